This is an optimization exercise on Yosys and OpenROAD, whose aim is small area, a short achievable clock period and few clock cycles, not a production implementation.
Function was checked by simulation only, so behaviour that the tests miss may differ from the original.
Runs are listed by start time; runs that overlapped did not see each other's results, and the first one shown may already differ from the original design.
Some runs may be left out. An edit can pass the tests and still lose a function that they never use.
Power is estimated from default activity; no workload was simulated.

## flow/design.v

```verilog
module fib (
        ap_clk,
        ap_rst,
        ap_start,
        ap_done,
        ap_idle,
        ap_ready,
        n,
        ap_return
);
input   ap_clk;
input   ap_rst;
input   ap_start;
output   ap_done;
output   ap_idle;
output   ap_ready;
input  [31:0] n;
output  [63:0] ap_return;
reg busy;         
reg done_r;       
reg init;         
reg [5:0] ph;     
reg cy;           
reg bw;           
reg nz;           
reg [63:0] a;     
reg [63:0] b;     
reg [31:0] r;     
wire in_tab = (n[31:7] == 25'd0);
wire [63:0] rom;
fib_rom u_rom (
    .x0(n[6]), .x1(n[5]), .x2(n[4]), .x3(n[3]), .x4(n[2]), .x5(n[1]), .x6(n[0]),
    .z00(rom[0]),
    .z01(rom[1]),
    .z02(rom[2]),
    .z03(rom[3]),
    .z04(rom[4]),
    .z05(rom[5]),
    .z06(rom[6]),
    .z07(rom[7]),
    .z08(rom[8]),
    .z09(rom[9]),
    .z10(rom[10]),
    .z11(rom[11]),
    .z12(rom[12]),
    .z13(rom[13]),
    .z14(rom[14]),
    .z15(rom[15]),
    .z16(rom[16]),
    .z17(rom[17]),
    .z18(rom[18]),
    .z19(rom[19]),
    .z20(rom[20]),
    .z21(rom[21]),
    .z22(rom[22]),
    .z23(rom[23]),
    .z24(rom[24]),
    .z25(rom[25]),
    .z26(rom[26]),
    .z27(rom[27]),
    .z28(rom[28]),
    .z29(rom[29]),
    .z30(rom[30]),
    .z31(rom[31]),
    .z32(rom[32]),
    .z33(rom[33]),
    .z34(rom[34]),
    .z35(rom[35]),
    .z36(rom[36]),
    .z37(rom[37]),
    .z38(rom[38]),
    .z39(rom[39]),
    .z40(rom[40]),
    .z41(rom[41]),
    .z42(rom[42]),
    .z43(rom[43]),
    .z44(rom[44]),
    .z45(rom[45]),
    .z46(rom[46]),
    .z47(rom[47]),
    .z48(rom[48]),
    .z49(rom[49]),
    .z50(rom[50]),
    .z51(rom[51]),
    .z52(rom[52]),
    .z53(rom[53]),
    .z54(rom[54]),
    .z55(rom[55]),
    .z56(rom[56]),
    .z57(rom[57]),
    .z58(rom[58]),
    .z59(rom[59]),
    .z60(rom[60]),
    .z61(rom[61]),
    .z62(rom[62]),
    .z63(rom[63])
);
wire ph0  = (ph == 6'd0);
wire ph63 = (ph == 6'd63);
wire a0 = a[0];
wire b0 = b[0];
wire cin = ph0 ? 1'b0 : cy;
wire s = a0 ^ b0 ^ cin;
wire a_in = init ? 1'b0 : b0;
wire b_in = init ? ph0 : s;
wire r0 = r[0];
wire bin = ph0 ? 1'b1 : bw;
wire dec = ph[5] ? r0 : (r0 ^ bin);
wire r_in = init ? n[ph[4:0]] : dec;
wire nz_n = ph[5] ? nz : ((~ph0 & nz) | dec);
wire last = ph63 & (init ? n[31] : ~nz);
always @(posedge ap_clk) begin
    a <= busy ? {a_in, a[63:1]} : rom;
    b <= {b_in, b[63:1]};
    r <= {r_in, r[31:1]};
    cy <= (a0 & b0) | (cin & (a0 ^ b0));
    bw <= ~r0 & bin;
    nz <= nz_n;
    ph <= busy ? ph + 6'd1 : 6'd0;
    init <= busy ? (init & ~ph63) : 1'b1;
end
always @(posedge ap_clk) begin
    if (ap_rst) begin
        busy <= 1'b0;
        done_r <= 1'b0;
    end else if (~busy) begin
        busy <= ap_start;
        done_r <= ap_start & in_tab;
    end else if (done_r) begin
        busy <= 1'b0;
        done_r <= 1'b0;
    end else begin
        done_r <= last;
    end
end
assign ap_done = done_r;
assign ap_ready = done_r;
assign ap_idle = ~ap_start & ~busy;
assign ap_return = a;
endmodule
module fib_rom ( 
    x0, x1, x2, x3, x4, x5, x6,
    z00, z01, z02, z03, z04, z05, z06, z07, z08, z09, z10, z11, z12, z13,
    z14, z15, z16, z17, z18, z19, z20, z21, z22, z23, z24, z25, z26, z27,
    z28, z29, z30, z31, z32, z33, z34, z35, z36, z37, z38, z39, z40, z41,
    z42, z43, z44, z45, z46, z47, z48, z49, z50, z51, z52, z53, z54, z55,
    z56, z57, z58, z59, z60, z61, z62, z63  );
  input  x0, x1, x2, x3, x4, x5, x6;
  output z00, z01, z02, z03, z04, z05, z06, z07, z08, z09, z10, z11, z12, z13,
    z14, z15, z16, z17, z18, z19, z20, z21, z22, z23, z24, z25, z26, z27,
    z28, z29, z30, z31, z32, z33, z34, z35, z36, z37, z38, z39, z40, z41,
    z42, z43, z44, z45, z46, z47, z48, z49, z50, z51, z52, z53, z54, z55,
    z56, z57, z58, z59, z60, z61, z62, z63;
  wire new_n72, new_n73, new_n74, new_n75, new_n76, new_n77, new_n78,
    new_n79, new_n80, new_n81, new_n82, new_n83, new_n84, new_n85, new_n86,
    new_n87, new_n88, new_n89, new_n90, new_n91, new_n92, new_n93, new_n94,
    new_n95, new_n96, new_n97, new_n98, new_n99, new_n100, new_n101,
    new_n102, new_n103, new_n104, new_n105, new_n106, new_n107, new_n108,
    new_n109, new_n110, new_n111, new_n112, new_n113, new_n114, new_n116,
    new_n117, new_n118, new_n119, new_n120, new_n121, new_n122, new_n123,
    new_n124, new_n125, new_n126, new_n127, new_n128, new_n129, new_n130,
    new_n131, new_n132, new_n133, new_n134, new_n135, new_n136, new_n137,
    new_n138, new_n139, new_n140, new_n141, new_n142, new_n143, new_n144,
    new_n145, new_n147, new_n148, new_n149, new_n150, new_n151, new_n152,
    new_n153, new_n154, new_n155, new_n156, new_n157, new_n158, new_n159,
    new_n160, new_n161, new_n162, new_n163, new_n164, new_n165, new_n166,
    new_n167, new_n168, new_n169, new_n170, new_n171, new_n173, new_n174,
    new_n175, new_n176, new_n177, new_n178, new_n179, new_n180, new_n181,
    new_n182, new_n183, new_n184, new_n185, new_n186, new_n187, new_n188,
    new_n189, new_n190, new_n191, new_n192, new_n193, new_n194, new_n195,
    new_n197, new_n198, new_n199, new_n200, new_n201, new_n202, new_n203,
    new_n204, new_n205, new_n206, new_n207, new_n208, new_n209, new_n210,
    new_n211, new_n212, new_n213, new_n214, new_n215, new_n216, new_n217,
    new_n218, new_n219, new_n220, new_n221, new_n222, new_n224, new_n225,
    new_n226, new_n227, new_n228, new_n229, new_n230, new_n231, new_n232,
    new_n233, new_n234, new_n235, new_n236, new_n237, new_n238, new_n239,
    new_n240, new_n241, new_n242, new_n243, new_n244, new_n245, new_n246,
    new_n247, new_n248, new_n249, new_n250, new_n251, new_n252, new_n253,
    new_n254, new_n255, new_n256, new_n257, new_n258, new_n259, new_n260,
    new_n261, new_n262, new_n263, new_n265, new_n266, new_n267, new_n268,
    new_n269, new_n270, new_n271, new_n272, new_n273, new_n274, new_n275,
    new_n276, new_n277, new_n278, new_n279, new_n280, new_n281, new_n282,
    new_n283, new_n284, new_n285, new_n286, new_n287, new_n288, new_n289,
    new_n290, new_n291, new_n292, new_n293, new_n294, new_n295, new_n296,
    new_n297, new_n298, new_n299, new_n300, new_n301, new_n302, new_n303,
    new_n304, new_n305, new_n306, new_n307, new_n308, new_n309, new_n310,
    new_n311, new_n312, new_n313, new_n314, new_n315, new_n317, new_n318,
    new_n319, new_n320, new_n321, new_n322, new_n323, new_n324, new_n325,
    new_n326, new_n327, new_n328, new_n329, new_n330, new_n331, new_n332,
    new_n333, new_n334, new_n335, new_n336, new_n337, new_n338, new_n339,
    new_n340, new_n341, new_n342, new_n343, new_n344, new_n345, new_n346,
    new_n347, new_n348, new_n349, new_n350, new_n351, new_n352, new_n354,
    new_n355, new_n356, new_n357, new_n358, new_n359, new_n360, new_n361,
    new_n362, new_n363, new_n364, new_n365, new_n366, new_n367, new_n368,
    new_n369, new_n370, new_n371, new_n372, new_n373, new_n374, new_n375,
    new_n376, new_n377, new_n378, new_n379, new_n380, new_n381, new_n382,
    new_n383, new_n384, new_n385, new_n386, new_n387, new_n388, new_n389,
    new_n390, new_n391, new_n392, new_n393, new_n394, new_n395, new_n397,
    new_n398, new_n399, new_n400, new_n401, new_n402, new_n403, new_n404,
    new_n405, new_n406, new_n407, new_n408, new_n409, new_n410, new_n411,
    new_n412, new_n413, new_n414, new_n415, new_n416, new_n417, new_n418,
    new_n419, new_n420, new_n421, new_n422, new_n423, new_n424, new_n425,
    new_n426, new_n427, new_n428, new_n429, new_n430, new_n431, new_n432,
    new_n433, new_n434, new_n435, new_n437, new_n438, new_n439, new_n440,
    new_n441, new_n442, new_n443, new_n444, new_n445, new_n446, new_n447,
    new_n448, new_n449, new_n450, new_n451, new_n452, new_n453, new_n454,
    new_n455, new_n456, new_n457, new_n458, new_n459, new_n460, new_n461,
    new_n462, new_n463, new_n464, new_n465, new_n466, new_n468, new_n469,
    new_n470, new_n471, new_n472, new_n473, new_n474, new_n475, new_n476,
    new_n477, new_n478, new_n479, new_n480, new_n481, new_n482, new_n483,
    new_n484, new_n485, new_n486, new_n487, new_n488, new_n489, new_n490,
    new_n491, new_n492, new_n493, new_n494, new_n496, new_n497, new_n498,
    new_n499, new_n500, new_n501, new_n502, new_n503, new_n504, new_n505,
    new_n506, new_n507, new_n508, new_n509, new_n510, new_n511, new_n512,
    new_n513, new_n514, new_n515, new_n516, new_n517, new_n518, new_n519,
    new_n520, new_n521, new_n522, new_n523, new_n524, new_n525, new_n526,
    new_n527, new_n528, new_n530, new_n531, new_n532, new_n533, new_n534,
    new_n535, new_n536, new_n537, new_n538, new_n539, new_n540, new_n541,
    new_n542, new_n543, new_n544, new_n545, new_n546, new_n547, new_n548,
    new_n549, new_n550, new_n551, new_n552, new_n553, new_n554, new_n555,
    new_n557, new_n558, new_n559, new_n560, new_n561, new_n562, new_n563,
    new_n564, new_n565, new_n566, new_n567, new_n568, new_n569, new_n570,
    new_n571, new_n572, new_n573, new_n574, new_n575, new_n576, new_n577,
    new_n578, new_n579, new_n580, new_n581, new_n582, new_n583, new_n585,
    new_n586, new_n587, new_n588, new_n589, new_n590, new_n591, new_n592,
    new_n593, new_n594, new_n595, new_n596, new_n597, new_n598, new_n599,
    new_n600, new_n601, new_n602, new_n603, new_n604, new_n605, new_n606,
    new_n607, new_n608, new_n609, new_n611, new_n612, new_n613, new_n614,
    new_n615, new_n616, new_n617, new_n618, new_n619, new_n620, new_n621,
    new_n622, new_n623, new_n624, new_n625, new_n626, new_n627, new_n628,
    new_n629, new_n630, new_n631, new_n632, new_n633, new_n634, new_n635,
    new_n636, new_n638, new_n639, new_n640, new_n641, new_n642, new_n643,
    new_n644, new_n645, new_n646, new_n647, new_n648, new_n649, new_n650,
    new_n651, new_n652, new_n653, new_n654, new_n655, new_n656, new_n657,
    new_n658, new_n659, new_n661, new_n662, new_n663, new_n664, new_n665,
    new_n666, new_n667, new_n668, new_n669, new_n670, new_n671, new_n672,
    new_n673, new_n674, new_n675, new_n676, new_n677, new_n678, new_n679,
    new_n680, new_n681, new_n682, new_n683, new_n685, new_n686, new_n687,
    new_n688, new_n689, new_n690, new_n691, new_n692, new_n693, new_n694,
    new_n695, new_n696, new_n697, new_n698, new_n699, new_n700, new_n701,
    new_n702, new_n703, new_n704, new_n705, new_n706, new_n708, new_n709,
    new_n710, new_n711, new_n712, new_n713, new_n714, new_n715, new_n716,
    new_n717, new_n718, new_n719, new_n720, new_n721, new_n722, new_n723,
    new_n724, new_n725, new_n726, new_n727, new_n728, new_n729, new_n731,
    new_n732, new_n733, new_n734, new_n735, new_n736, new_n737, new_n738,
    new_n739, new_n740, new_n741, new_n742, new_n743, new_n744, new_n745,
    new_n746, new_n747, new_n748, new_n749, new_n750, new_n751, new_n752,
    new_n753, new_n755, new_n756, new_n757, new_n758, new_n759, new_n760,
    new_n761, new_n762, new_n763, new_n764, new_n765, new_n766, new_n767,
    new_n768, new_n769, new_n770, new_n771, new_n773, new_n774, new_n775,
    new_n776, new_n777, new_n778, new_n779, new_n780, new_n781, new_n782,
    new_n783, new_n784, new_n785, new_n786, new_n787, new_n788, new_n789,
    new_n790, new_n791, new_n792, new_n793, new_n794, new_n795, new_n796,
    new_n798, new_n799, new_n800, new_n801, new_n802, new_n803, new_n804,
    new_n805, new_n806, new_n807, new_n808, new_n809, new_n810, new_n811,
    new_n812, new_n813, new_n814, new_n815, new_n816, new_n818, new_n819,
    new_n820, new_n821, new_n822, new_n823, new_n824, new_n825, new_n826,
    new_n827, new_n828, new_n829, new_n830, new_n831, new_n832, new_n833,
    new_n834, new_n835, new_n836, new_n837, new_n839, new_n840, new_n841,
    new_n842, new_n843, new_n844, new_n845, new_n846, new_n847, new_n848,
    new_n849, new_n850, new_n851, new_n852, new_n853, new_n854, new_n855,
    new_n856, new_n858, new_n859, new_n860, new_n861, new_n862, new_n863,
    new_n864, new_n865, new_n866, new_n867, new_n868, new_n869, new_n870,
    new_n871, new_n872, new_n873, new_n874, new_n875, new_n877, new_n878,
    new_n879, new_n880, new_n881, new_n882, new_n883, new_n884, new_n885,
    new_n886, new_n887, new_n888, new_n889, new_n890, new_n891, new_n892,
    new_n893, new_n894, new_n896, new_n897, new_n898, new_n899, new_n900,
    new_n901, new_n902, new_n903, new_n904, new_n905, new_n906, new_n907,
    new_n908, new_n909, new_n910, new_n911, new_n912, new_n913, new_n915,
    new_n916, new_n917, new_n918, new_n919, new_n920, new_n921, new_n922,
    new_n923, new_n924, new_n925, new_n926, new_n927, new_n928, new_n929,
    new_n930, new_n931, new_n932, new_n933, new_n934, new_n935, new_n937,
    new_n938, new_n939, new_n940, new_n941, new_n942, new_n943, new_n944,
    new_n945, new_n946, new_n947, new_n948, new_n949, new_n950, new_n951,
    new_n952, new_n954, new_n955, new_n956, new_n957, new_n958, new_n959,
    new_n960, new_n961, new_n962, new_n963, new_n964, new_n965, new_n966,
    new_n968, new_n969, new_n970, new_n971, new_n972, new_n973, new_n974,
    new_n975, new_n976, new_n977, new_n978, new_n979, new_n980, new_n981,
    new_n983, new_n984, new_n985, new_n986, new_n987, new_n988, new_n989,
    new_n990, new_n991, new_n992, new_n993, new_n994, new_n995, new_n997,
    new_n998, new_n999, new_n1000, new_n1001, new_n1002, new_n1003,
    new_n1004, new_n1005, new_n1006, new_n1007, new_n1008, new_n1009,
    new_n1010, new_n1011, new_n1012, new_n1013, new_n1014, new_n1016,
    new_n1017, new_n1018, new_n1019, new_n1020, new_n1021, new_n1022,
    new_n1023, new_n1024, new_n1025, new_n1026, new_n1027, new_n1028,
    new_n1029, new_n1030, new_n1031, new_n1033, new_n1034, new_n1035,
    new_n1036, new_n1037, new_n1038, new_n1039, new_n1040, new_n1041,
    new_n1042, new_n1043, new_n1044, new_n1045, new_n1046, new_n1047,
    new_n1048, new_n1050, new_n1051, new_n1052, new_n1053, new_n1054,
    new_n1055, new_n1056, new_n1057, new_n1058, new_n1059, new_n1060,
    new_n1061, new_n1063, new_n1064, new_n1065, new_n1066, new_n1067,
    new_n1068, new_n1069, new_n1070, new_n1071, new_n1072, new_n1073,
    new_n1074, new_n1075, new_n1076, new_n1077, new_n1078, new_n1079,
    new_n1080, new_n1082, new_n1083, new_n1084, new_n1085, new_n1086,
    new_n1087, new_n1088, new_n1089, new_n1090, new_n1091, new_n1092,
    new_n1093, new_n1094, new_n1096, new_n1097, new_n1098, new_n1099,
    new_n1100, new_n1101, new_n1102, new_n1103, new_n1104, new_n1105,
    new_n1106, new_n1107, new_n1108, new_n1109, new_n1110, new_n1111,
    new_n1113, new_n1114, new_n1115, new_n1116, new_n1117, new_n1118,
    new_n1119, new_n1120, new_n1121, new_n1122, new_n1123, new_n1125,
    new_n1126, new_n1127, new_n1128, new_n1129, new_n1130, new_n1131,
    new_n1132, new_n1133, new_n1135, new_n1136, new_n1137, new_n1138,
    new_n1139, new_n1140, new_n1141, new_n1142, new_n1143, new_n1144,
    new_n1146, new_n1147, new_n1148, new_n1149, new_n1150, new_n1151,
    new_n1152, new_n1153, new_n1154, new_n1155, new_n1156, new_n1158,
    new_n1159, new_n1160, new_n1161, new_n1162, new_n1163, new_n1164,
    new_n1165, new_n1166, new_n1167, new_n1169, new_n1170, new_n1171,
    new_n1172, new_n1173, new_n1174, new_n1175, new_n1176, new_n1177,
    new_n1178, new_n1179, new_n1181, new_n1182, new_n1183, new_n1184,
    new_n1185, new_n1186, new_n1187, new_n1188, new_n1189, new_n1190,
    new_n1191, new_n1192, new_n1193, new_n1194, new_n1196, new_n1197,
    new_n1198, new_n1199, new_n1200, new_n1201, new_n1202, new_n1203,
    new_n1205, new_n1206, new_n1207, new_n1208, new_n1209, new_n1210,
    new_n1211, new_n1212, new_n1213, new_n1214, new_n1215, new_n1217,
    new_n1218, new_n1219, new_n1220, new_n1221, new_n1222, new_n1223,
    new_n1224, new_n1225, new_n1226, new_n1227, new_n1228, new_n1229,
    new_n1231, new_n1232, new_n1233, new_n1234, new_n1235, new_n1236,
    new_n1237, new_n1238, new_n1239, new_n1240, new_n1242, new_n1243,
    new_n1244, new_n1245, new_n1246, new_n1247, new_n1248, new_n1249,
    new_n1251, new_n1252, new_n1253, new_n1254, new_n1255, new_n1256,
    new_n1257, new_n1258, new_n1259, new_n1260, new_n1262, new_n1263,
    new_n1264, new_n1265, new_n1266, new_n1267, new_n1268, new_n1269,
    new_n1270, new_n1272, new_n1273, new_n1274, new_n1275, new_n1276,
    new_n1277, new_n1278, new_n1279, new_n1280, new_n1282, new_n1283,
    new_n1284, new_n1285, new_n1286, new_n1287, new_n1288, new_n1289,
    new_n1291, new_n1292, new_n1293, new_n1294, new_n1295, new_n1296,
    new_n1298, new_n1299, new_n1300, new_n1301, new_n1302, new_n1303,
    new_n1305, new_n1306, new_n1307, new_n1308, new_n1309, new_n1310,
    new_n1311, new_n1313, new_n1314, new_n1315, new_n1316, new_n1317,
    new_n1318, new_n1319, new_n1321, new_n1322, new_n1323, new_n1324,
    new_n1325, new_n1326, new_n1327, new_n1329, new_n1330, new_n1331,
    new_n1332, new_n1333, new_n1334, new_n1335;
  assign new_n72 = x4 & ~x6;
  assign new_n73 = ~x4 & x6;
  assign new_n74 = ~new_n72 & ~new_n73;
  assign new_n75 = ~x3 & ~new_n74;
  assign new_n76 = x5 & ~x6;
  assign new_n77 = ~x5 & x6;
  assign new_n78 = ~new_n76 & ~new_n77;
  assign new_n79 = ~x3 & ~new_n78;
  assign new_n80 = x5 & new_n72;
  assign new_n81 = ~x4 & ~new_n77;
  assign new_n82 = ~new_n76 & new_n81;
  assign new_n83 = x3 & new_n82;
  assign new_n84 = ~new_n80 & ~new_n83;
  assign new_n85 = ~new_n79 & new_n84;
  assign new_n86 = ~new_n75 & ~new_n85;
  assign new_n87 = x2 & new_n86;
  assign new_n88 = ~x5 & ~x6;
  assign new_n89 = ~x4 & ~x5;
  assign new_n90 = ~new_n80 & ~new_n89;
  assign new_n91 = ~new_n88 & ~new_n90;
  assign new_n92 = x3 & x4;
  assign new_n93 = ~x3 & ~x4;
  assign new_n94 = ~x3 & ~x5;
  assign new_n95 = ~new_n93 & ~new_n94;
  assign new_n96 = ~new_n92 & new_n95;
  assign new_n97 = new_n91 & new_n96;
  assign new_n98 = new_n78 & new_n93;
  assign new_n99 = new_n78 & new_n92;
  assign new_n100 = ~new_n98 & ~new_n99;
  assign new_n101 = ~new_n97 & new_n100;
  assign new_n102 = x2 & new_n101;
  assign new_n103 = ~new_n86 & ~new_n102;
  assign new_n104 = ~new_n87 & ~new_n103;
  assign new_n105 = ~x2 & ~new_n101;
  assign new_n106 = ~new_n87 & ~new_n105;
  assign new_n107 = ~x0 & x1;
  assign new_n108 = new_n106 & new_n107;
  assign new_n109 = ~new_n104 & new_n108;
  assign new_n110 = x0 & ~x1;
  assign new_n111 = ~new_n107 & ~new_n110;
  assign new_n112 = ~new_n106 & new_n111;
  assign new_n113 = new_n104 & new_n110;
  assign new_n114 = ~new_n112 & ~new_n113;
  assign z00 = ~new_n109 & new_n114;
  assign new_n116 = x4 & ~x5;
  assign new_n117 = ~x6 & ~new_n116;
  assign new_n118 = ~x4 & x5;
  assign new_n119 = new_n117 & ~new_n118;
  assign new_n120 = x6 & new_n116;
  assign new_n121 = ~x3 & ~new_n120;
  assign new_n122 = ~new_n119 & new_n121;
  assign new_n123 = x5 & x6;
  assign new_n124 = ~x4 & new_n123;
  assign new_n125 = ~x5 & new_n72;
  assign new_n126 = ~new_n124 & ~new_n125;
  assign new_n127 = x3 & new_n126;
  assign new_n128 = ~new_n122 & ~new_n127;
  assign new_n129 = x2 & new_n128;
  assign new_n130 = x3 & ~new_n116;
  assign new_n131 = x5 & new_n74;
  assign new_n132 = ~new_n77 & ~new_n131;
  assign new_n133 = new_n130 & ~new_n132;
  assign new_n134 = new_n75 & new_n78;
  assign new_n135 = ~new_n133 & ~new_n134;
  assign new_n136 = x2 & new_n135;
  assign new_n137 = ~new_n128 & ~new_n136;
  assign new_n138 = ~new_n129 & ~new_n137;
  assign new_n139 = ~x2 & ~new_n135;
  assign new_n140 = ~new_n129 & ~new_n139;
  assign new_n141 = new_n107 & new_n140;
  assign new_n142 = ~new_n138 & new_n141;
  assign new_n143 = new_n111 & ~new_n140;
  assign new_n144 = new_n110 & new_n138;
  assign new_n145 = ~new_n143 & ~new_n144;
  assign z01 = new_n142 | ~new_n145;
  assign new_n147 = x6 & new_n92;
  assign new_n148 = ~new_n75 & ~new_n147;
  assign new_n149 = x2 & ~new_n148;
  assign new_n150 = ~x4 & ~x6;
  assign new_n151 = x3 & ~new_n150;
  assign new_n152 = x4 & x6;
  assign new_n153 = ~x3 & ~new_n152;
  assign new_n154 = ~x2 & ~new_n153;
  assign new_n155 = ~new_n151 & new_n154;
  assign new_n156 = ~new_n149 & ~new_n155;
  assign new_n157 = x3 & ~new_n72;
  assign new_n158 = ~new_n73 & new_n157;
  assign new_n159 = ~x2 & ~new_n158;
  assign new_n160 = x2 & ~new_n93;
  assign new_n161 = ~new_n159 & ~new_n160;
  assign new_n162 = new_n156 & new_n161;
  assign new_n163 = ~x2 & x3;
  assign new_n164 = ~new_n74 & ~new_n163;
  assign new_n165 = ~new_n149 & new_n164;
  assign new_n166 = ~new_n162 & ~new_n165;
  assign new_n167 = new_n107 & new_n156;
  assign new_n168 = new_n166 & new_n167;
  assign new_n169 = new_n111 & ~new_n156;
  assign new_n170 = new_n110 & ~new_n166;
  assign new_n171 = ~new_n169 & ~new_n170;
  assign z02 = new_n168 | ~new_n171;
  assign new_n173 = ~new_n123 & new_n153;
  assign new_n174 = x3 & x5;
  assign new_n175 = x4 & new_n174;
  assign new_n176 = ~new_n173 & ~new_n175;
  assign new_n177 = x2 & ~new_n176;
  assign new_n178 = x3 & ~x5;
  assign new_n179 = ~new_n158 & ~new_n178;
  assign new_n180 = x3 & ~new_n152;
  assign new_n181 = ~x5 & ~new_n180;
  assign new_n182 = ~new_n179 & ~new_n181;
  assign new_n183 = ~x2 & new_n95;
  assign new_n184 = ~new_n182 & new_n183;
  assign new_n185 = ~new_n177 & ~new_n184;
  assign new_n186 = ~new_n110 & new_n185;
  assign new_n187 = new_n95 & ~new_n182;
  assign new_n188 = x2 & ~new_n187;
  assign new_n189 = new_n176 & ~new_n188;
  assign new_n190 = ~new_n176 & new_n188;
  assign new_n191 = ~new_n189 & ~new_n190;
  assign new_n192 = ~new_n111 & ~new_n191;
  assign new_n193 = ~new_n186 & ~new_n192;
  assign new_n194 = new_n107 & new_n185;
  assign new_n195 = ~new_n191 & new_n194;
  assign z03 = new_n193 | new_n195;
  assign new_n197 = x3 & ~new_n118;
  assign new_n198 = x6 & new_n197;
  assign new_n199 = x3 & ~new_n198;
  assign new_n200 = ~x2 & ~new_n199;
  assign new_n201 = ~x3 & new_n116;
  assign new_n202 = new_n84 & ~new_n201;
  assign new_n203 = x2 & ~new_n202;
  assign new_n204 = ~new_n200 & ~new_n203;
  assign new_n205 = x1 & ~new_n204;
  assign new_n206 = ~x2 & new_n202;
  assign new_n207 = x3 & ~x6;
  assign new_n208 = ~new_n94 & ~new_n207;
  assign new_n209 = ~new_n89 & ~new_n208;
  assign new_n210 = x2 & new_n209;
  assign new_n211 = ~x1 & ~new_n210;
  assign new_n212 = ~new_n206 & new_n211;
  assign new_n213 = x0 & ~new_n212;
  assign new_n214 = ~new_n205 & new_n213;
  assign new_n215 = ~x1 & ~new_n204;
  assign new_n216 = x1 & x2;
  assign new_n217 = ~new_n199 & new_n216;
  assign new_n218 = x1 & ~x2;
  assign new_n219 = ~new_n209 & new_n218;
  assign new_n220 = ~x0 & ~new_n219;
  assign new_n221 = ~new_n217 & new_n220;
  assign new_n222 = ~new_n215 & new_n221;
  assign z04 = new_n214 | new_n222;
  assign new_n224 = ~x3 & ~new_n132;
  assign new_n225 = ~new_n201 & ~new_n224;
  assign new_n226 = ~new_n76 & new_n130;
  assign new_n227 = x2 & ~new_n226;
  assign new_n228 = new_n225 & new_n227;
  assign new_n229 = x3 & new_n73;
  assign new_n230 = ~new_n72 & new_n174;
  assign new_n231 = ~new_n229 & ~new_n230;
  assign new_n232 = ~x3 & ~new_n73;
  assign new_n233 = ~new_n89 & new_n232;
  assign new_n234 = ~x2 & ~new_n233;
  assign new_n235 = ~new_n79 & new_n234;
  assign new_n236 = new_n231 & new_n235;
  assign new_n237 = ~new_n228 & ~new_n236;
  assign new_n238 = new_n107 & ~new_n237;
  assign new_n239 = ~new_n92 & ~new_n207;
  assign new_n240 = ~new_n88 & ~new_n239;
  assign new_n241 = ~new_n116 & ~new_n118;
  assign new_n242 = new_n151 & new_n241;
  assign new_n243 = ~x2 & ~new_n242;
  assign new_n244 = ~new_n240 & new_n243;
  assign new_n245 = x6 & new_n130;
  assign new_n246 = ~x4 & new_n77;
  assign new_n247 = ~new_n95 & ~new_n246;
  assign new_n248 = ~new_n72 & new_n247;
  assign new_n249 = ~new_n245 & ~new_n248;
  assign new_n250 = x2 & ~new_n249;
  assign new_n251 = ~new_n244 & ~new_n250;
  assign new_n252 = new_n111 & ~new_n251;
  assign new_n253 = ~new_n118 & new_n130;
  assign new_n254 = ~x2 & ~new_n253;
  assign new_n255 = ~new_n98 & new_n254;
  assign new_n256 = ~x3 & new_n78;
  assign new_n257 = x2 & ~new_n256;
  assign new_n258 = new_n94 & ~new_n152;
  assign new_n259 = new_n257 & ~new_n258;
  assign new_n260 = ~new_n207 & new_n259;
  assign new_n261 = ~new_n255 & ~new_n260;
  assign new_n262 = new_n110 & ~new_n261;
  assign new_n263 = ~new_n252 & ~new_n262;
  assign z05 = ~new_n238 & new_n263;
  assign new_n265 = new_n74 & new_n130;
  assign new_n266 = ~x2 & ~new_n265;
  assign new_n267 = new_n225 & new_n266;
  assign new_n268 = ~new_n77 & ~new_n118;
  assign new_n269 = x3 & ~new_n268;
  assign new_n270 = x2 & ~new_n79;
  assign new_n271 = x4 & x5;
  assign new_n272 = ~x6 & ~new_n271;
  assign new_n273 = x2 & new_n272;
  assign new_n274 = ~new_n270 & ~new_n273;
  assign new_n275 = ~new_n269 & ~new_n274;
  assign new_n276 = ~new_n267 & ~new_n275;
  assign new_n277 = x1 & ~new_n276;
  assign new_n278 = ~x3 & new_n90;
  assign new_n279 = x3 & new_n78;
  assign new_n280 = ~new_n77 & new_n92;
  assign new_n281 = ~new_n279 & ~new_n280;
  assign new_n282 = ~x1 & ~x2;
  assign new_n283 = new_n281 & new_n282;
  assign new_n284 = ~new_n278 & new_n283;
  assign new_n285 = ~x5 & ~new_n152;
  assign new_n286 = ~x3 & ~new_n150;
  assign new_n287 = ~new_n285 & new_n286;
  assign new_n288 = ~x3 & ~new_n287;
  assign new_n289 = ~x1 & x2;
  assign new_n290 = new_n231 & new_n289;
  assign new_n291 = ~new_n288 & new_n290;
  assign new_n292 = x0 & ~new_n291;
  assign new_n293 = ~new_n284 & new_n292;
  assign new_n294 = ~new_n277 & new_n293;
  assign new_n295 = ~new_n120 & new_n197;
  assign new_n296 = ~x3 & ~new_n268;
  assign new_n297 = ~new_n295 & ~new_n296;
  assign new_n298 = ~x2 & ~new_n297;
  assign new_n299 = ~x3 & x6;
  assign new_n300 = ~new_n116 & new_n299;
  assign new_n301 = x2 & ~new_n300;
  assign new_n302 = ~new_n269 & new_n301;
  assign new_n303 = x1 & ~new_n302;
  assign new_n304 = ~new_n298 & new_n303;
  assign new_n305 = x3 & ~new_n285;
  assign new_n306 = ~new_n150 & new_n305;
  assign new_n307 = new_n282 & ~new_n306;
  assign new_n308 = ~x1 & ~new_n256;
  assign new_n309 = x2 & ~new_n201;
  assign new_n310 = new_n78 & new_n151;
  assign new_n311 = new_n309 & ~new_n310;
  assign new_n312 = new_n308 & new_n311;
  assign new_n313 = ~x0 & ~new_n312;
  assign new_n314 = ~new_n307 & new_n313;
  assign new_n315 = ~new_n304 & new_n314;
  assign z06 = new_n294 | new_n315;
  assign new_n317 = new_n116 & new_n163;
  assign new_n318 = ~x3 & ~new_n118;
  assign new_n319 = new_n74 & new_n318;
  assign new_n320 = ~new_n147 & ~new_n319;
  assign new_n321 = x2 & ~new_n320;
  assign new_n322 = ~new_n317 & ~new_n321;
  assign new_n323 = ~x1 & ~new_n322;
  assign new_n324 = ~new_n147 & ~new_n279;
  assign new_n325 = ~x2 & ~new_n122;
  assign new_n326 = new_n324 & new_n325;
  assign new_n327 = x3 & new_n76;
  assign new_n328 = new_n78 & new_n286;
  assign new_n329 = ~new_n327 & ~new_n328;
  assign new_n330 = x2 & ~new_n295;
  assign new_n331 = new_n329 & new_n330;
  assign new_n332 = x1 & ~new_n331;
  assign new_n333 = ~new_n326 & new_n332;
  assign new_n334 = ~new_n323 & ~new_n333;
  assign new_n335 = ~x0 & ~new_n334;
  assign new_n336 = ~x3 & ~new_n131;
  assign new_n337 = ~new_n246 & new_n336;
  assign new_n338 = ~new_n295 & ~new_n337;
  assign new_n339 = x2 & ~new_n338;
  assign new_n340 = ~x2 & ~new_n197;
  assign new_n341 = ~new_n95 & ~new_n123;
  assign new_n342 = ~new_n89 & new_n341;
  assign new_n343 = new_n340 & ~new_n342;
  assign new_n344 = ~x1 & ~new_n343;
  assign new_n345 = ~new_n339 & new_n344;
  assign new_n346 = ~new_n151 & ~new_n300;
  assign new_n347 = new_n218 & ~new_n346;
  assign new_n348 = new_n216 & ~new_n299;
  assign new_n349 = ~new_n117 & new_n348;
  assign new_n350 = x0 & ~new_n349;
  assign new_n351 = ~new_n347 & new_n350;
  assign new_n352 = ~new_n345 & new_n351;
  assign z07 = new_n335 | new_n352;
  assign new_n354 = x2 & ~new_n279;
  assign new_n355 = ~x3 & new_n131;
  assign new_n356 = ~new_n258 & ~new_n355;
  assign new_n357 = ~new_n147 & new_n356;
  assign new_n358 = new_n354 & new_n357;
  assign new_n359 = x3 & ~new_n91;
  assign new_n360 = ~x4 & new_n299;
  assign new_n361 = ~x2 & ~new_n360;
  assign new_n362 = ~new_n359 & new_n361;
  assign new_n363 = ~new_n358 & ~new_n362;
  assign new_n364 = new_n110 & ~new_n363;
  assign new_n365 = x3 & new_n289;
  assign new_n366 = new_n207 & new_n271;
  assign new_n367 = ~x1 & ~new_n366;
  assign new_n368 = ~new_n365 & ~new_n367;
  assign new_n369 = ~x6 & new_n89;
  assign new_n370 = new_n95 & ~new_n240;
  assign new_n371 = ~new_n369 & ~new_n370;
  assign new_n372 = x2 & ~new_n371;
  assign new_n373 = ~new_n368 & ~new_n372;
  assign new_n374 = ~x6 & ~new_n241;
  assign new_n375 = ~new_n246 & ~new_n374;
  assign new_n376 = ~x3 & new_n375;
  assign new_n377 = ~x4 & new_n207;
  assign new_n378 = x2 & ~new_n377;
  assign new_n379 = ~new_n279 & new_n378;
  assign new_n380 = ~new_n376 & new_n379;
  assign new_n381 = ~x3 & ~new_n285;
  assign new_n382 = new_n266 & ~new_n381;
  assign new_n383 = x1 & ~new_n382;
  assign new_n384 = ~new_n380 & new_n383;
  assign new_n385 = ~new_n373 & ~new_n384;
  assign new_n386 = ~x0 & ~new_n385;
  assign new_n387 = x0 & x1;
  assign new_n388 = x2 & ~new_n178;
  assign new_n389 = ~new_n376 & new_n388;
  assign new_n390 = ~x2 & ~new_n328;
  assign new_n391 = ~new_n147 & ~new_n178;
  assign new_n392 = new_n390 & new_n391;
  assign new_n393 = ~new_n389 & ~new_n392;
  assign new_n394 = new_n387 & ~new_n393;
  assign new_n395 = ~new_n386 & ~new_n394;
  assign z08 = ~new_n364 & new_n395;
  assign new_n397 = new_n123 & new_n163;
  assign new_n398 = x4 & new_n397;
  assign new_n399 = ~x1 & ~new_n398;
  assign new_n400 = ~x3 & x5;
  assign new_n401 = ~new_n74 & new_n400;
  assign new_n402 = new_n388 & ~new_n401;
  assign new_n403 = new_n399 & ~new_n402;
  assign new_n404 = ~new_n89 & new_n153;
  assign new_n405 = x2 & ~new_n404;
  assign new_n406 = ~new_n88 & ~new_n179;
  assign new_n407 = new_n405 & ~new_n406;
  assign new_n408 = ~x5 & new_n74;
  assign new_n409 = x3 & ~new_n408;
  assign new_n410 = ~new_n77 & new_n153;
  assign new_n411 = ~x2 & ~new_n410;
  assign new_n412 = ~new_n409 & new_n411;
  assign new_n413 = x1 & ~new_n412;
  assign new_n414 = ~new_n407 & new_n413;
  assign new_n415 = ~new_n403 & ~new_n414;
  assign new_n416 = ~x0 & ~new_n415;
  assign new_n417 = ~x3 & ~new_n408;
  assign new_n418 = ~new_n271 & new_n417;
  assign new_n419 = ~new_n123 & new_n418;
  assign new_n420 = new_n243 & ~new_n419;
  assign new_n421 = ~new_n74 & new_n253;
  assign new_n422 = new_n405 & ~new_n421;
  assign new_n423 = ~new_n420 & ~new_n422;
  assign new_n424 = new_n387 & ~new_n423;
  assign new_n425 = x5 & new_n150;
  assign new_n426 = new_n130 & ~new_n425;
  assign new_n427 = ~new_n278 & ~new_n426;
  assign new_n428 = ~x2 & ~new_n427;
  assign new_n429 = ~x3 & ~new_n125;
  assign new_n430 = ~new_n425 & new_n429;
  assign new_n431 = x2 & ~new_n265;
  assign new_n432 = ~new_n430 & new_n431;
  assign new_n433 = new_n110 & ~new_n432;
  assign new_n434 = ~new_n428 & new_n433;
  assign new_n435 = ~new_n424 & ~new_n434;
  assign z09 = ~new_n416 & new_n435;
  assign new_n437 = ~x2 & ~new_n310;
  assign new_n438 = ~new_n77 & new_n336;
  assign new_n439 = new_n437 & ~new_n438;
  assign new_n440 = ~new_n73 & new_n94;
  assign new_n441 = new_n378 & ~new_n440;
  assign new_n442 = ~x1 & ~new_n441;
  assign new_n443 = ~new_n439 & new_n442;
  assign new_n444 = ~new_n93 & ~new_n299;
  assign new_n445 = ~new_n426 & new_n444;
  assign new_n446 = new_n216 & ~new_n445;
  assign new_n447 = ~new_n89 & ~new_n179;
  assign new_n448 = ~x3 & new_n272;
  assign new_n449 = new_n218 & ~new_n448;
  assign new_n450 = ~new_n447 & new_n449;
  assign new_n451 = ~new_n446 & ~new_n450;
  assign new_n452 = ~new_n443 & new_n451;
  assign new_n453 = x0 & ~new_n452;
  assign new_n454 = ~new_n92 & ~new_n327;
  assign new_n455 = new_n289 & new_n454;
  assign new_n456 = ~new_n247 & new_n455;
  assign new_n457 = ~x0 & ~new_n456;
  assign new_n458 = x3 & ~new_n124;
  assign new_n459 = new_n444 & ~new_n458;
  assign new_n460 = new_n218 & ~new_n459;
  assign new_n461 = ~new_n116 & new_n216;
  assign new_n462 = ~new_n150 & new_n318;
  assign new_n463 = ~new_n230 & ~new_n462;
  assign new_n464 = new_n461 & ~new_n463;
  assign new_n465 = ~new_n460 & ~new_n464;
  assign new_n466 = new_n457 & new_n465;
  assign z10 = ~new_n453 & ~new_n466;
  assign new_n468 = x3 & new_n90;
  assign new_n469 = ~new_n233 & ~new_n468;
  assign new_n470 = new_n309 & ~new_n469;
  assign new_n471 = ~new_n89 & ~new_n131;
  assign new_n472 = ~x3 & new_n471;
  assign new_n473 = new_n254 & ~new_n472;
  assign new_n474 = x1 & ~new_n473;
  assign new_n475 = ~new_n470 & new_n474;
  assign new_n476 = new_n73 & new_n400;
  assign new_n477 = ~new_n182 & ~new_n476;
  assign new_n478 = new_n289 & ~new_n477;
  assign new_n479 = ~new_n147 & new_n282;
  assign new_n480 = ~new_n173 & new_n479;
  assign new_n481 = x0 & ~new_n480;
  assign new_n482 = ~new_n478 & new_n481;
  assign new_n483 = ~new_n475 & new_n482;
  assign new_n484 = new_n78 & ~new_n93;
  assign new_n485 = x2 & ~new_n484;
  assign new_n486 = new_n173 & ~new_n369;
  assign new_n487 = ~x2 & ~new_n280;
  assign new_n488 = ~new_n486 & new_n487;
  assign new_n489 = ~new_n485 & ~new_n488;
  assign new_n490 = x1 & ~new_n489;
  assign new_n491 = new_n90 & ~new_n360;
  assign new_n492 = new_n289 & new_n491;
  assign new_n493 = ~x0 & ~new_n492;
  assign new_n494 = ~new_n490 & new_n493;
  assign z11 = ~new_n483 & ~new_n494;
  assign new_n496 = ~x3 & new_n72;
  assign new_n497 = ~x2 & ~new_n201;
  assign new_n498 = ~new_n496 & new_n497;
  assign new_n499 = new_n78 & new_n130;
  assign new_n500 = new_n498 & ~new_n499;
  assign new_n501 = ~new_n79 & ~new_n130;
  assign new_n502 = x2 & new_n501;
  assign new_n503 = x0 & ~new_n502;
  assign new_n504 = ~new_n500 & new_n503;
  assign new_n505 = ~x3 & new_n126;
  assign new_n506 = x2 & ~new_n505;
  assign new_n507 = x6 & new_n253;
  assign new_n508 = ~x0 & ~new_n507;
  assign new_n509 = new_n506 & new_n508;
  assign new_n510 = ~new_n504 & ~new_n509;
  assign new_n511 = ~x1 & ~new_n510;
  assign new_n512 = x2 & ~new_n426;
  assign new_n513 = ~new_n417 & new_n512;
  assign new_n514 = x3 & ~new_n246;
  assign new_n515 = ~x2 & ~new_n514;
  assign new_n516 = ~new_n425 & new_n515;
  assign new_n517 = ~new_n513 & ~new_n516;
  assign new_n518 = new_n387 & ~new_n517;
  assign new_n519 = ~new_n118 & new_n158;
  assign new_n520 = x2 & ~new_n519;
  assign new_n521 = ~new_n336 & new_n520;
  assign new_n522 = new_n82 & ~new_n400;
  assign new_n523 = ~new_n120 & ~new_n496;
  assign new_n524 = ~new_n522 & new_n523;
  assign new_n525 = ~x2 & ~new_n524;
  assign new_n526 = ~new_n521 & ~new_n525;
  assign new_n527 = new_n107 & ~new_n526;
  assign new_n528 = ~new_n518 & ~new_n527;
  assign z12 = new_n511 | ~new_n528;
  assign new_n530 = ~x2 & ~new_n286;
  assign new_n531 = new_n281 & new_n530;
  assign new_n532 = ~new_n271 & new_n381;
  assign new_n533 = x2 & ~new_n310;
  assign new_n534 = ~new_n532 & new_n533;
  assign new_n535 = ~new_n531 & ~new_n534;
  assign new_n536 = x1 & ~new_n535;
  assign new_n537 = new_n318 & ~new_n408;
  assign new_n538 = ~x2 & new_n239;
  assign new_n539 = ~new_n537 & new_n538;
  assign new_n540 = ~new_n181 & ~new_n327;
  assign new_n541 = x2 & ~new_n540;
  assign new_n542 = ~x1 & ~new_n541;
  assign new_n543 = ~new_n539 & new_n542;
  assign new_n544 = ~new_n536 & ~new_n543;
  assign new_n545 = x0 & ~new_n544;
  assign new_n546 = ~new_n153 & new_n289;
  assign new_n547 = ~new_n447 & new_n546;
  assign new_n548 = ~new_n125 & ~new_n239;
  assign new_n549 = ~new_n417 & ~new_n548;
  assign new_n550 = new_n216 & ~new_n549;
  assign new_n551 = ~new_n92 & ~new_n119;
  assign new_n552 = new_n218 & ~new_n551;
  assign new_n553 = ~x0 & ~new_n552;
  assign new_n554 = ~new_n550 & new_n553;
  assign new_n555 = ~new_n547 & new_n554;
  assign z13 = ~new_n545 & ~new_n555;
  assign new_n557 = x3 & ~new_n374;
  assign new_n558 = ~new_n246 & new_n557;
  assign new_n559 = ~new_n93 & ~new_n558;
  assign new_n560 = x2 & ~new_n559;
  assign new_n561 = x3 & ~new_n117;
  assign new_n562 = ~new_n152 & new_n400;
  assign new_n563 = ~x2 & ~new_n562;
  assign new_n564 = ~new_n561 & new_n563;
  assign new_n565 = x1 & ~new_n564;
  assign new_n566 = ~new_n560 & new_n565;
  assign new_n567 = new_n180 & ~new_n369;
  assign new_n568 = ~new_n233 & ~new_n567;
  assign new_n569 = ~x6 & new_n530;
  assign new_n570 = ~x1 & ~new_n569;
  assign new_n571 = ~new_n568 & new_n570;
  assign new_n572 = x0 & ~new_n571;
  assign new_n573 = ~new_n566 & new_n572;
  assign new_n574 = ~new_n90 & new_n207;
  assign new_n575 = ~x2 & ~new_n574;
  assign new_n576 = ~new_n75 & new_n575;
  assign new_n577 = new_n431 & ~new_n476;
  assign new_n578 = x1 & ~new_n577;
  assign new_n579 = ~new_n576 & new_n578;
  assign new_n580 = new_n95 & new_n289;
  assign new_n581 = ~new_n253 & new_n580;
  assign new_n582 = ~x0 & ~new_n581;
  assign new_n583 = ~new_n579 & new_n582;
  assign z14 = ~new_n573 & ~new_n583;
  assign new_n585 = x4 & ~new_n77;
  assign new_n586 = ~x3 & ~new_n585;
  assign new_n587 = new_n216 & ~new_n586;
  assign new_n588 = ~new_n182 & new_n587;
  assign new_n589 = new_n289 & new_n514;
  assign new_n590 = x4 & new_n208;
  assign new_n591 = ~new_n150 & new_n218;
  assign new_n592 = ~new_n590 & new_n591;
  assign new_n593 = ~new_n589 & ~new_n592;
  assign new_n594 = ~new_n588 & new_n593;
  assign new_n595 = ~x0 & ~new_n594;
  assign new_n596 = ~new_n77 & new_n197;
  assign new_n597 = new_n235 & ~new_n596;
  assign new_n598 = ~new_n152 & new_n197;
  assign new_n599 = x2 & ~new_n296;
  assign new_n600 = ~new_n598 & new_n599;
  assign new_n601 = new_n110 & ~new_n600;
  assign new_n602 = ~new_n597 & new_n601;
  assign new_n603 = ~new_n88 & new_n130;
  assign new_n604 = new_n259 & ~new_n603;
  assign new_n605 = ~x2 & ~new_n174;
  assign new_n606 = ~new_n496 & new_n605;
  assign new_n607 = new_n387 & ~new_n606;
  assign new_n608 = ~new_n604 & new_n607;
  assign new_n609 = ~new_n602 & ~new_n608;
  assign z15 = new_n595 | ~new_n609;
  assign new_n611 = new_n281 & new_n365;
  assign new_n612 = new_n357 & new_n575;
  assign new_n613 = x2 & ~new_n81;
  assign new_n614 = ~new_n207 & new_n613;
  assign new_n615 = x1 & ~new_n614;
  assign new_n616 = ~new_n612 & new_n615;
  assign new_n617 = ~new_n611 & ~new_n616;
  assign new_n618 = ~x0 & ~new_n617;
  assign new_n619 = ~new_n123 & new_n429;
  assign new_n620 = new_n340 & ~new_n619;
  assign new_n621 = x3 & new_n88;
  assign new_n622 = x2 & ~new_n621;
  assign new_n623 = ~new_n118 & new_n622;
  assign new_n624 = ~x1 & ~new_n623;
  assign new_n625 = ~new_n620 & new_n624;
  assign new_n626 = ~x3 & ~new_n77;
  assign new_n627 = ~new_n72 & new_n626;
  assign new_n628 = ~new_n73 & new_n627;
  assign new_n629 = ~new_n458 & ~new_n628;
  assign new_n630 = new_n216 & ~new_n629;
  assign new_n631 = x3 & ~new_n78;
  assign new_n632 = new_n218 & ~new_n631;
  assign new_n633 = ~new_n627 & new_n632;
  assign new_n634 = x0 & ~new_n633;
  assign new_n635 = ~new_n630 & new_n634;
  assign new_n636 = ~new_n625 & new_n635;
  assign z16 = new_n618 | new_n636;
  assign new_n638 = ~new_n174 & ~new_n233;
  assign new_n639 = ~x2 & ~new_n638;
  assign new_n640 = new_n429 & new_n471;
  assign new_n641 = ~new_n279 & ~new_n640;
  assign new_n642 = x2 & ~new_n641;
  assign new_n643 = ~new_n639 & ~new_n642;
  assign new_n644 = new_n387 & ~new_n643;
  assign new_n645 = new_n159 & ~new_n430;
  assign new_n646 = ~new_n242 & new_n257;
  assign new_n647 = ~new_n645 & ~new_n646;
  assign new_n648 = x1 & ~new_n647;
  assign new_n649 = x6 & ~new_n241;
  assign new_n650 = new_n365 & new_n649;
  assign new_n651 = ~x0 & ~new_n650;
  assign new_n652 = ~new_n648 & new_n651;
  assign new_n653 = ~new_n279 & ~new_n355;
  assign new_n654 = ~x2 & new_n653;
  assign new_n655 = ~new_n174 & new_n585;
  assign new_n656 = x2 & ~new_n655;
  assign new_n657 = ~x1 & ~new_n656;
  assign new_n658 = ~new_n654 & new_n657;
  assign new_n659 = ~new_n652 & ~new_n658;
  assign z17 = ~new_n644 & new_n659;
  assign new_n661 = ~new_n306 & new_n563;
  assign new_n662 = ~new_n81 & ~new_n174;
  assign new_n663 = x2 & ~new_n662;
  assign new_n664 = ~x1 & ~new_n663;
  assign new_n665 = ~new_n661 & new_n664;
  assign new_n666 = new_n218 & ~new_n296;
  assign new_n667 = ~new_n359 & new_n666;
  assign new_n668 = new_n151 & ~new_n152;
  assign new_n669 = new_n461 & ~new_n668;
  assign new_n670 = ~new_n667 & ~new_n669;
  assign new_n671 = ~new_n665 & new_n670;
  assign new_n672 = x0 & ~new_n671;
  assign new_n673 = x2 & new_n92;
  assign new_n674 = ~x1 & ~new_n673;
  assign new_n675 = ~x0 & ~new_n674;
  assign new_n676 = x2 & ~new_n400;
  assign new_n677 = new_n281 & new_n676;
  assign new_n678 = ~new_n73 & new_n130;
  assign new_n679 = ~x2 & ~new_n440;
  assign new_n680 = ~new_n678 & new_n679;
  assign new_n681 = x1 & ~new_n680;
  assign new_n682 = ~new_n677 & new_n681;
  assign new_n683 = new_n675 & ~new_n682;
  assign z18 = new_n672 | new_n683;
  assign new_n685 = new_n153 & new_n241;
  assign new_n686 = ~new_n88 & new_n685;
  assign new_n687 = x2 & new_n454;
  assign new_n688 = ~new_n686 & new_n687;
  assign new_n689 = ~x3 & ~new_n116;
  assign new_n690 = ~new_n76 & new_n689;
  assign new_n691 = ~x2 & ~new_n690;
  assign new_n692 = ~new_n133 & new_n691;
  assign new_n693 = ~new_n688 & ~new_n692;
  assign new_n694 = ~x1 & ~new_n693;
  assign new_n695 = new_n216 & new_n391;
  assign new_n696 = ~new_n537 & new_n695;
  assign new_n697 = ~new_n125 & ~new_n318;
  assign new_n698 = new_n218 & ~new_n697;
  assign new_n699 = x0 & ~new_n698;
  assign new_n700 = ~new_n696 & new_n699;
  assign new_n701 = ~new_n694 & new_n700;
  assign new_n702 = ~x2 & ~new_n477;
  assign new_n703 = new_n270 & ~new_n561;
  assign new_n704 = ~new_n702 & ~new_n703;
  assign new_n705 = ~x0 & ~new_n367;
  assign new_n706 = ~new_n704 & new_n705;
  assign z19 = new_n701 | new_n706;
  assign new_n708 = ~new_n78 & new_n689;
  assign new_n709 = new_n227 & ~new_n708;
  assign new_n710 = ~x3 & ~new_n91;
  assign new_n711 = ~new_n558 & ~new_n710;
  assign new_n712 = ~x2 & ~new_n711;
  assign new_n713 = ~new_n709 & ~new_n712;
  assign new_n714 = x0 & ~new_n713;
  assign new_n715 = ~new_n306 & new_n676;
  assign new_n716 = ~x2 & new_n501;
  assign new_n717 = ~x0 & ~new_n716;
  assign new_n718 = ~new_n715 & new_n717;
  assign new_n719 = ~new_n714 & ~new_n718;
  assign new_n720 = x1 & ~new_n719;
  assign new_n721 = new_n123 & new_n675;
  assign new_n722 = ~new_n404 & ~new_n440;
  assign new_n723 = ~new_n596 & new_n722;
  assign new_n724 = x2 & ~new_n723;
  assign new_n725 = new_n361 & new_n391;
  assign new_n726 = x0 & ~new_n725;
  assign new_n727 = ~new_n724 & new_n726;
  assign new_n728 = ~new_n721 & ~new_n727;
  assign new_n729 = ~x1 & ~new_n728;
  assign z20 = new_n720 | new_n729;
  assign new_n731 = x5 & new_n152;
  assign new_n732 = ~new_n596 & ~new_n731;
  assign new_n733 = x2 & ~new_n628;
  assign new_n734 = new_n732 & new_n733;
  assign new_n735 = ~new_n118 & new_n157;
  assign new_n736 = ~x2 & ~new_n735;
  assign new_n737 = ~new_n342 & new_n736;
  assign new_n738 = x1 & ~new_n737;
  assign new_n739 = ~new_n734 & new_n738;
  assign new_n740 = ~new_n229 & ~new_n491;
  assign new_n741 = ~new_n78 & new_n92;
  assign new_n742 = x2 & ~new_n741;
  assign new_n743 = ~new_n740 & new_n742;
  assign new_n744 = ~x2 & ~new_n232;
  assign new_n745 = ~new_n226 & new_n744;
  assign new_n746 = ~x1 & ~new_n745;
  assign new_n747 = ~new_n743 & new_n746;
  assign new_n748 = x0 & ~new_n747;
  assign new_n749 = ~new_n739 & new_n748;
  assign new_n750 = ~new_n133 & new_n270;
  assign new_n751 = ~x2 & new_n540;
  assign new_n752 = new_n107 & ~new_n751;
  assign new_n753 = ~new_n750 & new_n752;
  assign z21 = new_n749 | new_n753;
  assign new_n755 = ~new_n305 & new_n506;
  assign new_n756 = new_n390 & ~new_n468;
  assign new_n757 = ~new_n755 & ~new_n756;
  assign new_n758 = ~x1 & ~new_n757;
  assign new_n759 = ~new_n99 & new_n231;
  assign new_n760 = new_n356 & new_n759;
  assign new_n761 = new_n216 & ~new_n760;
  assign new_n762 = ~new_n758 & ~new_n761;
  assign new_n763 = x0 & ~new_n762;
  assign new_n764 = ~x2 & ~new_n567;
  assign new_n765 = ~new_n233 & new_n764;
  assign new_n766 = ~new_n287 & new_n378;
  assign new_n767 = new_n107 & ~new_n766;
  assign new_n768 = ~new_n765 & new_n767;
  assign new_n769 = ~new_n242 & new_n387;
  assign new_n770 = new_n744 & new_n769;
  assign new_n771 = ~new_n768 & ~new_n770;
  assign z22 = new_n763 | ~new_n771;
  assign new_n773 = new_n309 & ~new_n668;
  assign new_n774 = ~x2 & ~new_n447;
  assign new_n775 = ~new_n685 & new_n774;
  assign new_n776 = ~new_n773 & ~new_n775;
  assign new_n777 = x1 & ~new_n776;
  assign new_n778 = ~x3 & new_n246;
  assign new_n779 = ~new_n241 & ~new_n299;
  assign new_n780 = ~new_n207 & new_n282;
  assign new_n781 = ~new_n779 & new_n780;
  assign new_n782 = ~new_n778 & new_n781;
  assign new_n783 = x2 & ~new_n242;
  assign new_n784 = ~x1 & ~new_n375;
  assign new_n785 = new_n783 & new_n784;
  assign new_n786 = ~new_n782 & ~new_n785;
  assign new_n787 = ~new_n777 & new_n786;
  assign new_n788 = x0 & ~new_n787;
  assign new_n789 = new_n391 & ~new_n430;
  assign new_n790 = new_n216 & ~new_n789;
  assign new_n791 = ~new_n77 & new_n130;
  assign new_n792 = ~new_n118 & new_n791;
  assign new_n793 = new_n218 & ~new_n619;
  assign new_n794 = ~new_n792 & new_n793;
  assign new_n795 = ~new_n790 & ~new_n794;
  assign new_n796 = ~x0 & ~new_n795;
  assign z23 = new_n788 | new_n796;
  assign new_n798 = new_n154 & ~new_n369;
  assign new_n799 = ~x6 & ~new_n96;
  assign new_n800 = x2 & ~new_n799;
  assign new_n801 = ~new_n798 & ~new_n800;
  assign new_n802 = new_n107 & ~new_n801;
  assign new_n803 = x3 & ~new_n272;
  assign new_n804 = new_n405 & ~new_n803;
  assign new_n805 = ~new_n472 & new_n515;
  assign new_n806 = ~new_n804 & ~new_n805;
  assign new_n807 = ~x1 & ~new_n806;
  assign new_n808 = ~new_n152 & new_n201;
  assign new_n809 = ~x2 & ~new_n808;
  assign new_n810 = ~new_n245 & new_n809;
  assign new_n811 = x2 & ~new_n98;
  assign new_n812 = ~new_n678 & new_n811;
  assign new_n813 = x1 & ~new_n812;
  assign new_n814 = ~new_n810 & new_n813;
  assign new_n815 = ~new_n807 & ~new_n814;
  assign new_n816 = x0 & ~new_n815;
  assign z24 = new_n802 | new_n816;
  assign new_n818 = ~new_n120 & new_n151;
  assign new_n819 = new_n183 & ~new_n818;
  assign new_n820 = ~new_n229 & new_n388;
  assign new_n821 = ~new_n472 & new_n820;
  assign new_n822 = ~new_n819 & ~new_n821;
  assign new_n823 = new_n107 & ~new_n822;
  assign new_n824 = ~new_n99 & ~new_n318;
  assign new_n825 = new_n282 & ~new_n286;
  assign new_n826 = new_n824 & new_n825;
  assign new_n827 = new_n444 & ~new_n735;
  assign new_n828 = new_n289 & ~new_n827;
  assign new_n829 = new_n216 & ~new_n232;
  assign new_n830 = ~new_n408 & new_n829;
  assign new_n831 = new_n94 & ~new_n150;
  assign new_n832 = new_n218 & new_n239;
  assign new_n833 = ~new_n831 & new_n832;
  assign new_n834 = ~new_n830 & ~new_n833;
  assign new_n835 = ~new_n828 & new_n834;
  assign new_n836 = ~new_n826 & new_n835;
  assign new_n837 = x0 & ~new_n836;
  assign z25 = new_n823 | new_n837;
  assign new_n839 = ~new_n121 & new_n391;
  assign new_n840 = new_n216 & ~new_n839;
  assign new_n841 = ~x6 & new_n130;
  assign new_n842 = new_n218 & new_n841;
  assign new_n843 = ~x0 & ~new_n842;
  assign new_n844 = ~new_n840 & new_n843;
  assign new_n845 = ~x2 & ~new_n357;
  assign new_n846 = new_n153 & ~new_n271;
  assign new_n847 = new_n783 & ~new_n846;
  assign new_n848 = ~x1 & ~new_n847;
  assign new_n849 = ~new_n845 & new_n848;
  assign new_n850 = new_n73 & new_n388;
  assign new_n851 = ~x2 & ~new_n269;
  assign new_n852 = ~new_n586 & new_n851;
  assign new_n853 = ~new_n850 & ~new_n852;
  assign new_n854 = x1 & ~new_n853;
  assign new_n855 = x0 & ~new_n854;
  assign new_n856 = ~new_n849 & new_n855;
  assign z26 = ~new_n844 & ~new_n856;
  assign new_n858 = x2 & ~new_n514;
  assign new_n859 = ~new_n119 & new_n341;
  assign new_n860 = new_n858 & ~new_n859;
  assign new_n861 = ~x3 & ~new_n82;
  assign new_n862 = ~new_n499 & ~new_n861;
  assign new_n863 = new_n498 & ~new_n862;
  assign new_n864 = ~new_n860 & ~new_n863;
  assign new_n865 = ~x1 & ~new_n864;
  assign new_n866 = ~new_n462 & new_n759;
  assign new_n867 = ~x2 & ~new_n866;
  assign new_n868 = ~new_n90 & new_n622;
  assign new_n869 = x1 & ~new_n868;
  assign new_n870 = ~new_n867 & new_n869;
  assign new_n871 = ~new_n865 & ~new_n870;
  assign new_n872 = x0 & ~new_n871;
  assign new_n873 = new_n160 & ~new_n709;
  assign new_n874 = new_n107 & ~new_n764;
  assign new_n875 = ~new_n873 & new_n874;
  assign z27 = new_n872 | new_n875;
  assign new_n877 = ~new_n224 & new_n512;
  assign new_n878 = ~new_n73 & new_n226;
  assign new_n879 = ~x2 & ~new_n79;
  assign new_n880 = ~new_n878 & new_n879;
  assign new_n881 = x1 & ~new_n880;
  assign new_n882 = ~new_n877 & new_n881;
  assign new_n883 = ~new_n596 & ~new_n640;
  assign new_n884 = new_n282 & ~new_n883;
  assign new_n885 = ~x1 & ~new_n685;
  assign new_n886 = new_n858 & new_n885;
  assign new_n887 = x0 & ~new_n886;
  assign new_n888 = ~new_n884 & new_n887;
  assign new_n889 = ~new_n882 & new_n888;
  assign new_n890 = x2 & ~new_n468;
  assign new_n891 = ~new_n859 & new_n890;
  assign new_n892 = ~new_n397 & ~new_n891;
  assign new_n893 = x1 & ~new_n892;
  assign new_n894 = ~x0 & ~new_n893;
  assign z28 = ~new_n889 & ~new_n894;
  assign new_n896 = ~new_n447 & new_n722;
  assign new_n897 = new_n289 & ~new_n896;
  assign new_n898 = ~new_n73 & ~new_n418;
  assign new_n899 = new_n216 & ~new_n898;
  assign new_n900 = ~new_n178 & ~new_n731;
  assign new_n901 = ~new_n150 & new_n900;
  assign new_n902 = new_n218 & ~new_n901;
  assign new_n903 = ~x3 & new_n374;
  assign new_n904 = ~x1 & new_n340;
  assign new_n905 = ~new_n903 & new_n904;
  assign new_n906 = ~new_n902 & ~new_n905;
  assign new_n907 = ~new_n899 & new_n906;
  assign new_n908 = ~new_n897 & new_n907;
  assign new_n909 = x0 & ~new_n908;
  assign new_n910 = ~new_n426 & ~new_n685;
  assign new_n911 = x2 & ~new_n910;
  assign new_n912 = new_n107 & ~new_n487;
  assign new_n913 = ~new_n911 & new_n912;
  assign z29 = new_n909 | new_n913;
  assign new_n915 = ~new_n224 & ~new_n310;
  assign new_n916 = new_n216 & ~new_n915;
  assign new_n917 = new_n218 & new_n741;
  assign new_n918 = ~new_n916 & ~new_n917;
  assign new_n919 = ~x0 & ~new_n918;
  assign new_n920 = ~x1 & new_n679;
  assign new_n921 = ~new_n359 & new_n920;
  assign new_n922 = new_n74 & new_n94;
  assign new_n923 = ~x2 & ~new_n226;
  assign new_n924 = ~new_n922 & new_n923;
  assign new_n925 = x2 & new_n239;
  assign new_n926 = ~new_n341 & new_n925;
  assign new_n927 = x1 & ~new_n926;
  assign new_n928 = ~new_n924 & new_n927;
  assign new_n929 = x3 & new_n125;
  assign new_n930 = ~new_n124 & new_n289;
  assign new_n931 = ~new_n685 & new_n930;
  assign new_n932 = ~new_n929 & new_n931;
  assign new_n933 = x0 & ~new_n932;
  assign new_n934 = ~new_n928 & new_n933;
  assign new_n935 = ~new_n921 & new_n934;
  assign z30 = new_n919 | new_n935;
  assign new_n937 = new_n506 & ~new_n791;
  assign new_n938 = ~x2 & ~new_n532;
  assign new_n939 = ~new_n406 & new_n938;
  assign new_n940 = ~new_n937 & ~new_n939;
  assign new_n941 = ~x1 & ~new_n940;
  assign new_n942 = ~x3 & ~new_n119;
  assign new_n943 = new_n437 & ~new_n942;
  assign new_n944 = new_n270 & ~new_n468;
  assign new_n945 = ~new_n943 & ~new_n944;
  assign new_n946 = x1 & ~new_n945;
  assign new_n947 = x0 & ~new_n946;
  assign new_n948 = ~new_n941 & new_n947;
  assign new_n949 = ~new_n418 & ~new_n791;
  assign new_n950 = ~x2 & ~new_n731;
  assign new_n951 = new_n107 & ~new_n950;
  assign new_n952 = ~new_n949 & new_n951;
  assign z31 = new_n948 | new_n952;
  assign new_n954 = ~new_n406 & new_n733;
  assign new_n955 = ~x2 & ~new_n258;
  assign new_n956 = ~new_n791 & new_n955;
  assign new_n957 = x1 & ~new_n956;
  assign new_n958 = ~new_n954 & new_n957;
  assign new_n959 = ~new_n419 & new_n455;
  assign new_n960 = ~new_n230 & new_n497;
  assign new_n961 = new_n308 & new_n960;
  assign new_n962 = ~new_n959 & ~new_n961;
  assign new_n963 = ~new_n958 & new_n962;
  assign new_n964 = x0 & ~new_n963;
  assign new_n965 = new_n107 & ~new_n381;
  assign new_n966 = new_n354 & new_n965;
  assign z32 = new_n964 | new_n966;
  assign new_n968 = ~x0 & new_n216;
  assign new_n969 = ~new_n306 & ~new_n903;
  assign new_n970 = new_n968 & ~new_n969;
  assign new_n971 = ~new_n337 & ~new_n359;
  assign new_n972 = ~new_n273 & ~new_n971;
  assign new_n973 = x1 & ~new_n972;
  assign new_n974 = ~x3 & ~new_n471;
  assign new_n975 = new_n890 & ~new_n974;
  assign new_n976 = ~x2 & ~new_n279;
  assign new_n977 = ~new_n628 & new_n976;
  assign new_n978 = ~new_n975 & ~new_n977;
  assign new_n979 = ~x1 & ~new_n978;
  assign new_n980 = x0 & ~new_n979;
  assign new_n981 = ~new_n973 & new_n980;
  assign z33 = new_n970 | new_n981;
  assign new_n983 = ~new_n88 & ~new_n299;
  assign new_n984 = new_n613 & ~new_n983;
  assign new_n985 = ~new_n661 & ~new_n984;
  assign new_n986 = new_n110 & ~new_n985;
  assign new_n987 = ~new_n472 & ~new_n557;
  assign new_n988 = new_n968 & ~new_n987;
  assign new_n989 = ~new_n125 & new_n530;
  assign new_n990 = new_n92 & ~new_n123;
  assign new_n991 = x2 & ~new_n990;
  assign new_n992 = ~new_n410 & new_n991;
  assign new_n993 = new_n387 & ~new_n992;
  assign new_n994 = ~new_n989 & new_n993;
  assign new_n995 = ~new_n988 & ~new_n994;
  assign z34 = new_n986 | ~new_n995;
  assign new_n997 = ~new_n558 & new_n950;
  assign new_n998 = ~new_n94 & new_n997;
  assign new_n999 = new_n197 & ~new_n408;
  assign new_n1000 = new_n78 & new_n153;
  assign new_n1001 = x2 & ~new_n1000;
  assign new_n1002 = ~new_n999 & new_n1001;
  assign new_n1003 = x1 & ~new_n1002;
  assign new_n1004 = ~new_n998 & new_n1003;
  assign new_n1005 = x2 & ~new_n690;
  assign new_n1006 = ~new_n558 & new_n1005;
  assign new_n1007 = ~x2 & ~new_n247;
  assign new_n1008 = ~new_n557 & new_n1007;
  assign new_n1009 = ~x1 & ~new_n1008;
  assign new_n1010 = ~new_n1006 & new_n1009;
  assign new_n1011 = x0 & ~new_n1010;
  assign new_n1012 = ~new_n1004 & new_n1011;
  assign new_n1013 = ~new_n121 & new_n968;
  assign new_n1014 = ~new_n735 & new_n1013;
  assign z35 = new_n1012 | new_n1014;
  assign new_n1016 = ~new_n328 & ~new_n603;
  assign new_n1017 = x2 & ~new_n1016;
  assign new_n1018 = ~new_n400 & ~new_n803;
  assign new_n1019 = new_n744 & new_n1018;
  assign new_n1020 = ~x1 & ~new_n1019;
  assign new_n1021 = ~new_n1017 & new_n1020;
  assign new_n1022 = ~x5 & ~new_n72;
  assign new_n1023 = ~new_n239 & ~new_n1022;
  assign new_n1024 = ~new_n288 & ~new_n1023;
  assign new_n1025 = new_n216 & ~new_n1024;
  assign new_n1026 = ~new_n803 & ~new_n1000;
  assign new_n1027 = new_n218 & ~new_n1026;
  assign new_n1028 = x0 & ~new_n1027;
  assign new_n1029 = ~new_n1025 & new_n1028;
  assign new_n1030 = ~new_n1021 & new_n1029;
  assign new_n1031 = new_n107 & new_n873;
  assign z36 = new_n1030 | new_n1031;
  assign new_n1033 = ~new_n732 & new_n968;
  assign new_n1034 = ~x2 & ~new_n1018;
  assign new_n1035 = ~new_n92 & ~new_n621;
  assign new_n1036 = new_n309 & new_n1035;
  assign new_n1037 = x1 & ~new_n1036;
  assign new_n1038 = ~new_n1034 & new_n1037;
  assign new_n1039 = x3 & new_n471;
  assign new_n1040 = ~new_n425 & new_n626;
  assign new_n1041 = ~x2 & ~new_n1040;
  assign new_n1042 = ~new_n1039 & new_n1041;
  assign new_n1043 = ~new_n131 & ~new_n197;
  assign new_n1044 = x2 & ~new_n1043;
  assign new_n1045 = ~x1 & ~new_n1044;
  assign new_n1046 = ~new_n1042 & new_n1045;
  assign new_n1047 = ~new_n1038 & ~new_n1046;
  assign new_n1048 = x0 & ~new_n1047;
  assign z37 = new_n1033 | new_n1048;
  assign new_n1050 = new_n561 & new_n968;
  assign new_n1051 = ~x1 & ~new_n642;
  assign new_n1052 = ~new_n98 & new_n216;
  assign new_n1053 = ~new_n295 & new_n1052;
  assign new_n1054 = ~new_n586 & ~new_n603;
  assign new_n1055 = ~x2 & ~new_n1054;
  assign new_n1056 = ~new_n1053 & ~new_n1055;
  assign new_n1057 = ~new_n1051 & new_n1056;
  assign new_n1058 = ~new_n118 & new_n282;
  assign new_n1059 = ~new_n841 & new_n1058;
  assign new_n1060 = x0 & ~new_n1059;
  assign new_n1061 = ~new_n1057 & new_n1060;
  assign z38 = new_n1050 | new_n1061;
  assign new_n1063 = new_n174 & new_n968;
  assign new_n1064 = ~new_n76 & new_n93;
  assign new_n1065 = ~new_n242 & ~new_n1064;
  assign new_n1066 = ~new_n240 & new_n1065;
  assign new_n1067 = ~x2 & ~new_n1066;
  assign new_n1068 = ~new_n410 & new_n520;
  assign new_n1069 = ~new_n1067 & ~new_n1068;
  assign new_n1070 = ~x1 & ~new_n1069;
  assign new_n1071 = ~new_n79 & ~new_n621;
  assign new_n1072 = x4 & ~new_n1071;
  assign new_n1073 = ~new_n245 & ~new_n1072;
  assign new_n1074 = ~x2 & ~new_n1073;
  assign new_n1075 = x2 & ~new_n92;
  assign new_n1076 = ~new_n328 & new_n1075;
  assign new_n1077 = x1 & ~new_n1076;
  assign new_n1078 = ~new_n1074 & new_n1077;
  assign new_n1079 = ~new_n1070 & ~new_n1078;
  assign new_n1080 = x0 & ~new_n1079;
  assign z39 = new_n1063 | new_n1080;
  assign new_n1082 = new_n121 & ~new_n131;
  assign new_n1083 = ~new_n174 & ~new_n1082;
  assign new_n1084 = ~x2 & ~new_n1083;
  assign new_n1085 = ~new_n653 & new_n1075;
  assign new_n1086 = new_n387 & ~new_n1085;
  assign new_n1087 = ~new_n1084 & new_n1086;
  assign new_n1088 = ~new_n174 & new_n390;
  assign new_n1089 = x2 & ~new_n496;
  assign new_n1090 = ~new_n792 & new_n1089;
  assign new_n1091 = ~new_n1088 & ~new_n1090;
  assign new_n1092 = new_n110 & ~new_n1091;
  assign new_n1093 = new_n280 & new_n968;
  assign new_n1094 = ~new_n1092 & ~new_n1093;
  assign z40 = new_n1087 | ~new_n1094;
  assign new_n1096 = new_n741 & new_n968;
  assign new_n1097 = new_n179 & ~new_n627;
  assign new_n1098 = x2 & ~new_n1097;
  assign new_n1099 = ~x2 & ~new_n831;
  assign new_n1100 = new_n454 & new_n1099;
  assign new_n1101 = ~x1 & ~new_n1100;
  assign new_n1102 = ~new_n1098 & new_n1101;
  assign new_n1103 = ~new_n94 & ~new_n496;
  assign new_n1104 = new_n976 & new_n1103;
  assign new_n1105 = x1 & ~new_n1104;
  assign new_n1106 = ~new_n1102 & ~new_n1105;
  assign new_n1107 = ~new_n152 & new_n253;
  assign new_n1108 = new_n216 & ~new_n922;
  assign new_n1109 = ~new_n1107 & new_n1108;
  assign new_n1110 = x0 & ~new_n1109;
  assign new_n1111 = ~new_n1106 & new_n1110;
  assign z41 = new_n1096 | new_n1111;
  assign new_n1113 = x6 & new_n1093;
  assign new_n1114 = ~new_n468 & ~new_n710;
  assign new_n1115 = new_n282 & ~new_n1114;
  assign new_n1116 = ~new_n118 & new_n121;
  assign new_n1117 = new_n512 & ~new_n1116;
  assign new_n1118 = x1 & ~new_n639;
  assign new_n1119 = ~new_n1117 & new_n1118;
  assign new_n1120 = new_n289 & ~new_n1065;
  assign new_n1121 = x0 & ~new_n1120;
  assign new_n1122 = ~new_n1119 & new_n1121;
  assign new_n1123 = ~new_n1115 & new_n1122;
  assign z42 = new_n1113 | new_n1123;
  assign new_n1125 = ~new_n296 & new_n858;
  assign new_n1126 = ~x2 & ~new_n429;
  assign new_n1127 = ~new_n507 & new_n1126;
  assign new_n1128 = ~new_n1125 & ~new_n1127;
  assign new_n1129 = ~x1 & ~new_n1128;
  assign new_n1130 = ~new_n93 & ~new_n596;
  assign new_n1131 = new_n216 & ~new_n1130;
  assign new_n1132 = x0 & ~new_n1131;
  assign new_n1133 = ~new_n667 & new_n1132;
  assign z43 = ~new_n1129 & new_n1133;
  assign new_n1135 = x2 & ~new_n824;
  assign new_n1136 = ~new_n336 & new_n515;
  assign new_n1137 = ~new_n1135 & ~new_n1136;
  assign new_n1138 = ~x1 & ~new_n1137;
  assign new_n1139 = new_n259 & new_n759;
  assign new_n1140 = ~x2 & ~new_n426;
  assign new_n1141 = ~new_n122 & new_n1140;
  assign new_n1142 = x1 & ~new_n1141;
  assign new_n1143 = ~new_n1139 & new_n1142;
  assign new_n1144 = ~new_n1138 & ~new_n1143;
  assign z44 = x0 & ~new_n1144;
  assign new_n1146 = ~new_n640 & new_n774;
  assign new_n1147 = ~new_n147 & new_n257;
  assign new_n1148 = ~x1 & ~new_n1147;
  assign new_n1149 = ~new_n1146 & new_n1148;
  assign new_n1150 = ~new_n287 & ~new_n305;
  assign new_n1151 = x2 & ~new_n1150;
  assign new_n1152 = ~new_n562 & ~new_n596;
  assign new_n1153 = new_n1099 & new_n1152;
  assign new_n1154 = x1 & ~new_n1153;
  assign new_n1155 = ~new_n1151 & new_n1154;
  assign new_n1156 = ~new_n1149 & ~new_n1155;
  assign z45 = x0 & ~new_n1156;
  assign new_n1158 = ~x1 & ~new_n94;
  assign new_n1159 = ~new_n240 & new_n1158;
  assign new_n1160 = ~new_n282 & ~new_n1159;
  assign new_n1161 = ~new_n253 & new_n497;
  assign new_n1162 = ~new_n1160 & ~new_n1161;
  assign new_n1163 = ~new_n201 & new_n217;
  assign new_n1164 = new_n218 & ~new_n562;
  assign new_n1165 = ~new_n649 & new_n1164;
  assign new_n1166 = ~new_n1163 & ~new_n1165;
  assign new_n1167 = ~new_n1162 & new_n1166;
  assign z46 = x0 & ~new_n1167;
  assign new_n1169 = ~new_n94 & new_n444;
  assign new_n1170 = new_n783 & new_n1169;
  assign new_n1171 = ~x2 & ~new_n689;
  assign new_n1172 = ~new_n1023 & new_n1171;
  assign new_n1173 = x1 & ~new_n1172;
  assign new_n1174 = ~new_n1170 & new_n1173;
  assign new_n1175 = new_n308 & new_n431;
  assign new_n1176 = ~new_n99 & new_n282;
  assign new_n1177 = new_n1169 & new_n1176;
  assign new_n1178 = ~new_n1175 & ~new_n1177;
  assign new_n1179 = ~new_n1174 & new_n1178;
  assign z47 = x0 & ~new_n1179;
  assign new_n1181 = ~x1 & new_n997;
  assign new_n1182 = ~new_n80 & ~new_n1022;
  assign new_n1183 = x3 & ~new_n1182;
  assign new_n1184 = new_n218 & ~new_n537;
  assign new_n1185 = ~new_n1183 & new_n1184;
  assign new_n1186 = new_n216 & ~new_n631;
  assign new_n1187 = ~x4 & ~new_n626;
  assign new_n1188 = ~new_n808 & ~new_n1187;
  assign new_n1189 = new_n1186 & new_n1188;
  assign new_n1190 = ~new_n151 & new_n289;
  assign new_n1191 = ~new_n628 & new_n1190;
  assign new_n1192 = x0 & ~new_n1191;
  assign new_n1193 = ~new_n1189 & new_n1192;
  assign new_n1194 = ~new_n1185 & new_n1193;
  assign z48 = ~new_n1181 & new_n1194;
  assign new_n1196 = ~new_n708 & new_n1140;
  assign new_n1197 = new_n309 & ~new_n791;
  assign new_n1198 = x1 & ~new_n1197;
  assign new_n1199 = ~new_n1196 & new_n1198;
  assign new_n1200 = new_n378 & ~new_n562;
  assign new_n1201 = ~x1 & ~new_n803;
  assign new_n1202 = ~new_n1200 & new_n1201;
  assign new_n1203 = x0 & ~new_n1202;
  assign z49 = ~new_n1199 & new_n1203;
  assign new_n1205 = ~new_n247 & ~new_n409;
  assign new_n1206 = new_n289 & ~new_n1205;
  assign new_n1207 = new_n218 & ~new_n310;
  assign new_n1208 = ~new_n319 & new_n1207;
  assign new_n1209 = ~new_n79 & ~new_n585;
  assign new_n1210 = new_n216 & ~new_n1209;
  assign new_n1211 = ~new_n89 & new_n180;
  assign new_n1212 = new_n282 & ~new_n1211;
  assign new_n1213 = x0 & ~new_n1212;
  assign new_n1214 = ~new_n1210 & new_n1213;
  assign new_n1215 = ~new_n1208 & new_n1214;
  assign z50 = ~new_n1206 & new_n1215;
  assign new_n1217 = ~new_n152 & new_n430;
  assign new_n1218 = new_n330 & ~new_n1217;
  assign new_n1219 = new_n72 & new_n163;
  assign new_n1220 = ~x1 & ~new_n1219;
  assign new_n1221 = ~new_n1218 & new_n1220;
  assign new_n1222 = ~new_n242 & ~new_n685;
  assign new_n1223 = ~new_n1023 & new_n1222;
  assign new_n1224 = new_n216 & ~new_n1223;
  assign new_n1225 = x1 & ~new_n360;
  assign new_n1226 = ~new_n791 & new_n1225;
  assign new_n1227 = new_n809 & new_n1226;
  assign new_n1228 = x0 & ~new_n1227;
  assign new_n1229 = ~new_n1224 & new_n1228;
  assign z51 = ~new_n1221 & new_n1229;
  assign new_n1231 = ~new_n123 & new_n130;
  assign new_n1232 = new_n216 & ~new_n1231;
  assign new_n1233 = ~new_n224 & new_n1232;
  assign new_n1234 = new_n301 & new_n324;
  assign new_n1235 = ~new_n366 & new_n479;
  assign new_n1236 = ~new_n289 & ~new_n1235;
  assign new_n1237 = ~new_n1234 & ~new_n1236;
  assign new_n1238 = ~new_n288 & new_n632;
  assign new_n1239 = x0 & ~new_n1238;
  assign new_n1240 = ~new_n1237 & new_n1239;
  assign z52 = ~new_n1233 & new_n1240;
  assign new_n1242 = new_n520 & ~new_n619;
  assign new_n1243 = new_n399 & ~new_n1242;
  assign new_n1244 = new_n497 & ~new_n519;
  assign new_n1245 = x2 & ~new_n147;
  assign new_n1246 = ~new_n173 & new_n1245;
  assign new_n1247 = x1 & ~new_n1246;
  assign new_n1248 = ~new_n1244 & new_n1247;
  assign new_n1249 = x0 & ~new_n1248;
  assign z53 = ~new_n1243 & new_n1249;
  assign new_n1251 = ~new_n77 & new_n689;
  assign new_n1252 = ~x1 & ~new_n1251;
  assign new_n1253 = ~new_n1184 & ~new_n1252;
  assign new_n1254 = ~new_n548 & ~new_n1253;
  assign new_n1255 = ~new_n271 & new_n626;
  assign new_n1256 = ~new_n81 & new_n180;
  assign new_n1257 = new_n216 & ~new_n1256;
  assign new_n1258 = ~new_n1255 & new_n1257;
  assign new_n1259 = x0 & ~new_n282;
  assign new_n1260 = ~new_n1258 & new_n1259;
  assign z54 = ~new_n1254 & new_n1260;
  assign new_n1262 = ~new_n72 & new_n130;
  assign new_n1263 = new_n722 & ~new_n1262;
  assign new_n1264 = new_n216 & ~new_n1263;
  assign new_n1265 = new_n308 & new_n520;
  assign new_n1266 = ~new_n76 & new_n586;
  assign new_n1267 = ~new_n174 & new_n218;
  assign new_n1268 = ~new_n1266 & new_n1267;
  assign new_n1269 = ~new_n1265 & ~new_n1268;
  assign new_n1270 = ~new_n1264 & new_n1269;
  assign z55 = x0 & ~new_n1270;
  assign new_n1272 = ~new_n271 & new_n299;
  assign new_n1273 = new_n487 & ~new_n1272;
  assign new_n1274 = ~new_n229 & ~new_n1040;
  assign new_n1275 = new_n354 & new_n1274;
  assign new_n1276 = ~new_n1273 & ~new_n1275;
  assign new_n1277 = new_n387 & ~new_n1276;
  assign new_n1278 = ~new_n287 & ~new_n548;
  assign new_n1279 = x0 & new_n289;
  assign new_n1280 = ~new_n1278 & new_n1279;
  assign z56 = new_n1277 | new_n1280;
  assign new_n1282 = ~new_n201 & ~new_n265;
  assign new_n1283 = x2 & ~new_n1282;
  assign new_n1284 = ~x1 & ~new_n1283;
  assign new_n1285 = new_n329 & new_n497;
  assign new_n1286 = new_n216 & ~new_n318;
  assign new_n1287 = ~new_n567 & new_n1286;
  assign new_n1288 = x0 & ~new_n1287;
  assign new_n1289 = ~new_n1285 & new_n1288;
  assign z57 = ~new_n1284 & new_n1289;
  assign new_n1291 = ~new_n233 & ~new_n548;
  assign new_n1292 = new_n216 & ~new_n1291;
  assign new_n1293 = ~new_n831 & new_n1267;
  assign new_n1294 = new_n346 & new_n580;
  assign new_n1295 = ~new_n1293 & ~new_n1294;
  assign new_n1296 = ~new_n1292 & new_n1295;
  assign z58 = x0 & ~new_n1296;
  assign new_n1298 = new_n289 & ~new_n900;
  assign new_n1299 = new_n976 & ~new_n1064;
  assign new_n1300 = ~new_n232 & new_n388;
  assign new_n1301 = x1 & ~new_n1300;
  assign new_n1302 = ~new_n1299 & new_n1301;
  assign new_n1303 = ~new_n1298 & ~new_n1302;
  assign z59 = x0 & ~new_n1303;
  assign new_n1305 = new_n242 & new_n289;
  assign new_n1306 = ~new_n306 & ~new_n685;
  assign new_n1307 = ~x2 & ~new_n1306;
  assign new_n1308 = ~new_n296 & new_n354;
  assign new_n1309 = x1 & ~new_n1308;
  assign new_n1310 = ~new_n1307 & new_n1309;
  assign new_n1311 = ~new_n1305 & ~new_n1310;
  assign z60 = x0 & ~new_n1311;
  assign new_n1313 = new_n289 & new_n447;
  assign new_n1314 = ~x6 & new_n689;
  assign new_n1315 = new_n520 & ~new_n1314;
  assign new_n1316 = ~new_n198 & new_n809;
  assign new_n1317 = x1 & ~new_n1316;
  assign new_n1318 = ~new_n1315 & new_n1317;
  assign new_n1319 = ~new_n1313 & ~new_n1318;
  assign z61 = x0 & ~new_n1319;
  assign new_n1321 = new_n216 & ~new_n598;
  assign new_n1322 = ~new_n288 & new_n1321;
  assign new_n1323 = ~new_n126 & new_n365;
  assign new_n1324 = ~new_n242 & ~new_n1251;
  assign new_n1325 = new_n218 & ~new_n1324;
  assign new_n1326 = ~new_n1323 & ~new_n1325;
  assign new_n1327 = ~new_n1322 & new_n1326;
  assign z62 = x0 & ~new_n1327;
  assign new_n1329 = ~new_n99 & new_n234;
  assign new_n1330 = x2 & ~new_n1262;
  assign new_n1331 = ~new_n337 & new_n1330;
  assign new_n1332 = ~new_n1329 & ~new_n1331;
  assign new_n1333 = x1 & ~new_n1332;
  assign new_n1334 = new_n152 & new_n365;
  assign new_n1335 = ~new_n1333 & ~new_n1334;
  assign z63 = x0 & ~new_n1335;
endmodule
```

## flow/run.sh

```bash
#!/bin/bash
# synth_recipe.tcl (not shown) runs the flow's synth.tcl, then flattens the netlist and writes it again
# the make line also repeats each setting of config.mk as NAME=value (left out here)
make -C /OpenROAD-flow-scripts/flow DESIGN_CONFIG=/design/flow/config.mk WORK_HOME=/design/flow/orfs CLKGATE_MAP_FILE= SYNTH_SCRIPT=/design/flow/synth_recipe.tcl finish
```

## flow/config.mk

```make
export PLATFORM = sky130hd
export DESIGN_NAME = fib
export DESIGN_NICKNAME = fib
export VERILOG_FILES = /design/flow/design.v
export SDC_FILE = /design/flow/constraint.sdc
export NUM_CORES = 4
export LEC_CHECK = 0
export ABC_AREA = 1
export CAP_MARGIN = 20
export CORE_MARGIN = 2
export CORE_UTILIZATION = 30
export PLACE_DENSITY = 0.35
export SLEW_MARGIN = 20
export SYNTH_MEMORY_MAX_BITS = 16384
```

## flow/constraint.sdc

```tcl
create_clock -name core_clock -period 4.5 [get_ports {ap_clk}]
set_input_delay 0.9000 -clock core_clock [delete_from_list [all_inputs] [get_ports {ap_clk}]]
set_output_delay 0.9000 -clock core_clock [all_outputs]
set_load 0.01 [all_outputs]
```

==> impl_metrics.py, run 1 <==
metrics = {
    "global_route": {
        "met3_usage_pct": 14.4,
        "track_usage_pct": 42.7,
        "antenna_found_initial": 6,
        "busiest_layer": "met2",
        "use_met2_pct": 61.7,
        "gr-usage-met1_pct": 52.9,
        "grt_max_degree": 45,
        "grt_pass1_vias": 12100,
        "overflow": 0,
        "grt_pass1_wl_um": 96400,
    },
    "logic_synthesis": {
        "ys_ff_latch": 172,
        "synth_edf_count": 1,
        "yosys.area_share.xor_xnor_pct": 0,
        "synthArstFlopShare_pct": 0,
        "ys.flop_type": "dfxtp_1",
        "synth_top_family_by_area": "simple AND/OR/NAND/NOR gates",
        "yosysWarnings": 1,
        "synthMuxAreaShare_pct": 0,
        "syn_inst": 1448,
        "synth.distinct_cells": 40,
        "synth_nets": 1508,
        "synthSimpleGateAreaFrac_pct": 33.4,
        "synth-seq-area-share_pct": 36.5,
        "synth_compound_area_share_pct": 18.2,
        "synth_adder_area_share_pct": 3.38,
        "synth_area_mm2": 0.00947,
        "post_synth.cell_area_avg_um2": 6.54,
    },
    "worst_setup_path": {
        "worst-path-stages": 14,
        "slowest_delay_ns": 0.55,
        "r2r_slack_ns": 1.77,
        "startpoint_type": "primary input",
        "critPathMaxFanout": 15,
        "cp_common_cell": "nand2_1",
        "crit_arrival_ns": 3.85,
        "slowest_stage": "ha_1",
        "endpoint_kind": "register",
        "crit_required_ns": 4.85,
        "cp-startpoint": "n[2]",
        "worstSetupPathType": "primary input to register",
        "worstRegToRegCells": 10,
        "rr_startpoint": "ph[1]",
        "crit_family": "simple AND/OR/NAND/NOR gates",
        "crit_chain": "clkdlybuf4s50_1, buf_4, ha_1, inv_1, nand2_1, nand2_1, nand2_1, o21ai_0, nand2_1, nand2_1, nand3_1, nand2_1, nand2_1, nand2_1",
        "critPathBufInv": 3,
    },
    "clock_tree": {
        "clock_sinks": 172,
        "cts_buffer_depth": 2,
        "cts_resized": 0,
        "root_buffer": "clkbuf_16",
        "tritoncts": "built",
        "cts_buffers": 17,
        "postCtsSetupBuffers": 0,
        "htreeDepth": 4,
        "cts_hold_buffers": 0,
        "clock_latency_ns": 0.46,
        "cts.clk_slew.worst_paths_ns": 0.08,
    },
    "timing": {
        "finalMaxSlewViolations": 0,
        "tightest_slew_ns": 1.13,
        "fmax_mhz": 285,
        "hold_viol_final": 0,
        "layout_worst_path_cycle_share_pct": 77.9,
        "fin_crit_ns": 3.50,
        "finalSetupTns_ns": 0,
        "finalSetupViolCount": 0,
        "skew_ns": 0.0216,
        "rsz0062_at_grt": "no",
        "relSlewSlack_pct": 23.9,
    },
    "worst_hold_path": {
        "min_path_type": "register to register",
        "hold_depth": 0,
        "worstHoldStart": "r[7]",
    },
    "floorplanning": {
        "io_pins": 102,
        "fp.dieW_um": 182,
        "dieArea_mm2": 0.0330,
        "core_area_mm2": 0.0313,
        "start_util_pct": 30.2,
        "row_count": 65,
        "die_h_um": 182,
    },
    "final_layout": {
        "num-fill-cells": 3427,
        "final_nets": 1691,
        "final_util_pct": 39.3,
        "layout_common_cells": "nand2_1 (384), dfxtp_1 (170), nand3_1 (164), nor2_1 (144), buf_4 (132)",
        "instances_no_fill": 2050,
        "final_common_cell": "nand2_1",
        "syn_to_final_growth_pct": 29.9,
        "layout-drive-gt1-share_pct": 12.4,
    },
    "place": {
        "dp.cells": 2014,
        "hpwl_um": 55300,
        "placement.io_buffers": 101,
        "gp_congestion": 1.11,
    },
    "detailed_routing": {
        "drc": 0,
        "drt-initial-drc-count": 1957,
        "drt-total-wl_um": 70700,
        "ant_nets": 0,
        "vias": 12400,
        "vias_per_cell": 6.07,
        "dr.pass1.iters": 6,
        "drt-wirelength-per-cell_um": 34.5,
    },
    "pwr": {
        "peakVddDrop_v": 0.000351,
        "p_leak_nw": 5.69,
        "p_total_mw": 4.86,
        "power_density_mw_per_mm2": 395,
    },
    "job": {
        "drv_cap": 0,
    },
    "outcome": {
        "status": "no timing/DRC/antenna violations",
    },
}
-- power by group --
part	switching [mW]	internal (mW)
sequential	0.118	1.72
clock	0.757	0.820
combinational	0.968	0.470
total	1.84	3.01
-- layer usage --
metal	vias to the layer above	wire length (um)
li1	5207	-
met3	282	8900
met1	5863	27100
met5	-	0
met2	1095	28800
met4	0	5900
-- cell usage after synthesis (all sizes together) (10+ instances only) --
cell type	n	area, um^2
clkbuf	30	113
nand4	11	68.8
o211ai	22	165
nand3	164	821
nor2	156	623
a31oi	21	131
dfxtp	171	3420
nand2	392	1490
buf	41	230
o21ai	136	681
o22ai	10	62.6
ha	24	300
a21oi	89	445
inv	119	447
-- registers in the layout, indices dropped and copies added, names as in the netlist --
signal	count
a	64
b	64
busy	1
bw	1
cy	1
done_r	1
init	1
nz	1
ph	6
r	32
-- cell type report --
| cell class | instances | area (um^2) | area share [%] |
|---|---|---|---|
| timing repair buffer | 235 | 2030 | 16.5 |
| tap | 402 | 503 | 4.09 |
| inverter | 122 | 458 | 3.72 |
| sequential | 172 | 3450 | 28.1 |
| clock inverter | 14 | 191 | 1.56 |
| multi-input combinational | 1083 | 5220 | 42.4 |
| antenna | 4 | 10.0 | 0.0814 |
| clock buffer | 18 | 439 | 3.57 |
-- path summary, 6_finish.rpt --
check / endpoint
worst max register to register: r[31]
worst min register to register: r[6]
worst min-delay path: r[6]
worst max-delay path: a[19]
-- stage by stage --
stage | hold slack (ns) | area (um^2) | worst slack (ns)
floorplan | 0.310 | 9470 | 1.96
global placement | 0.310 | 11700 | 0.530
detailed placement | 0.312 | 11700 | 0.629
CTS | 0.317 | 12300 | 1.11
global route | 0.329 | 12300 | 0.929
finish | 0.315 | 12300 | 0.996
-- kinds of logic after synthesis --
kind of cell / count (synthesis)
AOI/OAI and AO/OA: 308
adders and majority gates: 25
and+or+nand+nor: 750
DFF: 172
buffers and inverters: 193
Testbench counts, summed over its fixed seeds: cycles 1,024.
==> run 2, diff against run 1 <==
==> flow/flow/run.sh (new file) <==
#!/bin/bash
# The standard layout, with plain buffers (rather than delay cells) on the ports, and sizing free
# to change a cell's footprint so those buffers and the logic can be resized for timing.
set -euo pipefail
bash standard.sh \
  "BUFFER_PORTS_ARGS=-buffer_cell sky130_fd_sc_hd__buf_2" \
  MATCH_CELL_FOOTPRINT=0 \
  finish > standard_flow.log 2>&1
==> flow/standard.sh (new file) <==
#!/bin/bash
# synth_recipe.tcl (not shown) runs the flow's synth.tcl, then flattens the netlist and writes it again
# the make line also repeats each setting of config.mk as NAME=value (left out here)
make -C /OpenROAD-flow-scripts/flow DESIGN_CONFIG=/design/flow/config.mk WORK_HOME=/design/flow/orfs CLKGATE_MAP_FILE= SYNTH_SCRIPT=/design/flow/synth_recipe.tcl "${@:-finish}"
removed: flow/run.sh
==> run 2 against run 1 <==
Register-to-register slack lost 0.06 ns. Setup slack lost 0.049 ns. Still clean. Clock-buffer cell count is the same. Largest cell class unchanged. Wire length shrank 5.4%. Sequential cell count is the same. Synthesized area is the same. Total power shrank 5.4%. Critical path type unchanged. Combinational power shrank 12%.
==> impl_metrics.py, run 2 <==
metrics = {
    "detailed_routing": {
        "drc": 0,
        "drt-initial-drc-count": 1890,
        "drt-total-wl_um": 66800,
        "vias_per_cell": 6.13,
        "ant_nets": 0,
        "vias": 12300,
        "dr.pass1.iters": 6,
        "drt-wirelength-per-cell_um": 33.4,
    },
    "final_layout": {
        "syn_to_final_growth_pct": 20.4,
        "layout-drive-gt1-share_pct": 15.7,
        "fin_area_mm2": 0.0114,
        "regArea_mm2": 0.00345,
        "layout_common_cells": "nand2_1 (384), dfxtp_1 (170), nand3_1 (164), nor2_1 (144), o21ai_0 (130)",
        "num-fill-cells": 3464,
        "multi_input_area_mm2": 0.00522,
        "reg_top3": "a: 64 flops, b: 64 flops, r: 32 flops",
        "final_nets": 1641,
        "final_util_pct": 36.4,
        "final_common_cell": "nand2_1",
    },
    "timing": {
        "layout_worst_path_cycle_share_pct": 78.9,
        "rsz0062_at_grt": "no",
        "tightest_slew_ns": 0.954,
        "fin_crit_ns": 3.55,
        "finalSetupTns_ns": 0,
        "finalMaxSlewViolations": 0,
        "fmax_mhz": 281,
        "relSlewSlack_pct": 36.2,
        "finalSetupViolCount": 0,
        "skew_ns": 0.0121,
        "hold_viol_final": 0,
    },
    "worst_setup_path": {
        "critPathMaxFanout": 10,
        "worstRegToRegCells": 10,
        "reg2reg_to": "r[31]",
        "startpoint_type": "primary input",
        "cp-startpoint": "n[2]",
        "crit_arrival_ns": 3.88,
        "r2r_slack_ns": 1.71,
        "endpoint_kind": "register",
        "crit_required_ns": 4.83,
        "rr_startpoint": "ph[1]",
        "crit_path_end": "a[53]",
        "worstSetupPathType": "primary input to register",
    },
    "logic_synthesis": {
        "synth_common_cells": "nand2_1 (384), dfxtp_1 (171), nand3_1 (164)",
        "post_synth.cell_area_avg_um2": 6.54,
        "synthArstFlopShare_pct": 0,
        "ys_ff_latch": 172,
        "yosysTopAreaCellShare_pct": 36.2,
        "synth_top_area_cell": "dfxtp_1",
        "synth_compound_area_share_pct": 18.2,
        "synth_adder_area_share_pct": 3.38,
        "synth_nets": 1508,
        "synth_area_mm2": 0.00947,
        "synth-seq-area-share_pct": 36.5,
        "synth.distinct_cells": 40,
        "ys_top_cells_by_area": "dfxtp_1 (36%), nand2_1 (15%), nand3_1 (8.7%), o21ai_0 (6.9%), nor2_1 (5.7%)",
        "syn_inst": 1448,
        "yosysMostFrequentCell": "nand2_1",
        "synth_top_family_by_area": "simple AND/OR/NAND/NOR gates",
        "synthMuxAreaShare_pct": 0,
        "ys.flop_type": "dfxtp_1",
        "yosys.area_share.xor_xnor_pct": 0,
        "synth_edf_count": 1,
        "yosysWarnings": 1,
        "synthSimpleGateAreaFrac_pct": 33.4,
    },
    "place": {
        "place_area_mm2": 0.0108,
        "placement.io_buffers": 101,
        "hpwl_um": 51600,
        "gp_congestion": 1.11,
    },
    "global_route": {
        "track_usage_pct": 40.2,
        "grt_max_degree": 57,
        "grt_pass1_vias": 11700,
        "overflow": 0,
        "antenna_found_initial": 4,
        "grt_pass1_wl_um": 91400,
    },
    "clock_tree": {
        "htreeDepth": 4,
        "cts_buffer_depth": 2,
        "clock_latency_ns": 0.46,
        "postCtsSetupBuffers": 0,
        "root_buffer": "clkbuf_16",
        "cts_hold_buffers": 0,
        "tritoncts": "built",
        "cts.clk_slew.worst_paths_ns": 0.07,
        "clock_sinks": 172,
        "cts_resized": 0,
        "cts_buffers": 17,
    },
    "pwr": {
        "p_leak_nw": 5.48,
        "power_density_mw_per_mm2": 403,
        "peakVddDrop_v": 0.000313,
    },
    "floorplanning": {
        "row_count": 65,
        "die_h_um": 182,
        "core_area_mm2": 0.0313,
        "fp.dieW_um": 182,
        "dieArea_mm2": 0.0330,
        "start_util_pct": 30.2,
        "io_pins": 102,
    },
    "worst_hold_path": {
        "hold_depth": 0,
        "min_path_type": "register to register",
    },
    "job": {
        "drv_cap": 0,
    },
    "outcome": {
        "status": "no timing/DRC/antenna violations",
    },
}
[run 2: cell count changes in the layout (fill, tap and decap cells not counted), sizes merged]
| cell | before | now |
|---|---|---|
| diode | 4 | 3 |
| buf | 137 | 185 |
| bufinv | 1 | 0 |
| clkdlybuf4s50 | 98 | 0 |
| clkinv | 9 | 10 |
[run 2: report_power, final]
group	internal (mW)	leakage (nW)	switching, mW	total [mW]
registers	1.72	1.44	0.105	1.83
clock network	0.751	0.289	0.744	1.49
logic	0.336	3.75	0.934	1.27
[run 2: cell type report]
class | count | share of cell area [%]
Timing Repair Buffer | 185 | 10.2
Clock inverter | 14 | 1.49
Sequential cell | 172 | 30.3
Multi-Input combinational cell | 1083 | 45.8
Tap cell | 402 | 4.41
Inverter | 122 | 4.02
Antenna cell | 3 | 0.0659
Clock buffer | 18 | 3.76
[run 2: logic make-up after synthesis]
group | Yosys count
simple gates | 750
compound gates | 308
buf+inv | 193
flops | 172
fa+ha+maj | 25
[run 2: per-stage QoR]
stage | instances | setup WS (ns) | power, mW | hold WS (ns)
2_1_floorplan | 1448 | 1.96 | 2.41 | 0.310
3_3_place_gp | 1964 | 0.520 | 3.09 | 0.310
3_5_place_dp | 1964 | 0.703 | 3.05 | 0.312
4_1_cts | 1996 | 1.18 | 4.56 | 0.324
5_1_grt | 1996 | 0.919 | 4.72 | 0.331
6_report | 1999 | 0.947 | 4.59 | 0.326
[run 2: metal layers]
| metal | wire (um) | track usage, % | up-vias |
|---|---|---|---|
| li1 | - | - | 5097 |
| met2 | 26700 | 57.3 | 1027 |
| met5 | 16 | 0 | - |
| met4 | 5130 | 26.3 | 2 |
| met3 | 8800 | 13.6 | 274 |
| met1 | 26200 | 51.5 | 5855 |
[run 2: worst min-delay path by stage]
stage / from / endpoint
3_3_place_gp: b[10] / b[9]
6_report: r[2] / r[1]
4_1_cts: b[45] / b[44]
2_1_floorplan: b[1] / b[0]
3_5_place_dp: r[11] / r[10]
5_1_grt: b[45] / b[44]
[run 2: critical path, stage by stage]
cell,delay [ns]
buf_2,0.10
inv_1,0.20
buf_4,0.28
ha_1,0.23
inv_1,0.22
nand2_2,0.31
nor2_1,0.55
nand2_1,0.35
nand2_1,0.24
nor2_1,0.13
o211ai_1,0.25
nand2_1,0.09
==> run 3, diff against run 2 <==
==> flow/run.sh (new file) <==
#!/bin/bash
# synth_recipe.tcl (not shown) runs the flow's synth.tcl, then flattens the netlist and writes it again
# the make line also repeats each setting of config.mk as NAME=value (left out here)
make -C /OpenROAD-flow-scripts/flow DESIGN_CONFIG=/design/flow/config.mk WORK_HOME=/design/flow/orfs CLKGATE_MAP_FILE= SYNTH_SCRIPT=/design/flow/synth_recipe.tcl finish
==> flow/config.mk (replaced) <==
export PLATFORM = sky130hd
export DESIGN_NAME = fib
export DESIGN_NICKNAME = fib
export VERILOG_FILES = /design/flow/design.v
export SDC_FILE = /design/flow/constraint.sdc
export NUM_CORES = 4
export LEC_CHECK = 0
export CAP_MARGIN = 20
export CELL_PAD_IN_SITES_DETAIL_PLACEMENT = 1
export CELL_PAD_IN_SITES_GLOBAL_PLACEMENT = 2
export CORE_MARGIN = 2
export CORE_UTILIZATION = 30
export PLACE_DENSITY = 0.35
export SETUP_SLACK_MARGIN = 2.2
export SLEW_MARGIN = 20
removed: flow/flow/run.sh
removed: flow/standard.sh
==> run 3 against run 2 <==
Sequential cell count unchanged. Register-to-register slack better by 0.64 ns. Largest cell class unchanged. Sequential share of layout area down 8.3 points. Non-clock buffer count up 131. Die area up 8.3%. Design area up 39%. Final cell count down 3.2%. First-iteration DRC count up 22%. Maximum frequency up 42%. Synthesized cell count down 12%. Combinational power up 43%. Clock-buffer cell count down 1.
==> impl_metrics.py, run 3 <==
metrics = {
    "outcome": {
        "status": "no timing/DRC/antenna violations",
    },
    "final_layout": {
        "layout_common_cells": "dfxtp_1 (154), buf_4 (153), nand2_1 (99), nor2_1 (76), o21ai_0 (68)",
        "layout-drive-gt1-share_pct": 36.2,
        "multi_input_area_mm2": 0.00764,
        "reg_top3": "a: 64 flops, b: 64 flops, r: 32 flops",
        "final_common_cell": "dfxtp_1",
        "num-fill-cells": 3733,
        "final_nets": 1532,
        "syn_to_final_growth_pct": 53.7,
        "regArea_mm2": 0.00348,
    },
    "detailed_routing": {
        "drt-total-wl_um": 78000,
        "vias": 13500,
        "ant_nets": 0,
        "drc": 0,
        "vias_per_cell": 6.95,
        "dr.pass1.iters": 6,
        "drt-initial-drc-count": 2305,
        "drt-wirelength-per-cell_um": 40.3,
    },
    "global_route": {
        "antenna_found_initial": 5,
        "gr-usage-met1_pct": 52.7,
        "grt_max_degree": 54,
        "track_usage_pct": 42.7,
        "busiest_layer": "met2",
        "grt_pass1_vias": 13000,
        "use_met2_pct": 60.8,
        "grt_pass1_wl_um": 106000,
        "met3_usage_pct": 15.7,
        "overflow": 0,
    },
    "place": {
        "pre_cts_slack_ns": 0.339,
        "hpwl_um": 52000,
        "placement.io_buffers": 101,
        "gp_congestion": 1.04,
    },
    "logic_synthesis": {
        "ys_ff_latch": 172,
        "post_synth.cell_area_avg_um2": 8.08,
        "synth-seq-area-share_pct": 33.6,
        "synth_area_mm2": 0.0103,
        "synth_nets": 1332,
        "yosysTopAreaCellShare_pct": 33.3,
        "synth_edf_count": 1,
        "synth_common_cells": "dfxtp_1 (171), nand2_1 (111), o21ai_0 (97)",
        "ys.flop_type": "dfxtp_1",
        "ys_top_cells_by_area": "dfxtp_1 (33%), o21ai_0 (4.7%), nand2_1 (4.1%), nor2_1 (3.5%), a21oi_1 (3.3%)",
        "synth.distinct_cells": 85,
        "syn_inst": 1272,
        "synth_top_area_cell": "dfxtp_1",
        "yosysWarnings": 1,
        "yosysMostFrequentCell": "dfxtp_1",
        "synthArstFlopShare_pct": 0,
    },
    "timing": {
        "finalSetupTns_ns": 0,
        "relSlewSlack_pct": 34.0,
        "skew_ns": 0.0228,
        "finalSetupViolCount": 0,
        "fin_crit_ns": 2.50,
        "fmax_mhz": 400,
        "tightest_slew_ns": 0.985,
        "rsz0062_at_grt": "yes",
        "finalMaxSlewViolations": 0,
        "hold_viol_final": 0,
        "layout_worst_path_cycle_share_pct": 55.6,
        "setup_slack_ns": 2.00,
    },
    "worst_hold_path": {
        "min_path_type": "register to register",
        "worstHoldStart": "b[24]",
    },
    "floorplanning": {
        "row_count": 67,
        "die_h_um": 189,
        "fp.dieW_um": 189,
        "io_pins": 102,
        "start_util_pct": 30.6,
        "core_area_mm2": 0.0336,
        "dieArea_mm2": 0.0357,
    },
    "worst_setup_path": {
        "startpoint_type": "primary input",
        "worstSetupPathType": "primary input to register",
        "rr_startpoint": "ph[0]",
        "endpoint_kind": "register",
        "cp-startpoint": "n[1]",
        "crit_arrival_ns": 2.82,
        "crit_required_ns": 4.82,
        "critPathMaxFanout": 8,
    },
    "pwr": {
        "p_leak_nw": 6.21,
        "peakVddDrop_v": 0.000296,
        "power_density_mw_per_mm2": 335,
    },
    "clock_tree": {
        "cts_hold_buffers": 0,
        "clock_sinks": 172,
        "cts_buffer_depth": 2,
        "root_buffer": "clkbuf_16",
        "clock_latency_ns": 0.50,
        "htreeDepth": 4,
        "cts.clk_slew.worst_paths_ns": 0.08,
        "tritoncts": "built",
        "cts_buffers": 17,
    },
    "job": {
        "drv_cap": 0,
    },
}
[run 3: worst max-delay path: stages]
cell	delay, ns
buf_12	0.09
clkinvlp_4	0.14
buf_12	0.18
ha_4	0.37
buf_12	0.16
nand2_4	0.07
o21a_4	0.26
o211ai_1	0.39
a41oi_2	0.25
[run 3: kinds of logic after synthesis]
group | after synthesis | synth area share [%]
buffers and inverters | 161 | 7.39
xor gates and xnor gates | 4 | 0.341
muxes | 16 | 2.91
and+or+nand+nor | 433 | 20.8
AOI/OAI and AO/OA | 461 | 31.8
adders and majority gates | 25 | 3.12
DFF | 172 | 33.6
[run 3: metrics by stage]
step                      utilization [%]  power [mW]  instance area [um^2]  cells  hold slack (ns)
after floorplan                         -        2.48                 10600   1272            0.310
after global placement               35.8        3.23                 12000   1773            0.310
after CTS                            43.9        5.09                 14700   1890            0.331
after global routing                 47.0        5.41                 15800   1933            0.335
after detailed placement             35.9        3.21                 12100   1773            0.313
final                                47.0        5.29                 15800   1936            0.328
[run 3: area by class of cell]
type | instances | share of cell area (%)
diodes | 3 | 0.0475
clock buffers | 17 | 2.69
clock inverters | 15 | 1.39
inverters | 26 | 0.927
multi-input cells | 939 | 48.4
flip-flops and latches | 172 | 22.0
well taps | 448 | 3.55
repair buffers | 316 | 20.9
[run 3: metal layers]
layer | vias to the layer above | part of all wire [%] | wire, um
li1 | 5236 | - | -
met1 | 6575 | 38 | 29400
met2 | 1243 | 41 | 31700
met3 | 398 | 13 | 9990
met4 | 2 | 8.8 | 6880
met5 | - | 0.017 | 13
[run 3: worst paths after layout]
kind                            endpoint  slack (ns)  cells after the start
worst min-delay path               b[23]        0.33                      0
worst max register to register     r[31]        2.35                     11
worst max-delay path               a[15]        2.00                      9
worst min register to register     b[23]        0.33                      0
[run 3: what timing repair did]
item,CTS,global route
setup buffers,81,41
gates resized for setup,355,153
pin swaps,65,80
gates cloned,4,2
setup endpoints to repair,104,82
[run 3: power by group]
part	switching [mW]	total [mW]	internal, mW
clock	0.825	1.64	0.817
combinational	1.11	1.82	0.708
sequential	0.117	1.83	1.72
==> run 4, diff against run 3 <==
==> flow/config.mk (replaced) <==
export PLATFORM = sky130hd
export DESIGN_NAME = fib
export DESIGN_NICKNAME = fib
export VERILOG_FILES = /design/flow/design.v
export SDC_FILE = /design/flow/constraint.sdc
export NUM_CORES = 4
export LEC_CHECK = 0
export CAP_MARGIN = 20
export CORE_MARGIN = 2
export CORE_UTILIZATION = 30
export PLACE_DENSITY = 0.35
export SETUP_SLACK_MARGIN = 1.5
export SLEW_MARGIN = 20
==> run 4 against run 3 <==
Highest routed layer unchanged. Maximum frequency is 20% lower. Design area is 20% lower. Largest cell class unchanged. Critical path depth is 1 lower. Register-to-register slack worse by 0.55 ns.
==> impl_metrics.py, run 4 <==
metrics = {
    "outcome": {
        "status": "no timing/DRC/antenna violations",
    },
    "worst_setup_path": {
        "endpoint_kind": "register",
        "critPathBufInv": 2,
        "crit_family": "compound AO/OA/AOI/OAI gates",
        "crit_arrival_ns": 3.48,
        "worst-path-stages": 8,
        "cp-startpoint": "n[2]",
        "slowest_delay_ns": 0.81,
        "slowest_stage": "a2111oi_2",
        "critPathMaxFanout": 22,
        "worstSetupPathType": "primary input to register",
        "crit_required_ns": 4.84,
        "rr_startpoint": "busy",
        "worstRegToRegCells": 5,
        "crit_chain": "buf_2, buf_4, ha_1, a21oi_1, a2111oi_2, a31oi_1, nor2_1, o311ai_1",
        "startpoint_type": "primary input",
    },
    "logic_synthesis": {
        "ys_top_cells_by_area": "dfxtp_1 (33%), o21ai_0 (4.7%), nand2_1 (4.1%), nor2_1 (3.5%), a21oi_1 (3.3%)",
        "yosysWarnings": 1,
        "synth_top_area_cell": "dfxtp_1",
        "ys_ff_latch": 172,
        "synthArstFlopShare_pct": 0,
        "yosysMostFrequentCell": "dfxtp_1",
        "post_synth.cell_area_avg_um2": 8.08,
        "synth_area_mm2": 0.0103,
        "synth_common_cells": "dfxtp_1 (171), nand2_1 (111), o21ai_0 (97)",
        "ys.flop_type": "dfxtp_1",
        "synth.distinct_cells": 85,
        "synth_nets": 1332,
        "synth_edf_count": 1,
        "syn_inst": 1272,
        "synth-seq-area-share_pct": 33.6,
        "yosysTopAreaCellShare_pct": 33.3,
    },
    "floorplanning": {
        "core_area_mm2": 0.0336,
        "io_pins": 102,
        "row_count": 67,
        "start_util_pct": 30.6,
        "die_h_um": 189,
        "dieArea_mm2": 0.0357,
        "fp.dieW_um": 189,
    },
    "final_layout": {
        "reg_top3": "a: 64 flops, b: 64 flops, r: 32 flops",
        "layout_common_cells": "dfxtp_1 (170), nand2_1 (110), o21ai_0 (96), clkdlybuf4s50_1 (95), nor2_1 (91)",
        "instances_no_fill": 1812,
        "num-fill-cells": 3552,
        "syn_to_final_growth_pct": 23.3,
        "final_nets": 1408,
        "layout-drive-gt1-share_pct": 13.8,
        "final_common_cell": "dfxtp_1",
    },
    "clock_tree": {
        "tritoncts": "built",
        "root_buffer": "clkbuf_16",
        "clock_latency_ns": 0.48,
        "cts_buffer_depth": 2,
        "htreeDepth": 4,
        "cts_buffers": 17,
        "clock_sinks": 172,
        "cts.clk_slew.worst_paths_ns": 0.09,
    },
    "worst_hold_path": {
        "hold_depth": 0,
        "worstHoldStart": "b[37]",
        "min_path_type": "register to register",
    },
    "detailed_routing": {
        "vias_per_cell": 6.78,
        "dr.pass1.iters": 6,
        "vias": 12300,
        "drc": 0,
        "drt-wirelength-per-cell_um": 37.8,
        "drt-total-wl_um": 68400,
        "drt-initial-drc-count": 2243,
        "ant_nets": 0,
    },
    "place": {
        "pre_cts_slack_ns": 0.626,
        "gp_congestion": 1.06,
        "dp.cells": 1776,
        "hpwl_um": 48900,
        "placement.io_buffers": 101,
    },
    "timing": {
        "layout_worst_path_cycle_share_pct": 69.9,
        "setup_slack_ns": 1.36,
        "hold_viol_final": 0,
        "relSlewSlack_pct": 15.9,
        "skew_ns": 0.0225,
        "rsz0062_at_grt": "yes",
        "finalSetupTns_ns": 0,
        "fmax_mhz": 318,
        "tightest_slew_ns": 1.26,
        "fin_crit_ns": 3.14,
        "finalSetupViolCount": 0,
        "finalMaxSlewViolations": 0,
    },
    "global_route": {
        "grt_pass1_wl_um": 94200,
        "overflow": 0,
        "antenna_found_initial": 7,
        "grt_max_degree": 102,
        "track_usage_pct": 37.7,
        "grt_pass1_vias": 11800,
    },
    "job": {
        "drv_cap": 0,
    },
    "pwr": {
        "p_total_mw": 4.80,
        "p_leak_nw": 4.65,
        "clkPwrFrac_pct": 32.9,
        "power_density_mw_per_mm2": 378,
        "power_switching_mw": 1.82,
        "p_int_mw": 2.97,
        "pwr-share-seq_pct": 37.9,
        "comb_power_share_pct": 29.2,
        "peakVddDrop_v": 0.000281,
        "switching_share_pct": 38.0,
    },
}
run 4: what timing repair did:
| action | CTS | global route |
|---|---|---|
| hold buffers | 0 | 0 |
| buffers inserted | 0 | 1 |
| hold endpoints to repair | 0 | 0 |
| setup endpoints to repair | 27 | 31 |
| pin swaps | 0 | 2 |
| resized for setup | 13 | 17 |
run 4: worst reg2reg max path, cell delays in order, from the launching register on:
cell and delay [ns]:
dfxtp_4 0.37, buf_4 0.29, nor2_1 1.09, o311ai_0 0.51, o22ai_1 0.24, a21oi_1 0.07
run 4: stage by stage:
| step | hold slack, ns | area [um^2] | utilization (%) |
|---|---|---|---|
| 4_1_cts | 0.315 | 12600 | 37.5 |
| 3_3_place_gp | 0.310 | 11900 | 35.5 |
| 3_5_place_dp | 0.312 | 11900 | 35.5 |
| 5_1_grt | 0.328 | 12700 | 37.7 |
| 2_1_floorplan | 0.310 | 10300 | - |
| 6_report | 0.314 | 12700 | 37.7 |
run 4: logic make-up (layout without fill, tap and decap cells):
kind of cell | Yosys count | count (layout) | share of synthesized area (%)
and+or+nand+nor | 433 | 433 | 20.8
AOI/OAI and AO/OA | 461 | 461 | 31.8
other | 0 | 3 | 0
adders and majority gates | 25 | 25 | 3.12
xor gates and xnor gates | 4 | 4 | 0.341
DFF | 172 | 172 | 33.6
buffers and inverters | 161 | 250 | 7.39
muxes | 16 | 16 | 2.91
run 4: metal layers:
metal	track usage [%]	vias up	wire length, um
met2	55.0	1076	28000
met3	10.7	278	7890
li1	-	4968	-
met1	48.4	5947	27100
met5	0	-	57
met4	24.7	8	5410
run 4: final timing paths:
| check | slack, ns | end |
|---|---|---|
| worst max-delay path | 1.36 | a[7] |
| worst min-delay path | 0.31 | b[36] |
| worst max register to register | 1.80 | a[13] |
| worst min register to register | 0.31 | b[36] |
run 4: cell type report:
class	count	area [um^2]	share of cell area, %
antenna	3	7.51	0.0592
clock buffer	17	425	3.36
clock inverter	15	189	1.49
inverter	26	105	0.829
multi-input combinational	939	6160	48.6
sequential	172	3460	27.3
tap	448	561	4.42
timing repair buffer	192	1760	13.9
run 4: power by group through the flow:
stage	Combinational, mW	Clock, mW	Sequential [mW]
2_1_floorplan	0.613	0	1.84
3_3_place_gp	1.33	0	1.85
3_5_place_dp	1.31	0	1.85
4_1_cts	1.32	1.60	1.82
5_1_grt	1.42	1.66	1.84
6_report	1.40	1.58	1.82
==> run 5, diff against run 4 <==
==> flow/flow/run.sh (new file) <==
#!/bin/bash
# The standard layout, with plain buffers (rather than delay cells) on the ports, and sizing free
# to change a cell's footprint so those buffers and the logic can be resized for timing.
set -euo pipefail
bash standard.sh \
  "BUFFER_PORTS_ARGS=-buffer_cell sky130_fd_sc_hd__buf_2" \
  MATCH_CELL_FOOTPRINT=0 \
  finish > standard_flow.log 2>&1
==> flow/standard.sh (new file) <==
#!/bin/bash
# synth_recipe.tcl (not shown) runs the flow's synth.tcl, then flattens the netlist and writes it again
# the make line also repeats each setting of config.mk as NAME=value (left out here)
make -C /OpenROAD-flow-scripts/flow DESIGN_CONFIG=/design/flow/config.mk WORK_HOME=/design/flow/orfs CLKGATE_MAP_FILE= SYNTH_SCRIPT=/design/flow/synth_recipe.tcl "${@:-finish}"
--- a/flow/config.mk
+++ b/flow/config.mk
@@ -6,8 +6,10 @@
 export NUM_CORES = 4
 export LEC_CHECK = 0
 export CAP_MARGIN = 20
+export CELL_PAD_IN_SITES_DETAIL_PLACEMENT = 1
+export CELL_PAD_IN_SITES_GLOBAL_PLACEMENT = 2
 export CORE_MARGIN = 2
 export CORE_UTILIZATION = 30
 export PLACE_DENSITY = 0.35
-export SETUP_SLACK_MARGIN = 1.5
+export SETUP_SLACK_MARGIN = 1.8
 export SLEW_MARGIN = 20
removed: flow/run.sh
==> run 5 against run 4 <==
Still clean. Wire length increased by 6.2%. Total power increased by 1.0%. Final cell count increased by 2.5%. Critical path type unchanged.
==> impl_metrics.py, run 5 <==
metrics = {
    "outcome": {
        "status": "no timing/DRC/antenna violations",
    },
    "logic_synthesis": {
        "synth_common_cells": "dfxtp_1 (171), nand2_1 (111), o21ai_0 (97)",
        "synth_edf_count": 1,
        "synth.distinct_cells": 85,
        "post_synth.cell_area_avg_um2": 8.08,
        "synth_area_mm2": 0.0103,
        "ys_ff_latch": 172,
        "yosysMostFrequentCell": "dfxtp_1",
        "synth_nets": 1332,
        "synth_top_area_cell": "dfxtp_1",
        "yosysWarnings": 1,
        "ys_top_cells_by_area": "dfxtp_1 (33%), o21ai_0 (4.7%), nand2_1 (4.1%), nor2_1 (3.5%), a21oi_1 (3.3%)",
        "synth-seq-area-share_pct": 33.6,
        "syn_inst": 1272,
        "ys.flop_type": "dfxtp_1",
        "yosysTopAreaCellShare_pct": 33.3,
        "synthArstFlopShare_pct": 0,
    },
    "worst_setup_path": {
        "crit_required_ns": 4.92,
        "rr_startpoint": "ph[1]",
        "slowest_delay_ns": 0.60,
        "worstSetupPathType": "primary input to register",
        "critPathBufInv": 3,
        "endpoint_kind": "register",
        "crit_chain": "buf_8, clkinvlp_4, buf_4, ha_4, nor2b_1, nor4_1, a221oi_1, o2111ai_1, nand3_1",
        "crit_family": "compound AO/OA/AOI/OAI gates",
        "critPathMaxFanout": 17,
        "worstRegToRegCells": 10,
        "reg2reg_to": "r[31]",
        "cp-startpoint": "n[0]",
        "startpoint_type": "primary input",
        "r2r_slack_ns": 1.97,
        "crit_arrival_ns": 3.21,
        "slowest_stage": "a221oi_1",
        "worst-path-stages": 9,
    },
    "timing": {
        "relSlewSlack_pct": 48.1,
        "setup_slack_ns": 1.70,
        "skew_ns": 0.0201,
        "hold_viol_final": 0,
        "finalSetupTns_ns": 0,
        "rsz0062_at_grt": "yes",
        "tightest_slew_ns": 0.778,
        "fin_crit_ns": 2.80,
        "finalSetupViolCount": 0,
        "fmax_mhz": 358,
        "finalMaxSlewViolations": 0,
        "layout_worst_path_cycle_share_pct": 62.2,
    },
    "worst_hold_path": {
        "min_path_type": "register to register",
        "hold_path_end": "b[29]",
        "hold_depth": 0,
        "worstHoldStart": "b[30]",
    },
    "final_layout": {
        "layout_common_cells": "dfxtp_1 (170), buf_4 (120), nand2_1 (106), buf_2 (97), o21ai_0 (89)",
        "reg_top3": "a: 64 flops, b: 64 flops, r: 32 flops",
        "final_nets": 1454,
        "num-fill-cells": 3986,
        "final_common_cell": "dfxtp_1",
        "regArea_mm2": 0.00346,
        "multi_input_area_mm2": 0.00655,
        "layout-drive-gt1-share_pct": 27.9,
        "syn_to_final_growth_pct": 26.9,
    },
    "detailed_routing": {
        "dr.pass1.iters": 8,
        "drt-wirelength-per-cell_um": 39.1,
        "drt-total-wl_um": 72600,
        "drc": 0,
        "vias": 12700,
        "vias_per_cell": 6.86,
        "ant_nets": 0,
        "drt-initial-drc-count": 1791,
    },
    "clock_tree": {
        "root_buffer": "clkbuf_16",
        "clock_latency_ns": 0.48,
        "cts.clk_slew.worst_paths_ns": 0.09,
        "cts_buffer_depth": 2,
        "tritoncts": "built",
        "htreeDepth": 4,
        "cts_buffers": 17,
        "clock_sinks": 172,
    },
    "pwr": {
        "power_density_mw_per_mm2": 372,
        "peakVddDrop_v": 0.000325,
        "p_leak_nw": 5.02,
    },
    "place": {
        "pre_cts_slack_ns": 0.777,
        "placement.io_buffers": 101,
        "hpwl_um": 51700,
        "gp_congestion": 1.05,
    },
    "floorplanning": {
        "io_pins": 102,
        "dieArea_mm2": 0.0357,
        "row_count": 67,
        "core_area_mm2": 0.0336,
        "start_util_pct": 30.6,
        "fp.dieW_um": 189,
        "die_h_um": 189,
    },
    "job": {
        "drv_cap": 0,
    },
    "global_route": {
        "overflow": 0,
        "antenna_found_initial": 4,
        "track_usage_pct": 40.2,
        "grt_pass1_wl_um": 100000,
        "grt_pass1_vias": 12500,
        "grt_max_degree": 74,
    },
}
## run 5: cell counts after synthesis
Identical to the previous run, type by type.
## run 5: routing by layer
layer / up-vias / global-route usage (%) / share of wire [%]
li1: 5058 / - / -
met1: 6206 / 50.0 / 38
met2: 1103 / 59.0 / 41
met3: 363 / 11.6 / 11
met4: 4 / 29.1 / 9.4
met5: - / 1.65 / 0.030
## run 5: worst max-delay path by stage
stage	end	slack, ns
finish	a[16]	1.70
global route	a[63]	1.71
global placement	a[11]	0.72
detailed placement	a[57]	0.78
floorplan	a[1]	1.51
CTS	a[49]	1.77
## run 5: metrics by stage
step	power (mW)	hold slack (ns)	utilization, %	instance area (um^2)	instances
3_3_place_gp	3.14	0.309	34.8	11700	1792
6_report	4.84	0.309	38.8	13000	1857
3_5_place_dp	3.12	0.313	34.8	11700	1792
4_1_cts	4.75	0.315	37.8	12700	1842
2_1_floorplan	2.48	0.310	-	10500	1272
5_1_grt	4.97	0.326	38.8	13000	1855
## run 5: cell type report
type	instances	area share, %
sequential	172	26.5
multi-input combinational	939	50.3
clock buffer	17	3.26
tap	448	4.30
timing repair buffer	238	13.2
inverter	26	0.835
clock inverter	15	1.63
antenna	2	0.0384
## run 5: cells by family (layout without fill, tap and decap cells)
kind of cell	after synthesis	in the layout	share of synthesized area, %
buf+inv	161	296	7.39
compound gates	461	461	31.8
xor+xnor	4	4	0.341
other cells	0	2	0
flops	172	172	33.6
fa+ha+maj	25	25	3.12
mux	16	16	2.91
simple gates	433	433	20.8
## run 5: repair_timing
| action | in CTS | in global routing |
|---|---|---|
| endpoints found under the hold margin | 0 | 0 |
| resized for setup | 61 | 56 |
| hold buffers | 0 | 0 |
| cloned | 0 | 1 |
| setup endpoints to repair | 62 | 48 |
| setup buffers | 18 | 12 |
| pin swaps | 10 | 7 |
## run 5: where the power goes
part / internal, mW / leakage, nW / total (mW) / switching [mW]
sequential: 1.71 / 1.44 / 1.81 / 0.101
clock: 0.768 / 0.302 / 1.58 / 0.814
combinational: 0.479 / 3.28 / 1.45 / 0.969
==> run 6, diff against run 5 <==
--- a/flow/config.mk
+++ b/flow/config.mk
@@ -5,6 +5,7 @@
 export SDC_FILE = /design/flow/constraint.sdc
 export NUM_CORES = 4
 export LEC_CHECK = 0
+export ABC_AREA = 1
 export CAP_MARGIN = 20
 export CELL_PAD_IN_SITES_DETAIL_PLACEMENT = 1
 export CELL_PAD_IN_SITES_GLOBAL_PLACEMENT = 2
==> run 6 against run 5 <==
Still clean on timing, DRC and antenna. Setup slack better by 0.020 ns. Hold slack improved by 0.016 ns. Sequential share of layout area grew 3.0 points. Synthesized area decreased by 7.8%. Clock skew is 0.0034 ns lower. Maximum frequency rose by 0.71%. First-iteration DRC count fell by 12%.
==> impl_metrics.py, run 6 <==
metrics = {
    "outcome": {
        "status": "no timing/DRC/antenna violations",
    },
    "global_route": {
        "track_usage_pct": 43.1,
        "grt_pass1_vias": 12600,
        "antenna_found_initial": 4,
        "grt_pass1_wl_um": 98200,
        "grt_max_degree": 72,
        "overflow": 0,
    },
    "final_layout": {
        "final_common_cell": "nand2_1",
        "layout_common_cells": "nand2_1 (365), dfxtp_1 (169), nand3_1 (163), nor2_1 (133), o21ai_0 (117)",
        "final_nets": 1646,
        "num-fill-cells": 3982,
        "syn_to_final_growth_pct": 23.7,
        "layout-drive-gt1-share_pct": 19.4,
        "reg_top3": "a: 64 flops, b: 64 flops, r: 32 flops",
        "fin_area_mm2": 0.0117,
        "multi_input_area_mm2": 0.00541,
        "regArea_mm2": 0.00346,
    },
    "detailed_routing": {
        "top_layer_used": "met5",
        "vias_per_cell": 6.13,
        "drc": 0,
        "dr.pass1.iters": 6,
        "wl_met3_um": 8620,
        "drt-initial-drc-count": 1572,
        "drt-wirelength-per-cell_um": 35.5,
        "wirelength_met1_um": 27800,
        "drt-total-wl_um": 71000,
        "ant_nets": 0,
        "route.met2.wl_um": 28700,
        "vias": 12300,
    },
    "clock_tree": {
        "cts_buffers": 17,
        "cts_hold_buffers": 0,
        "cts.clk_slew.worst_paths_ns": 0.07,
        "cts_buffer_depth": 2,
        "clock_sinks": 172,
        "clock_latency_ns": 0.47,
        "tritoncts": "built",
        "root_buffer": "clkbuf_16",
        "htreeDepth": 4,
    },
    "logic_synthesis": {
        "yosysMostFrequentCell": "nand2_1",
        "ys_ff_latch": 172,
        "synth_edf_count": 1,
        "syn_inst": 1448,
        "yosysWarnings": 1,
        "synth_area_mm2": 0.00947,
        "ys_top_cells_by_area": "dfxtp_1 (36%), nand2_1 (15%), nand3_1 (8.7%), o21ai_0 (6.9%), nor2_1 (5.7%)",
        "yosysTopAreaCellShare_pct": 36.2,
        "synth.distinct_cells": 40,
        "synth_nets": 1508,
        "post_synth.cell_area_avg_um2": 6.54,
        "synthArstFlopShare_pct": 0,
        "synth_top_area_cell": "dfxtp_1",
        "synth_common_cells": "nand2_1 (384), dfxtp_1 (171), nand3_1 (164)",
        "synth-seq-area-share_pct": 36.5,
        "ys.flop_type": "dfxtp_1",
    },
    "pwr": {
        "pwr-share-seq_pct": 38.9,
        "comb_power_share_pct": 28.2,
        "p_leak_nw": 5.55,
        "peakVddDrop_v": 0.000266,
        "clkPwrFrac_pct": 32.9,
        "p_int_mw": 2.85,
        "power_density_mw_per_mm2": 404,
        "switching_share_pct": 39.8,
        "power_switching_mw": 1.88,
    },
    "timing": {
        "finalSetupTns_ns": 0,
        "layout_worst_path_cycle_share_pct": 61.7,
        "fin_crit_ns": 2.78,
        "fmax_mhz": 360,
        "skew_ns": 0.0167,
        "relSlewSlack_pct": 46.7,
        "tightest_slew_ns": 0.798,
        "finalMaxSlewViolations": 0,
        "hold_viol_final": 0,
        "finalSetupViolCount": 0,
        "rsz0062_at_grt": "yes",
        "worst_hold_slack_ns": 0.325,
    },
    "worst_setup_path": {
        "endpoint_kind": "register",
        "worstSetupPathType": "primary input to register",
        "startpoint_type": "primary input",
        "rr_startpoint": "ph[0]",
        "critPathMaxFanout": 16,
        "cp-startpoint": "n[2]",
        "crit_arrival_ns": 3.14,
        "crit_required_ns": 4.87,
    },
    "place": {
        "gp_congestion": 1.15,
        "hpwl_um": 54300,
        "placement.io_buffers": 101,
        "place_area_mm2": 0.0108,
    },
    "floorplanning": {
        "row_count": 65,
        "start_util_pct": 30.2,
        "io_pins": 102,
        "fp.dieW_um": 182,
        "dieArea_mm2": 0.0330,
        "core_area_mm2": 0.0313,
        "die_h_um": 182,
    },
    "worst_hold_path": {
        "worstHoldStart": "b[9]",
        "min_path_type": "register to register",
    },
    "job": {
        "drv_cap": 0,
    },
}
-- run 6: changes by cell type after synthesis, sizes merged, moves of 27 or more --
cell,previous run,this run
clkbuf,74,30
nand2b,33,0
o21ai,101,136
nand2,111,392
nand3,38,164
nor3,49,9
inv,22,119
nor2,96,156
nor2b,27,0
-- run 6: path summary, 6_finish.rpt --
path	end	slack (ns)	cells after the start
worst max-delay path	a[48]	1.72	11
worst min-delay path	b[8]	0.33	0
worst max register to register	r[31]	2.02	11
worst min register to register	b[8]	0.33	0
-- run 6: cells by family (layout without fill, tap and decap cells) --
kind of cell	count (synthesis)	in the layout	synth area share, %
AO/OA/AOI/OAI	308	308	18.2
other	0	2	0
adder cells (fa/ha/maj)	25	25	3.38
buffers and inverters	193	344	8.46
AND/OR/NAND/NOR	750	750	33.4
flip-flops	172	172	36.5
-- run 6: area by class of cell --
class                           instances  share of cell area, %
Multi-Input combinational cell       1083                   46.2
Sequential cell                       172                   29.5
Timing Repair Buffer                  190                   10.6
Tap cell                              402                   4.30
Inverter                              122                   4.09
Clock buffer                           18                   3.75
Clock inverter                         14                   1.42
Antenna cell                            2                 0.0427
-- run 6: worst max-delay path: stages --
cell        delay, ns
buf_6            0.20
clkinvlp_4       0.20
buf_4            0.21
buf_4            0.17
ha_1             0.23
inv_1            0.20
nand3_1          0.11
buf_4            0.18
a31oi_1          0.29
o21ai_0          0.18
o31ai_1          0.26
-- run 6: metrics by stage --
step / instances / utilization, % / setup slack (ns) / total power, mW
floorplan: 1448 / - / 1.96 / 2.41
global placement: 1966 / 34.6 / 0.386 / 3.10
detailed placement: 1966 / 34.6 / 0.506 / 3.10
CTS: 2000 / 36.9 / 1.73 / 4.65
global route: 2001 / 37.4 / 1.74 / 4.85
finish: 2003 / 37.4 / 1.72 / 4.73
-- run 6: power by group through the flow --
| stage | logic, mW | registers, mW | clock network (mW) |
|---|---|---|---|
| floorplan | 0.553 | 1.85 | 0 |
| global placement | 1.24 | 1.86 | 0 |
| detailed placement | 1.22 | 1.87 | 0 |
| CTS | 1.25 | 1.84 | 1.57 |
| global route | 1.37 | 1.86 | 1.62 |
| finish | 1.33 | 1.84 | 1.56 |
-- run 6: repair_timing --
action / CTS / global route
gates cloned: 0 / 0
endpoints found under the setup margin: 65 / 37
gates resized for setup: 47 / 44
setup buffers: 2 / 1
-- run 6: layer usage --
metal,vias to the layer above,track usage (%)
met5,-,1.48
met4,6,27.8
met3,291,14.8
met2,948,62.8
met1,5917,53.8
li1,5113,-
==> run 7, diff against run 6 <==
--- a/flow/config.mk
+++ b/flow/config.mk
@@ -12,5 +12,5 @@
 export CORE_MARGIN = 2
 export CORE_UTILIZATION = 30
 export PLACE_DENSITY = 0.35
-export SETUP_SLACK_MARGIN = 1.8
+export SETUP_SLACK_MARGIN = 2.3
 export SLEW_MARGIN = 20
==> run 7 against run 6 <==
Sequential power is essentially flat. Largest power group unchanged. Die area is the same. Via count grew 8.8%. Setup slack gained 0.47 ns. Critical endpoint is now a[21]. Sequential share of layout area shrank 5.3 points. Final cell count grew 5.1%. Design area grew 22%. Clock skew shrank 0.00089 ns. Non-clock buffer count grew 102.
==> impl_metrics.py, run 7 <==
metrics = {
    "clock_tree": {
        "root_buffer": "clkbuf_16",
        "tritoncts": "built",
        "clock_sinks": 172,
        "htreeDepth": 4,
        "cts_buffers": 17,
        "cts_buffer_depth": 2,
        "cts.clk_slew.worst_paths_ns": 0.08,
        "clock_latency_ns": 0.47,
    },
    "logic_synthesis": {
        "yosysMostFrequentCell": "nand2_1",
        "synth_area_mm2": 0.00947,
        "synthArstFlopShare_pct": 0,
        "synth-seq-area-share_pct": 36.5,
        "post_synth.cell_area_avg_um2": 6.54,
        "ys.flop_type": "dfxtp_1",
        "synth_common_cells": "nand2_1 (384), dfxtp_1 (171), nand3_1 (164)",
        "synth_edf_count": 1,
        "ys_ff_latch": 172,
        "synth_nets": 1508,
        "yosysWarnings": 1,
        "synth_top_area_cell": "dfxtp_1",
        "yosysTopAreaCellShare_pct": 36.2,
        "ys_top_cells_by_area": "dfxtp_1 (36%), nand2_1 (15%), nand3_1 (8.7%), o21ai_0 (6.9%), nor2_1 (5.7%)",
        "synth.distinct_cells": 40,
        "syn_inst": 1448,
    },
    "job": {
        "drv_cap": 0,
    },
    "timing": {
        "fin_crit_ns": 2.31,
        "relSlewSlack_pct": 56.1,
        "finalSetupViolCount": 0,
        "finalMaxSlewViolations": 0,
        "finalSetupTns_ns": 0,
        "rsz0062_at_grt": "yes",
        "layout_worst_path_cycle_share_pct": 51.3,
        "fmax_mhz": 433,
        "hold_viol_final": 0,
        "setup_slack_ns": 2.19,
        "skew_ns": 0.0158,
        "tightest_slew_ns": 0.654,
    },
    "pwr": {
        "p_int_mw": 3.10,
        "clkPwrFrac_pct": 31.4,
        "p_leak_nw": 6.43,
        "power_density_mw_per_mm2": 359,
        "p_total_mw": 5.14,
        "peakVddDrop_v": 0.000300,
        "comb_power_share_pct": 32.8,
        "power_switching_mw": 2.04,
        "pwr-share-seq_pct": 35.9,
        "switching_share_pct": 39.7,
    },
    "detailed_routing": {
        "drt-initial-drc-count": 2043,
        "dr.pass1.iters": 6,
        "ant_nets": 0,
        "vias_per_cell": 6.35,
        "drc": 0,
        "vias": 13400,
        "drt-total-wl_um": 74900,
        "drt-wirelength-per-cell_um": 35.6,
    },
    "place": {
        "gp_congestion": 1.17,
        "pre_cts_slack_ns": -0.0247,
        "dp.cells": 1926,
        "hpwl_um": 53600,
        "placement.io_buffers": 101,
    },
    "global_route": {
        "antenna_found_initial": 4,
        "grt_pass1_vias": 12700,
        "grt_pass1_wl_um": 101000,
        "overflow": 0,
        "grt_max_degree": 41,
        "track_usage_pct": 44.6,
    },
    "final_layout": {
        "final_common_cell": "nand2_1",
        "layout-drive-gt1-share_pct": 36.3,
        "final_nets": 1748,
        "layout_common_cells": "nand2_1 (298), dfxtp_1 (167), nand3_1 (148), buf_4 (139), buf_2 (95)",
        "final_util_pct": 45.7,
        "instances_no_fill": 2105,
        "reg_top3": "a: 64 flops, b: 64 flops, r: 32 flops",
        "syn_to_final_growth_pct": 51.0,
    },
    "floorplanning": {
        "core_area_mm2": 0.0313,
        "io_pins": 102,
        "fp.dieW_um": 182,
        "row_count": 65,
        "start_util_pct": 30.2,
        "dieArea_mm2": 0.0330,
        "die_h_um": 182,
    },
    "worst_setup_path": {
        "cp-startpoint": "n[1]",
        "endpoint_kind": "register",
        "critPathMaxFanout": 7,
        "startpoint_type": "primary input",
        "crit_required_ns": 4.90,
        "worstSetupPathType": "primary input to register",
        "rr_startpoint": "ph[0]",
        "crit_arrival_ns": 2.71,
    },
    "outcome": {
        "status": "no timing/DRC/antenna violations",
    },
    "worst_hold_path": {
        "min_path_type": "register to register",
        "worstHoldStart": "b[49]",
    },
}
run 7: cell types whose count changed in the layout (fill, tap and decap cells not counted), moves of 34 or more:
cell	previous run	this run
o21ai_0	117	80
nor2_1	133	91
nand2_1	365	298
nor2_4	5	40
inv_1	106	72
buf_4	82	139
nand2_2	22	58
run 7: layer usage:
metal  wire, um  track usage, %  vias to the layer above  part of all wire, %
li1           -               -                     5345                    -
met4       6710            30.1                        6                  9.0
met3       9840            16.4                      387                   13
met5         49               0                        -                0.065
met2      29200            62.2                     1208                   39
met1      29100            56.9                     6411                   39
run 7: what timing repair did:
action                                  4_1_cts  5_1_grt
setup buffers                                86       53
gates resized for setup                     310      165
pin swaps                                    30       59
endpoints found under the setup margin       71       64
cloned                                        5        1
hold buffers                                  0        0
endpoints found under the hold margin         0        0
run 7: cell families (layout without fill, tap and decap cells):
logic type	Yosys count	after routing	share of synthesized area, %
buf+inv	193	446	8.46
fa+ha+maj	25	25	3.38
simple gates	750	750	33.4
compound gates	308	308	18.2
flops	172	172	36.5
other cells	0	2	0
run 7: worst paths after layout:
| kind | to | slack (ns) | cells after the start |
|---|---|---|---|
| hold reg to reg | b[48] | 0.33 | 0 |
| setup / recovery | a[21] | 2.19 | 11 |
| hold / removal | b[48] | 0.33 | 0 |
| setup reg to reg | b[63] | 2.41 | 10 |
run 7: worst max-delay path, cell delays in order:
cell and delay (ns):
buf_16 0.13, clkinv_16 0.06, buf_4 0.18, ha_4 0.18, clkinvlp_4 0.17, buf_12 0.18, nand3_1 0.17, nand3b_1 0.21
nand3_1 0.25, nand3_1 0.13, a21oi_1 0.14
run 7: power groups by stage:
stage                     registers (mW)  logic (mW)  clock network (mW)
after CTS                           1.84        1.43                1.63
after global placement              1.87        1.22                   0
final                               1.84        1.68                1.61
after global routing                1.86        1.71                1.68
after detailed placement            1.87        1.20                   0
after floorplan                     1.85       0.583                   0
run 7: final cells by class:
| cell class | instances | area (um^2) |
|---|---|---|
| antenna | 2 | 5.00 |
| clock buffer | 18 | 439 |
| clock inverter | 14 | 194 |
| fill | 3853 | 17000 |
| inverter | 122 | 634 |
| multi-input combinational | 1083 | 6530 |
| sequential | 172 | 3470 |
| tap | 402 | 503 |
| timing repair buffer | 292 | 2520 |
run 7: per-stage QoR:
| stage | area (um^2) | hold WS (ns) |
|---|---|---|
| floorplan | 9690 | 0.310 |
| finish | 14300 | 0.326 |
| detailed placement | 10700 | 0.313 |
| CTS | 13200 | 0.328 |
| global placement | 10700 | 0.311 |
| global route | 14300 | 0.329 |
==> run 8, diff against run 7 <==
--- a/flow/config.mk
+++ b/flow/config.mk
@@ -11,6 +11,8 @@
 export CELL_PAD_IN_SITES_GLOBAL_PLACEMENT = 2
 export CORE_MARGIN = 2
 export CORE_UTILIZATION = 30
+export CTS_BUF_LIST = sky130_fd_sc_hd__clkbuf_8
+export CTS_CLUSTER_SIZE = 30
 export PLACE_DENSITY = 0.35
-export SETUP_SLACK_MARGIN = 2.3
+export SETUP_SLACK_MARGIN = 1.8
 export SLEW_MARGIN = 20
==> run 8 against run 7 <==
Final cell count fell by 4.8%. Hold slack is essentially flat. Die area stayed put. Utilization shrank 9.3 points. First-iteration DRC count shrank 19%. Register-to-register slack lost 0.40 ns. Critical endpoint is now a[57].
==> impl_metrics.py, run 8 <==
metrics = {
    "outcome": {
        "status": "no timing/DRC/antenna violations",
    },
    "detailed_routing": {
        "vias_per_cell": 6.16,
        "drt-wirelength-per-cell_um": 35.2,
        "drc": 0,
        "dr.pass1.iters": 5,
        "ant_nets": 0,
        "vias": 12300,
        "drt-total-wl_um": 70500,
        "drt-initial-drc-count": 1657,
    },
    "logic_synthesis": {
        "synth_edf_count": 1,
        "ys_ff_latch": 172,
        "synth.distinct_cells": 40,
        "post_synth.cell_area_avg_um2": 6.54,
        "synth_nets": 1508,
        "synthArstFlopShare_pct": 0,
        "syn_inst": 1448,
        "synth_common_cells": "nand2_1 (384), dfxtp_1 (171), nand3_1 (164)",
        "synth_top_area_cell": "dfxtp_1",
        "synth-seq-area-share_pct": 36.5,
        "yosysWarnings": 1,
        "yosysTopAreaCellShare_pct": 36.2,
        "ys_top_cells_by_area": "dfxtp_1 (36%), nand2_1 (15%), nand3_1 (8.7%), o21ai_0 (6.9%), nor2_1 (5.7%)",
        "ys.flop_type": "dfxtp_1",
        "yosysMostFrequentCell": "nand2_1",
        "synth_area_mm2": 0.00947,
    },
    "final_layout": {
        "syn_to_final_growth_pct": 20.4,
        "final_util_pct": 36.4,
        "reg_top3": "a: 64 flops, b: 64 flops, r: 32 flops",
        "layout-drive-gt1-share_pct": 18.3,
        "fin_area_mm2": 0.0114,
        "final_nets": 1646,
        "num-fill-cells": 4030,
        "final_common_cell": "nand2_1",
        "layout_common_cells": "nand2_1 (371), dfxtp_1 (169), nand3_1 (163), nor2_1 (137), o21ai_0 (120)",
    },
    "global_route": {
        "track_usage_pct": 42.8,
        "grt_max_degree": 72,
        "grt_pass1_wl_um": 97500,
        "overflow": 0,
        "grt_pass1_vias": 12400,
        "antenna_found_initial": 3,
    },
    "worst_hold_path": {
        "worstHoldStart": "b[9]",
        "min_path_type": "register to register",
        "hold_depth": 0,
        "hold_path_end": "b[8]",
    },
    "clock_tree": {
        "cts_buffers": 17,
        "cts_hold_buffers": 0,
        "htreeDepth": 4,
        "cts_buffer_depth": 2,
        "clock_sinks": 172,
        "clock_latency_ns": 0.53,
        "tritoncts": "built",
        "cts.clk_slew.worst_paths_ns": 0.10,
        "root_buffer": "clkbuf_8",
    },
    "floorplanning": {
        "row_count": 65,
        "die_h_um": 182,
        "io_pins": 102,
        "dieArea_mm2": 0.0330,
        "fp.dieW_um": 182,
        "core_area_mm2": 0.0313,
        "start_util_pct": 30.2,
    },
    "worst_setup_path": {
        "worstSetupPathType": "primary input to register",
        "crit_required_ns": 4.91,
        "endpoint_kind": "register",
        "crit_arrival_ns": 3.24,
        "slowest_stage": "nand2_2",
        "rr_startpoint": "ph[0]",
        "reg2reg_to": "r[31]",
        "worstRegToRegCells": 11,
        "critPathMaxFanout": 12,
        "crit_family": "simple AND/OR/NAND/NOR gates",
        "crit_chain": "buf_2, clkinvlp_4, nand2_2, nand2_1, inv_1, nand3_1, nand3_1, nand2_1",
        "r2r_slack_ns": 2.01,
        "critPathBufInv": 3,
        "slowest_delay_ns": 0.52,
        "startpoint_type": "primary input",
    },
    "timing": {
        "tightest_slew_ns": 0.930,
        "finalSetupViolCount": 0,
        "finalMaxSlewViolations": 0,
        "layout_worst_path_cycle_share_pct": 62.8,
        "relSlewSlack_pct": 37.3,
        "fmax_mhz": 354,
        "finalSetupTns_ns": 0,
        "hold_viol_final": 0,
        "worst_hold_slack_ns": 0.326,
        "skew_ns": 0.0249,
        "fin_crit_ns": 2.83,
        "rsz0062_at_grt": "yes",
    },
    "pwr": {
        "power_switching_mw": 1.81,
        "power_density_mw_per_mm2": 379,
        "comb_power_share_pct": 30.5,
        "clkPwrFrac_pct": 26.9,
        "p_leak_nw": 5.44,
        "switching_share_pct": 41.8,
        "p_int_mw": 2.51,
        "peakVddDrop_v": 0.000290,
        "pwr-share-seq_pct": 42.6,
    },
    "place": {
        "gp_congestion": 1.15,
        "hpwl_um": 54300,
        "place_area_mm2": 0.0108,
        "placement.io_buffers": 101,
    },
    "job": {
        "drv_cap": 0,
    },
}
-- run 8: cell counts after synthesis --
Identical to the previous run, type by type.
-- run 8: logic make-up (layout without fill, tap and decap cells) --
logic type / after synthesis / after routing / share of synthesized area [%]
simple gates: 750 / 750 / 33.4
compound gates: 308 / 308 / 18.2
buf+inv: 193 / 344 / 8.46
flops: 172 / 172 / 36.5
fa+ha+maj: 25 / 25 / 3.38
other cells: 0 / 2 / 0
-- run 8: worst max path at each step --
stage          start    end  slack (ns)  cells after the start
6_report        n[3]  a[57]        1.67                      8
5_1_grt         n[0]  a[28]        1.72                     12
4_1_cts         n[3]  a[24]        1.80                     10
3_5_place_dp    n[2]  a[24]        0.51                     12
3_3_place_gp    n[2]  a[24]        0.39                     12
2_1_floorplan   n[2]   a[1]        1.96                     14
-- run 8: cell type report --
| cell class | instances | area, um^2 | share of cell area, % |
|---|---|---|---|
| multi-input cells | 1083 | 5320 | 46.7 |
| flip-flops and latches | 172 | 3460 | 30.3 |
| repair buffers | 190 | 1230 | 10.8 |
| well taps | 402 | 503 | 4.41 |
| inverters | 122 | 470 | 4.13 |
| clock buffers | 18 | 248 | 2.17 |
| clock inverters | 14 | 166 | 1.46 |
| diodes | 2 | 5.00 | 0.0439 |
-- run 8: layer usage --
metal | share of wire, % | GRT usage (%) | up-vias
met1 | 39 | 54.5 | 5980
met3 | 12 | 13.3 | 301
met4 | 8.3 | 29.6 | 6
li1 | - | - | 5107
met2 | 40 | 61.5 | 948
met5 | 0.13 | 0 | -
-- run 8: power groups by stage --
| stage | clock network [mW] | logic [mW] | registers [mW] |
|---|---|---|---|
| floorplan | 0 | 0.553 | 1.85 |
| global placement | 0 | 1.24 | 1.86 |
| detailed placement | 0 | 1.22 | 1.87 |
| CTS | 1.18 | 1.24 | 1.84 |
| global route | 1.24 | 1.35 | 1.86 |
| finish | 1.16 | 1.32 | 1.84 |
-- run 8: per-stage QoR --
stage,total power [mW],cells,worst slack (ns)
after floorplan,2.41,1448,1.96
after global placement,3.10,1966,0.386
after detailed placement,3.10,1966,0.506
after CTS,4.26,2000,1.80
after global routing,4.45,2001,1.72
final,4.32,2003,1.67
-- run 8: repair_timing --
| action | in CTS | in global routing |
|---|---|---|
| buffers inserted | 2 | 1 |
| pin swaps | 0 | 1 |
| resized for setup | 36 | 24 |
| endpoints found under the setup margin | 60 | 40 |
| endpoints found under the hold margin | 0 | 0 |
==> run 9, diff against run 8 <==
--- a/flow/config.mk
+++ b/flow/config.mk
@@ -11,8 +11,7 @@
 export CELL_PAD_IN_SITES_GLOBAL_PLACEMENT = 2
 export CORE_MARGIN = 2
 export CORE_UTILIZATION = 30
-export CTS_BUF_LIST = sky130_fd_sc_hd__clkbuf_8
-export CTS_CLUSTER_SIZE = 30
+export GPL_TIMING_DRIVEN = 0
 export PLACE_DENSITY = 0.35
 export SETUP_SLACK_MARGIN = 1.8
 export SLEW_MARGIN = 20
==> run 9 against run 8 <==
Via count rose by 4.1%. Total power grew 14%. Clock power rose by about 40%. Design area rose by 7.6%. Wire length up 6.8%. Clock-buffer cell count shrank 1. Critical path depth is 5 higher. Final cell count grew 1.4%. Register-to-register slack got worse by 0.05 ns. Largest power group unchanged.
==> impl_metrics.py, run 9 <==
metrics = {
    "clock_tree": {
        "clock_latency_ns": 0.47,
        "root_buffer": "clkbuf_16",
        "cts.clk_slew.worst_paths_ns": 0.08,
        "cts_buffer_depth": 2,
        "tritoncts": "built",
        "cts_buffers": 17,
        "clock_sinks": 172,
        "htreeDepth": 4,
    },
    "worst_setup_path": {
        "cp_common_cell": "nand2_1",
        "critPathMaxFanout": 13,
        "crit_required_ns": 4.87,
        "slowest_stage": "nor2_4",
        "worstSetupPathType": "primary input to register",
        "crit_chain": "buf_4, clkinv_8, ha_1, inv_1, nor2_1, nor2_4, nor2_1, nand2_1, nand2_1, a21oi_1, nand2_1, o21ai_1, inv_1",
        "reg2reg_to": "a[11]",
        "crit_arrival_ns": 3.17,
        "worstRegToRegCells": 5,
        "r2r_slack_ns": 1.96,
        "startpoint_type": "primary input",
        "endpoint_kind": "register",
        "slowest_delay_ns": 0.31,
        "rr_startpoint": "busy",
    },
    "final_layout": {
        "syn_to_final_growth_pct": 29.5,
        "num-fill-cells": 4015,
        "layout-drive-gt1-share_pct": 24.1,
        "layout_common_cells": "nand2_1 (341), dfxtp_1 (171), nand3_1 (158), buf_2 (118), nor2_1 (112)",
        "final_common_cell": "nand2_1",
        "fin_area_mm2": 0.0123,
        "instances_no_fill": 2031,
        "reg_top3": "a: 64 flops, b: 64 flops, r: 32 flops",
        "final_nets": 1675,
    },
    "detailed_routing": {
        "drt-total-wl_um": 75300,
        "drc": 0,
        "vias_per_cell": 6.32,
        "drt-initial-drc-count": 1840,
        "dr.pass1.iters": 9,
        "ant_nets": 0,
        "vias": 12800,
        "drt-wirelength-per-cell_um": 37.1,
    },
    "logic_synthesis": {
        "synth_edf_count": 1,
        "synth_nets": 1508,
        "syn_inst": 1448,
        "ys_top_cells_by_area": "dfxtp_1 (36%), nand2_1 (15%), nand3_1 (8.7%), o21ai_0 (6.9%), nor2_1 (5.7%)",
        "ys_ff_latch": 172,
        "synth-seq-area-share_pct": 36.5,
        "yosysMostFrequentCell": "nand2_1",
        "ys.flop_type": "dfxtp_1",
        "yosysWarnings": 1,
        "yosysTopAreaCellShare_pct": 36.2,
        "synthArstFlopShare_pct": 0,
        "synth_area_mm2": 0.00947,
        "synth.distinct_cells": 40,
        "post_synth.cell_area_avg_um2": 6.54,
        "synth_common_cells": "nand2_1 (384), dfxtp_1 (171), nand3_1 (164)",
        "synth_top_area_cell": "dfxtp_1",
    },
    "timing": {
        "tightest_slew_ns": 1.23,
        "layout_worst_path_cycle_share_pct": 62.2,
        "fmax_mhz": 357,
        "skew_ns": 0.0125,
        "rsz0062_at_grt": "yes",
        "finalSetupTns_ns": 0,
        "relSlewSlack_pct": 18.0,
        "fin_crit_ns": 2.80,
        "hold_viol_final": 0,
        "finalSetupViolCount": 0,
        "finalMaxSlewViolations": 0,
    },
    "place": {
        "hpwl_um": 56600,
        "place_area_mm2": 0.0105,
        "placement.io_buffers": 100,
        "gp_congestion": 1.19,
        "dp.cells": 1951,
    },
    "pwr": {
        "p_total_mw": 4.90,
        "power_density_mw_per_mm2": 400,
        "p_leak_nw": 5.69,
        "peakVddDrop_v": 0.000298,
    },
    "floorplanning": {
        "die_h_um": 182,
        "core_area_mm2": 0.0313,
        "row_count": 65,
        "dieArea_mm2": 0.0330,
        "start_util_pct": 30.2,
        "io_pins": 102,
        "fp.dieW_um": 182,
    },
    "worst_hold_path": {
        "min_path_type": "register to register",
        "hold_path_end": "r[18]",
        "hold_depth": 0,
        "worstHoldStart": "r[19]",
    },
    "global_route": {
        "overflow": 0,
        "antenna_found_initial": 1,
        "grt_pass1_vias": 12400,
        "grt_max_degree": 22,
        "grt_pass1_wl_um": 101000,
        "track_usage_pct": 45.2,
    },
    "outcome": {
        "status": "no timing/DRC/antenna violations",
    },
    "job": {
        "drv_cap": 0,
    },
}
run 9: worst max path at each step:
stage	startpoint	endpoint	slack, ns
floorplan	n[2]	a[1]	1.96
global placement	n[6]	a[32]	-0.1
detailed placement	n[6]	a[32]	0.03
CTS	n[6]	a[32]	1.68
global route	n[3]	a[8]	1.73
finish	n[1]	a[12]	1.70
run 9: worst max-delay path, delay by kind of cell:
family | cells | cell delay, ns
and+or+nand+nor | 6 | 1.08
AOI/OAI and AO/OA | 2 | 0.34
buffers and inverters | 4 | 0.59
adders and majority gates | 1 | 0.24
run 9: logic make-up (layout without fill, tap and decap cells):
group           count (synthesis)  after routing  synth area share [%]
other cells                     0              1                     0
flops                         172            172                  36.5
compound gates                308            308                  18.2
fa+ha+maj                      25             25                  3.38
simple gates                  750            750                  33.4
buf+inv                       193            373                  8.46
run 9: cell type report:
class / count / area, um^2 / share of cell area (%)
diodes: 1 / 2.50 / 0.0204
plain buffers: 71 / 420 / 3.43
clock buffers: 17 / 425 / 3.47
clock inverters: 15 / 238 / 1.94
inverters: 122 / 507 / 4.13
multi-input cells: 1083 / 5800 / 47.3
flip-flops and latches: 172 / 3450 / 28.2
well taps: 402 / 503 / 4.10
repair buffers: 148 / 913 / 7.45
run 9: per-layer routing:
metal	GRT usage, %	up-vias	wire length [um]
li1	-	5191	-
met1	55.6	6151	28400
met2	63.9	1139	29700
met3	16.2	362	9980
met4	34.9	2	7120
met5	2.52	-	134
run 9: stage by stage:
stage | utilization, % | hold slack (ns) | setup WS [ns]
final | 39.2 | 0.318 | 1.70
after global routing | 39.2 | 0.332 | 1.73
after CTS | 37.9 | 0.324 | 1.68
after detailed placement | 33.5 | 0.313 | 0.0257
after global placement | 33.4 | 0.310 | -0.0964
after floorplan | - | 0.310 | 1.96
run 9: power by group:
| part | internal (mW) | switching [mW] |
|---|---|---|
| Combinational | 0.385 | 1.08 |
| Clock | 0.826 | 0.795 |
| Sequential | 1.72 | 0.0941 |
run 9: timing repair:
item                       4_1_cts  5_1_grt
resized for setup              213       63
buffers inserted                24       23
hold buffers                     0        0
setup endpoints to repair       65       55
pin swaps                       16        9
==> run 10, diff against run 9 <==
--- a/flow/design.v
+++ b/flow/design.v
@@ -18,6 +18,7 @@
 output  [63:0] ap_return;
 reg busy;         
 reg done_r;       
+reg idle_r;       
 reg init;         
 reg [5:0] ph;     
 reg cy;           
@@ -106,13 +107,13 @@
 wire r0 = r[0];
 wire bin = ph0 ? 1'b1 : bw;
 wire dec = ph[5] ? r0 : (r0 ^ bin);
-wire r_in = init ? n[ph[4:0]] : dec;
+wire r_in = init ? r0 : dec;
 wire nz_n = ph[5] ? nz : ((~ph0 & nz) | dec);
 wire last = ph63 & (init ? n[31] : ~nz);
 always @(posedge ap_clk) begin
     a <= busy ? {a_in, a[63:1]} : rom;
     b <= {b_in, b[63:1]};
-    r <= {r_in, r[31:1]};
+    r <= busy ? {r_in, r[31:1]} : n;
     cy <= (a0 & b0) | (cin & (a0 ^ b0));
     bw <= ~r0 & bin;
     nz <= nz_n;
@@ -122,12 +123,15 @@
 always @(posedge ap_clk) begin
     if (ap_rst) begin
         busy <= 1'b0;
+        idle_r <= 1'b1;
         done_r <= 1'b0;
     end else if (~busy) begin
         busy <= ap_start;
+        idle_r <= ~ap_start;
         done_r <= ap_start & in_tab;
     end else if (done_r) begin
         busy <= 1'b0;
+        idle_r <= 1'b1;
         done_r <= 1'b0;
     end else begin
         done_r <= last;
@@ -135,7 +139,7 @@
 end
 assign ap_done = done_r;
 assign ap_ready = done_r;
-assign ap_idle = ~ap_start & ~busy;
+assign ap_idle = ~ap_start & idle_r;
 assign ap_return = a;
 endmodule
 module fib_rom ( 
--- a/flow/config.mk
+++ b/flow/config.mk
@@ -11,7 +11,8 @@
 export CELL_PAD_IN_SITES_GLOBAL_PLACEMENT = 2
 export CORE_MARGIN = 2
 export CORE_UTILIZATION = 30
-export GPL_TIMING_DRIVEN = 0
+export CTS_BUF_LIST = sky130_fd_sc_hd__clkbuf_8
+export CTS_CLUSTER_SIZE = 20
 export PLACE_DENSITY = 0.35
 export SETUP_SLACK_MARGIN = 1.8
 export SLEW_MARGIN = 20
==> run 10 against run 9 <==
Design area decreased by 6.3%. Critical path type unchanged. Final cell count shrank 0.25%. Sequential share of layout area rose by 2.1 points. Highest routed layer unchanged. Clock skew is 0.0083 ns higher. Still clean.
==> impl_metrics.py, run 10 <==
metrics = {
    "pwr": {
        "pwr-share-seq_pct": 42.1,
        "comb_power_share_pct": 30.7,
        "switching_share_pct": 41.1,
        "p_total_mw": 4.32,
        "peakVddDrop_v": 0.000369,
        "p_int_mw": 2.55,
        "power_switching_mw": 1.78,
        "clkPwrFrac_pct": 27.2,
        "power_density_mw_per_mm2": 376,
        "p_leak_nw": 5.54,
    },
    "logic_synthesis": {
        "synth_area_mm2": 0.00957,
        "synth_edf_count": 1,
        "yosysWarnings": 1,
        "synth_top_area_cell": "dfxtp_1",
        "post_synth.cell_area_avg_um2": 6.49,
        "synth.distinct_cells": 45,
        "ys_ff_latch": 173,
        "ys.flop_type": "dfxtp_1",
        "synth-seq-area-share_pct": 36.3,
        "ys_top_cells_by_area": "dfxtp_1 (36%), nand2_1 (17%), nand3_1 (8.2%), o21ai_0 (6.1%), nor2_1 (5.3%)",
        "synth_nets": 1534,
        "yosysMostFrequentCell": "nand2_1",
        "synthArstFlopShare_pct": 0,
        "syn_inst": 1474,
        "yosysTopAreaCellShare_pct": 36.0,
        "synth_common_cells": "nand2_1 (434), dfxtp_1 (172), nand3_1 (157)",
    },
    "timing": {
        "finalSetupTns_ns": 0,
        "rsz0062_at_grt": "yes",
        "fin_crit_ns": 2.83,
        "finalSetupViolCount": 0,
        "layout_worst_path_cycle_share_pct": 63.0,
        "skew_ns": 0.0208,
        "tightest_slew_ns": 0.988,
        "relSlewSlack_pct": 33.9,
        "setup_slack_ns": 1.67,
        "fmax_mhz": 353,
        "finalMaxSlewViolations": 0,
        "hold_viol_final": 0,
    },
    "detailed_routing": {
        "vias": 12400,
        "vias_per_cell": 6.12,
        "dr.pass1.iters": 6,
        "drc": 0,
        "ant_nets": 0,
        "drt-wirelength-per-cell_um": 34.3,
        "drt-total-wl_um": 69500,
        "drt-initial-drc-count": 2038,
    },
    "worst_setup_path": {
        "crit_required_ns": 4.97,
        "startpoint_type": "primary input",
        "crit_arrival_ns": 3.30,
        "crit_chain": "buf_2, clkinvlp_4, buf_4, ha_4, nor2_1, inv_1, nand3_1, a21oi_1, nor2_1, nor3_1, nand2_1, nand2_1",
        "endpoint_kind": "register",
        "critPathMaxFanout": 8,
        "worstSetupPathType": "primary input to register",
        "worstRegToRegCells": 6,
        "slowest_delay_ns": 0.34,
        "slowest_stage": "nand3_1",
    },
    "floorplanning": {
        "core_area_mm2": 0.0315,
        "dieArea_mm2": 0.0334,
        "die_h_um": 183,
        "row_count": 65,
        "io_pins": 102,
        "start_util_pct": 30.4,
        "fp.dieW_um": 183,
    },
    "global_route": {
        "busiest_layer": "met2",
        "grt_pass1_vias": 12200,
        "use_met2_pct": 60.2,
        "grt_max_degree": 66,
        "overflow": 0,
        "track_usage_pct": 42.1,
        "antenna_found_initial": 2,
        "gr-usage-met1_pct": 52.3,
        "met3_usage_pct": 12.1,
        "grt_pass1_wl_um": 96200,
    },
    "clock_tree": {
        "cts_buffers": 17,
        "clock_sinks": 173,
        "clock_latency_ns": 0.54,
        "cts.clk_slew.worst_paths_ns": 0.11,
        "htreeDepth": 4,
        "cts_buffer_depth": 2,
        "root_buffer": "clkbuf_8",
        "cts_hold_buffers": 0,
        "tritoncts": "built",
    },
    "final_layout": {
        "instances_no_fill": 2026,
        "final_nets": 1670,
        "syn_to_final_growth_pct": 20.0,
        "reg_top3": "a: 64 flops, b: 64 flops, r: 32 flops",
        "layout-drive-gt1-share_pct": 17.9,
        "num-fill-cells": 4084,
        "final_common_cell": "nand2_1",
        "layout_common_cells": "nand2_1 (425), dfxtp_1 (171), nand3_1 (156), nor2_1 (127), o21ai_0 (109)",
        "final_util_pct": 36.5,
    },
    "worst_hold_path": {
        "min_path_type": "register to register",
        "hold_depth": 0,
    },
    "job": {
        "drv_cap": 0,
    },
    "place": {
        "dp.cells": 1985,
        "pre_cts_slack_ns": 0.749,
        "placement.io_buffers": 101,
        "hpwl_um": 53700,
        "gp_congestion": 1.13,
    },
    "outcome": {
        "status": "no timing/DRC/antenna violations",
    },
}
-- run 10: repair_timing --
| action | 4_1_cts | 5_1_grt |
|---|---|---|
| setup buffers | 0 | 8 |
| setup endpoints to repair | 33 | 36 |
| pin swaps | 0 | 3 |
| cloned | 0 | 0 |
| gates resized for setup | 14 | 32 |
| hold endpoints to repair | 0 | 0 |
-- run 10: stage by stage --
stage,hold WS [ns],cell area (um^2)
floorplan,0.310,9570
CTS,0.332,11300
detailed placement,0.313,10900
finish,0.322,11500
global placement,0.311,10900
global route,0.337,11500
-- run 10: kinds of logic after synthesis --
family                     synth area share, %
adders and majority gates                 3.35
DFF                                       36.3
buffers and inverters                     8.21
and+or+nand+nor                           35.3
AOI/OAI and AO/OA                         16.9
-- run 10: worst paths after layout --
kind,startpoint,end,slack (ns)
setup / recovery,n[0],a[27],1.67
hold / removal,b[15],b[14],0.32
setup reg to reg,busy,a[27],2.51
hold reg to reg,b[15],b[14],0.32
-- run 10: metal layers --
metal,wire [um],part of all wire (%),vias up
li1,-,-,5148
met2,27900,40,913
met5,9,0.013,-
met4,7130,10,2
met1,27100,39,6001
met3,7400,11,329
-- run 10: cell type report --
type	instances	area (um^2)	share of cell area, %
repair buffers	190	1210	10.5
clock buffers	18	248	2.16
diodes	2	5.00	0.0436
inverters	119	459	4.00
clock inverters	13	149	1.30
well taps	402	503	4.38
multi-input cells	1109	5440	47.3
flip-flops and latches	173	3480	30.3
-- run 10: power groups by stage --
stage | sequential, mW | clock, mW | combinational (mW)
after floorplan | 1.85 | 0 | 0.563
after global placement | 1.85 | 0 | 1.24
after CTS | 1.82 | 1.20 | 1.23
after global routing | 1.84 | 1.26 | 1.37
after detailed placement | 1.86 | 0 | 1.22
final | 1.82 | 1.17 | 1.33
-- run 10: worst max-delay path: cells and delay by family --
kind,cells,cell delay (ns)
and+or+nand+nor,6,1.04
buffers and inverters,4,0.76
adders and majority gates,1,0.33
AOI/OAI and AO/OA,1,0.25
Testbench counts for the RTL of run 10, summed over its fixed seeds: cycles 1,024.
==> run 11, diff against run 10 <==
--- a/flow/config.mk
+++ b/flow/config.mk
@@ -14,5 +14,5 @@
 export CTS_BUF_LIST = sky130_fd_sc_hd__clkbuf_8
 export CTS_CLUSTER_SIZE = 20
 export PLACE_DENSITY = 0.35
-export SETUP_SLACK_MARGIN = 1.8
+export SETUP_SLACK_MARGIN = 2.0
 export SLEW_MARGIN = 20
==> run 11 against run 10 <==
Synthesized area did not move. Total power rose by 2.3%. Sequential share of layout area fell by 1.6 points. First-iteration DRC count fell by 8.8%. Largest cell class unchanged. Combinational power rose by 6%. Non-clock buffer count rose by 33. Global-route usage rose by 1.0 points. Critical path depth fell by 2. Register-to-register slack got worse by 0.26 ns.
==> impl_metrics.py, run 11 <==
metrics = {
    "outcome": {
        "status": "no timing/DRC/antenna violations",
    },
    "final_layout": {
        "fin_area_mm2": 0.0121,
        "syn_to_final_growth_pct": 26.5,
        "layout-drive-gt1-share_pct": 23.0,
        "final_util_pct": 38.5,
        "layout_common_cells": "nand2_1 (407), dfxtp_1 (171), nand3_1 (150), nor2_1 (117), buf_4 (109)",
        "final_nets": 1703,
        "final_common_cell": "nand2_1",
        "reg_top3": "a: 64 flops, b: 64 flops, r: 32 flops",
    },
    "worst_setup_path": {
        "reg2reg_to": "a[20]",
        "worstRegToRegCells": 6,
        "crit_required_ns": 4.88,
        "worstSetupPathType": "primary input to register",
        "endpoint_kind": "register",
        "rr_startpoint": "busy",
        "critPathMaxFanout": 32,
        "crit_family": "buffers and inverters",
        "slowest_delay_ns": 0.43,
        "r2r_slack_ns": 2.25,
        "crit_chain": "clkbuf_4, inv_2, buf_12, nand2_2, buf_4, nor2_2, o31ai_1, nor3_4, buf_4, o21ai_0",
        "slowest_stage": "nor3_4",
        "cp_common_cell": "buf_4",
        "crit_arrival_ns": 3.04,
        "startpoint_type": "primary input",
        "critPathBufInv": 5,
    },
    "clock_tree": {
        "htreeDepth": 4,
        "tritoncts": "built",
        "cts_buffer_depth": 2,
        "cts.clk_slew.worst_paths_ns": 0.10,
        "cts_hold_buffers": 0,
        "clock_latency_ns": 0.52,
        "root_buffer": "clkbuf_8",
        "cts_buffers": 17,
        "clock_sinks": 173,
    },
    "pwr": {
        "p_total_mw": 4.42,
        "power_density_mw_per_mm2": 365,
        "peakVddDrop_v": 0.000322,
        "p_leak_nw": 5.77,
    },
    "detailed_routing": {
        "drc": 0,
        "drt-total-wl_um": 71400,
        "drt-wirelength-per-cell_um": 34.7,
        "drt-initial-drc-count": 1858,
        "vias": 12600,
        "vias_per_cell": 6.10,
        "ant_nets": 0,
        "dr.pass1.iters": 7,
    },
    "global_route": {
        "overflow": 0,
        "track_usage_pct": 43.1,
        "antenna_found_initial": 3,
        "busiest_layer": "met2",
        "grt_pass1_wl_um": 98600,
        "use_met2_pct": 62.7,
        "met3_usage_pct": 14.3,
        "grt_pass1_vias": 12400,
        "gr-usage-met1_pct": 53.1,
        "grt_max_degree": 61,
    },
    "timing": {
        "finalSetupTns_ns": 0,
        "hold_viol_final": 0,
        "fin_crit_ns": 2.67,
        "relSlewSlack_pct": 35.9,
        "finalMaxSlewViolations": 0,
        "skew_ns": 0.0143,
        "finalSetupViolCount": 0,
        "layout_worst_path_cycle_share_pct": 59.3,
        "rsz0062_at_grt": "yes",
        "fmax_mhz": 375,
        "tightest_slew_ns": 0.961,
    },
    "floorplanning": {
        "core_area_mm2": 0.0315,
        "row_count": 65,
        "fp.dieW_um": 183,
        "io_pins": 102,
        "dieArea_mm2": 0.0334,
        "start_util_pct": 30.4,
        "die_h_um": 183,
    },
    "place": {
        "hpwl_um": 54300,
        "placement.io_buffers": 101,
        "place_area_mm2": 0.0110,
        "gp_congestion": 1.13,
    },
    "logic_synthesis": {
        "synth-seq-area-share_pct": 36.3,
        "yosysMostFrequentCell": "nand2_1",
        "synth.distinct_cells": 45,
        "synth_nets": 1534,
        "synth_edf_count": 1,
        "yosysWarnings": 1,
        "post_synth.cell_area_avg_um2": 6.49,
        "ys_top_cells_by_area": "dfxtp_1 (36%), nand2_1 (17%), nand3_1 (8.2%), o21ai_0 (6.1%), nor2_1 (5.3%)",
        "ys.flop_type": "dfxtp_1",
        "yosysTopAreaCellShare_pct": 36.0,
        "syn_inst": 1474,
        "synthArstFlopShare_pct": 0,
        "synth_top_area_cell": "dfxtp_1",
        "synth_common_cells": "nand2_1 (434), dfxtp_1 (172), nand3_1 (157)",
        "ys_ff_latch": 173,
        "synth_area_mm2": 0.00957,
    },
    "worst_hold_path": {
        "worstHoldStart": "b[7]",
        "hold_path_end": "b[6]",
        "hold_depth": 0,
        "min_path_type": "register to register",
    },
    "job": {
        "drv_cap": 0,
    },
}
## run 11: cell type report
cell class              instances  area (um^2)
well taps                     402          503
inverters                     119          474
flip-flops and latches        173         3480
multi-input cells            1109         5720
fillers                      4026        19400
repair buffers                223         1530
clock inverters                13          143
diodes                          1         2.50
clock buffers                  19          262
## run 11: stage by stage
stage,cells,hold WS (ns),worst slack (ns)
finish,2059,0.328,1.83
floorplan,1474,0.310,2.01
CTS,2041,0.335,1.91
global placement,2002,0.313,0.615
detailed placement,2002,0.314,0.649
global route,2058,0.343,1.83
## run 11: where the power goes
part	total [mW]	leakage, nW	switching, mW	internal [mW]
registers	1.83	1.45	0.108	1.72
logic	1.41	4.13	1.01	0.401
clock network	1.18	0.200	0.695	0.488
## run 11: how the worst max path moves through the flow
stage / endpoint / cells past startpoint / startpoint / slack (ns)
CTS: a[52] / 9 / n[1] / 1.91
global route: a[25] / 11 / n[0] / 1.83
detailed placement: a[6] / 12 / n[0] / 0.65
global placement: a[6] / 12 / n[0] / 0.62
finish: a[25] / 10 / n[3] / 1.83
floorplan: a[2] / 12 / n[0] / 2.01
## run 11: per-layer routing
layer / share of wire, % / wire length [um]
met1: 39 / 27600
met2: 41 / 29100
met3: 11 / 8050
met4: 9.3 / 6660
met5: 0.018 / 13
## run 11: cell families (layout without fill, tap and decap cells)
kind of cell / after synthesis / count (layout) / share of synthesized area (%)
and+or+nand+nor: 797 / 797 / 35.3
other: 0 / 1 / 0
adders and majority gates: 25 / 25 / 3.35
buffers and inverters: 192 / 374 / 8.21
AOI/OAI and AO/OA: 287 / 287 / 16.9
DFF: 173 / 173 / 36.3
## run 11: what timing repair did
item                                    4_1_cts  5_1_grt
pin swaps                                     6       11
endpoints found under the setup margin       60       54
buffers inserted                              7       17
resized for setup                            64       77
==> run 12, diff against run 11 <==
--- a/flow/config.mk
+++ b/flow/config.mk
@@ -11,8 +11,6 @@
 export CELL_PAD_IN_SITES_GLOBAL_PLACEMENT = 2
 export CORE_MARGIN = 2
 export CORE_UTILIZATION = 30
-export CTS_BUF_LIST = sky130_fd_sc_hd__clkbuf_8
-export CTS_CLUSTER_SIZE = 20
 export PLACE_DENSITY = 0.35
-export SETUP_SLACK_MARGIN = 2.0
+export SETUP_SLACK_MARGIN = 2.3
 export SLEW_MARGIN = 20
==> run 12 against run 11 <==
Clock-buffer cell count shrank 1. Sequential share of layout area fell by 3.4 points. Wire length grew 0.55%. Total power grew 13%. Sequential power barely moved.
==> impl_metrics.py, run 12 <==
metrics = {
    "global_route": {
        "grt_pass1_vias": 12700,
        "overflow": 0,
        "gr-usage-met1_pct": 51.3,
        "grt_pass1_wl_um": 98100,
        "use_met2_pct": 61.7,
        "busiest_layer": "met2",
        "met3_usage_pct": 14.0,
        "antenna_found_initial": 4,
        "track_usage_pct": 42.4,
        "grt_max_degree": 60,
    },
    "final_layout": {
        "instances_no_fill": 2077,
        "final_common_cell": "nand2_1",
        "syn_to_final_growth_pct": 43.6,
        "reg_top3": "a: 64 flops, b: 64 flops, r: 32 flops",
        "layout_common_cells": "nand2_1 (360), dfxtp_1 (171), nand3_1 (131), buf_4 (106), buf_2 (95)",
        "final_util_pct": 43.7,
        "final_nets": 1723,
        "diodes": 0,
        "layout-drive-gt1-share_pct": 33.9,
        "fin_area_mm2": 0.0137,
    },
    "logic_synthesis": {
        "yosysWarnings": 1,
        "synth_common_cells": "nand2_1 (434), dfxtp_1 (172), nand3_1 (157)",
        "synth.distinct_cells": 45,
        "ys_top_cells_by_area": "dfxtp_1 (36%), nand2_1 (17%), nand3_1 (8.2%), o21ai_0 (6.1%), nor2_1 (5.3%)",
        "synth_top_area_cell": "dfxtp_1",
        "ys_ff_latch": 173,
        "synth-seq-area-share_pct": 36.3,
        "synth_area_mm2": 0.00957,
        "yosysTopAreaCellShare_pct": 36.0,
        "yosysMostFrequentCell": "nand2_1",
        "synth_edf_count": 1,
        "synth_nets": 1534,
        "post_synth.cell_area_avg_um2": 6.49,
        "syn_inst": 1474,
        "ys.flop_type": "dfxtp_1",
        "synthArstFlopShare_pct": 0,
    },
    "floorplanning": {
        "die_h_um": 183,
        "io_pins": 102,
        "dieArea_mm2": 0.0334,
        "row_count": 65,
        "core_area_mm2": 0.0315,
        "start_util_pct": 30.4,
        "fp.dieW_um": 183,
    },
    "detailed_routing": {
        "dr.pass1.iters": 8,
        "ant_nets": 0,
        "vias_per_cell": 6.20,
        "drt-wirelength-per-cell_um": 34.6,
        "drc": 0,
        "vias": 12900,
        "drt-total-wl_um": 71800,
        "drt-initial-drc-count": 1842,
    },
    "timing": {
        "skew_ns": 0.0112,
        "fin_crit_ns": 2.46,
        "rsz0062_at_grt": "yes",
        "hold_viol_final": 0,
        "relSlewSlack_pct": 55.0,
        "finalMaxSlewViolations": 0,
        "finalSetupTns_ns": 0,
        "tightest_slew_ns": 0.667,
        "layout_worst_path_cycle_share_pct": 54.6,
        "finalSetupViolCount": 0,
        "fmax_mhz": 407,
    },
    "outcome": {
        "status": "no timing/DRC/antenna violations",
    },
    "worst_setup_path": {
        "critPathMaxFanout": 8,
        "crit_required_ns": 4.92,
        "startpoint_type": "primary input",
        "crit_arrival_ns": 2.88,
        "worstSetupPathType": "primary input to register",
        "endpoint_kind": "register",
    },
    "place": {
        "gp_congestion": 1.14,
        "placement.io_buffers": 101,
        "place_area_mm2": 0.0108,
        "hpwl_um": 51100,
        "dp.cells": 1952,
    },
    "pwr": {
        "peakVddDrop_v": 0.000286,
        "power_density_mw_per_mm2": 363,
        "p_total_mw": 4.98,
        "p_leak_nw": 6.26,
    },
    "job": {
        "drv_cap": 0,
    },
    "clock_tree": {
        "clock_latency_ns": 0.47,
        "tritoncts": "built",
        "cts_buffer_depth": 2,
        "cts.clk_slew.worst_paths_ns": 0.08,
        "clock_sinks": 173,
        "cts_buffers": 17,
        "root_buffer": "clkbuf_16",
        "htreeDepth": 4,
    },
    "worst_hold_path": {
        "min_path_type": "register to register",
    },
}
[run 12: timing repair]
action / 4_1_cts / 5_1_grt
endpoints found under the setup margin: 65 / 61
pin swaps: 31 / 56
hold buffers: 0 / 0
setup buffers: 44 / 46
resized for setup: 264 / 168
gates cloned: 2 / 2
[run 12: area by class of cell]
type | count | area [um^2]
clock inverter | 13 | 146
multi-input combinational | 1109 | 6670
timing repair buffer | 243 | 1960
fill | 3890 | 17700
tap | 402 | 503
clock buffer | 18 | 450
sequential | 173 | 3480
inverter | 119 | 547
[run 12: report_power, final]
part	leakage (nW)	internal [mW]	total, mW	switching (mW)
clock network	0.295	0.816	1.55	0.732
logic	4.52	0.500	1.61	1.11
registers	1.45	1.72	1.82	0.106
total	6.26	3.03	4.98	1.95
[run 12: logic make-up after synthesis]
group / share of synthesized area [%]
buf+inv: 8.21
fa+ha+maj: 3.35
compound gates: 16.9
simple gates: 35.3
flops: 36.3
[run 12: path summary, 6_finish.rpt]
path,from,to,slack [ns],cells after the start
setup / recovery,n[0],a[12],2.04,11
hold / removal,b[45],b[44],0.32,0
setup reg to reg,busy,done_r,2.52,7
hold reg to reg,b[45],b[44],0.32,0
[run 12: critical path, cell delays in order]
cell and delay, ns:
buf_16 0.10, clkinvlp_4 0.11, buf_12 0.17, ha_4 0.28, buf_8 0.15, buf_6 0.12
o211ai_1 0.54, nand2_1 0.19, o31ai_2 0.10, a21boi_1 0.12, nand2_1 0.08
[run 12: stage by stage]
step                      setup WS, ns  hold slack [ns]
after floorplan                   2.19            0.310
after global placement           0.739            0.312
after detailed placement         0.833            0.313
after CTS                         2.20            0.324
after global routing              2.10            0.329
final                             2.04            0.322
[run 12: metal layers]
metal	vias up	part of all wire, %
met5	-	0.020
met4	2	9.7
met3	381	13
met2	1075	40
met1	6144	37
li1	5276	-
==> run 13, diff against run 12 <==
--- a/flow/config.mk
+++ b/flow/config.mk
@@ -10,7 +10,7 @@
 export CELL_PAD_IN_SITES_DETAIL_PLACEMENT = 1
 export CELL_PAD_IN_SITES_GLOBAL_PLACEMENT = 2
 export CORE_MARGIN = 2
-export CORE_UTILIZATION = 30
-export PLACE_DENSITY = 0.35
+export CORE_UTILIZATION = 40
+export PLACE_DENSITY = 0.45
 export SETUP_SLACK_MARGIN = 2.3
 export SLEW_MARGIN = 20
==> run 13 against run 12 <==
The flow now stops in global routing. Synthesized cell count stayed put. Synthesized area stayed put.
==> impl_metrics.py, run 13 <==
metrics = {
    "outcome": {
        "status": "did not finish",
        "failing_step": "global routing",
        "firstError": "[ERROR GRT-0232] Routing congestion too high. Check the congestion heatmap in the GUI.",
    },
    "floorplanning": {
        "fp.dieW_um": 159,
        "row_count": 56,
        "die_h_um": 159,
        "io_pins": 102,
        "start_util_pct": 40.8,
    },
    "logic_synthesis": {
        "yosysWarnings": 1,
        "synth_top_area_cell": "dfxtp_1",
        "synth.distinct_cells": 45,
        "synth_common_cells": "nand2_1 (434), dfxtp_1 (172), nand3_1 (157)",
        "ys_ff_latch": 173,
        "post_synth.cell_area_avg_um2": 6.49,
        "synth_nets": 1534,
        "yosysMostFrequentCell": "nand2_1",
        "yosysTopAreaCellShare_pct": 36.0,
        "ys_top_cells_by_area": "dfxtp_1 (36%), nand2_1 (17%), nand3_1 (8.2%), o21ai_0 (6.1%), nor2_1 (5.3%)",
        "synth_area_mm2": 0.00957,
        "syn_inst": 1474,
        "synth_edf_count": 1,
        "synth-seq-area-share_pct": 36.3,
        "ys.flop_type": "dfxtp_1",
        "synthArstFlopShare_pct": 0,
    },
    "place": {
        "dp.cells": 1854,
        "placement.io_buffers": 101,
        "hpwl_um": 42900,
        "gp_congestion": 1.37,
    },
    "clock_tree": {
        "cts_buffer_depth": 2,
        "cts_buffers": 17,
        "clock_sinks": 173,
        "root_buffer": "clkbuf_16",
        "htreeDepth": 4,
        "cts_hold_buffers": 0,
    },
    "timing": {
        "worst_endpoint": "a[29]$_DFF_P_/D",
        "endpoint_type": "register input",
    },
    "global_route": {
        "grt_max_degree": 62,
        "overflow": 12,
        "track_usage_pct": 66.5,
    },
}
## run 13: cell counts after synthesis
Identical to the previous run, type by type.
## run 13: power by group through the flow
stage / clock network (mW) / registers (mW) / logic, mW
CTS: 1.64 / 1.83 / 1.21
global placement: 0 / 1.86 / 1.11
floorplan: 0 / 1.85 / 0.589
detailed placement: 0 / 1.86 / 1.10
## run 13: repair_timing
| item | 4_1_cts |
|---|---|
| resized for setup | 166 |
| buffers inserted | 29 |
| pin swaps | 18 |
| setup endpoints to repair | 64 |
## run 13: kinds of logic after synthesis
logic type / share of synthesized area (%)
AO/OA/AOI/OAI: 16.9
adder cells (fa/ha/maj): 3.35
buffers and inverters: 8.21
flip-flops: 36.3
AND/OR/NAND/NOR: 35.3
## run 13: how the worst min path moves through the flow
stage / from / to / slack (ns) / cells past startpoint
after floorplan: b[1] / b[0] / 0.31 / 0
after global placement: b[37] / b[36] / 0.31 / 0
after detailed placement: b[54] / b[53] / 0.31 / 0
after CTS: b[13] / b[12] / 0.33 / 0
## run 13: routing by layer
| metal | track usage (%) | overflow |
|---|---|---|
| met3 | 55.6 | 0 |
| met2 | 80.0 | 4 |
| met4 | 59.5 | 8 |
| met1 | 67.9 | 0 |
| met5 | 31.5 | 0 |
## run 13: stage by stage
step	cell area (um^2)	setup slack, ns
after floorplan	9760	2.19
after global placement	10500	1.09
after detailed placement	10500	1.11
after CTS	11900	2.21
==> run 14, diff against run 13 <==
--- a/flow/config.mk
+++ b/flow/config.mk
@@ -10,7 +10,9 @@
 export CELL_PAD_IN_SITES_DETAIL_PLACEMENT = 1
 export CELL_PAD_IN_SITES_GLOBAL_PLACEMENT = 2
 export CORE_MARGIN = 2
-export CORE_UTILIZATION = 40
-export PLACE_DENSITY = 0.45
-export SETUP_SLACK_MARGIN = 2.3
+export CORE_UTILIZATION = 30
+export CTS_BUF_LIST = sky130_fd_sc_hd__clkbuf_8
+export CTS_CLUSTER_SIZE = 15
+export PLACE_DENSITY = 0.35
+export SETUP_SLACK_MARGIN = 2.5
 export SLEW_MARGIN = 20
==> run 14 against run 13 <==
Now clean on timing, DRC and antenna. Synthesized cell count is the same. Synthesized area is the same.
==> impl_metrics.py, run 14 <==
metrics = {
    "place": {
        "placement.io_buffers": 101,
        "gp_congestion": 1.09,
        "hpwl_um": 54500,
    },
    "global_route": {
        "grt_pass1_vias": 13000,
        "grt_pass1_wl_um": 103000,
        "grt_max_degree": 60,
        "overflow": 0,
        "antenna_found_initial": 1,
        "track_usage_pct": 45.1,
    },
    "clock_tree": {
        "htreeDepth": 4,
        "tritoncts": "built",
        "cts_buffers": 17,
        "cts.clk_slew.worst_paths_ns": 0.11,
        "cts_buffer_depth": 2,
        "clock_sinks": 173,
        "clock_latency_ns": 0.53,
        "root_buffer": "clkbuf_8",
    },
    "worst_hold_path": {
        "hold_depth": 0,
        "hold_path_end": "b[7]",
        "worstHoldStart": "b[8]",
        "min_path_type": "register to register",
    },
    "worst_setup_path": {
        "critPathMaxFanout": 11,
        "worstRegToRegCells": 5,
        "crit_arrival_ns": 2.89,
        "cp_common_cell": "buf_12",
        "endpoint_kind": "register",
        "crit_family": "simple AND/OR/NAND/NOR gates",
        "rr_startpoint": "busy",
        "r2r_slack_ns": 2.49,
        "slowest_delay_ns": 0.28,
        "crit_chain": "buf_12, buf_12, ha_4, nor2_4, inv_1, o21ai_1, nand3_1, nand4_1, o21ai_0, nor2_1",
        "startpoint_type": "primary input",
        "slowest_stage": "nor2_4",
        "worstSetupPathType": "primary input to register",
        "critPathBufInv": 3,
        "crit_required_ns": 4.96,
        "reg2reg_to": "a[17]",
    },
    "final_layout": {
        "reg_top3": "a: 64 flops, b: 64 flops, r: 32 flops",
        "layout-drive-gt1-share_pct": 42.1,
        "final_util_pct": 46.4,
        "final_common_cell": "nand2_1",
        "final_nets": 1756,
        "layout_common_cells": "nand2_1 (344), dfxtp_1 (153), buf_4 (121), nand3_1 (106), buf_2 (93)",
        "syn_to_final_growth_pct": 52.7,
    },
    "timing": {
        "fin_crit_ns": 2.43,
        "hold_viol_final": 0,
        "skew_ns": 0.0173,
        "tightest_slew_ns": 0.980,
        "finalMaxSlewViolations": 0,
        "worst_hold_slack_ns": 0.316,
        "layout_worst_path_cycle_share_pct": 54.0,
        "relSlewSlack_pct": 34.7,
        "fmax_mhz": 411,
        "finalSetupViolCount": 0,
        "rsz0062_at_grt": "yes",
        "finalSetupTns_ns": 0,
    },
    "logic_synthesis": {
        "synth_common_cells": "nand2_1 (434), dfxtp_1 (172), nand3_1 (157)",
        "post_synth.cell_area_avg_um2": 6.49,
        "ys_top_cells_by_area": "dfxtp_1 (36%), nand2_1 (17%), nand3_1 (8.2%), o21ai_0 (6.1%), nor2_1 (5.3%)",
        "ys.flop_type": "dfxtp_1",
        "ys_ff_latch": 173,
        "synth_edf_count": 1,
        "synth-seq-area-share_pct": 36.3,
        "synth_top_area_cell": "dfxtp_1",
        "yosysTopAreaCellShare_pct": 36.0,
        "synth.distinct_cells": 45,
        "syn_inst": 1474,
        "synth_nets": 1534,
        "yosysWarnings": 1,
        "synth_area_mm2": 0.00957,
        "yosysMostFrequentCell": "nand2_1",
        "synthArstFlopShare_pct": 0,
    },
    "pwr": {
        "comb_power_share_pct": 37.8,
        "p_leak_nw": 6.52,
        "clkPwrFrac_pct": 23.7,
        "power_switching_mw": 2.00,
        "peakVddDrop_v": 0.000357,
        "p_int_mw": 2.72,
        "pwr-share-seq_pct": 38.5,
        "switching_share_pct": 42.4,
        "power_density_mw_per_mm2": 324,
    },
    "floorplanning": {
        "start_util_pct": 30.4,
        "dieArea_mm2": 0.0334,
        "row_count": 65,
        "die_h_um": 183,
        "io_pins": 102,
        "core_area_mm2": 0.0315,
        "fp.dieW_um": 183,
    },
    "job": {
        "drv_cap": 0,
    },
    "detailed_routing": {
        "drt-initial-drc-count": 1745,
        "vias_per_cell": 6.19,
        "drt-wirelength-per-cell_um": 35.4,
        "vias": 13100,
        "dr.pass1.iters": 6,
        "drc": 0,
        "drt-total-wl_um": 74700,
        "ant_nets": 0,
    },
    "outcome": {
        "status": "no timing/DRC/antenna violations",
    },
}
[run 14: cell counts after synthesis]
Identical to the previous run, type by type.
[run 14: final cells by class]
| class | count | area (um^2) |
|---|---|---|
| Tap cell | 402 | 503 |
| Fill cell | 3875 | 16900 |
| Antenna cell | 1 | 2.50 |
| Clock inverter | 14 | 128 |
| Sequential cell | 173 | 3500 |
| Inverter | 119 | 623 |
| Multi-Input combinational cell | 1109 | 7300 |
| Timing Repair Buffer | 276 | 2310 |
| Clock buffer | 18 | 248 |
[run 14: per-layer routing]
metal  up-vias  routed length (um)  share of wire [%]  GRT usage, %
li1       5353                   -                  -             -
met1      6380               28300                 38          54.8
met2       977               30800                 41          66.1
met3       365                8230                 11          14.4
met4         2                7380                9.9          34.4
met5         -                  13              0.017             0
[run 14: kinds of logic after synthesis]
logic type	count (synthesis)	share of synthesized area, %
simple gates	797	35.3
compound gates	287	16.9
buf+inv	192	8.21
flops	173	36.3
fa+ha+maj	25	3.35
[run 14: metrics by stage]
stage | std cells | total power, mW | setup slack (ns) | instance area, um^2
floorplan | 1474 | 2.45 | 2.19 | 9840
global placement | 1960 | 3.11 | 0.770 | 10900
detailed placement | 1960 | 3.10 | 0.839 | 10900
CTS | 2066 | 4.50 | 2.22 | 13400
global route | 2111 | 4.87 | 2.06 | 14600
finish | 2112 | 4.73 | 2.07 | 14600
[run 14: power groups by stage]
| stage | clock [mW] | combinational, mW | sequential, mW |
|---|---|---|---|
| 2_1_floorplan | 0 | 0.598 | 1.85 |
| 3_3_place_gp | 0 | 1.26 | 1.86 |
| 3_5_place_dp | 0 | 1.24 | 1.86 |
| 4_1_cts | 1.14 | 1.53 | 1.83 |
| 5_1_grt | 1.20 | 1.83 | 1.84 |
| 6_report | 1.12 | 1.79 | 1.82 |
[run 14: timing repair]
action	CTS	global route
pin swaps	73	108
hold endpoints to repair	0	0
gates cloned	1	0
gates resized for setup	420	209
hold buffers	0	0
buffers inserted	73	45
setup endpoints to repair	82	74
[run 14: worst max-delay path by stage]
stage	start	end	slack, ns	depth (start not counted)
floorplan	n[0]	a[6]	2.19	12
global placement	n[0]	a[23]	0.77	10
detailed placement	n[0]	a[23]	0.84	10
CTS	n[0]	a[18]	2.22	11
global route	n[1]	a[50]	2.06	8
finish	n[1]	a[10]	2.07	10
[run 14: worst reg2reg max path: stages, from the launching register on]
cell and delay, ns:
dfxtp_4 0.38, buf_12 0.14, inv_4 0.36, buf_4 0.46, nand4_1 0.43, nand2_1 0.17
==> run 15, diff against run 14 <==
--- a/flow/config.mk
+++ b/flow/config.mk
@@ -12,7 +12,7 @@
 export CORE_MARGIN = 2
 export CORE_UTILIZATION = 30
 export CTS_BUF_LIST = sky130_fd_sc_hd__clkbuf_8
-export CTS_CLUSTER_SIZE = 15
+export CTS_CLUSTER_SIZE = 20
 export PLACE_DENSITY = 0.35
-export SETUP_SLACK_MARGIN = 2.5
+export SETUP_SLACK_MARGIN = 2.3
 export SLEW_MARGIN = 20
==> run 15 against run 14 <==
First-iteration DRC count rose by 7.4%. Register-to-register slack improved by 0.07 ns. Critical endpoint is now a[27]. Critical path depth is 3 higher. Synthesized area did not move. Sequential cell count is the same.
==> impl_metrics.py, run 15 <==
metrics = {
    "clock_tree": {
        "cts_hold_buffers": 0,
        "root_buffer": "clkbuf_8",
        "tritoncts": "built",
        "clock_latency_ns": 0.54,
        "clock_sinks": 173,
        "cts.clk_slew.worst_paths_ns": 0.11,
        "htreeDepth": 4,
        "cts_buffer_depth": 2,
        "cts_buffers": 17,
    },
    "place": {
        "hpwl_um": 51100,
        "place_area_mm2": 0.0108,
        "gp_congestion": 1.14,
        "placement.io_buffers": 101,
    },
    "pwr": {
        "comb_power_share_pct": 33.9,
        "p_int_mw": 2.70,
        "p_leak_nw": 6.05,
        "power_density_mw_per_mm2": 348,
        "peakVddDrop_v": 0.000287,
        "power_switching_mw": 1.87,
        "p_total_mw": 4.57,
        "switching_share_pct": 40.9,
        "pwr-share-seq_pct": 39.9,
        "clkPwrFrac_pct": 26.2,
    },
    "timing": {
        "relSlewSlack_pct": 53.4,
        "rsz0062_at_grt": "yes",
        "tightest_slew_ns": 0.692,
        "fmax_mhz": 425,
        "hold_viol_final": 0,
        "finalMaxSlewViolations": 0,
        "finalSetupViolCount": 0,
        "finalSetupTns_ns": 0,
        "fin_crit_ns": 2.35,
        "layout_worst_path_cycle_share_pct": 52.3,
        "skew_ns": 0.0229,
    },
    "logic_synthesis": {
        "synth_adder_area_share_pct": 3.35,
        "synth_top_family_by_area": "simple AND/OR/NAND/NOR gates",
        "synth_area_mm2": 0.00957,
        "synthMuxAreaShare_pct": 0,
        "synthArstFlopShare_pct": 0,
        "synth_nets": 1534,
        "post_synth.cell_area_avg_um2": 6.49,
        "synth-seq-area-share_pct": 36.3,
        "synth.distinct_cells": 45,
        "yosysWarnings": 1,
        "ys.flop_type": "dfxtp_1",
        "yosysMostFrequentCell": "nand2_1",
        "yosysTopAreaCellShare_pct": 36.0,
        "ys_ff_latch": 173,
        "synth_top_area_cell": "dfxtp_1",
        "ys_top_cells_by_area": "dfxtp_1 (36%), nand2_1 (17%), nand3_1 (8.2%), o21ai_0 (6.1%), nor2_1 (5.3%)",
        "yosys.area_share.xor_xnor_pct": 0,
        "synth_common_cells": "nand2_1 (434), dfxtp_1 (172), nand3_1 (157)",
        "syn_inst": 1474,
        "synth_compound_area_share_pct": 16.9,
        "synthSimpleGateAreaFrac_pct": 35.3,
        "synth_edf_count": 1,
    },
    "worst_setup_path": {
        "crit_arrival_ns": 2.82,
        "worstSetupPathType": "primary input to register",
        "crit_path_end": "a[27]",
        "cp-startpoint": "n[0]",
        "slowest_stage": "ha_4",
        "rr_startpoint": "busy",
        "endpoint_kind": "register",
        "slowest_delay_ns": 0.37,
        "startpoint_type": "primary input",
        "crit_required_ns": 4.97,
        "worstRegToRegCells": 7,
        "crit_chain": "buf_16, clkinvlp_4, buf_12, ha_4, buf_8, nor2_4, clkinv_4, nand3_4, a21oi_1, nor2_1, nor3_2, nand2_2, nand2_1",
        "reg2reg_to": "done_r",
        "r2r_slack_ns": 2.56,
        "critPathMaxFanout": 7,
    },
    "detailed_routing": {
        "drc": 0,
        "drt-wirelength-per-cell_um": 34.6,
        "ant_nets": 0,
        "vias_per_cell": 6.17,
        "dr.pass1.iters": 7,
        "drt-initial-drc-count": 1875,
        "drt-total-wl_um": 71300,
        "vias": 12700,
    },
    "final_layout": {
        "reg_top3": "a: 64 flops, b: 64 flops, r: 32 flops",
        "layout_common_cells": "nand2_1 (374), dfxtp_1 (171), nand3_1 (138), buf_4 (99)",
        "final_nets": 1709,
        "final_common_cell": "nand2_1",
        "layout-drive-gt1-share_pct": 30.6,
        "fin_area_mm2": 0.0131,
        "syn_to_final_growth_pct": 37.1,
    },
    "floorplanning": {
        "row_count": 65,
        "die_h_um": 183,
        "io_pins": 102,
        "fp.dieW_um": 183,
        "dieArea_mm2": 0.0334,
        "start_util_pct": 30.4,
        "core_area_mm2": 0.0315,
    },
    "global_route": {
        "grt_pass1_wl_um": 97300,
        "track_usage_pct": 42.3,
        "grt_max_degree": 60,
        "antenna_found_initial": 3,
        "grt_pass1_vias": 12500,
        "overflow": 0,
    },
    "job": {
        "drv_cap": 0,
    },
    "worst_hold_path": {
        "min_path_type": "register to register",
    },
    "outcome": {
        "status": "no timing/DRC/antenna violations",
    },
}
==> run 15: cell counts after synthesis <==
No cell type changed its count.
==> run 15: metal layers <==
| metal | global-route usage (%) | wire (um) | up-vias |
|---|---|---|---|
| met5 | 0 | 56 | - |
| met4 | 33.5 | 6890 | 2 |
| met3 | 13.5 | 8460 | 359 |
| met2 | 61.2 | 29000 | 1005 |
| met1 | 51.5 | 27000 | 6126 |
| li1 | - | - | 5245 |
==> run 15: power by group through the flow <==
stage | clock network (mW) | registers, mW | logic [mW]
CTS | 1.22 | 1.82 | 1.34
global placement | 0 | 1.86 | 1.21
global route | 1.28 | 1.84 | 1.59
floorplan | 0 | 1.85 | 0.589
detailed placement | 0 | 1.86 | 1.19
finish | 1.20 | 1.82 | 1.55
==> run 15: final cells by class <==
type | instances | area [um^2]
clock buffer | 17 | 234
multi-input combinational | 1109 | 6400
fill | 3930 | 18400
tap | 402 | 503
timing repair buffer | 229 | 1810
clock inverter | 14 | 176
sequential | 173 | 3480
inverter | 119 | 523
antenna | 1 | 2.50
==> run 15: worst min path at each step <==
| stage | start | endpoint | cells after the start |
|---|---|---|---|
| 6_report | b[45] | b[44] | 0 |
| 5_1_grt | b[17] | b[16] | 0 |
| 4_1_cts | b[45] | b[44] | 0 |
| 3_5_place_dp | b[33] | b[32] | 0 |
| 3_3_place_gp | b[18] | b[17] | 0 |
| 2_1_floorplan | b[1] | b[0] | 0 |
==> run 15: cells by family (layout without fill, tap and decap cells) <==
| group | after synthesis | after routing |
|---|---|---|
| other | 0 | 1 |
| AO/OA/AOI/OAI | 287 | 287 |
| flip-flops | 173 | 173 |
| adder cells (fa/ha/maj) | 25 | 25 |
| buffers and inverters | 192 | 379 |
| AND/OR/NAND/NOR | 797 | 797 |
==> run 15: stage by stage <==
step / setup slack, ns / hold WS (ns) / utilization, % / cells
after detailed placement: 0.833 / 0.313 / 34.2 / 1952
final: 2.15 / 0.318 / 41.7 / 2064
after CTS: 2.24 / 0.326 / 38.7 / 2019
after global placement: 0.739 / 0.312 / 34.2 / 1952
after floorplan: 2.19 / 0.310 / - / 1474
after global routing: 2.16 / 0.332 / 41.7 / 2063
==> run 15: repair_timing <==
action | CTS | global route
resized for setup | 197 | 158
buffers inserted | 35 | 42
setup endpoints to repair | 65 | 61
pin swaps | 19 | 46
cloned | 1 | 2
==> run 15: critical path, delay by kind of cell <==
family,cells,cell delay (ns)
compound gates,1,0.16
fa+ha+maj,1,0.37
simple gates,6,0.74
buf+inv,5,0.62
==> run 16, diff against run 15 <==
==> flow/flow/run.sh (replaced) <==
#!/bin/bash
# The standard layout, with plain buffers (rather than delay cells) on the ports, sizing free to
# change a cell's footprint, and no half/full-adder extraction in synthesis (the only adder is a
# 6-bit counter; extraction mostly turns XOR pairs of the table logic into half-adder cells).
set -euo pipefail
bash standard.sh \
  ADDER_MAP_FILE= \
  "BUFFER_PORTS_ARGS=-buffer_cell sky130_fd_sc_hd__buf_2" \
  MATCH_CELL_FOOTPRINT=0 \
  finish > standard_flow.log 2>&1
==> run 16 against run 15 <==
Utilization increased by 0.70 points. Wire length decreased by 3.0%. Non-clock buffer count increased by 25. Critical path depth decreased by 1. Clock-buffer cell count unchanged.
==> impl_metrics.py, run 16 <==
metrics = {
    "detailed_routing": {
        "drt-initial-drc-count": 1722,
        "drt-wirelength-per-cell_um": 33.3,
        "ant_nets": 0,
        "drc": 0,
        "vias_per_cell": 6.12,
        "drt-total-wl_um": 69200,
        "vias": 12700,
        "dr.pass1.iters": 7,
    },
    "worst_setup_path": {
        "endpoint_kind": "register",
        "worstSetupPathType": "primary input to register",
        "crit_required_ns": 4.93,
        "crit_arrival_ns": 2.78,
        "startpoint_type": "primary input",
        "cp_common_cell": "nand2_1",
        "slowest_delay_ns": 0.47,
        "slowest_stage": "a32oi_1",
        "critPathMaxFanout": 15,
        "critPathBufInv": 5,
        "crit_chain": "buf_12, inv_4, buf_8, nand2_2, nand2_8, inv_2, nand2_1, buf_6, a32oi_1, nand2_1, nand2_1, nand2_1",
        "crit_family": "buffers and inverters",
    },
    "timing": {
        "tightest_slew_ns": 1.16,
        "skew_ns": 0.0216,
        "fmax_mhz": 426,
        "layout_worst_path_cycle_share_pct": 52.2,
        "finalSetupViolCount": 0,
        "worst_hold_slack_ns": 0.323,
        "fin_crit_ns": 2.35,
        "relSlewSlack_pct": 22.1,
        "finalMaxSlewViolations": 0,
        "rsz0062_at_grt": "yes",
        "finalSetupTns_ns": 0,
        "hold_viol_final": 0,
    },
    "logic_synthesis": {
        "synth_top_area_cell": "dfxtp_1",
        "synthArstFlopShare_pct": 0,
        "synthMuxAreaShare_pct": 0,
        "yosysWarnings": 1,
        "synth_compound_area_share_pct": 16.8,
        "ys_ff_latch": 173,
        "synth-seq-area-share_pct": 37.6,
        "ys_top_cells_by_area": "dfxtp_1 (37%), nand2_1 (19%), nand3_1 (8.8%), o21ai_0 (6.2%), nor2_1 (5.5%)",
        "synth_nets": 1495,
        "syn_inst": 1460,
        "synth_adder_area_share_pct": 0,
        "synth_common_cells": "nand2_1 (465), dfxtp_1 (172), nand3_1 (162)",
        "synth.distinct_cells": 43,
        "synth_top_family_by_area": "simple AND/OR/NAND/NOR gates",
        "post_synth.cell_area_avg_um2": 6.32,
        "yosys.area_share.xor_xnor_pct": 0.190,
        "ys.flop_type": "dfxtp_1",
        "synthSimpleGateAreaFrac_pct": 37.5,
        "yosysMostFrequentCell": "nand2_1",
        "synth_edf_count": 1,
        "yosysTopAreaCellShare_pct": 37.3,
        "synth_area_mm2": 0.00923,
    },
    "job": {
        "drv_cap": 0,
    },
    "final_layout": {
        "regArea_mm2": 0.00348,
        "layout-drive-gt1-share_pct": 30.9,
        "num-fill-cells": 3861,
        "layout_common_cells": "nand2_1 (389), dfxtp_1 (170), nand3_1 (144), buf_4 (113)",
        "multi_input_area_mm2": 0.00599,
        "syn_to_final_growth_pct": 39.7,
        "instances_no_fill": 2076,
        "reg_top3": "a: 64 flops, b: 64 flops, r: 32 flops",
        "final_nets": 1700,
        "final_common_cell": "nand2_1",
    },
    "global_route": {
        "overflow": 0,
        "use_met2_pct": 60.9,
        "grt_max_degree": 70,
        "grt_pass1_wl_um": 95500,
        "met3_usage_pct": 14.6,
        "gr-usage-met1_pct": 50.8,
        "track_usage_pct": 41.8,
        "grt_pass1_vias": 12300,
        "antenna_found_initial": 6,
        "busiest_layer": "met2",
    },
    "worst_hold_path": {
        "min_path_type": "register to register",
    },
    "floorplanning": {
        "die_h_um": 179,
        "start_util_pct": 30.3,
        "io_pins": 102,
        "fp.dieW_um": 179,
        "dieArea_mm2": 0.0322,
        "core_area_mm2": 0.0304,
        "row_count": 64,
    },
    "pwr": {
        "p_leak_nw": 6.10,
        "power_density_mw_per_mm2": 349,
        "peakVddDrop_v": 0.000453,
        "p_total_mw": 4.50,
    },
    "clock_tree": {
        "tritoncts": "built",
        "cts_buffer_depth": 2,
        "htreeDepth": 4,
        "cts.clk_slew.worst_paths_ns": 0.11,
        "cts_buffers": 17,
        "root_buffer": "clkbuf_8",
        "clock_sinks": 173,
        "clock_latency_ns": 0.53,
        "cts_hold_buffers": 0,
    },
    "outcome": {
        "status": "no timing/DRC/antenna violations",
    },
    "place": {
        "hpwl_um": 51400,
        "gp_congestion": 1.15,
        "placement.io_buffers": 101,
        "dp.cells": 1984,
    },
}
run 16: area by class of cell:
class                   count  area share, %
diodes                      2         0.0388
clock buffers              17           1.81
clock inverters            15           1.70
inverters                 116           3.77
multi-input cells        1103           46.4
flip-flops and latches    173           27.0
well taps                 396           3.84
repair buffers            254           15.5
run 16: power breakdown:
group / leakage (nW) / switching (mW) / total, mW / internal [mW]
sequential: 1.45 / 0.103 / 1.82 / 1.72
combinational: 4.43 / 1.02 / 1.46 / 0.443
clock: 0.222 / 0.732 / 1.22 / 0.486
total: 6.10 / 1.85 / 4.50 / 2.65
run 16: through the flow:
stage	utilization, %	setup slack (ns)	area (um^2)
3_5_place_dp	35.1	0.913	10700
4_1_cts	39.0	2.21	11900
6_report	42.4	2.15	12900
5_1_grt	42.4	2.18	12900
2_1_floorplan	-	2.31	9240
3_3_place_gp	35.1	0.892	10700
run 16: what timing repair did:
item                       CTS  global route
gates resized for setup    192           171
setup endpoints to repair   66            60
buffers inserted            15            41
pin swaps                    9            36
cloned                       0             2
run 16: cells by family after synthesis:
kind of cell	after synthesis
AND/OR/NAND/NOR	826
XOR/XNOR	2
AO/OA/AOI/OAI	275
buffers and inverters	184
flip-flops	173
run 16: per-layer routing:
layer / up-vias / share of wire [%]
met1: 6089 / 38
met4: 4 / 10
li1: 5253 / -
met2: 1001 / 40
met5: - / 0.032
met3: 366 / 12
run 16: worst paths after layout:
path	slack (ns)	cells after the start	start	end
hold / removal	0.32	0	b[58]	b[57]
hold reg to reg	0.32	0	b[58]	b[57]
setup reg to reg	2.38	2	busy	r[0]
setup / recovery	2.15	12	n[0]	a[47]
==> run 17, diff against run 16 <==
--- a/flow/config.mk
+++ b/flow/config.mk
@@ -13,6 +13,6 @@
 export CORE_UTILIZATION = 30
 export CTS_BUF_LIST = sky130_fd_sc_hd__clkbuf_8
 export CTS_CLUSTER_SIZE = 20
-export PLACE_DENSITY = 0.35
+export PLACE_DENSITY = 0.42
 export SETUP_SLACK_MARGIN = 2.3
 export SLEW_MARGIN = 20
==> run 17 against run 16 <==
Register-to-register slack barely moved. Maximum frequency is the same. Clock skew is the same. Critical path depth is the same. Setup slack is the same. First-iteration DRC count did not move. Sequential cell count is the same. Hold slack unchanged. Total power unchanged. Synthesized cell count unchanged. Critical endpoint unchanged. Largest cell class unchanged. Largest power group unchanged.
==> impl_metrics.py, run 17 <==
metrics = {
    "clock_tree": {
        "cts_hold_buffers": 0,
        "clock_latency_ns": 0.53,
        "tritoncts": "built",
        "htreeDepth": 4,
        "clock_sinks": 173,
        "cts_buffers": 17,
        "cts_buffer_depth": 2,
        "cts.clk_slew.worst_paths_ns": 0.11,
        "root_buffer": "clkbuf_8",
    },
    "worst_setup_path": {
        "endpoint_kind": "register",
        "cp_common_cell": "nand2_1",
        "r2r_slack_ns": 2.38,
        "rr_startpoint": "busy",
        "crit_required_ns": 4.93,
        "startpoint_type": "primary input",
        "slowest_stage": "a32oi_1",
        "worstRegToRegCells": 2,
        "reg2reg_to": "r[0]",
        "slowest_delay_ns": 0.47,
        "worstSetupPathType": "primary input to register",
        "crit_arrival_ns": 2.78,
        "crit_chain": "buf_12, inv_4, buf_8, nand2_2, nand2_8, inv_2, nand2_1, buf_6, a32oi_1, nand2_1, nand2_1, nand2_1",
        "critPathMaxFanout": 15,
    },
    "logic_synthesis": {
        "synth_top_area_cell": "dfxtp_1",
        "synth_edf_count": 1,
        "post_synth.cell_area_avg_um2": 6.32,
        "synthMuxAreaShare_pct": 0,
        "ys_ff_latch": 173,
        "synth.distinct_cells": 43,
        "syn_inst": 1460,
        "ys_top_cells_by_area": "dfxtp_1 (37%), nand2_1 (19%), nand3_1 (8.8%), o21ai_0 (6.2%), nor2_1 (5.5%)",
        "synth-seq-area-share_pct": 37.6,
        "synth_nets": 1495,
        "synth_adder_area_share_pct": 0,
        "synthSimpleGateAreaFrac_pct": 37.5,
        "yosysWarnings": 1,
        "synth_common_cells": "nand2_1 (465), dfxtp_1 (172), nand3_1 (162)",
        "synth_compound_area_share_pct": 16.8,
        "synth_area_mm2": 0.00923,
        "ys.flop_type": "dfxtp_1",
        "yosys.area_share.xor_xnor_pct": 0.190,
        "yosysTopAreaCellShare_pct": 37.3,
        "synthArstFlopShare_pct": 0,
        "yosysMostFrequentCell": "nand2_1",
        "synth_top_family_by_area": "simple AND/OR/NAND/NOR gates",
    },
    "floorplanning": {
        "die_h_um": 179,
        "fp.dieW_um": 179,
        "row_count": 64,
        "core_area_mm2": 0.0304,
        "io_pins": 102,
        "start_util_pct": 30.3,
        "dieArea_mm2": 0.0322,
    },
    "final_layout": {
        "fin_area_mm2": 0.0129,
        "layout-drive-gt1-share_pct": 30.9,
        "final_nets": 1700,
        "syn_to_final_growth_pct": 39.7,
        "reg_top3": "a: 64 flops, b: 64 flops, r: 32 flops",
        "regArea_mm2": 0.00348,
        "multi_input_area_mm2": 0.00599,
        "layout_common_cells": "nand2_1 (389), dfxtp_1 (170), nand3_1 (144), buf_4 (113)",
        "final_common_cell": "nand2_1",
        "num-fill-cells": 3861,
    },
    "pwr": {
        "p_leak_nw": 6.10,
        "p_int_mw": 2.65,
        "peakVddDrop_v": 0.000453,
        "comb_power_share_pct": 32.5,
        "power_density_mw_per_mm2": 349,
        "pwr-share-seq_pct": 40.4,
        "switching_share_pct": 41.2,
        "power_switching_mw": 1.85,
        "clkPwrFrac_pct": 27.1,
    },
    "timing": {
        "fmax_mhz": 426,
        "finalSetupViolCount": 0,
        "rsz0062_at_grt": "yes",
        "finalMaxSlewViolations": 0,
        "relSlewSlack_pct": 22.1,
        "fin_crit_ns": 2.35,
        "finalSetupTns_ns": 0,
        "hold_viol_final": 0,
        "tightest_slew_ns": 1.16,
        "skew_ns": 0.0216,
        "layout_worst_path_cycle_share_pct": 52.2,
    },
    "worst_hold_path": {
        "min_path_type": "register to register",
        "hold_depth": 0,
        "worstHoldStart": "b[58]",
        "hold_path_end": "b[57]",
    },
    "job": {
        "drv_cap": 0,
    },
    "place": {
        "hpwl_um": 51400,
        "gp_congestion": 1.15,
        "place_area_mm2": 0.0107,
        "placement.io_buffers": 101,
    },
    "detailed_routing": {
        "dr.pass1.iters": 7,
        "vias_per_cell": 6.12,
        "drt-total-wl_um": 69200,
        "vias": 12700,
        "drt-initial-drc-count": 1722,
        "drt-wirelength-per-cell_um": 33.3,
        "ant_nets": 0,
        "drc": 0,
    },
    "global_route": {
        "track_usage_pct": 41.8,
        "grt_max_degree": 70,
        "overflow": 0,
        "grt_pass1_vias": 12300,
        "antenna_found_initial": 6,
        "grt_pass1_wl_um": 95500,
    },
    "outcome": {
        "status": "no timing/DRC/antenna violations",
    },
}
[run 17: routing by layer]
| layer | vias up | wire length [um] | GRT usage, % |
|---|---|---|---|
| li1 | 5253 | - | - |
| met1 | 6089 | 25900 | 50.8 |
| met2 | 1001 | 27900 | 60.9 |
| met3 | 366 | 8300 | 14.6 |
| met4 | 4 | 7050 | 31.1 |
| met5 | - | 22 | 0 |
[run 17: area by class of cell]
class	instances	share of cell area, %
multi-input cells	1103	46.4
flip-flops and latches	173	27.0
repair buffers	254	15.5
well taps	396	3.84
inverters	116	3.77
clock buffers	17	1.81
clock inverters	15	1.70
diodes	2	0.0388
[run 17: worst max-delay path, delay by kind of cell]
family	cells	cell delay [ns]
AOI/OAI and AO/OA	1	0.47
buffers and inverters	5	0.75
and+or+nand+nor	6	0.63
[run 17: stage by stage]
stage                     setup slack [ns]  std cells  hold WS (ns)  total power, mW  utilization (%)
after floorplan                       2.31       1460         0.310             2.38                -
after global placement               0.892       1984         0.310             3.04             35.1
after detailed placement             0.913       1984         0.313             3.03             35.1
after CTS                             2.21       2031         0.330             4.33             39.0
after global routing                  2.18       2074         0.325             4.64             42.4
final                                 2.15       2076         0.323             4.50             42.4
[run 17: kinds of logic (layout without fill, tap and decap cells)]
family | Yosys count | count (layout)
XOR/XNOR | 2 | 2
AND/OR/NAND/NOR | 826 | 826
buffers and inverters | 184 | 402
flip-flops | 173 | 173
AO/OA/AOI/OAI | 275 | 275
other | 0 | 2
[run 17: how the worst max path moves through the flow]
stage | end | startpoint | depth (start not counted)
finish | a[47] | n[0] | 12
CTS | a[6] | n[1] | 13
floorplan | a[20] | n[1] | 12
detailed placement | a[50] | n[0] | 10
global route | a[25] | n[1] | 11
global placement | a[36] | n[2] | 12
[run 17: timing repair]
| action | 4_1_cts | 5_1_grt |
|---|---|---|
| cloned | 0 | 2 |
| pin swaps | 9 | 36 |
| resized for setup | 192 | 171 |
| setup endpoints to repair | 66 | 60 |
| buffers inserted | 15 | 41 |
[run 17: power groups by stage]
stage	registers, mW	clock network [mW]	logic, mW
floorplan	1.85	0	0.536
global placement	1.85	0	1.19
detailed placement	1.85	0	1.17
CTS	1.82	1.24	1.26
global route	1.84	1.29	1.50
finish	1.82	1.22	1.46
==> run 18, diff against run 17 <==
--- a/flow/config.mk
+++ b/flow/config.mk
@@ -13,6 +13,6 @@
 export CORE_UTILIZATION = 30
 export CTS_BUF_LIST = sky130_fd_sc_hd__clkbuf_8
 export CTS_CLUSTER_SIZE = 20
-export PLACE_DENSITY = 0.42
-export SETUP_SLACK_MARGIN = 2.3
+export PLACE_DENSITY = 0.35
+export SETUP_SLACK_MARGIN = 2.1
 export SLEW_MARGIN = 20
==> run 18 against run 17 <==
Still clean. Design area down 8.1%. Utilization down 3.4 points. Synthesized area unchanged. Hold slack worse by 0.0095 ns. Wire length up 1.3%. Largest cell class unchanged.
==> impl_metrics.py, run 18 <==
metrics = {
    "clock_tree": {
        "cts_buffers": 17,
        "cts.clk_slew.worst_paths_ns": 0.11,
        "htreeDepth": 4,
        "cts_hold_buffers": 0,
        "clock_latency_ns": 0.53,
        "clock_sinks": 173,
        "cts_buffer_depth": 2,
        "tritoncts": "built",
        "root_buffer": "clkbuf_8",
    },
    "detailed_routing": {
        "drt-total-wl_um": 70100,
        "vias": 12500,
        "drt-initial-drc-count": 1943,
        "drc": 0,
        "vias_per_cell": 6.13,
        "dr.pass1.iters": 8,
        "ant_nets": 0,
        "drt-wirelength-per-cell_um": 34.2,
    },
    "timing": {
        "tightest_slew_ns": 0.814,
        "fin_crit_ns": 2.52,
        "fmax_mhz": 397,
        "skew_ns": 0.0280,
        "finalSetupViolCount": 0,
        "finalSetupTns_ns": 0,
        "rsz0062_at_grt": "yes",
        "hold_viol_final": 0,
        "worst_hold_slack_ns": 0.314,
        "layout_worst_path_cycle_share_pct": 55.9,
        "relSlewSlack_pct": 45.7,
        "finalMaxSlewViolations": 0,
    },
    "floorplanning": {
        "dieArea_mm2": 0.0322,
        "core_area_mm2": 0.0304,
        "row_count": 64,
        "io_pins": 102,
        "start_util_pct": 30.3,
        "die_h_um": 179,
        "fp.dieW_um": 179,
    },
    "place": {
        "gp_congestion": 1.14,
        "placement.io_buffers": 101,
        "hpwl_um": 52900,
        "dp.cells": 2003,
    },
    "logic_synthesis": {
        "synth_edf_count": 1,
        "ys_top_cells_by_area": "dfxtp_1 (37%), nand2_1 (19%), nand3_1 (8.8%), o21ai_0 (6.2%), nor2_1 (5.5%)",
        "ys_ff_latch": 173,
        "yosysMostFrequentCell": "nand2_1",
        "synth_nets": 1495,
        "synth_top_area_cell": "dfxtp_1",
        "synthArstFlopShare_pct": 0,
        "synth.distinct_cells": 43,
        "synth-seq-area-share_pct": 37.6,
        "synth_common_cells": "nand2_1 (465), dfxtp_1 (172), nand3_1 (162)",
        "syn_inst": 1460,
        "yosysWarnings": 1,
        "yosysTopAreaCellShare_pct": 37.3,
        "ys.flop_type": "dfxtp_1",
        "post_synth.cell_area_avg_um2": 6.32,
        "synth_area_mm2": 0.00923,
    },
    "final_layout": {
        "final_nets": 1674,
        "layout-drive-gt1-share_pct": 23.1,
        "diodes": 0,
        "multi_input_area_mm2": 0.00544,
        "syn_to_final_growth_pct": 28.4,
        "reg_top3": "a: 64 flops, b: 64 flops, r: 32 flops",
        "num-fill-cells": 3975,
        "layout_common_cells": "nand2_1 (435), dfxtp_1 (171), nand3_1 (153), buf_4 (112), nor2_1 (110)",
        "final_util_pct": 38.9,
        "regArea_mm2": 0.00348,
        "instances_no_fill": 2047,
        "final_common_cell": "nand2_1",
    },
    "worst_setup_path": {
        "slowest_stage": "a21oi_2",
        "crit_arrival_ns": 2.93,
        "crit_chain": "clkbuf_4, buf_6, nand2_2, buf_4, nand2_1, nand2_1, nor2_4, nand3_1, a21oi_2, buf_4, o21ai_0",
        "critPathMaxFanout": 11,
        "critPathBufInv": 4,
        "rr_startpoint": "busy",
        "startpoint_type": "primary input",
        "slowest_delay_ns": 0.27,
        "cp-startpoint": "n[1]",
        "endpoint_kind": "register",
        "crit_required_ns": 4.91,
        "crit_family": "buffers and inverters",
        "worstSetupPathType": "primary input to register",
    },
    "pwr": {
        "p_leak_nw": 5.76,
        "power_density_mw_per_mm2": 364,
        "p_total_mw": 4.31,
        "peakVddDrop_v": 0.000245,
    },
    "global_route": {
        "overflow": 0,
        "grt_max_degree": 70,
        "grt_pass1_vias": 12400,
        "track_usage_pct": 43.2,
        "antenna_found_initial": 4,
        "grt_pass1_wl_um": 97600,
    },
    "worst_hold_path": {
        "worstHoldStart": "b[43]",
        "min_path_type": "register to register",
    },
    "outcome": {
        "status": "no timing/DRC/antenna violations",
    },
    "job": {
        "drv_cap": 0,
    },
}
[run 18: per-stage QoR]
stage                     setup WS, ns  instance area [um^2]
after detailed placement         0.808                 10800
after global placement           0.669                 10800
final                             1.98                 11900
after CTS                         2.02                 11500
after global routing              2.02                 11900
after floorplan                   2.28                  9230
[run 18: cell families after synthesis]
group                     synth area share (%)
and+or+nand+nor                           37.5
AOI/OAI and AO/OA                         16.8
buffers and inverters                     7.95
DFF                                       37.6
xor gates and xnor gates                 0.190
[run 18: final cells by class]
type                            count  area share, %
Timing Repair Buffer              228           13.5
Inverter                          116           3.98
Tap cell                          396           4.18
Clock inverter                     14           1.12
Sequential cell                   173           29.3
Multi-Input combinational cell   1103           45.9
Clock buffer                       17           1.97
[run 18: power by group]
group          total (mW)  switching, mW  leakage (nW)  internal [mW]
clock network        1.13          0.679         0.193          0.447
registers            1.82          0.104          1.45           1.72
logic                1.37          0.982          4.12          0.384
[run 18: layer usage]
metal | track usage (%) | vias to the layer above | wire [um]
met2 | 60.5 | 1049 | 27600
met3 | 17.4 | 371 | 9320
met5 | 0 | - | 23
met1 | 52.4 | 5922 | 26200
li1 | - | 5199 | -
met4 | 33.3 | 4 | 6950
[run 18: worst paths after layout]
kind	endpoint	slack [ns]	cells after the start
worst max-delay path	a[44]	1.98	11
worst min-delay path	b[42]	0.31	0
worst min register to register	b[42]	0.31	0
worst max register to register	a[37]	2.30	6
[run 18: repair_timing]
action	4_1_cts	5_1_grt
setup buffers	5	7
gates cloned	1	0
setup endpoints to repair	54	47
pin swaps	1	6
gates resized for setup	71	87
==> run 19, diff against run 18 <==
--- a/flow/config.mk
+++ b/flow/config.mk
@@ -14,5 +14,5 @@
 export CTS_BUF_LIST = sky130_fd_sc_hd__clkbuf_8
 export CTS_CLUSTER_SIZE = 20
 export PLACE_DENSITY = 0.35
-export SETUP_SLACK_MARGIN = 2.1
+export SETUP_SLACK_MARGIN = 1.95
 export SLEW_MARGIN = 20
==> run 19 against run 18 <==
Sequential power hardly changed. Clock power hardly changed. Non-clock buffer count fell by 6. Design area decreased by 3.0%. First-iteration DRC count fell by 10%. Sequential cell count did not move. Highest routed layer unchanged.
==> impl_metrics.py, run 19 <==
metrics = {
    "timing": {
        "fin_crit_ns": 2.76,
        "relSlewSlack_pct": 45.1,
        "hold_viol_final": 0,
        "fmax_mhz": 362,
        "layout_worst_path_cycle_share_pct": 61.4,
        "tightest_slew_ns": 0.823,
        "skew_ns": 0.0296,
        "setup_slack_ns": 1.74,
        "finalMaxSlewViolations": 0,
        "finalSetupViolCount": 0,
        "finalSetupTns_ns": 0,
        "worst_hold_slack_ns": 0.312,
        "rsz0062_at_grt": "yes",
    },
    "outcome": {
        "status": "no timing/DRC/antenna violations",
    },
    "worst_setup_path": {
        "reg2reg_to": "a[7]",
        "cp-startpoint": "n[1]",
        "worstSetupPathType": "primary input to register",
        "critPathBufInv": 5,
        "crit_required_ns": 4.91,
        "cp_common_cell": "buf_4",
        "r2r_slack_ns": 2.23,
        "crit_chain": "buf_2, buf_4, nor2_1, buf_4, nand2_1, inv_1, nor2_4, nand3_1, a21oi_1, buf_4, o21ai_0",
        "worst-path-stages": 11,
        "endpoint_kind": "register",
        "crit_arrival_ns": 3.17,
        "startpoint_type": "primary input",
        "rr_startpoint": "busy",
        "slowest_delay_ns": 0.39,
        "worstRegToRegCells": 7,
        "critPathMaxFanout": 11,
        "slowest_stage": "a21oi_1",
        "crit_family": "buffers and inverters",
        "crit_path_end": "a[44]",
    },
    "global_route": {
        "grt_max_degree": 70,
        "track_usage_pct": 42.7,
        "antenna_found_initial": 3,
        "overflow": 0,
        "grt_pass1_wl_um": 96800,
        "grt_pass1_vias": 12400,
    },
    "place": {
        "pre_cts_slack_ns": 0.808,
        "dp.cells": 2003,
        "gp_congestion": 1.14,
        "hpwl_um": 52900,
        "placement.io_buffers": 101,
    },
    "clock_tree": {
        "tritoncts": "built",
        "clock_sinks": 173,
        "cts.clk_slew.worst_paths_ns": 0.11,
        "htreeDepth": 4,
        "root_buffer": "clkbuf_8",
        "cts_buffer_depth": 2,
        "clock_latency_ns": 0.54,
        "cts_buffers": 17,
        "cts_hold_buffers": 0,
    },
    "logic_synthesis": {
        "syn_inst": 1460,
        "synth_edf_count": 1,
        "yosysMostFrequentCell": "nand2_1",
        "synth-seq-area-share_pct": 37.6,
        "yosysWarnings": 1,
        "synth_area_mm2": 0.00923,
        "synth_nets": 1495,
        "post_synth.cell_area_avg_um2": 6.32,
        "ys_top_cells_by_area": "dfxtp_1 (37%), nand2_1 (19%), nand3_1 (8.8%), o21ai_0 (6.2%), nor2_1 (5.5%)",
        "synthArstFlopShare_pct": 0,
        "ys_ff_latch": 173,
        "synth_common_cells": "nand2_1 (465), dfxtp_1 (172), nand3_1 (162)",
        "synth.distinct_cells": 43,
        "ys.flop_type": "dfxtp_1",
        "yosysTopAreaCellShare_pct": 37.3,
        "synth_top_area_cell": "dfxtp_1",
    },
    "pwr": {
        "p_total_mw": 4.26,
        "p_leak_nw": 5.67,
        "power_density_mw_per_mm2": 371,
        "peakVddDrop_v": 0.000244,
    },
    "detailed_routing": {
        "drt-initial-drc-count": 1748,
        "ant_nets": 0,
        "drt-wirelength-per-cell_um": 33.9,
        "wl_met3_um": 8680,
        "top_layer_used": "met5",
        "route.met2.wl_um": 27200,
        "drt-total-wl_um": 69300,
        "wirelength_met1_um": 26300,
        "drc": 0,
        "vias": 12400,
        "dr.pass1.iters": 6,
        "vias_per_cell": 6.09,
    },
    "final_layout": {
        "instances_no_fill": 2043,
        "final_common_cell": "nand2_1",
        "reg_top3": "a: 64 flops, b: 64 flops, r: 32 flops",
        "layout-drive-gt1-share_pct": 19.7,
        "final_nets": 1668,
        "syn_to_final_growth_pct": 24.5,
        "layout_common_cells": "nand2_1 (449), dfxtp_1 (171), nand3_1 (161), nor2_1 (121), buf_4 (113)",
    },
    "floorplanning": {
        "dieArea_mm2": 0.0322,
        "die_h_um": 179,
        "fp.dieW_um": 179,
        "start_util_pct": 30.3,
        "core_area_mm2": 0.0304,
        "io_pins": 102,
        "row_count": 64,
    },
    "job": {
        "drv_cap": 0,
    },
    "worst_hold_path": {
        "min_path_type": "register to register",
    },
}
-- run 19: final cells by class --
class | instances | area, um^2
multi-input cells | 1103 | 5190
clock inverters | 14 | 133
well taps | 396 | 495
repair buffers | 222 | 1510
inverters | 116 | 449
clock buffers | 17 | 234
flip-flops and latches | 173 | 3480
diodes | 2 | 5.00
fillers | 4018 | 18900
-- run 19: per-layer routing --
| metal | vias up | global-route usage [%] |
|---|---|---|
| li1 | 5174 | - |
| met1 | 5943 | 51.5 |
| met2 | 969 | 60.3 |
| met3 | 340 | 16.1 |
| met4 | 6 | 34.5 |
| met5 | - | 0 |
-- run 19: what timing repair did --
action	4_1_cts	5_1_grt
endpoints found under the setup margin	39	39
pin swaps	0	2
setup buffers	1	6
gates resized for setup	28	40
-- run 19: report_power, final --
group          switching (mW)  internal [mW]  leakage (nW)
registers               0.104           1.72          1.45
logic                   0.952          0.364          4.03
clock network           0.682          0.447         0.193
-- run 19: metrics by stage --
step / utilization (%) / instance area (um^2)
after floorplan: - / 9230
after global placement: 35.6 / 10800
final: 37.8 / 11500
after global routing: 37.8 / 11500
after detailed placement: 35.6 / 10800
after CTS: 37.2 / 11300
-- run 19: worst min path at each step --
stage,start,slack [ns],endpoint,depth (start not counted)
final,b[43],0.31,b[42],0
after CTS,b[43],0.32,b[42],0
after global routing,b[43],0.33,b[42],0
after floorplan,b[1],0.31,b[0],0
after detailed placement,b[26],0.31,b[25],0
after global placement,b[38],0.31,b[37],0
-- run 19: kinds of logic after synthesis --
family          count (synthesis)  synth area share [%]
compound gates                275                  16.8
xor+xnor                        2                 0.190
simple gates                  826                  37.5
flops                         173                  37.6
buf+inv                       184                  7.95
==> run 20, diff against run 19 <==
--- a/flow/config.mk
+++ b/flow/config.mk
@@ -12,7 +12,7 @@
 export CORE_MARGIN = 2
 export CORE_UTILIZATION = 30
 export CTS_BUF_LIST = sky130_fd_sc_hd__clkbuf_8
-export CTS_CLUSTER_SIZE = 20
+export CTS_CLUSTER_SIZE = 16
 export PLACE_DENSITY = 0.35
-export SETUP_SLACK_MARGIN = 1.95
+export SETUP_SLACK_MARGIN = 2.1
 export SLEW_MARGIN = 20
==> run 20 against run 19 <==
Clock skew decreased by 0.0016 ns. Sequential power about the same. Global-route usage increased by 0.46 points. Clock-buffer cell count unchanged. Synthesized cell count unchanged. Maximum frequency increased by 9.8%. Largest power group unchanged. Register-to-register slack improved by 0.07 ns. Combinational power increased by 4%. Still clean. Setup slack improved by 0.25 ns. Final cell count increased by 0.20%. Via count increased by 0.91%.
==> impl_metrics.py, run 20 <==
metrics = {
    "outcome": {
        "status": "no timing/DRC/antenna violations",
    },
    "floorplanning": {
        "start_util_pct": 30.3,
        "row_count": 64,
        "dieArea_mm2": 0.0322,
        "io_pins": 102,
        "core_area_mm2": 0.0304,
        "fp.dieW_um": 179,
        "die_h_um": 179,
    },
    "worst_setup_path": {
        "slowest_stage": "a21oi_2",
        "worstSetupPathType": "primary input to register",
        "slowest_delay_ns": 0.27,
        "startpoint_type": "primary input",
        "crit_arrival_ns": 2.93,
        "crit_chain": "clkbuf_4, buf_6, nand2_2, buf_4, nand2_1, nand2_1, nor2_4, nand3_1, a21oi_2, buf_4, o21ai_0",
        "worstRegToRegCells": 6,
        "endpoint_kind": "register",
        "critPathMaxFanout": 11,
        "crit_required_ns": 4.91,
    },
    "place": {
        "gp_congestion": 1.14,
        "placement.io_buffers": 101,
        "hpwl_um": 52900,
        "pre_cts_slack_ns": 0.808,
    },
    "final_layout": {
        "reg_top3": "a: 64 flops, b: 64 flops, r: 32 flops",
        "multi_input_area_mm2": 0.00544,
        "layout_common_cells": "nand2_1 (435), dfxtp_1 (171), nand3_1 (153), buf_4 (112), nor2_1 (110)",
        "final_common_cell": "nand2_1",
        "diodes": 0,
        "layout-drive-gt1-share_pct": 23.1,
        "num-fill-cells": 3975,
        "regArea_mm2": 0.00348,
        "syn_to_final_growth_pct": 28.4,
        "final_nets": 1674,
    },
    "logic_synthesis": {
        "synth_common_cells": "nand2_1 (465), dfxtp_1 (172), nand3_1 (162)",
        "synth_compound_area_share_pct": 16.8,
        "yosysMostFrequentCell": "nand2_1",
        "yosysWarnings": 1,
        "post_synth.cell_area_avg_um2": 6.32,
        "yosys.area_share.xor_xnor_pct": 0.190,
        "yosysTopAreaCellShare_pct": 37.3,
        "synthSimpleGateAreaFrac_pct": 37.5,
        "synth.distinct_cells": 43,
        "synth_adder_area_share_pct": 0,
        "synth_area_mm2": 0.00923,
        "synth-seq-area-share_pct": 37.6,
        "synth_top_area_cell": "dfxtp_1",
        "synthArstFlopShare_pct": 0,
        "synth_nets": 1495,
        "synth_top_family_by_area": "simple AND/OR/NAND/NOR gates",
        "synth_edf_count": 1,
        "syn_inst": 1460,
        "ys_top_cells_by_area": "dfxtp_1 (37%), nand2_1 (19%), nand3_1 (8.8%), o21ai_0 (6.2%), nor2_1 (5.5%)",
        "ys.flop_type": "dfxtp_1",
        "ys_ff_latch": 173,
        "synthMuxAreaShare_pct": 0,
    },
    "timing": {
        "finalMaxSlewViolations": 0,
        "hold_viol_final": 0,
        "finalSetupTns_ns": 0,
        "rsz0062_at_grt": "yes",
        "tightest_slew_ns": 0.814,
        "skew_ns": 0.0280,
        "setup_slack_ns": 1.98,
        "finalSetupViolCount": 0,
        "fmax_mhz": 397,
        "fin_crit_ns": 2.52,
        "layout_worst_path_cycle_share_pct": 55.9,
        "worst_hold_slack_ns": 0.314,
        "relSlewSlack_pct": 45.7,
    },
    "pwr": {
        "power_density_mw_per_mm2": 364,
        "p_leak_nw": 5.76,
        "peakVddDrop_v": 0.000245,
    },
    "job": {
        "drv_cap": 0,
    },
    "clock_tree": {
        "htreeDepth": 4,
        "root_buffer": "clkbuf_8",
        "cts_buffer_depth": 2,
        "clock_sinks": 173,
        "cts_hold_buffers": 0,
        "clock_latency_ns": 0.53,
        "cts_buffers": 17,
        "cts.clk_slew.worst_paths_ns": 0.11,
        "tritoncts": "built",
    },
    "global_route": {
        "overflow": 0,
        "grt_max_degree": 70,
        "grt_pass1_wl_um": 97600,
        "antenna_found_initial": 4,
        "grt_pass1_vias": 12400,
        "track_usage_pct": 43.2,
    },
    "detailed_routing": {
        "drt-wirelength-per-cell_um": 34.2,
        "vias": 12500,
        "vias_per_cell": 6.13,
        "drc": 0,
        "ant_nets": 0,
        "drt-total-wl_um": 70100,
        "drt-initial-drc-count": 1943,
        "dr.pass1.iters": 8,
    },
    "worst_hold_path": {
        "hold_depth": 0,
        "min_path_type": "register to register",
    },
}
==> run 20: cell counts after synthesis <==
Identical to the previous run, type by type.
==> run 20: final cells by class <==
class                   instances  area share [%]
multi-input cells            1103            45.9
flip-flops and latches        173            29.3
repair buffers                228            13.5
well taps                     396            4.18
inverters                     116            3.98
clock buffers                  17            1.97
clock inverters                14            1.12
==> run 20: logic make-up (layout without fill, tap and decap cells) <==
| family | after synthesis | in the layout |
|---|---|---|
| AND/OR/NAND/NOR | 826 | 826 |
| AO/OA/AOI/OAI | 275 | 275 |
| buffers and inverters | 184 | 375 |
| flip-flops | 173 | 173 |
| XOR/XNOR | 2 | 2 |
==> run 20: routing by layer <==
layer / track usage, % / vias up / share of wire (%)
met3: 17.4 / 371 / 13
met2: 60.5 / 1049 / 39
met1: 52.4 / 5922 / 37
met4: 33.3 / 4 / 9.9
met5: 0 / - / 0.033
li1: - / 5199 / -
==> run 20: final timing paths <==
path	slack [ns]	end	start
worst min-delay path	0.31	b[42]	b[43]
worst max-delay path	1.98	a[44]	n[1]
worst max register to register	2.30	a[37]	busy
worst min register to register	0.31	b[42]	b[43]
==> run 20: where the power goes <==
| part | total, mW | internal, mW | switching [mW] |
|---|---|---|---|
| sequential | 1.82 | 1.72 | 0.104 |
| clock | 1.13 | 0.447 | 0.679 |
| combinational | 1.37 | 0.384 | 0.982 |
==> run 20: critical path: cells and delay by family <==
kind            cells  cell delay [ns]
buf+inv             4             0.84
simple gates        5             0.84
compound gates      2             0.33
==> run 20: what timing repair did <==
item	in CTS	in global routing
buffers inserted	5	7
gates cloned	1	0
pin swaps	1	6
resized for setup	71	87
endpoints found under the setup margin	54	47
==> run 20: per-stage QoR <==
| step | utilization [%] | cells | cell area [um^2] | total power [mW] |
|---|---|---|---|---|
| after floorplan | - | 1460 | 9230 | 2.38 |
| after global placement | 35.6 | 2003 | 10800 | 3.07 |
| after detailed placement | 35.6 | 2003 | 10800 | 3.06 |
| after CTS | 37.8 | 2040 | 11500 | 4.21 |
| after global routing | 38.9 | 2047 | 11900 | 4.45 |
| final | 38.9 | 2047 | 11900 | 4.31 |
==> run 21, diff against run 20 <==
--- a/flow/config.mk
+++ b/flow/config.mk
@@ -6,13 +6,13 @@
 export NUM_CORES = 4
 export LEC_CHECK = 0
 export ABC_AREA = 1
-export CAP_MARGIN = 20
+export CAP_MARGIN = 5
 export CELL_PAD_IN_SITES_DETAIL_PLACEMENT = 1
 export CELL_PAD_IN_SITES_GLOBAL_PLACEMENT = 2
 export CORE_MARGIN = 2
 export CORE_UTILIZATION = 30
 export CTS_BUF_LIST = sky130_fd_sc_hd__clkbuf_8
-export CTS_CLUSTER_SIZE = 16
+export CTS_CLUSTER_SIZE = 20
 export PLACE_DENSITY = 0.35
 export SETUP_SLACK_MARGIN = 2.1
-export SLEW_MARGIN = 20
+export SLEW_MARGIN = 5
==> run 21 against run 20 <==
Critical path type unchanged. Hold slack is the same. Sequential share of layout area unchanged. Clock power about the same. Die area unchanged. Sequential power about the same. Setup slack stayed put. Via count unchanged. Clock skew unchanged. Combinational power about the same. Wire length unchanged.
==> impl_metrics.py, run 21 <==
metrics = {
    "floorplanning": {
        "core_area_mm2": 0.0304,
        "row_count": 64,
        "io_pins": 102,
        "die_h_um": 179,
        "start_util_pct": 30.3,
        "dieArea_mm2": 0.0322,
        "fp.dieW_um": 179,
    },
    "logic_synthesis": {
        "ys.flop_type": "dfxtp_1",
        "synth_common_cells": "nand2_1 (465), dfxtp_1 (172), nand3_1 (162)",
        "synth_area_mm2": 0.00923,
        "synth-seq-area-share_pct": 37.6,
        "synth_top_area_cell": "dfxtp_1",
        "yosysTopAreaCellShare_pct": 37.3,
        "syn_inst": 1460,
        "ys_top_cells_by_area": "dfxtp_1 (37%), nand2_1 (19%), nand3_1 (8.8%), o21ai_0 (6.2%), nor2_1 (5.5%)",
        "post_synth.cell_area_avg_um2": 6.32,
        "ys_ff_latch": 173,
        "yosysWarnings": 1,
        "synth_nets": 1495,
        "yosysMostFrequentCell": "nand2_1",
        "synth.distinct_cells": 43,
        "synth_edf_count": 1,
        "synthArstFlopShare_pct": 0,
    },
    "worst_setup_path": {
        "crit_arrival_ns": 2.93,
        "crit_chain": "clkbuf_4, buf_6, nand2_2, buf_4, nand2_1, nand2_1, nor2_4, nand3_1, a21oi_2, buf_4, o21ai_0",
        "critPathMaxFanout": 11,
        "rr_startpoint": "busy",
        "startpoint_type": "primary input",
        "worstSetupPathType": "primary input to register",
        "reg2reg_to": "a[37]",
        "slowest_delay_ns": 0.27,
        "endpoint_kind": "register",
        "worstRegToRegCells": 6,
        "r2r_slack_ns": 2.30,
        "slowest_stage": "a21oi_2",
        "crit_required_ns": 4.91,
    },
    "global_route": {
        "grt_pass1_vias": 12400,
        "antenna_found_initial": 4,
        "grt_pass1_wl_um": 97600,
        "track_usage_pct": 43.2,
        "overflow": 0,
        "grt_max_degree": 70,
    },
    "final_layout": {
        "num-fill-cells": 3975,
        "fin_area_mm2": 0.0119,
        "reg_top3": "a: 64 flops, b: 64 flops, r: 32 flops",
        "diodes": 0,
        "final_nets": 1674,
        "layout_common_cells": "nand2_1 (435), dfxtp_1 (171), nand3_1 (153), buf_4 (112), nor2_1 (110)",
        "syn_to_final_growth_pct": 28.4,
        "instances_no_fill": 2047,
        "final_common_cell": "nand2_1",
        "layout-drive-gt1-share_pct": 23.1,
    },
    "timing": {
        "skew_ns": 0.0280,
        "layout_worst_path_cycle_share_pct": 55.9,
        "fin_crit_ns": 2.52,
        "finalMaxSlewViolations": 0,
        "tightest_slew_ns": 0.814,
        "relSlewSlack_pct": 45.7,
        "fmax_mhz": 397,
        "finalSetupTns_ns": 0,
        "hold_viol_final": 0,
        "worst_hold_slack_ns": 0.314,
        "finalSetupViolCount": 0,
        "rsz0062_at_grt": "yes",
    },
    "place": {
        "hpwl_um": 52900,
        "placement.io_buffers": 101,
        "dp.cells": 2003,
        "gp_congestion": 1.14,
        "place_area_mm2": 0.0108,
    },
    "pwr": {
        "switching_share_pct": 40.9,
        "pwr-share-seq_pct": 42.2,
        "peakVddDrop_v": 0.000245,
        "p_total_mw": 4.31,
        "p_int_mw": 2.55,
        "power_switching_mw": 1.76,
        "p_leak_nw": 5.76,
        "clkPwrFrac_pct": 26.1,
        "comb_power_share_pct": 31.7,
        "power_density_mw_per_mm2": 364,
    },
    "clock_tree": {
        "cts_buffer_depth": 2,
        "cts_buffers": 17,
        "clock_latency_ns": 0.53,
        "clock_sinks": 173,
        "tritoncts": "built",
        "cts.clk_slew.worst_paths_ns": 0.11,
        "cts_hold_buffers": 0,
        "htreeDepth": 4,
        "root_buffer": "clkbuf_8",
    },
    "detailed_routing": {
        "vias": 12500,
        "vias_per_cell": 6.13,
        "drt-initial-drc-count": 1943,
        "ant_nets": 0,
        "drc": 0,
        "drt-wirelength-per-cell_um": 34.2,
        "dr.pass1.iters": 8,
        "drt-total-wl_um": 70100,
    },
    "worst_hold_path": {
        "hold_depth": 0,
        "min_path_type": "register to register",
        "hold_path_end": "b[42]",
        "worstHoldStart": "b[43]",
    },
    "job": {
        "drv_cap": 0,
    },
    "outcome": {
        "status": "no timing/DRC/antenna violations",
    },
}
[run 21: how the worst max path moves through the flow]
stage | slack [ns] | start | cells after the start | endpoint
2_1_floorplan | 2.28 | n[1] | 12 | a[1]
3_3_place_gp | 0.67 | n[3] | 12 | a[20]
3_5_place_dp | 0.81 | n[3] | 12 | a[20]
4_1_cts | 2.02 | n[3] | 15 | a[20]
5_1_grt | 2.02 | n[1] | 12 | a[12]
6_report | 1.98 | n[1] | 11 | a[44]
[run 21: layout make-up]
class	count	area (um^2)	share of cell area, %
inverter	116	472	3.98
multi-input combinational	1103	5440	45.9
timing repair buffer	228	1600	13.5
sequential	173	3480	29.3
clock inverter	14	133	1.12
clock buffer	17	234	1.97
tap	396	495	4.18
[run 21: cells by family (layout without fill, tap and decap cells)]
logic type / count (synthesis) / in the layout / synth area share [%]
AO/OA/AOI/OAI: 275 / 275 / 16.8
XOR/XNOR: 2 / 2 / 0.190
buffers and inverters: 184 / 375 / 7.95
flip-flops: 173 / 173 / 37.6
AND/OR/NAND/NOR: 826 / 826 / 37.5
[run 21: power by group through the flow]
stage | clock [mW] | sequential (mW) | combinational, mW
2_1_floorplan | 0 | 1.85 | 0.535
3_3_place_gp | 0 | 1.85 | 1.22
3_5_place_dp | 0 | 1.85 | 1.20
4_1_cts | 1.14 | 1.82 | 1.25
5_1_grt | 1.20 | 1.84 | 1.40
6_report | 1.13 | 1.82 | 1.37
[run 21: layer usage]
| layer | vias up | track usage (%) | routed length, um |
|---|---|---|---|
| met1 | 5922 | 52.4 | 26200 |
| met2 | 1049 | 60.5 | 27600 |
| met5 | - | 0 | 23 |
| met4 | 4 | 33.3 | 6950 |
| met3 | 371 | 17.4 | 9320 |
| li1 | 5199 | - | - |
[run 21: timing repair]
item                       4_1_cts  5_1_grt
hold endpoints to repair         0        0
buffers inserted                 5        7
gates cloned                     1        0
pin swaps                        1        6
setup endpoints to repair       54       47
resized for setup               71       87
[run 21: stage by stage]
stage | util (%) | setup slack [ns]
global placement | 35.6 | 0.669
CTS | 37.8 | 2.02
global route | 38.9 | 2.02
detailed placement | 35.6 | 0.808
finish | 38.9 | 1.98
floorplan | - | 2.28
[run 21: worst max-delay path, delay by kind of cell]
kind | cells | cell delay [ns]
buffers and inverters | 4 | 0.84
and+or+nand+nor | 5 | 0.84
AOI/OAI and AO/OA | 2 | 0.33
==> run 22, diff against run 21 <==
--- a/flow/config.mk
+++ b/flow/config.mk
@@ -6,13 +6,14 @@
 export NUM_CORES = 4
 export LEC_CHECK = 0
 export ABC_AREA = 1
-export CAP_MARGIN = 5
+export CAP_MARGIN = 20
 export CELL_PAD_IN_SITES_DETAIL_PLACEMENT = 1
 export CELL_PAD_IN_SITES_GLOBAL_PLACEMENT = 2
 export CORE_MARGIN = 2
 export CORE_UTILIZATION = 30
 export CTS_BUF_LIST = sky130_fd_sc_hd__clkbuf_8
 export CTS_CLUSTER_SIZE = 20
+export GPL_ROUTABILITY_DRIVEN = 0
 export PLACE_DENSITY = 0.35
 export SETUP_SLACK_MARGIN = 2.1
-export SLEW_MARGIN = 5
+export SLEW_MARGIN = 20
==> run 22 against run 21 <==
Clock skew decreased by 0.0077 ns. First-iteration DRC count decreased by 20%. Setup slack got worse by 0.12 ns. Register-to-register slack improved by 0.16 ns. Critical path depth increased by 1. Critical path type unchanged. Highest routed layer unchanged.
==> impl_metrics.py, run 22 <==
metrics = {
    "outcome": {
        "status": "no timing/DRC/antenna violations",
    },
    "worst_setup_path": {
        "r2r_slack_ns": 2.46,
        "reg2reg_to": "r[0]",
        "slowest_delay_ns": 0.46,
        "critPathMaxFanout": 17,
        "crit_required_ns": 4.90,
        "startpoint_type": "primary input",
        "worstRegToRegCells": 3,
        "rr_startpoint": "busy",
        "crit_arrival_ns": 3.04,
        "slowest_stage": "nand2_1",
        "crit_chain": "buf_2, buf_12, nor2_1, buf_4, nand2_1, inv_1, nor2_2, nand2_1, nand2_2, nand3_1, a21oi_1, nor2_1",
        "worstSetupPathType": "primary input to register",
        "endpoint_kind": "register",
        "critPathBufInv": 4,
        "crit_family": "simple AND/OR/NAND/NOR gates",
    },
    "timing": {
        "skew_ns": 0.0203,
        "fin_crit_ns": 2.63,
        "layout_worst_path_cycle_share_pct": 58.5,
        "worst_hold_slack_ns": 0.326,
        "rsz0062_at_grt": "yes",
        "relSlewSlack_pct": 44.0,
        "finalMaxSlewViolations": 0,
        "hold_viol_final": 0,
        "setup_slack_ns": 1.87,
        "tightest_slew_ns": 0.840,
        "finalSetupTns_ns": 0,
        "fmax_mhz": 380,
        "finalSetupViolCount": 0,
    },
    "detailed_routing": {
        "drt-initial-drc-count": 1562,
        "drt-wirelength-per-cell_um": 32.6,
        "ant_nets": 0,
        "vias": 12400,
        "vias_per_cell": 6.16,
        "drc": 0,
        "dr.pass1.iters": 12,
        "drt-total-wl_um": 65500,
    },
    "final_layout": {
        "final_util_pct": 38.0,
        "layout-drive-gt1-share_pct": 20.7,
        "fin_area_mm2": 0.0116,
        "final_common_cell": "nand2_1",
        "final_nets": 1634,
        "syn_to_final_growth_pct": 25.4,
        "reg_top3": "a: 64 flops, b: 64 flops, r: 32 flops",
        "instances_no_fill": 2011,
        "layout_common_cells": "nand2_1 (439), dfxtp_1 (171), nand3_1 (155), nor2_1 (113), o21ai_0 (108)",
    },
    "floorplanning": {
        "die_h_um": 179,
        "start_util_pct": 30.3,
        "dieArea_mm2": 0.0322,
        "core_area_mm2": 0.0304,
        "row_count": 64,
        "fp.dieW_um": 179,
        "io_pins": 102,
    },
    "clock_tree": {
        "clock_sinks": 173,
        "cts.clk_slew.worst_paths_ns": 0.10,
        "clock_latency_ns": 0.52,
        "tritoncts": "built",
        "root_buffer": "clkbuf_8",
        "htreeDepth": 4,
        "cts_buffer_depth": 2,
        "cts_buffers": 17,
    },
    "logic_synthesis": {
        "synthArstFlopShare_pct": 0,
        "ys_top_cells_by_area": "dfxtp_1 (37%), nand2_1 (19%), nand3_1 (8.8%), o21ai_0 (6.2%), nor2_1 (5.5%)",
        "post_synth.cell_area_avg_um2": 6.32,
        "yosysMostFrequentCell": "nand2_1",
        "synth_nets": 1495,
        "synth_top_area_cell": "dfxtp_1",
        "synth_common_cells": "nand2_1 (465), dfxtp_1 (172), nand3_1 (162)",
        "yosysWarnings": 1,
        "yosysTopAreaCellShare_pct": 37.3,
        "synth.distinct_cells": 43,
        "ys.flop_type": "dfxtp_1",
        "synth_edf_count": 1,
        "syn_inst": 1460,
        "ys_ff_latch": 173,
        "synth_area_mm2": 0.00923,
        "synth-seq-area-share_pct": 37.6,
    },
    "worst_hold_path": {
        "min_path_type": "register to register",
        "hold_depth": 0,
        "hold_path_end": "b[36]",
        "worstHoldStart": "b[37]",
    },
    "pwr": {
        "p_total_mw": 4.28,
        "peakVddDrop_v": 0.000309,
        "p_leak_nw": 5.59,
        "power_density_mw_per_mm2": 370,
    },
    "place": {
        "pre_cts_slack_ns": 0.954,
        "placement.io_buffers": 101,
        "hpwl_um": 46900,
        "dp.cells": 1958,
        "place_area_mm2": 0.0105,
    },
    "job": {
        "drv_cap": 0,
    },
    "global_route": {
        "grt_max_degree": 70,
        "overflow": 0,
        "grt_pass1_wl_um": 91800,
        "grt_pass1_vias": 12100,
        "antenna_found_initial": 7,
        "track_usage_pct": 40.0,
    },
}
[run 22: worst max-delay path by stage]
stage | cells after the start | startpoint | slack (ns) | to
floorplan | 12 | n[1] | 2.28 | a[1]
global placement | 11 | n[3] | 0.87 | a[50]
detailed placement | 11 | n[3] | 0.95 | a[50]
CTS | 13 | n[1] | 2.05 | a[11]
global route | 12 | n[1] | 1.95 | a[15]
finish | 12 | n[1] | 1.87 | a[15]
[run 22: layout make-up]
class                           instances  area, um^2
Antenna cell                            3        7.51
Clock buffer                           17         234
Clock inverter                         15         194
Inverter                              116         477
Tap cell                              396         495
Multi-Input combinational cell       1103        5390
Fill cell                            3945       18900
Timing Repair Buffer                  188        1300
Sequential cell                       173        3480
[run 22: routing by layer]
| layer | share of wire, % | GRT usage (%) | up-vias |
|---|---|---|---|
| met3 | 15 | 18.0 | 336 |
| met5 | 0.15 | 0 | - |
| li1 | - | - | 5129 |
| met1 | 37 | 48.5 | 5832 |
| met4 | 9.0 | 30.6 | 10 |
| met2 | 39 | 54.9 | 1076 |
[run 22: cells by family (layout without fill, tap and decap cells)]
family / after synthesis / in the layout / share of synthesized area [%]
flip-flops: 173 / 173 / 37.6
other: 0 / 3 / 0
buffers and inverters: 184 / 336 / 7.95
XOR/XNOR: 2 / 2 / 0.190
AO/OA/AOI/OAI: 275 / 275 / 16.8
AND/OR/NAND/NOR: 826 / 826 / 37.5
[run 22: timing repair]
action	CTS	global route
buffers inserted	3	14
gates cloned	0	1
pin swaps	0	10
endpoints found under the setup margin	57	45
hold buffers	0	0
resized for setup	48	95
[run 22: where the power goes]
part | leakage [nW] | internal (mW) | switching (mW)
sequential | 1.45 | 1.72 | 0.101
clock | 0.216 | 0.477 | 0.691
combinational | 3.93 | 0.355 | 0.940
total | 5.59 | 2.55 | 1.73
==> run 23, diff against run 22 <==
--- a/flow/config.mk
+++ b/flow/config.mk
@@ -12,8 +12,8 @@
 export CORE_MARGIN = 2
 export CORE_UTILIZATION = 30
 export CTS_BUF_LIST = sky130_fd_sc_hd__clkbuf_8
-export CTS_CLUSTER_SIZE = 20
-export GPL_ROUTABILITY_DRIVEN = 0
+export CTS_CLUSTER_DIAMETER = 40
+export CTS_CLUSTER_SIZE = 12
 export PLACE_DENSITY = 0.35
 export SETUP_SLACK_MARGIN = 2.1
 export SLEW_MARGIN = 20
==> run 23 against run 22 <==
Maximum frequency is 4.7% higher. Die area stayed put. Critical path depth is 1 lower. Design area is 2.4% higher. Total power is 0.71% higher. Largest power group unchanged. Highest routed layer unchanged.
==> impl_metrics.py, run 23 <==
metrics = {
    "outcome": {
        "status": "no timing/DRC/antenna violations",
    },
    "worst_setup_path": {
        "endpoint_kind": "register",
        "worstSetupPathType": "primary input to register",
        "worstRegToRegCells": 6,
        "rr_startpoint": "busy",
        "crit_arrival_ns": 2.93,
        "startpoint_type": "primary input",
        "r2r_slack_ns": 2.30,
        "reg2reg_to": "a[37]",
        "slowest_delay_ns": 0.27,
        "crit_chain": "clkbuf_4, buf_6, nand2_2, buf_4, nand2_1, nand2_1, nor2_4, nand3_1, a21oi_2, buf_4, o21ai_0",
        "worst-path-stages": 11,
        "crit_required_ns": 4.91,
        "slowest_stage": "a21oi_2",
        "crit_family": "buffers and inverters",
        "critPathBufInv": 4,
        "critPathMaxFanout": 11,
    },
    "logic_synthesis": {
        "synth_area_mm2": 0.00923,
        "synth_top_area_cell": "dfxtp_1",
        "synth_common_cells": "nand2_1 (465), dfxtp_1 (172), nand3_1 (162)",
        "ys_ff_latch": 173,
        "ys.flop_type": "dfxtp_1",
        "synth.distinct_cells": 43,
        "yosysMostFrequentCell": "nand2_1",
        "synth-seq-area-share_pct": 37.6,
        "synth_nets": 1495,
        "syn_inst": 1460,
        "synthArstFlopShare_pct": 0,
        "synth_edf_count": 1,
        "post_synth.cell_area_avg_um2": 6.32,
        "yosysTopAreaCellShare_pct": 37.3,
        "ys_top_cells_by_area": "dfxtp_1 (37%), nand2_1 (19%), nand3_1 (8.8%), o21ai_0 (6.2%), nor2_1 (5.5%)",
        "yosysWarnings": 1,
    },
    "clock_tree": {
        "clock_latency_ns": 0.53,
        "htreeDepth": 4,
        "cts_buffers": 17,
        "cts.clk_slew.worst_paths_ns": 0.11,
        "cts_buffer_depth": 2,
        "clock_sinks": 173,
        "cts_hold_buffers": 0,
        "root_buffer": "clkbuf_8",
        "tritoncts": "built",
    },
    "floorplanning": {
        "row_count": 64,
        "die_h_um": 179,
        "io_pins": 102,
        "core_area_mm2": 0.0304,
        "dieArea_mm2": 0.0322,
        "fp.dieW_um": 179,
        "start_util_pct": 30.3,
    },
    "final_layout": {
        "layout-drive-gt1-share_pct": 23.1,
        "layout_common_cells": "nand2_1 (435), dfxtp_1 (171), nand3_1 (153), buf_4 (112), nor2_1 (110)",
        "final_util_pct": 38.9,
        "multi_input_area_mm2": 0.00544,
        "reg_top3": "a: 64 flops, b: 64 flops, r: 32 flops",
        "syn_to_final_growth_pct": 28.4,
        "regArea_mm2": 0.00348,
        "final_nets": 1674,
        "num-fill-cells": 3975,
        "final_common_cell": "nand2_1",
        "diodes": 0,
    },
    "pwr": {
        "power_density_mw_per_mm2": 364,
        "p_total_mw": 4.31,
        "peakVddDrop_v": 0.000245,
        "p_leak_nw": 5.76,
    },
    "timing": {
        "finalMaxSlewViolations": 0,
        "worst_hold_slack_ns": 0.314,
        "setup_slack_ns": 1.98,
        "tightest_slew_ns": 0.814,
        "rsz0062_at_grt": "yes",
        "hold_viol_final": 0,
        "fmax_mhz": 397,
        "finalSetupTns_ns": 0,
        "fin_crit_ns": 2.52,
        "layout_worst_path_cycle_share_pct": 55.9,
        "finalSetupViolCount": 0,
        "skew_ns": 0.0280,
        "relSlewSlack_pct": 45.7,
    },
    "worst_hold_path": {
        "worstHoldStart": "b[43]",
        "hold_path_end": "b[42]",
        "hold_depth": 0,
        "min_path_type": "register to register",
    },
    "detailed_routing": {
        "vias_per_cell": 6.13,
        "drt-wirelength-per-cell_um": 34.2,
        "drt-initial-drc-count": 1943,
        "dr.pass1.iters": 8,
        "drt-total-wl_um": 70100,
        "ant_nets": 0,
        "vias": 12500,
        "drc": 0,
    },
    "global_route": {
        "grt_max_degree": 70,
        "grt_pass1_vias": 12400,
        "grt_pass1_wl_um": 97600,
        "overflow": 0,
        "antenna_found_initial": 4,
        "track_usage_pct": 43.2,
    },
    "job": {
        "drv_cap": 0,
    },
    "place": {
        "gp_congestion": 1.14,
        "pre_cts_slack_ns": 0.808,
        "placement.io_buffers": 101,
        "hpwl_um": 52900,
    },
}
==> run 23: stage by stage <==
stage | area [um^2] | std cells
2_1_floorplan | 9230 | 1460
3_3_place_gp | 10800 | 2003
3_5_place_dp | 10800 | 2003
4_1_cts | 11500 | 2040
5_1_grt | 11900 | 2047
6_report | 11900 | 2047
==> run 23: how the worst max path moves through the flow <==
stage	startpoint	endpoint	slack, ns
finish	n[1]	a[44]	1.98
global route	n[1]	a[12]	2.02
CTS	n[3]	a[20]	2.02
detailed placement	n[3]	a[20]	0.81
global placement	n[3]	a[20]	0.67
floorplan	n[1]	a[1]	2.28
==> run 23: layout make-up <==
| type | count | area share (%) |
|---|---|---|
| clock buffers | 17 | 1.97 |
| clock inverters | 14 | 1.12 |
| inverters | 116 | 3.98 |
| multi-input cells | 1103 | 45.9 |
| flip-flops and latches | 173 | 29.3 |
| well taps | 396 | 4.18 |
| repair buffers | 228 | 13.5 |
==> run 23: routing by layer <==
metal  vias to the layer above  GRT usage, %  wire length (um)
met2                      1049          60.5             27600
met1                      5922          52.4             26200
met4                         4          33.3              6950
met3                       371          17.4              9320
met5                         -             0                23
li1                       5199             -                 -
==> run 23: power breakdown <==
group | total, mW | leakage (nW) | internal (mW) | switching (mW)
Clock | 1.13 | 0.193 | 0.447 | 0.679
Sequential | 1.82 | 1.45 | 1.72 | 0.104
Combinational | 1.37 | 4.12 | 0.384 | 0.982
Total | 4.31 | 5.76 | 2.55 | 1.76
==> run 23: logic make-up (layout without fill, tap and decap cells) <==
group	Yosys count	after routing	synth area share [%]
AND/OR/NAND/NOR	826	826	37.5
flip-flops	173	173	37.6
buffers and inverters	184	375	7.95
AO/OA/AOI/OAI	275	275	16.8
XOR/XNOR	2	2	0.190
==> run 23: repair_timing <==
item                                    CTS  global route
pin swaps                                 1             6
buffers inserted                          5             7
gates resized for setup                  71            87
endpoints found under the setup margin   54            47
cloned                                    1             0
==> run 24, diff against run 23 <==
==> flow/config.mk (replaced) <==
export PLATFORM = sky130hd
export DESIGN_NAME = fib
export DESIGN_NICKNAME = fib
export VERILOG_FILES = /design/flow/design.v
export SDC_FILE = /design/flow/constraint.sdc
export NUM_CORES = 4
export LEC_CHECK = 0
export ABC_AREA = 1
export CAP_MARGIN = 20
export CORE_MARGIN = 2
export CORE_UTILIZATION = 30
export CTS_BUF_LIST = sky130_fd_sc_hd__clkbuf_8
export CTS_CLUSTER_SIZE = 20
export PLACE_DENSITY = 0.35
export SETUP_SLACK_MARGIN = 2.1
export SLEW_MARGIN = 20
==> run 24 against run 23 <==
Still clean on timing, DRC and antenna. Die area unchanged. Setup slack improved by 0.046 ns. Sequential share of layout area increased by 0.059 points. Highest routed layer unchanged.
==> impl_metrics.py, run 24 <==
metrics = {
    "floorplanning": {
        "dieArea_mm2": 0.0322,
        "io_pins": 102,
        "die_h_um": 179,
        "core_area_mm2": 0.0304,
        "fp.dieW_um": 179,
        "start_util_pct": 30.3,
        "row_count": 64,
    },
    "logic_synthesis": {
        "synthArstFlopShare_pct": 0,
        "yosysTopAreaCellShare_pct": 37.3,
        "ys_ff_latch": 173,
        "yosysWarnings": 1,
        "synth-seq-area-share_pct": 37.6,
        "syn_inst": 1460,
        "yosysMostFrequentCell": "nand2_1",
        "synth.distinct_cells": 43,
        "synth_area_mm2": 0.00923,
        "ys_top_cells_by_area": "dfxtp_1 (37%), nand2_1 (19%), nand3_1 (8.8%), o21ai_0 (6.2%), nor2_1 (5.5%)",
        "synth_nets": 1495,
        "ys.flop_type": "dfxtp_1",
        "synth_edf_count": 1,
        "synth_common_cells": "nand2_1 (465), dfxtp_1 (172), nand3_1 (162)",
        "post_synth.cell_area_avg_um2": 6.32,
        "synth_top_area_cell": "dfxtp_1",
    },
    "detailed_routing": {
        "drt-total-wl_um": 68800,
        "ant_nets": 0,
        "vias": 12500,
        "dr.pass1.iters": 7,
        "vias_per_cell": 6.07,
        "drt-wirelength-per-cell_um": 33.4,
        "drt-initial-drc-count": 1882,
        "drc": 0,
    },
    "pwr": {
        "p_leak_nw": 5.77,
        "peakVddDrop_v": 0.000236,
        "p_total_mw": 4.28,
        "switching_share_pct": 40.1,
        "pwr-share-seq_pct": 42.7,
        "power_density_mw_per_mm2": 362,
        "clkPwrFrac_pct": 26.1,
        "p_int_mw": 2.56,
        "power_switching_mw": 1.72,
        "comb_power_share_pct": 31.2,
    },
    "job": {
        "drv_cap": 0,
    },
    "worst_setup_path": {
        "endpoint_kind": "register",
        "worstRegToRegCells": 3,
        "worstSetupPathType": "primary input to register",
        "reg2reg_to": "r[0]",
        "rr_startpoint": "busy",
        "cp-startpoint": "n[2]",
        "crit_path_end": "a[50]",
        "r2r_slack_ns": 2.22,
        "crit_arrival_ns": 2.92,
        "crit_required_ns": 4.95,
        "critPathMaxFanout": 12,
        "startpoint_type": "primary input",
    },
    "final_layout": {
        "reg_top3": "a: 64 flops, b: 64 flops, r: 32 flops",
        "final_common_cell": "nand2_1",
        "layout_common_cells": "nand2_1 (440), dfxtp_1 (171), nand3_1 (156), buf_4 (122), nor2_1 (115)",
        "final_util_pct": 38.9,
        "fin_area_mm2": 0.0118,
        "final_nets": 1680,
        "layout-drive-gt1-share_pct": 22.4,
        "num-fill-cells": 3406,
        "syn_to_final_growth_pct": 28.1,
    },
    "timing": {
        "fin_crit_ns": 2.47,
        "tightest_slew_ns": 0.890,
        "finalMaxSlewViolations": 0,
        "layout_worst_path_cycle_share_pct": 54.9,
        "relSlewSlack_pct": 40.1,
        "rsz0062_at_grt": "yes",
        "finalSetupTns_ns": 0,
        "hold_viol_final": 0,
        "worst_hold_slack_ns": 0.327,
        "fmax_mhz": 405,
        "finalSetupViolCount": 0,
        "skew_ns": 0.0224,
    },
    "place": {
        "place_area_mm2": 0.0109,
        "placement.io_buffers": 101,
        "gp_congestion": 1.14,
        "hpwl_um": 52000,
    },
    "clock_tree": {
        "clock_sinks": 173,
        "tritoncts": "built",
        "cts_hold_buffers": 0,
        "cts_buffers": 17,
        "clock_latency_ns": 0.52,
        "cts_buffer_depth": 2,
        "cts.clk_slew.worst_paths_ns": 0.10,
        "root_buffer": "clkbuf_8",
        "htreeDepth": 4,
    },
    "global_route": {
        "grt_max_degree": 70,
        "grt_pass1_vias": 11900,
        "track_usage_pct": 41.9,
        "grt_pass1_wl_um": 94200,
        "antenna_found_initial": 5,
        "overflow": 0,
    },
    "worst_hold_path": {
        "min_path_type": "register to register",
    },
    "outcome": {
        "status": "no timing/DRC/antenna violations",
    },
}
run 24: cell counts after synthesis:
Identical to the previous run, type by type.
run 24: cell type report:
class / instances / area, um^2 / share of cell area, %
multi-input combinational: 1103 / 5340 / 45.1
sequential: 173 / 3480 / 29.4
timing repair buffer: 234 / 1640 / 13.9
tap: 396 / 495 / 4.19
inverter: 116 / 477 / 4.03
clock buffer: 18 / 248 / 2.09
clock inverter: 14 / 135 / 1.14
antenna: 5 / 12.5 / 0.106
run 24: stage by stage:
step | std cells | setup WS [ns]
3_3_place_gp | 2006 | 0.542
5_1_grt | 2055 | 2.04
4_1_cts | 2047 | 2.07
6_report | 2059 | 2.03
3_5_place_dp | 2006 | 0.665
2_1_floorplan | 1460 | 2.28
run 24: repair_timing:
action	CTS	global route
buffers inserted	8	7
hold endpoints to repair	0	0
endpoints found under the setup margin	61	49
pin swaps	1	9
cloned	1	0
resized for setup	73	63
run 24: logic make-up (layout without fill, tap and decap cells):
kind of cell | Yosys count | in the layout | share of synthesized area, %
AND/OR/NAND/NOR | 826 | 826 | 37.5
AO/OA/AOI/OAI | 275 | 275 | 16.8
buffers and inverters | 184 | 382 | 7.95
flip-flops | 173 | 173 | 37.6
XOR/XNOR | 2 | 2 | 0.190
other | 0 | 5 | 0
run 24: worst max-delay path: stages:
cell and delay (ns):
buf_2 0.13, buf_12 0.16, nor2_4 0.38, nand2_1 0.35
nand2_4 0.24, inv_1 0.12, o31ai_1 0.26, o2111ai_2 0.25
nand2_1 0.11
run 24: per-layer routing:
metal / wire length, um / up-vias / part of all wire, % / global-route usage [%]
met2: 27200 / 1067 / 40 / 58.7
met3: 8800 / 301 / 13 / 14.6
li1: - / 5214 / - / -
met4: 5780 / 7 / 8.4 / 29.1
met1: 26900 / 5902 / 39 / 53.4
met5: 106 / - / 0.15 / 1.78
run 24: power by group through the flow:
stage / Sequential [mW] / Clock, mW / Combinational (mW)
floorplan: 1.85 / 0 / 0.535
global placement: 1.86 / 0 / 1.22
detailed placement: 1.86 / 0 / 1.19
CTS: 1.83 / 1.15 / 1.23
global route: 1.84 / 1.19 / 1.38
finish: 1.83 / 1.12 / 1.34
run 24: worst min path at each step:
| stage | endpoint | start | slack (ns) | cells past startpoint |
|---|---|---|---|---|
| 2_1_floorplan | b[0] | b[1] | 0.31 | 0 |
| 3_3_place_gp | b[33] | b[34] | 0.31 | 0 |
| 3_5_place_dp | b[2] | b[3] | 0.31 | 0 |
| 4_1_cts | b[58] | b[59] | 0.33 | 0 |
| 5_1_grt | b[10] | b[11] | 0.34 | 0 |
| 6_report | b[58] | b[59] | 0.33 | 0 |
==> run 25, diff against run 24 <==
--- a/flow/config.mk
+++ b/flow/config.mk
@@ -12,5 +12,5 @@
 export CTS_BUF_LIST = sky130_fd_sc_hd__clkbuf_8
 export CTS_CLUSTER_SIZE = 20
 export PLACE_DENSITY = 0.35
-export SETUP_SLACK_MARGIN = 2.1
+export SETUP_SLACK_MARGIN = 2.2
 export SLEW_MARGIN = 20
==> run 25 against run 24 <==
Design area rose by 2.4%. Clock power barely moved. Clock skew barely moved. Clock-buffer cell count did not move. Combinational power barely moved. First-iteration DRC count fell by 5.5%. Register-to-register slack improved by 0.20 ns. Still clean on timing, DRC and antenna. Sequential power barely moved. Via count rose by 0.18%.
==> impl_metrics.py, run 25 <==
metrics = {
    "place": {
        "dp.cells": 2006,
        "placement.io_buffers": 101,
        "gp_congestion": 1.14,
        "pre_cts_slack_ns": 0.665,
        "hpwl_um": 52000,
    },
    "final_layout": {
        "instances_no_fill": 2072,
        "regArea_mm2": 0.00348,
        "num-fill-cells": 3391,
        "final_common_cell": "nand2_1",
        "multi_input_area_mm2": 0.00546,
        "layout-drive-gt1-share_pct": 25.4,
        "syn_to_final_growth_pct": 31.2,
        "layout_common_cells": "nand2_1 (424), dfxtp_1 (171), nand3_1 (155), buf_4 (130), nor2_1 (106)",
        "reg_top3": "a: 64 flops, b: 64 flops, r: 32 flops",
        "final_nets": 1694,
    },
    "floorplanning": {
        "core_area_mm2": 0.0304,
        "start_util_pct": 30.3,
        "io_pins": 102,
        "row_count": 64,
        "fp.dieW_um": 179,
        "dieArea_mm2": 0.0322,
        "die_h_um": 179,
    },
    "detailed_routing": {
        "vias_per_cell": 6.04,
        "drt-initial-drc-count": 1778,
        "drc": 0,
        "drt-total-wl_um": 68800,
        "dr.pass1.iters": 8,
        "vias": 12500,
        "drt-wirelength-per-cell_um": 33.2,
        "ant_nets": 0,
    },
    "logic_synthesis": {
        "synth_edf_count": 1,
        "synth.distinct_cells": 43,
        "synth_nets": 1495,
        "post_synth.cell_area_avg_um2": 6.32,
        "synth_common_cells": "nand2_1 (465), dfxtp_1 (172), nand3_1 (162)",
        "ys_top_cells_by_area": "dfxtp_1 (37%), nand2_1 (19%), nand3_1 (8.8%), o21ai_0 (6.2%), nor2_1 (5.5%)",
        "ys_ff_latch": 173,
        "yosysWarnings": 1,
        "yosysMostFrequentCell": "nand2_1",
        "synth-seq-area-share_pct": 37.6,
        "synth_top_area_cell": "dfxtp_1",
        "syn_inst": 1460,
        "synthArstFlopShare_pct": 0,
        "synth_area_mm2": 0.00923,
        "yosysTopAreaCellShare_pct": 37.3,
        "ys.flop_type": "dfxtp_1",
    },
    "worst_hold_path": {
        "hold_depth": 0,
        "min_path_type": "register to register",
    },
    "outcome": {
        "status": "no timing/DRC/antenna violations",
    },
    "clock_tree": {
        "cts.clk_slew.worst_paths_ns": 0.11,
        "htreeDepth": 4,
        "tritoncts": "built",
        "clock_sinks": 173,
        "cts_hold_buffers": 0,
        "clock_latency_ns": 0.51,
        "root_buffer": "clkbuf_8",
        "cts_buffer_depth": 2,
        "cts_buffers": 17,
    },
    "timing": {
        "fmax_mhz": 418,
        "hold_viol_final": 0,
        "relSlewSlack_pct": 42.5,
        "worst_hold_slack_ns": 0.327,
        "finalSetupViolCount": 0,
        "tightest_slew_ns": 0.854,
        "layout_worst_path_cycle_share_pct": 53.2,
        "rsz0062_at_grt": "yes",
        "finalMaxSlewViolations": 0,
        "setup_slack_ns": 2.11,
        "finalSetupTns_ns": 0,
        "fin_crit_ns": 2.39,
        "skew_ns": 0.0228,
    },
    "global_route": {
        "grt_max_degree": 70,
        "grt_pass1_wl_um": 94500,
        "overflow": 0,
        "grt_pass1_vias": 12000,
        "track_usage_pct": 42.0,
        "antenna_found_initial": 5,
    },
    "worst_setup_path": {
        "startpoint_type": "primary input",
        "slowest_delay_ns": 0.31,
        "critPathBufInv": 3,
        "worstSetupPathType": "primary input to register",
        "crit_family": "simple AND/OR/NAND/NOR gates",
        "crit_chain": "buf_2, buf_12, buf_4, nor2_4, nand2_1, nand3_1, nand2_1, nand2_1, nand2_1, a21oi_1, nor2_1",
        "slowest_stage": "nand3_1",
        "cp_common_cell": "nand2_1",
        "critPathMaxFanout": 12,
        "crit_required_ns": 4.91,
        "worst-path-stages": 11,
        "worstRegToRegCells": 8,
        "endpoint_kind": "register",
        "crit_arrival_ns": 2.81,
    },
    "pwr": {
        "p_leak_nw": 5.86,
        "peakVddDrop_v": 0.000234,
        "power_density_mw_per_mm2": 356,
    },
    "job": {
        "drv_cap": 0,
    },
}
run 25: cell counts after synthesis:
Identical to the previous run, type by type.
run 25: kinds of logic after synthesis:
family | after synthesis | share of synthesized area [%]
AO/OA/AOI/OAI | 275 | 16.8
XOR/XNOR | 2 | 0.190
buffers and inverters | 184 | 7.95
flip-flops | 173 | 37.6
AND/OR/NAND/NOR | 826 | 37.5
run 25: path summary, 6_finish.rpt:
path                            slack, ns  endpoint  start
worst max register to register       2.42    done_r   busy
worst min-delay path                 0.33     b[58]  b[59]
worst max-delay path                 2.11      a[7]   n[2]
worst min register to register       0.33     b[58]  b[59]
run 25: final cells by class:
| cell class | instances | area share (%) |
|---|---|---|
| tap | 396 | 4.09 |
| sequential | 173 | 28.7 |
| clock inverter | 14 | 1.12 |
| inverter | 116 | 4.02 |
| timing repair buffer | 248 | 14.8 |
| clock buffer | 18 | 2.05 |
| antenna | 4 | 0.0827 |
| multi-input combinational | 1103 | 45.1 |
run 25: power breakdown:
part	switching [mW]	internal [mW]	total, mW
clock	0.651	0.464	1.11
sequential	0.111	1.72	1.83
combinational	0.969	0.404	1.37
run 25: what timing repair did:
| action | in CTS | in global routing |
|---|---|---|
| cloned | 1 | 0 |
| pin swaps | 6 | 10 |
| buffers inserted | 15 | 14 |
| gates resized for setup | 99 | 93 |
| setup endpoints to repair | 62 | 59 |
run 25: per-stage QoR:
stage          utilization (%)  total power, mW  area, um^2
2_1_floorplan                -             2.38        9230
3_3_place_gp              35.7             3.08       10900
3_5_place_dp              35.7             3.05       10900
4_1_cts                   38.4             4.22       11700
5_1_grt                   39.8             4.45       12100
6_report                  39.8             4.31       12100
run 25: per-layer routing:
metal  global-route usage, %  vias up  part of all wire, %
li1                        -     5253                    -
met1                    52.8     5832                   39
met2                    58.5     1090                   39
met3                    15.7      335                   13
met4                    30.1        4                  9.0
met5                    1.78        -                 0.15

## afterwards: timing with drivers on the ports
The flow's constraints put no driver on any port. The routed layouts listed below were extracted and timed again, unchanged, in two steps.
Step 1 sets driving cells, clkbuf_16 on the clock port and buf_2 on the other inputs (assumed; they add their load-dependent delay and slew).
Step 2, shift: input delay + t, output delay - t, t = (earliest + latest rising clock arrival at the registers) / 2. This alone moves slack from input paths to output paths.
Three values: ideal ports, drivers, drivers and shift; two values: the first two.
run | shift t [ns] | setup WS [ns] | worst setup path after step 2 | worst slew at a driven data input, ns | pins driven straight from the clock port
run 1 | 0.508 | 0.996 / 1.021 / 0.513 | input to register | 0.04 | 1
run 2 | 0.508 | 0.947 / 0.987 / 0.478 | input to register | 0.04 | 1
run 3 | 0.546 | 1.998 / 1.986 / 1.439 | input to register | 0.18 | 1
run 4 | 0.522 | 1.356 / 1.379 / 0.857 | input to register | 0.04 | 1
run 5 | 0.528 | 1.703 / 1.714 / 1.187 | input to register | 0.06 | 1
run 6 | 0.514 | 1.723 / 1.727 / 1.213 | input to register | 0.04 | 1
run 7 | 0.518 | 2.190 / 2.083 / 1.565 | input to register | 0.20 | 1
run 8 | 0.573 | 1.674 / 1.705 / 1.132 | input to register | 0.04 | 1
run 9 | 0.522 | 1.699 / 1.728 / 1.206 | input to register | 0.04 | 1
run 10 | 0.576 | 1.667 / 1.700 / 1.125 | input to register | 0.04 | 1
run 11 | 0.571 | 1.831 / 1.863 / 1.292 | input to register | 0.04 | 1
run 12 | 0.518 | 2.043 / 2.012 / 1.493 | input to register | 0.08 | 1
run 14 | 0.571 | 2.069 / 2.064 / 1.493 | input to register | 0.06 | 1
run 15 | 0.579 | 2.147 / 2.116 / 1.537 | input to register | 0.11 | 1
run 16 | 0.567 | 2.152 / 2.140 / 1.573 | input to register | 0.06 | 1
run 17 | 0.567 | 2.152 / 2.140 / 1.573 | input to register | 0.06 | 1
run 18 | 0.567 | 1.983 / 1.994 / 1.427 | input to register | 0.04 | 1
run 19 | 0.574 | 1.735 / 1.755 / 1.181 | input to register | 0.04 | 1
run 20 | 0.567 | 1.983 / 1.994 / 1.427 | input to register | 0.04 | 1
run 21 | 0.567 | 1.983 / 1.994 / 1.427 | input to register | 0.04 | 1
run 22 | 0.557 | 1.865 / 1.886 / 1.329 | input to register | 0.10 | 1
run 23 | 0.567 | 1.983 / 1.994 / 1.427 | input to register | 0.04 | 1
run 24 | 0.558 | 2.028 / 2.039 / 1.481 | input to register | 0.06 | 1
run 25 | 0.551 | 2.106 / 2.113 / 1.562 | input to register | 0.07 | 1
After both steps setup and hold are still met in every run listed. For run 7, which loses most, drivers alone change the setup slack by -0.107 ns; drivers and shift together by -0.625 ns.
